This design comes from an exercise in tuning for small area on the open sky130 flow, not from production work. RTL that was checked went through simulation tests only; none was proved equivalent to the original. Runs are listed by start time; runs that overlapped did not see each other's results, and the first one shown may already differ from the original design. Some runs may be left out. An edit can pass the tests and still lose a function that they never use. The RTL of runs 6, 7 and 9 was laid out without a check of its function. In runs 11 to 13 the design's own scripts or RTL, not TritonCTS, make the clock network. The flow treats the clock pin as an ideal source. Dropping or thinning the clock tree relies on that and would not hold on a real chip.

<file path="flow/design.v">
module keypad_scanner #(
    parameter CLK_FREQ = 27_000_000,
    parameter SCAN_FREQ = 1900 
)(
    input  logic clk_27mhz,
    input  logic reset_n,
    output logic [3:0] keypad_cols,
    input  logic [3:0] keypad_rows,
    output logic key_pressed,      
    output logic [7:0] key_code_raw 
);
    localparam SCAN_RATE_DIV = CLK_FREQ / (SCAN_FREQ * 4); 
    logic [$clog2(SCAN_RATE_DIV)-1:0] scan_counter;
    logic [1:0] col_reg;
    typedef enum logic { SCANNING, PRESSED } state_t;
    state_t state;
    logic [3:0] latched_cols;
    logic [3:0] latched_rows;
    wire any_row_low = ~(&keypad_rows);  
    always_comb begin
        case (col_reg)
            2'b00:   keypad_cols = 4'b1110;  
            2'b01:   keypad_cols = 4'b1101;  
            2'b10:   keypad_cols = 4'b1011;  
            default: keypad_cols = 4'b0111;  
        endcase
    end
    always_ff @(posedge clk_27mhz or negedge reset_n) begin
        if (!reset_n) begin
            scan_counter <= '0;
            col_reg <= '0;
            state <= SCANNING;
            latched_cols <= 4'b1111;
            latched_rows <= 4'b1111;
        end else begin
            case (state)
                SCANNING: begin
                    if (scan_counter == SCAN_RATE_DIV - 1) begin
                        scan_counter <= '0;
                        col_reg <= col_reg + 1;
                    end else begin
                        scan_counter <= scan_counter + 1;
                    end
                    if (any_row_low) begin
                        state <= PRESSED;
                        latched_cols <= keypad_cols;  
                        latched_rows <= keypad_rows; 
                    end
                end
                PRESSED: begin
                    if (!any_row_low) begin 
                        state <= SCANNING;  
                        latched_cols <= 4'b1111;  
                        latched_rows <= 4'b1111;
                    end
                end
            endcase
        end
    end
    assign key_pressed = (state == PRESSED);
    assign key_code_raw = {latched_cols, latched_rows};
endmodule
module debouncer #(
    parameter CLK_FREQ = 27_000_000,
    parameter DEBOUNCE_TIME_MS = 20
)(
    input  logic clk,
    input  logic reset_n,
    input  logic noisy_in,
    output logic clean_level,
    output logic tick_out
);
    localparam COUNTER_MAX = (CLK_FREQ / 1000) * DEBOUNCE_TIME_MS;
    localparam N = $clog2(COUNTER_MAX);
    typedef enum logic [1:0] { ZERO, WAIT1, ONE, WAIT0 } state_t;
    state_t state_reg, state_next;
    logic [N-1:0] q_reg, q_next;
    wire q_is_zero;
    always_ff @(posedge clk or negedge reset_n) begin
        if (!reset_n) begin
            state_reg <= ZERO; q_reg <= '0;
        end else begin
            state_reg <= state_next; q_reg <= q_next;
        end
    end
    assign q_next = (state_reg == ZERO || state_reg == ONE) ? COUNTER_MAX - 1 :
                    (q_is_zero) ? '0 : q_reg - 1;
    assign q_is_zero = (q_reg == 0);
    always_comb begin
        state_next = state_reg;
        tick_out = 1'b0;
        clean_level = (state_reg == ONE || state_reg == WAIT0);
        case (state_reg)
            ZERO:  if (noisy_in) state_next = WAIT1;
            WAIT1: if (!noisy_in) state_next = ZERO;
                   else if (q_is_zero) begin state_next = ONE; tick_out = 1'b1; end
            ONE:   if (!noisy_in) state_next = WAIT0;
            WAIT0: if (noisy_in) state_next = ONE;
                   else if (q_is_zero) begin state_next = ZERO; tick_out = 1'b1; end
            default: state_next = ZERO;
        endcase
    end
endmodule
module key_deco(
    input  logic clk_27mhz,
    input  logic reset_n,
    input  logic key_valid,
    input  logic [7:0] key_code_raw,
    output logic key_is_digit,
    output logic [3:0] digit_value
);
    logic [7:0] key_code_stable;
    always_ff @(posedge clk_27mhz or negedge reset_n) begin
        if (!reset_n)
            key_code_stable <= '0;
        else if (key_valid)
            key_code_stable <= key_code_raw;
    end
    always_comb begin
        key_is_digit = 0; 
        digit_value = 4'hF;
        if (key_valid) begin
            case (key_code_stable)
                8'b1110_1110: begin key_is_digit = 1; digit_value = 4'h1; end
                8'b1110_1101: begin key_is_digit = 1; digit_value = 4'h4; end
                8'b1110_1011: begin key_is_digit = 1; digit_value = 4'h7; end
                8'b1110_0111: begin key_is_digit = 1; digit_value = 4'hE; end
                8'b1101_1110: begin key_is_digit = 1; digit_value = 4'h2; end
                8'b1101_1101: begin key_is_digit = 1; digit_value = 4'h5; end
                8'b1101_1011: begin key_is_digit = 1; digit_value = 4'h8; end
                8'b1101_0111: begin key_is_digit = 1; digit_value = 4'h0; end
                8'b1011_1110: begin key_is_digit = 1; digit_value = 4'h3; end
                8'b1011_1101: begin key_is_digit = 1; digit_value = 4'h6; end
                8'b1011_1011: begin key_is_digit = 1; digit_value = 4'h9; end
                8'b1011_0111: begin key_is_digit = 1; digit_value = 4'hF; end
                8'b0111_1110: begin key_is_digit = 1; digit_value = 4'hA; end
                8'b0111_1101: begin key_is_digit = 1; digit_value = 4'hB; end
                8'b0111_1011: begin key_is_digit = 1; digit_value = 4'hC; end
                8'b0111_0111: begin key_is_digit = 1; digit_value = 4'hD; end
                default: begin
                    key_is_digit = 0;
                    digit_value = 4'hF;
                end
            endcase
        end
    end
endmodule
module button_controller(
    input  logic clk_27mhz,
    input  logic reset_n,
    input  logic btn_div,       
    input  logic btn_quot,      
    input  logic btn_rem,       
    input  logic btn_clear,     
    output logic op_div,        
    output logic op_quot,       
    output logic op_rem,        
    output logic op_clear       
);
    logic [2:0] btn_div_sync;
    logic [2:0] btn_quot_sync;
    logic [2:0] btn_rem_sync;
    logic [2:0] btn_clear_sync;
    logic btn_div_prev, btn_quot_prev, btn_rem_prev, btn_clear_prev;
    always_ff @(posedge clk_27mhz or negedge reset_n) begin
        if (!reset_n) begin
            btn_div_sync <= 3'b111;
            btn_quot_sync <= 3'b111;
            btn_rem_sync <= 3'b111;
            btn_clear_sync <= 3'b111;
            btn_div_prev <= 1'b1;
            btn_quot_prev <= 1'b1;
            btn_rem_prev <= 1'b1;
            btn_clear_prev <= 1'b1;
        end else begin
            btn_div_sync <= {btn_div_sync[1:0], btn_div};
            btn_quot_sync <= {btn_quot_sync[1:0], btn_quot};
            btn_rem_sync <= {btn_rem_sync[1:0], btn_rem};
            btn_clear_sync <= {btn_clear_sync[1:0], btn_clear};
            btn_div_prev <= btn_div_sync[2];
            btn_quot_prev <= btn_quot_sync[2];
            btn_rem_prev <= btn_rem_sync[2];
            btn_clear_prev <= btn_clear_sync[2];
        end
    end
    assign op_div = (btn_div_prev && !btn_div_sync[2]);
    assign op_quot = (btn_quot_prev && !btn_quot_sync[2]);
    assign op_rem = (btn_rem_prev && !btn_rem_sync[2]);
    assign op_clear = (btn_clear_prev && !btn_clear_sync[2]);
endmodule
module num_reg(
    input  logic clk,
    input  logic reset_n,
    input  logic clear,
    input  logic write_en,
    input  logic [3:0] digit_in,
    output logic [7:0] number_out
);
    logic [7:0] number_next;
    logic first_digit;  
    always_ff @(posedge clk or negedge reset_n) begin
        if (!reset_n) begin
            number_out <= '0;
            first_digit <= 1'b1;
        end else if (clear) begin
            number_out <= '0;
            first_digit <= 1'b1;
        end else if (write_en) begin
            number_out <= number_next;
            first_digit <= 1'b0;  
        end
    end
    always_comb begin
        if (first_digit) begin
            number_next = {4'b0, digit_in};
        end else begin
            number_next = (number_out << 4) | digit_in;
        end
    end
endmodule
module division_unit (
    input  logic        clk,
    input  logic        reset_n,
    input  logic        start,
    input  logic [7:0]  dividend,
    input  logic [7:0]  divisor,
    output logic [7:0]  quotient,
    output logic [7:0]  remainder,
    output logic        done,
    output logic        error  
);
    logic [15:0] shift_reg;  
    logic [3:0]  counter;  
    logic        busy;  
    logic [7:0]  divisor_reg;
    logic [8:0]  temp_diff;  
    logic        error_flag;
    always_ff @(posedge clk or negedge reset_n) begin
        if (!reset_n) begin
            shift_reg <= 0;
            counter <= 0;
            busy <= 0;
            error_flag <= 0;
            divisor_reg <= 0;
        end else begin
            if (start && !busy) begin
                error_flag <= 0;
                if (divisor == 0) begin
                    error_flag <= 1;
                    busy <= 0;  
                end else begin
                    shift_reg <= {8'b0, dividend};
                    divisor_reg <= divisor;
                    counter <= 8;
                    busy <= 1;
                end
            end else if (busy) begin
                if (counter > 0) begin
                    temp_diff = {shift_reg[14:8], shift_reg[7]} - {1'b0, divisor_reg};
                    if (!temp_diff[8]) begin  
                        shift_reg <= {temp_diff[7:0], shift_reg[6:0], 1'b1};
                    end else begin
                        shift_reg <= {shift_reg[14:0], 1'b0};
                    end
                    counter <= counter - 1;
                end else begin
                    busy <= 0;
                end
            end
        end
    end
    assign quotient = (error_flag) ? 8'hEE : shift_reg[7:0];  
    assign remainder = (error_flag) ? 8'hEE : shift_reg[15:8];  
    assign done = !busy; 
    assign error = error_flag;
endmodule
module fsm_controller(
    input  logic clk_27mhz,
    input  logic reset_n,
    input  logic key_is_digit,
    input  logic [3:0] digit_value,
    input  logic btn_div,
    input  logic btn_quot, 
    input  logic btn_rem,
    input  logic btn_clear,
    input  logic [7:0] quotient,
    input  logic [7:0] remainder,
    input  logic division_done,
    input  logic division_error,
    output logic num1_write_en,
    output logic num2_write_en,
    output logic num1_clear,
    output logic num2_clear,
    output logic start_division,
    output logic [15:0] display_data_out,
    output logic [2:0] current_state
);
    typedef enum logic [2:0] {
        IDLE,
        INPUT_NUM1,
        INPUT_NUM2,
        CALCULATING,
        SHOW_QUOTIENT,
        SHOW_REMAINDER,
        SHOW_ERROR   
    } state_t;
    state_t state_reg, state_next;
    logic [7:0] num1_reg, num2_reg;
    logic last_operation;  
    logic error_occurred;  
    always_ff @(posedge clk_27mhz or negedge reset_n) begin
        if (!reset_n) begin
            state_reg      <= IDLE;
            num1_reg       <= '0;
            num2_reg       <= '0;
            last_operation <= 0;
            error_occurred <= 0;
        end 
        else begin
            state_reg <= state_next;
            if (num1_clear)
                num1_reg <= '0;
            else if (num1_write_en)
                num1_reg <= (num1_reg << 4) | digit_value;
            if (num2_clear)
                num2_reg <= '0;
            else if (num2_write_en)
                num2_reg <= (num2_reg << 4) | digit_value;
            if (state_reg == INPUT_NUM2) begin
                if (btn_quot) last_operation <= 0;
                else if (btn_rem) last_operation <= 1;
            end
            if (division_done && division_error) begin
                error_occurred <= 1;
            end else if (btn_clear || btn_div) begin
                error_occurred <= 0;  
            end
        end
    end
    always_comb begin
        state_next     = state_reg;
        num1_write_en  = 1'b0;
        num2_write_en  = 1'b0;
        num1_clear     = 1'b0;
        num2_clear     = 1'b0;
        start_division = 1'b0;
        if (btn_clear) begin
            state_next = IDLE;
            num1_clear = 1'b1;
            num2_clear = 1'b1;
        end
        else begin
            case (state_reg)
                IDLE: begin
                    if (key_is_digit) begin
                        num1_clear    = 1'b1;
                        num1_write_en = 1'b1;
                        state_next    = INPUT_NUM1;
                    end
                end
                INPUT_NUM1: begin
                    if (key_is_digit)
                        num1_write_en = 1'b1;
                    else if (btn_div) begin
                        num2_clear = 1'b1;
                        state_next = INPUT_NUM2;
                    end
                end
                INPUT_NUM2: begin
                    if (key_is_digit) begin
                        num2_write_en = 1'b1;
                    end else if (btn_quot || btn_rem) begin
                        start_division = 1'b1;
                        state_next = CALCULATING;
                    end
                end
                CALCULATING: begin
                    if (division_done) begin
                        if (division_error) begin
                            state_next = SHOW_ERROR;
                        end else if (last_operation == 0) begin
                            state_next = SHOW_QUOTIENT;
                        end else begin
                            state_next = SHOW_REMAINDER;
                        end
                    end
                end
                SHOW_QUOTIENT: begin
                    if (btn_rem)
                        state_next = SHOW_REMAINDER;
                    else if (btn_div) begin
                        num1_clear = 1'b1;
                        num2_clear = 1'b1;
                        state_next = INPUT_NUM1;
                    end
                end
                SHOW_REMAINDER: begin
                    if (btn_quot)
                        state_next = SHOW_QUOTIENT;
                    else if (btn_div) begin
                        num1_clear = 1'b1;
                        num2_clear = 1'b1;
                        state_next = INPUT_NUM1;
                    end
                end
                SHOW_ERROR: begin
                    if (btn_clear) begin
                        state_next = IDLE;
                        num1_clear = 1'b1;
                        num2_clear = 1'b1;
                    end else if (btn_div) begin
                        num1_clear = 1'b1;
                        num2_clear = 1'b1;
                        state_next = INPUT_NUM1;
                    end
                end
                default: begin
                    state_next = IDLE;
                end
            endcase
        end
    end
    always_comb begin
        case (state_reg)
            IDLE:            display_data_out = 16'h0000;
            INPUT_NUM1:      display_data_out = {8'h00, num1_reg};
            INPUT_NUM2:      display_data_out = {8'h00, num2_reg};
            CALCULATING:     display_data_out = 16'hDDDD;
            SHOW_QUOTIENT:   display_data_out = {8'h00, quotient};
            SHOW_REMAINDER:  display_data_out = {8'h00, remainder};
            SHOW_ERROR:      display_data_out = 16'hEEEE;   
            default:         display_data_out = 16'h0000;
        endcase
    end
    assign current_state = state_reg;
endmodule
module display_refresh (
    input  logic clk,
    input  logic reset_n,
    input  logic [15:0] bcd_in,   
    output logic [7:0] segmentos_out,
    output logic [3:0] anodos_out
);
    localparam COUNTER_WIDTH = 14;
    logic [COUNTER_WIDTH-1:0] refresh_counter;
    always_ff @(posedge clk or negedge reset_n) begin
        if (!reset_n)
            refresh_counter <= '0;
        else
            refresh_counter <= refresh_counter + 1;
    end
    logic [3:0] bcd_digit;
    logic [1:0] digit_select;
    assign digit_select = refresh_counter[COUNTER_WIDTH-1:COUNTER_WIDTH-2];
    always_comb begin
        case (digit_select)
            2'b00:  bcd_digit = bcd_in[15:12];  
            2'b01:  bcd_digit = bcd_in[11:8];   
            2'b10:  bcd_digit = bcd_in[7:4];    
            default: bcd_digit = bcd_in[3:0];    
        endcase
    end
    always_comb begin
        case (bcd_digit)
            4'h0: segmentos_out[6:0] = 7'b0111111;  
            4'h1: segmentos_out[6:0] = 7'b0000110;  
            4'h2: segmentos_out[6:0] = 7'b1011011;  
            4'h3: segmentos_out[6:0] = 7'b1001111;  
            4'h4: segmentos_out[6:0] = 7'b1100110;  
            4'h5: segmentos_out[6:0] = 7'b1101101;  
            4'h6: segmentos_out[6:0] = 7'b1111101;  
            4'h7: segmentos_out[6:0] = 7'b0000111;  
            4'h8: segmentos_out[6:0] = 7'b1111111;  
            4'h9: segmentos_out[6:0] = 7'b1101111;  
            4'hA: segmentos_out[6:0] = 7'b1110111;  
            4'hB: segmentos_out[6:0] = 7'b1111100;  
            4'hC: segmentos_out[6:0] = 7'b0111001;  
            4'hD: segmentos_out[6:0] = 7'b1011110;  
            4'hE: segmentos_out[6:0] = 7'b1111001;  
            4'hF: segmentos_out[6:0] = 7'b1110001;  
            default: segmentos_out[6:0] = 7'b0000000;  
        endcase
        if (digit_select == 2'b01) 
            segmentos_out[7] = 1'b1; 
        else 
            segmentos_out[7] = 1'b0;
    end
    always_comb begin
        case (digit_select)
            2'b00:  anodos_out = 4'b0001;  
            2'b01:  anodos_out = 4'b0010;  
            2'b10:  anodos_out = 4'b0100;  
            default: anodos_out = 4'b1000;  
        endcase
    end
endmodule
module top (
    input  logic clk_27mhz,
    input  logic reset_n,
    output logic [3:0] keypad_cols,
    input  logic [3:0] keypad_rows,
    input  logic btn_div,       
    input  logic btn_quot,      
    input  logic btn_rem,       
    input  logic btn_clear,     
    output logic [7:0] segmentos_out,
    output logic [3:0] anodos_out
);
    logic key_pressed_noisy;
    logic [7:0] key_code_raw;
    logic key_valid_pulse;
    logic key_is_digit;
    logic [3:0] digit_value;
    logic op_div, op_quot, op_rem, op_clear;
    logic num1_write_en, num2_write_en;
    logic num1_clear, num2_clear;
    logic start_division;
    logic [2:0] current_state;
    logic [7:0] num1_reg, num2_reg;
    logic division_done, division_error;
    logic [7:0] quotient, remainder;
    logic [15:0] display_data;
    keypad_scanner u_scanner (
        .clk_27mhz(clk_27mhz),
        .reset_n(reset_n),
        .keypad_cols(keypad_cols),
        .keypad_rows(keypad_rows),
        .key_pressed(key_pressed_noisy),
        .key_code_raw(key_code_raw)
    );
    debouncer u_debouncer (
        .clk(clk_27mhz),
        .reset_n(reset_n),
        .noisy_in(key_pressed_noisy),
        .clean_level(),  
        .tick_out(key_valid_pulse)
    );
    key_deco u_decoder (
        .clk_27mhz(clk_27mhz),
        .reset_n(reset_n),
        .key_valid(key_valid_pulse),
        .key_code_raw(key_code_raw),
        .key_is_digit(key_is_digit),
        .digit_value(digit_value)
    );
    button_controller u_buttons (
        .clk_27mhz(clk_27mhz),
        .reset_n(reset_n),
        .btn_div(btn_div),
        .btn_quot(btn_quot),
        .btn_rem(btn_rem),
        .btn_clear(btn_clear),
        .op_div(op_div),
        .op_quot(op_quot),
        .op_rem(op_rem),
        .op_clear(op_clear)
    );
    num_reg u_reg1 (
        .clk(clk_27mhz),
        .reset_n(reset_n),
        .clear(num1_clear),
        .write_en(num1_write_en),
        .digit_in(digit_value),
        .number_out(num1_reg)
    );
    num_reg u_reg2 (
        .clk(clk_27mhz),
        .reset_n(reset_n),
        .clear(num2_clear),
        .write_en(num2_write_en),
        .digit_in(digit_value),
        .number_out(num2_reg)
    );
    division_unit u_div (
        .clk(clk_27mhz),
        .reset_n(reset_n),
        .start(start_division),
        .dividend(num1_reg),
        .divisor(num2_reg),
        .quotient(quotient),
        .remainder(remainder),
        .done(division_done),
        .error(division_error)
    );
    fsm_controller u_fsm (
        .clk_27mhz(clk_27mhz),
        .reset_n(reset_n),
        .key_is_digit(key_is_digit),
        .digit_value(digit_value),
        .btn_div(op_div),
        .btn_quot(op_quot),
        .btn_rem(op_rem),
        .btn_clear(op_clear),
        .quotient(quotient),
        .remainder(remainder),
        .division_done(division_done),
        .division_error(division_error),
        .num1_write_en(num1_write_en),
        .num2_write_en(num2_write_en),
        .num1_clear(num1_clear),
        .num2_clear(num2_clear),
        .start_division(start_division),
        .display_data_out(display_data),
        .current_state(current_state)
    );
    display_refresh u_display (
        .clk(clk_27mhz),
        .reset_n(reset_n),
        .bcd_in(display_data),
        .segmentos_out(segmentos_out),
        .anodos_out(anodos_out)
    );
endmodule
</file>
<file path="flow/run.sh">
#!/bin/bash
# synth_recipe.tcl (not shown) runs the flow's synth.tcl, then flattens the netlist and writes it again
# the make line also repeats each setting of config.mk as NAME=value (left out here)
make -C /OpenROAD-flow-scripts/flow DESIGN_CONFIG=/design/flow/config.mk WORK_HOME=/design/flow/orfs CLKGATE_MAP_FILE= SYNTH_SCRIPT=/design/flow/synth_recipe.tcl finish
</file>
<file path="flow/config.mk">
export PLATFORM = sky130hd
export DESIGN_NAME = top
export DESIGN_NICKNAME = top
export VERILOG_FILES = /design/flow/design.v
export SDC_FILE = /design/flow/constraint.sdc
export NUM_CORES = 4
export LEC_CHECK = 0
export CAP_MARGIN = 20
export CORE_MARGIN = 2
export CORE_UTILIZATION = 40
export SLEW_MARGIN = 20
</file>
<file path="flow/constraint.sdc">
create_clock -name core_clock -period 10.0 [get_ports {clk_27mhz}]
set_input_delay 2.0000 -clock core_clock [delete_from_list [all_inputs] [get_ports {clk_27mhz}]]
set_output_delay 2.0000 -clock core_clock [all_outputs]
set_load 0.01 [all_outputs]
</file>
==> results.py, run 1 <==
metrics = {
    "status": {
        "result_of_the_run": "finished clean",
    },
    "sta": {
        "final_hold_viol_count": 0,
        "tns_ns": 0,
        "layout_min_cycle_time_ns": 6.206,
        "max_freq_ghz": 0.1611,
        "setup_repair_after_global_routing_missed_its_margin": "false",
        "least_margin_pin_slew_ns": 0.9833,
        "final_max_slew_viol_count": 0,
        "worst_slew_margin_rel_pct": 34.29,
        "clock_skew_ns": 0.006682,
        "setup_viol_count_final": 0,
        "layout_worst_path_cycle_share_pct": 62.06,
    },
    "logic_synthesis": {
        "netlist_instances": 813,
        "synthArstFlopShare_pct": 100.0,
        "synth.net_count": 849,
        "synth-adder-area-share_pct": 4.276,
        "post_synthesis_mux_area_share_pct": 3.135,
        "synthesized_area_fraction_occupied_by_xor_and_xnor_cells_pct": 5.626,
        "syn_avg_cell_area_sq_um": 9.574,
        "yosys.area_share.simple_pct": 19.27,
        "count_of_cell_types_in_the_netlist": 75,
        "number_of_enable_flip_flop_cells_after_synthesis": 0,
        "post_synth_instance_area_sq_mm": 0.007784,
        "largest_family_of_logic_cells_by_synthesized_area": "simple AND/OR/NAND/NOR gates",
        "ys_seq_area_share_pct": 46.39,
        "synth-main-ff-cell": "dfrtp_1",
        "yosys_register_bits": 143,
        "yosysWarnings": 8,
        "synth-compound-area-share_pct": 16.70,
    },
    "die": {
        "fp.dieW_microns": 143.5,
        "placeable_core_region_sq_mm": 0.01927,
        "initial_utilization_pct": 40.39,
        "ioPinCount": 26,
        "die_area_sq_mm": 0.02059,
        "dieHeight_microns": 143.5,
        "fp-row-count": 51,
    },
    "global_route": {
        "maximum_number_of_pins_on_one_net_before_global_route_repair": 75,
        "grt_first_pass_wirelength_mm": 27.90,
        "gr-usage-all-layers_pct": 17.02,
        "grt_antenna_before_repair": 0,
        "grt.overflow.total": 0,
        "first_global_vias": 5545,
    },
    "detailed_routing": {
        "drt_wl_total_mm": 16.20,
        "first_iter_violations": 316,
        "drt_pre_antenna_iters": 5,
        "wl_per_cell_microns": 14.76,
        "final_antenna_net_count": 0,
        "dr_total_vias": 5820,
        "detail_route.drc_violations": 0,
        "detail_route.vias_per_cell": 5.301,
    },
    "clock_tree": {
        "cts.repair_timing.setup_buffer_count": 0,
        "total_clock_buffers_created_by_cts": 17,
        "cts_root_buf": "clkbuf_16",
        "tritoncts": "built",
        "cts_resized": 0,
        "worstSkewPairLatency_ns": 0.43,
        "cts_htree_levels": 4,
        "postCtsHoldBufs": 0,
        "clock_sinks": 143,
        "cts.clk_slew.worst_paths_ns": 0.06,
        "ctsLongestPathBuffers": 2,
    },
    "critical_path": {
        "worst_ep_required_time_ns": 8.00,
        "slowest_cell_on_crit_path": "dfrtp_1",
        "timing.setup.critical_path_class": "register to output pin",
        "critical_path.endpoint_type": "output pin",
        "crit_path_max_incr_delay_ns": 0.96,
        "worst_setup_path_start_kind": "register",
        "cp.arrival_ns": 4.21,
        "timing.critical_path.mode_cell": "inv_1",
        "path_max_fanout": 31,
        "series_of_cell_instances_along_the_critical_path": "mux2i_1 -> o311ai_0 -> a21oi_1 -> nor3_1 -> inv_1 -> ha_1 -> mux4_2 -> inv_1 -> clkdlybuf4s50_1",
    },
    "placement": {
        "buffer_ports.inserted": 25,
        "dp_hpwl_mm": 10.95,
        "place_congestion": 0.8213,
    },
    "final_layout": {
        "diodes": 0,
        "largest_reg_flops": 20,
        "area_growth_pct": 13.70,
        "share_of_post_route_cells_with_drive_strength_above_1_pct": 11.76,
        "design.final.nets": 856,
    },
    "run": {
        "maxCapViolCount": 0,
    },
    "hold_path": {
        "min-delay-path-class": "register to register",
    },
}
[final timing paths]
| kind | from | endpoint | slack (ns) | cells past startpoint |
|---|---|---|---|---|
| setup / recovery | u_fsm.state_reg[0] | segmentos_out[3] | 3.79 | 9 |
| max in group asynchronous | reset_n | u_fsm.state_reg[2] | 7.09 | 2 |
| hold / removal | u_buttons.btn_div_sync[0] | u_buttons.btn_div_sync[1] | 0.35 | 0 |
| min in group asynchronous | reset_n | u_debouncer.q_reg[5] | 1.58 | 1 |
| setup reg to reg | u_debouncer.q_reg[12] | u_div.shift_reg[1] | 6.66 | 8 |
| hold reg to reg | u_buttons.btn_div_sync[0] | u_buttons.btn_div_sync[1] | 0.35 | 0 |
[routing by layer]
layer  track usage, %  wire [microns]
met3            3.299             662
met2            25.74            7370
met4            7.121             422
met1            23.92            7745
met5                0               0
[per-stage QoR]
step	worst slack, ns	instance area (sq um)	cells	hold slack [ns]	util, %
final	3.794	8850	1098	0.3524	45.92
after global routing	3.444	8850	1098	0.3547	45.92
after CTS	3.778	8841	1098	0.3534	45.88
after detailed placement	4.227	8207	1066	0.3481	42.59
after global placement	4.348	8207	1066	0.3467	42.59
after floorplan	5.237	7784	813	0.3452	-
[cell type report]
cell class                 instances  area, sq um
fill                            1875        10420
multi-input combinational        586         3830
sequential                       143         3611
clock buffer                      17        425.4
tap                              265        331.6
timing repair buffer              29        281.5
clock inverter                    15        209.0
inverter                          43        161.4
[worst max-delay path, delay by kind of cell (launching register included)]
| family | cells | cell delay (ns) |
|---|---|---|
| DFF | 1 | 0.96 |
| adders and majority gates | 1 | 0.28 |
| and+or+nand+nor | 1 | 0.61 |
| muxes | 2 | 0.67 |
| AOI/OAI and AO/OA | 2 | 0.43 |
| buffers and inverters | 3 | 0.83 |
[cells in the final DEF (no fill, tap or decap), drive strengths merged, types with 10 or more instances in the layout]
| cell | netlist | routed |
|---|---|---|
| a211oi | 18 | 18 |
| a21oi | 30 | 30 |
| a22o | 12 | 12 |
| clkbuf | 30 | 17 |
| clkdlybuf4s50 | 0 | 24 |
| dfrtp | 117 | 117 |
| dfstp | 26 | 26 |
| ha | 25 | 25 |
| inv | 43 | 47 |
| mux2i | 12 | 12 |
| nand2 | 73 | 73 |
| nand2b | 20 | 20 |
| nand3 | 32 | 32 |
| nor2 | 79 | 79 |
| nor2b | 17 | 17 |
| nor3 | 21 | 21 |
| nor4 | 10 | 10 |
| o21a | 11 | 11 |
| o21ai | 59 | 59 |
| xnor2 | 28 | 28 |
| xor2 | 22 | 22 |
[cells by family (layout without fill, tap and decap cells)]
group | count (synthesis) | in the layout
AOI/OAI and AO/OA | 190 | 190
xor gates and xnor gates | 50 | 50
adders and majority gates | 26 | 26
buffers and inverters | 84 | 104
DFF | 143 | 143
muxes | 22 | 22
and+or+nand+nor | 298 | 298
[synth_stat cells (all sizes together) (7+ instances only)]
cell	n	area share, %
dfrtp	117	38
nor2	79	3.9
nand2	73	3.6
o21ai	59	3.8
inv	43	2.1
nand3	32	2.1
a21oi	30	2.0
clkbuf	30	1.4
xnor2	28	3.2
dfstp	26	8.8
ha	25	4.0
xor2	22	2.5
nor3	21	1.4
nand2b	20	1.6
a211oi	18	2.2
nor2b	17	1.4
a22o	12	1.4
mux2i	12	1.5
buf	11	1.1
o21a	11	1.1
nor4	10	0.80
a31oi	9	0.92
mux2	9	1.3
o22ai	8	0.64
or3	8	0.77
or4	7	0.77
Power of run 1 is not shown: the default activity estimate is doubtful for this run.
==> inputs of run 2 (changes only) <==
==> flow/design.v (replaced) <==
module top (
    input  logic clk_27mhz,
    input  logic reset_n,
    output logic [3:0] keypad_cols,
    input  logic [3:0] keypad_rows,
    input  logic btn_div,
    input  logic btn_quot,
    input  logic btn_rem,
    input  logic btn_clear,
    output logic [7:0] segmentos_out,
    output logic [3:0] anodos_out
);
    localparam int          SN      = 12;
    localparam logic [SN-1:0] SC_TAPS = 12'd2179;
    localparam logic [SN-1:0] SC_X    = 12'd1634;
    localparam logic [SN-1:0] SC_S0   = 12'd3268;
    logic          sc_pressed;
    logic [SN-1:0] sc_t;
    logic [1:0]    col;
    wire any_row_low = ~&keypad_rows;
    wire sc_end = (sc_t == SC_X);
    wire sc_fb  = (^(sc_t & SC_TAPS)) ^ sc_end;
    always_ff @(posedge clk_27mhz or negedge reset_n) begin
        if (!reset_n) begin
            sc_pressed <= 1'b0;
            sc_t       <= SC_S0;
            col        <= '0;
        end else if (!sc_pressed) begin
            sc_t <= {sc_t[SN-2:0], sc_fb};
            if (sc_end) col <= col + 2'd1;
            if (any_row_low) sc_pressed <= 1'b1;
        end else if (!any_row_low) begin
            sc_pressed <= 1'b0;
        end
    end
    always_comb begin
        case (col)
            2'd0:    keypad_cols = 4'b1110;
            2'd1:    keypad_cols = 4'b1101;
            2'd2:    keypad_cols = 4'b1011;
            default: keypad_cols = 4'b0111;
        endcase
    end
    localparam int          DN      = 20;
    localparam logic [DN-1:0] DB_TAPS = 20'd524292;
    localparam logic [DN-1:0] DB_L    = 20'd0;
    localparam logic [DN-1:0] DB_T    = 20'd380236;
    logic          db_wait, db_level;
    logic [DN-1:0] db_q;
    wire db_diff = sc_pressed ^ db_level;
    wire db_done = (db_q == DB_T);
    wire tick    = db_wait & db_diff & db_done;
    always_ff @(posedge clk_27mhz or negedge reset_n) begin
        if (!reset_n) begin
            db_wait  <= 1'b0;
            db_level <= 1'b0;
        end else begin
            db_wait  <= db_diff & ~(db_wait & db_done);
            db_level <= db_level ^ tick;
        end
    end
    always_ff @(posedge clk_27mhz) begin
        if (db_wait) db_q <= {~db_q[DN-2:0], ^(db_q & DB_TAPS)};
        else         db_q <= DB_L;
    end
    logic       cur_valid;
    logic [3:0] cur_val;
    always_comb begin
        cur_valid = 1'b1;
        case ({col, keypad_rows})
            6'b00_1110: cur_val = 4'h1;
            6'b00_1101: cur_val = 4'h4;
            6'b00_1011: cur_val = 4'h7;
            6'b00_0111: cur_val = 4'hE;
            6'b01_1110: cur_val = 4'h2;
            6'b01_1101: cur_val = 4'h5;
            6'b01_1011: cur_val = 4'h8;
            6'b01_0111: cur_val = 4'h0;
            6'b10_1110: cur_val = 4'h3;
            6'b10_1101: cur_val = 4'h6;
            6'b10_1011: cur_val = 4'h9;
            6'b10_0111: cur_val = 4'hF;
            6'b11_1110: cur_val = 4'hA;
            6'b11_1101: cur_val = 4'hB;
            6'b11_1011: cur_val = 4'hC;
            6'b11_0111: cur_val = 4'hD;
            default: begin cur_valid = 1'b0; cur_val = 4'hx; end
        endcase
    end
    logic       key_valid;
    logic [3:0] key_val;
    always_ff @(posedge clk_27mhz) begin
        if (!sc_pressed && (!db_level || tick)) begin
            key_valid <= cur_valid;
            key_val   <= cur_val;
        end
    end
    wire       kd = tick & db_level & key_valid;
    wire [3:0] dv = key_val;
    logic [2:0] s_div, s_quot, s_rem, s_clr;
    logic p_div, p_quot, p_rem, p_clr;
    always_ff @(posedge clk_27mhz or negedge reset_n) begin
        if (!reset_n) begin
            s_div <= 3'b111; s_quot <= 3'b111; s_rem <= 3'b111; s_clr <= 3'b111;
            p_div <= 1'b1;   p_quot <= 1'b1;   p_rem <= 1'b1;   p_clr <= 1'b1;
        end else begin
            s_div  <= {s_div[1:0],  btn_div};
            s_quot <= {s_quot[1:0], btn_quot};
            s_rem  <= {s_rem[1:0],  btn_rem};
            s_clr  <= {s_clr[1:0],  btn_clear};
            p_div  <= s_div[2];
            p_quot <= s_quot[2];
            p_rem  <= s_rem[2];
            p_clr  <= s_clr[2];
        end
    end
    wire opd = p_div  & ~s_div[2];
    wire opq = p_quot & ~s_quot[2];
    wire opr = p_rem  & ~s_rem[2];
    wire opc = p_clr  & ~s_clr[2];
    typedef enum logic [2:0] {
        IDLE, NUM1, NUM2, CALC_Q, CALC_R, SHOW_Q, SHOW_R, SHOW_E
    } state_t;
    state_t st;
    logic [15:0] sr;        
    logic [7:0]  num2;      
    logic        n1z, n2z;  
    logic [3:0]  dc;        
    localparam logic [3:0] DC_ERR = 4'hF;
    wire       busy  = (dc != 4'd0) && (dc != DC_ERR);
    wire       step  = busy && (dc != 4'd1);
    wire [7:0] num1v = n1z ? 8'h00 : sr[7:0];
    wire [7:0] num2v = n2z ? 8'h00 : num2;
    wire       start = (st == NUM2) && !opc && !kd && (opq || opr);
    wire       w1    = (st == NUM1) && !opc && kd;
    wire       w2    = (st == NUM2) && !opc && kd;
    wire [8:0] diff  = {1'b0, sr[14:7]} - {1'b0, num2};
    always_ff @(posedge clk_27mhz or negedge reset_n) begin
        if (!reset_n) begin
            st <= IDLE;
            dc <= 4'd0;
        end else begin
            if (start && !busy)  dc <= (num2v == 8'h00) ? DC_ERR : 4'd9;
            else if (busy)       dc <= dc - 4'd1;
            if (opc) st <= IDLE;
            else case (st)
                IDLE:   if (kd) st <= NUM1;
                NUM1:   if (!kd && opd) st <= NUM2;
                NUM2:   if (start) st <= opq ? CALC_Q : CALC_R;
                CALC_Q, CALC_R:
                        if (!busy) st <= (dc == DC_ERR) ? SHOW_E :
                                         (st == CALC_Q) ? SHOW_Q : SHOW_R;
                SHOW_Q: if (opr) st <= SHOW_R; else if (opd) st <= NUM1;
                SHOW_R: if (opq) st <= SHOW_Q; else if (opd) st <= NUM1;
                SHOW_E: if (opd) st <= NUM1;
                default: st <= IDLE;
            endcase
        end
    end
    wire to_num1 = !opc && (((st == IDLE) && kd) ||
                            ((st == SHOW_Q) && !opr && opd) ||
                            ((st == SHOW_R) && !opq && opd) ||
                            ((st == SHOW_E) && opd));
    wire to_num2 = !opc && (st == NUM1) && !kd && opd;
    always_ff @(posedge clk_27mhz) begin
        if (start && !busy)
            sr <= {8'h00, num1v};
        else if (step)
            sr <= diff[8] ? {sr[14:0], 1'b0} : {diff[7:0], sr[6:0], 1'b1};
        else if (w1)
            sr[7:0] <= {num1v[3:0], dv};
        if (to_num1)  n1z <= 1'b1;
        else if (w1)  n1z <= 1'b0;
        if (w2)       num2 <= {num2v[3:0], dv};
        if (to_num2)  n2z <= 1'b1;
        else if (w2)  n2z <= 1'b0;
    end
    localparam int          RL      = 12;
    localparam logic [RL-1:0] RF_TAPS = 12'd2179;
    logic [RL-1:0] rf_t;
    logic [1:0]    dsel;
    wire rf_end = (rf_t == '0);
    wire rf_fb  = (^(rf_t & RF_TAPS)) ^ (rf_t[RL-2:0] == '0);
    always_ff @(posedge clk_27mhz or negedge reset_n) begin
        if (!reset_n) begin
            rf_t <= RL'(1);
            dsel <= 2'd0;
        end else begin
            rf_t <= {rf_t[RL-2:0], rf_fb};
            if (rf_end) dsel <= dsel + 2'd1;
        end
    end
    logic [7:0] val;
    always_comb begin
        case (st)
            NUM1:    val = num1v;
            NUM2:    val = num2v;
            SHOW_Q:  val = sr[7:0];
            SHOW_R:  val = sr[15:8];
            default: val = 8'h00;
        endcase
    end
    logic [3:0] digit;
    always_comb begin
        if (st == CALC_Q || st == CALC_R) digit = 4'hD;
        else if (st == SHOW_E)            digit = 4'hE;
        else case (dsel)
            2'd2:    digit = val[7:4];
            2'd3:    digit = val[3:0];
            default: digit = 4'h0;
        endcase
    end
    always_comb begin
        case (digit)
            4'h0: segmentos_out[6:0] = 7'b0111111;
            4'h1: segmentos_out[6:0] = 7'b0000110;
            4'h2: segmentos_out[6:0] = 7'b1011011;
            4'h3: segmentos_out[6:0] = 7'b1001111;
            4'h4: segmentos_out[6:0] = 7'b1100110;
            4'h5: segmentos_out[6:0] = 7'b1101101;
            4'h6: segmentos_out[6:0] = 7'b1111101;
            4'h7: segmentos_out[6:0] = 7'b0000111;
            4'h8: segmentos_out[6:0] = 7'b1111111;
            4'h9: segmentos_out[6:0] = 7'b1101111;
            4'hA: segmentos_out[6:0] = 7'b1110111;
            4'hB: segmentos_out[6:0] = 7'b1111100;
            4'hC: segmentos_out[6:0] = 7'b0111001;
            4'hD: segmentos_out[6:0] = 7'b1011110;
            4'hE: segmentos_out[6:0] = 7'b1111001;
            default: segmentos_out[6:0] = 7'b1110001;
        endcase
        segmentos_out[7] = (dsel == 2'd1);
    end
    always_comb begin
        case (dsel)
            2'd0:    anodos_out = 4'b0001;
            2'd1:    anodos_out = 4'b0010;
            2'd2:    anodos_out = 4'b0100;
            default: anodos_out = 4'b1000;
        endcase
    end
endmodule
==> run 2 against run 1 <==
  * Still clean
  * Global-route usage is 1.5 points lower
  * Wire length fell by 34%
  * Critical path depth is 1 lower
  * Die area down 28%
  * Design area decreased by 30%
  * Synthesized cell count decreased by 35%
  * Worst setup slack improved by 0.68 ns
  * Register-to-register slack worse by 0.28 ns
  * First-iteration DRC count fell by 35%
==> results.py, run 2 <==
metrics = {
    "critical_path": {
        "cp.arrival_ns": 3.53,
        "worst_ep_required_time_ns": 8.00,
        "critical_path.endpoint_type": "output pin",
        "path_max_fanout": 29,
        "timing.setup.critical_path_class": "register to output pin",
        "crit_path_max_incr_delay_ns": 0.96,
        "series_of_cell_instances_along_the_critical_path": "mux2_2 -> a22oi_1 -> o22ai_1 -> a211o_1 -> ha_1 -> mux2_4 -> mux2i_1 -> clkdlybuf4s50_1",
        "slowest_cell_on_crit_path": "dfrtp_1",
        "worst_setup_path_start_kind": "register",
    },
    "final_layout": {
        "layout.cells.most_common": "nand2_1",
        "design.final.nets": 585,
        "share_of_post_route_cells_with_drive_strength_above_1_pct": 13.55,
        "final_cell_mix": "nand2_1, inv_1, ha_1, dfrtp_1, nor2b_1",
        "finalNonFillerCells": 722,
        "largest_reg_flops": 20,
        "diodes": 0,
        "area_growth_pct": 11.71,
        "fin_util_pct": 46.16,
    },
    "placement": {
        "placement.setup.worst_slack_ns": 4.840,
        "place_congestion": 0.8140,
        "buffer_ports.inserted": 25,
        "placed_cells_incl_taps": 706,
        "dp_hpwl_mm": 7.737,
    },
    "clock_tree": {
        "postCtsHoldBufs": 0,
        "clock_sinks": 105,
        "cts_root_buf": "clkbuf_16",
        "total_clock_buffers_created_by_cts": 9,
        "tritoncts": "built",
        "ctsLongestPathBuffers": 2,
        "cts_htree_levels": 3,
        "cts_resized": 0,
        "cts.clk_slew.worst_paths_ns": 0.07,
        "worstSkewPairLatency_ns": 0.35,
        "cts.repair_timing.setup_buffer_count": 0,
    },
    "sta": {
        "layout_min_cycle_time_ns": 5.530,
        "final.setup.worst_slack_ns": 4.470,
        "final_max_slew_viol_count": 0,
        "tns_ns": 0,
        "setup_repair_after_global_routing_missed_its_margin": "false",
        "final_hold_viol_count": 0,
        "least_margin_pin_slew_ns": 0.9480,
        "clock_skew_ns": 0.008458,
        "worst_slew_margin_rel_pct": 36.80,
        "max_freq_ghz": 0.1808,
        "layout_worst_path_cycle_share_pct": 55.30,
        "setup_viol_count_final": 0,
    },
    "die": {
        "placeable_core_region_sq_mm": 0.01335,
        "fp.dieW_microns": 121.4,
        "initial_utilization_pct": 41.32,
        "die_area_sq_mm": 0.01474,
        "dieHeight_microns": 121.4,
        "ioPinCount": 26,
        "fp-row-count": 42,
    },
    "logic_synthesis": {
        "ys_top_cells_by_area": "dfrtp_1, edfxtp_1, dfxtp_1",
        "synth-adder-area-share_pct": 7.849,
        "netlist_instances": 526,
        "post-synth-top-area-fraction_pct": 14.52,
        "most_used_standard_cells_in_the_synthesized_netlist": "nand2_1, inv_1, ha_1",
        "syn_avg_cell_area_sq_um": 10.49,
        "post_synth_instance_area_sq_mm": 0.005515,
        "largest_family_of_logic_cells_by_synthesized_area": "compound AO/OA/AOI/OAI gates",
        "cell_accounting_for_the_most_synthesized_area": "dfrtp_1",
        "yosys.area_share.simple_pct": 16.22,
        "yosys_register_bits": 105,
        "post_synthesis_mux_area_share_pct": 5.422,
        "synth.most_common_cell": "nand2_1",
        "count_of_cell_types_in_the_netlist": 81,
        "synthArstFlopShare_pct": 51.43,
        "number_of_enable_flip_flop_cells_after_synthesis": 21,
        "synth-compound-area-share_pct": 16.27,
        "synthesized_area_fraction_occupied_by_xor_and_xnor_cells_pct": 1.906,
        "synth-main-ff-cell": "dfrtp_1",
        "synth.net_count": 570,
        "ys_seq_area_share_pct": 47.32,
        "yosysWarnings": 1,
    },
    "global_route": {
        "grt.overflow.total": 0,
        "grt_antenna_before_repair": 0,
        "maximum_number_of_pins_on_one_net_before_global_route_repair": 55,
        "gr-usage-all-layers_pct": 15.55,
        "first_global_vias": 3747,
        "grt_first_pass_wirelength_mm": 18.22,
    },
    "detailed_routing": {
        "met2RoutedLength_mm": 4.967,
        "wl_per_cell_microns": 14.81,
        "route.met3.wl_microns": 472,
        "dr_total_vias": 3905,
        "first_iter_violations": 204,
        "route.top_layer_used": "met4",
        "drt_wl_total_mm": 10.69,
        "detail_route.vias_per_cell": 5.409,
        "drt_pre_antenna_iters": 5,
        "detail_route.drc_violations": 0,
        "wl_met1_mm": 5.065,
        "final_antenna_net_count": 0,
    },
    "hold_path": {
        "min-delay-path-class": "register to register",
    },
    "run": {
        "maxCapViolCount": 0,
    },
    "status": {
        "result_of_the_run": "finished clean",
    },
}
run 2: cell count changes in the layout (fill, tap and decap cells not counted), moves of 25 or more:
| cell | delta |
|---|---|
| nand2_1 | -30 |
| dfrtp_1 | -85 |
| nor2_1 | -50 |
| dfxtp_1 | +30 |
| nand3_1 | -25 |
| o21ai_0 | -41 |
run 2: worst max-delay path: cells and delay by family, from the launching register on:
kind	cells	cell delay, ns
AOI/OAI and AO/OA	3	0.57
adders and majority gates	1	0.25
buffers and inverters	1	0.55
DFF	1	0.96
muxes	3	0.84
run 2: cell families (layout without fill, tap and decap cells):
kind of cell,after synthesis,count (layout)
AOI/OAI and AO/OA,125,125
muxes,27,27
DFF,105,105
and+or+nand+nor,160,160
adders and majority gates,34,34
xor gates and xnor gates,12,12
buffers and inverters,63,83
run 2: worst paths after layout:
path / from / depth (start not counted) / endpoint / slack, ns
min in group asynchronous: reset_n / 2 / sc_t[8] / 1.77
setup / recovery: st[2] / 8 / segmentos_out[3] / 4.47
max in group asynchronous: reset_n / 2 / st[2] / 7.78
hold reg to reg: s_quot[0] / 0 / s_quot[1] / 0.35
setup reg to reg: sc_pressed / 9 / sr[5] / 6.38
hold / removal: s_quot[0] / 0 / s_quot[1] / 0.35
run 2: final cells by class:
class,instances,area (sq um)
Fill cell,1270,7187
Multi-Input combinational cell,358,2629
Sequential cell,105,2610
Timing Repair Buffer,27,260.3
Clock buffer,12,257.7
Tap cell,176,220.2
Inverter,40,150.1
Clock inverter,4,33.78
run 2: layer usage:
layer	vias to the layer above	track usage, %
met1	1885	21.10
li1	1904	-
met3	20	3.336
met4	0	5.819
met5	-	0
met2	96	24.44
run 2: through the flow:
stage / area (sq um) / hold WS (ns)
floorplan: 5515 / 0.3452
global placement: 5869 / 0.3466
detailed placement: 5869 / 0.3478
CTS: 6161 / 0.3515
global route: 6161 / 0.3512
finish: 6161 / 0.3502
Power of run 2 is not shown: the default activity estimate is doubtful for this run.
==> inputs of run 3 (changes only) <==
--- a/flow/config.mk
+++ b/flow/config.mk
@@ -7,5 +7,8 @@
 export LEC_CHECK = 0
 export CAP_MARGIN = 20
 export CORE_MARGIN = 2
-export CORE_UTILIZATION = 40
+export CORE_UTILIZATION = 65
+export CTS_BUF_LIST = sky130_fd_sc_hd__clkbuf_4 sky130_fd_sc_hd__clkbuf_8
+export CTS_CLUSTER_DIAMETER = 100
+export CTS_CLUSTER_SIZE = 30
 export SLEW_MARGIN = 20
==> run 3 against run 2 <==
  * Die area is 37% lower
  * Register-to-register slack better by 0.18 ns
  * Worst setup slack worse by 0.034 ns
  * Cell count is 9.8% lower
  * Hold slack better by 0.0068 ns
  * Non-clock buffer count stayed put
  * Sequential share of layout area is 1.4 points higher
  * Synthesized cell count stayed put
  * Design area is 3.1% lower
  * Critical path type unchanged
  * Critical endpoint unchanged
  * Highest routed layer unchanged
==> results.py, run 3 <==
metrics = {
    "sta": {
        "clock_skew_ns": 0.01403,
        "tns_ns": 0,
        "setup_viol_count_final": 0,
        "least_margin_pin_slew_ns": 0.9466,
        "layout_worst_path_cycle_share_pct": 55.63,
        "worst_slew_margin_rel_pct": 36.90,
        "setup_repair_after_global_routing_missed_its_margin": "false",
        "max_freq_ghz": 0.1797,
        "final_hold_viol_count": 0,
        "layout_min_cycle_time_ns": 5.563,
        "final_max_slew_viol_count": 0,
    },
    "critical_path": {
        "slowest_cell_on_crit_path": "dfrtp_1",
        "path_max_fanout": 29,
        "critical_path_buf_inv_count": 1,
        "worst_setup_path_start_kind": "register",
        "worst_ep_required_time_ns": 8.00,
        "critical_path.endpoint_type": "output pin",
        "crit_path_max_incr_delay_ns": 0.98,
        "cp.arrival_ns": 3.56,
        "timing.setup.critical_path_class": "register to output pin",
        "critical-path-top-delay-family": "flip-flops",
        "series_of_cell_instances_along_the_critical_path": "mux2_2 -> a22oi_1 -> o22ai_1 -> a211o_1 -> ha_1 -> mux2_4 -> mux2i_1 -> clkdlybuf4s50_1",
    },
    "logic_synthesis": {
        "netlist_instances": 526,
        "yosysWarnings": 1,
        "cell_accounting_for_the_most_synthesized_area": "dfrtp_1",
        "yosys_register_bits": 105,
        "ys_seq_area_share_pct": 47.32,
        "number_of_enable_flip_flop_cells_after_synthesis": 21,
        "synth.most_common_cell": "nand2_1",
        "synth-main-ff-cell": "dfrtp_1",
        "synth.net_count": 570,
        "most_used_standard_cells_in_the_synthesized_netlist": "nand2_1, inv_1, ha_1",
        "count_of_cell_types_in_the_netlist": 81,
        "ys_top_cells_by_area": "dfrtp_1, edfxtp_1, dfxtp_1",
        "post-synth-top-area-fraction_pct": 14.52,
        "post_synth_instance_area_sq_mm": 0.005515,
        "syn_avg_cell_area_sq_um": 10.49,
        "synthArstFlopShare_pct": 51.43,
    },
    "final_layout": {
        "design.final.nets": 585,
        "largest_reg_flops": 20,
        "share_of_post_route_cells_with_drive_strength_above_1_pct": 13.92,
        "diodes": 0,
        "area_growth_pct": 8.212,
        "layout.cells.most_common": "nand2_1",
        "final_cell_mix": "nand2_1, inv_1, ha_1, dfrtp_1, nor2b_1",
        "final.fill_count": 604,
    },
    "die": {
        "fp.dieW_microns": 96.12,
        "dieHeight_microns": 96.12,
        "placeable_core_region_sq_mm": 0.008217,
        "fp-row-count": 33,
        "initial_utilization_pct": 67.12,
        "ioPinCount": 26,
        "die_area_sq_mm": 0.009238,
    },
    "placement": {
        "dp_hpwl_mm": 7.586,
        "place_congestion": 0.8769,
        "buffer_ports.inserted": 25,
    },
    "global_route": {
        "first_global_vias": 3778,
        "grtUsageMet1_pct": 32.59,
        "maximum_number_of_pins_on_one_net_before_global_route_repair": 55,
        "gr-usage-all-layers_pct": 24.20,
        "grt.overflow.total": 0,
        "global_route.usage.met2_pct": 39.41,
        "grt_most_used_layer": "met2",
        "grt_antenna_before_repair": 0,
        "gr-usage-met3_pct": 4.150,
        "grt_first_pass_wirelength_mm": 17.37,
    },
    "detailed_routing": {
        "first_iter_violations": 200,
        "wl_per_cell_microns": 15.96,
        "final_antenna_net_count": 0,
        "detail_route.vias_per_cell": 5.978,
        "drt_wl_total_mm": 10.39,
        "drt_pre_antenna_iters": 5,
        "detail_route.drc_violations": 0,
        "dr_total_vias": 3892,
    },
    "run": {
        "maxCapViolCount": 0,
    },
    "clock_tree": {
        "cts.repair_timing.setup_buffer_count": 0,
        "clock_sinks": 105,
        "postCtsHoldBufs": 0,
        "worstSkewPairLatency_ns": 0.37,
        "cts_htree_levels": 3,
        "tritoncts": "built",
        "total_clock_buffers_created_by_cts": 9,
        "ctsLongestPathBuffers": 2,
        "cts_resized": 0,
        "cts.clk_slew.worst_paths_ns": 0.11,
        "cts_root_buf": "clkbuf_8",
    },
    "hold_path": {
        "min-delay-path-class": "register to register",
    },
    "status": {
        "result_of_the_run": "finished clean",
    },
}
==> run 3: cell families (layout without fill, tap and decap cells) <==
| group | after synthesis | in the layout | synth area share [%] |
|---|---|---|---|
| AOI/OAI and AO/OA | 125 | 125 | 16.27 |
| xor gates and xnor gates | 12 | 12 | 1.906 |
| adders and majority gates | 34 | 34 | 7.849 |
| buffers and inverters | 63 | 83 | 5.013 |
| DFF | 105 | 105 | 47.32 |
| muxes | 27 | 27 | 5.422 |
| and+or+nand+nor | 160 | 160 | 16.22 |
==> run 3: final timing paths <==
kind / from / end / slack, ns / cells past startpoint
setup / recovery: st[2] / segmentos_out[3] / 4.44 / 8
hold / removal: s_rem[0] / s_rem[1] / 0.36 / 0
setup reg to reg: sc_pressed / sr[0] / 6.56 / 9
hold reg to reg: s_rem[0] / s_rem[1] / 0.36 / 0
max in group asynchronous: reset_n / db_wait / 7.81 / 2
min in group asynchronous: reset_n / rf_t[1] / 1.74 / 2
==> run 3: cell type report <==
cell class	instances	area, sq um	area share (%)
Timing Repair Buffer	27	260.3	4.361
Tap cell	105	131.4	2.201
Inverter	40	150.1	2.516
Sequential cell	105	2610	43.73
Multi-Input combinational cell	358	2629	44.05
Clock buffer	9	123.9	2.075
Clock inverter	7	63.81	1.069
==> run 3: through the flow <==
| step | cells | util, % | hold WS [ns] | cell area [sq um] | setup WS, ns |
|---|---|---|---|---|---|
| floorplan | 526 | - | 0.3452 | 5515 | 5.624 |
| global placement | 635 | 70.35 | 0.3453 | 5781 | 4.935 |
| detailed placement | 635 | 70.35 | 0.3472 | 5781 | 4.841 |
| CTS | 651 | 72.64 | 0.3607 | 5968 | 4.425 |
| global route | 651 | 72.64 | 0.3616 | 5968 | 4.248 |
| finish | 651 | 72.64 | 0.3569 | 5968 | 4.437 |
==> run 3: layer usage <==
metal	share of wire (%)	vias up
li1	-	1917
met1	47	1872
met2	48	87
met3	3.7	16
met4	1.6	0
met5	0	-
Power of run 3 is not shown: the default activity estimate is doubtful for this run.
==> inputs of run 4 (changes only) <==
==> flow/flow/run.sh (new file) <==
#!/bin/bash
# Layout flow: the standard synthesis, its combinational logic re-mapped by
# ABC for area (flip-flops untouched, checked equivalent), then the standard
# ORFS floorplan-to-finish with smaller port buffers and a leaner clock tree.
set -euo pipefail
HERE=$(pwd)
R=$HERE/orfs/results/$FLOW_PLATFORM/top/base
LIB=$FLOW_HOME/platforms/sky130hd/lib/sky130_fd_sc_hd__tt_025C_1v80.lib

bash standard.sh synth > log_1_synth.txt 2>&1

cp "$R/1_2_yosys.v" "$HERE/synth_std.v"
for f in reabc check equiv; do
  sed -e "s|@LIB@|$LIB|g" -e "s|@IN@|$HERE/synth_std.v|g" -e "s|@OUT@|$HERE/synth_area.v|g" \
      -e "s|@ABC@|$HERE/flow/area.abc|g" -e "s|@STAT@|$HERE/synth_area_stat.txt|g" \
      "flow/$f.ys" > "$HERE/$f.ys"
done
if yosys -s "$HERE/reabc.ys" > log_2_reabc.txt 2>&1 &&
   yosys -s "$HERE/check.ys" > log_3_check.txt 2>&1 &&
   yosys -s "$HERE/equiv.ys" > log_4_equiv.txt 2>&1; then
  echo "using the re-mapped netlist" > netlist_choice.txt
  cp "$HERE/synth_area.v" "$R/1_2_yosys.v"
  rm -f "$R/1_synth.odb" "$R/1_synth.sdc"
else
  echo "re-mapping failed; using the standard netlist" > netlist_choice.txt
fi

bash standard.sh \
  "BUFFER_PORTS_ARGS=-buffer_cell sky130_fd_sc_hd__buf_1" \
  "CTS_ARGS=$(cat flow/cts_args.txt)" \
  finish > log_5_finish.txt 2>&1
==> flow/flow/area.abc (new file) <==
strash
&get -n
&deepsyn -T 20
&put
dch -f
amap
==> flow/flow/check.ys (new file) <==
read_liberty -lib @LIB@
read_verilog @OUT@
hierarchy -top top
check -assert -mapped
==> flow/flow/cts_args.txt (new file) <==
-sink_clustering_enable -repair_clock_nets -buf_list sky130_fd_sc_hd__clkbuf_16 -sink_clustering_size 30 -sink_clustering_max_diameter 100
==> flow/flow/equiv.ys (new file) <==
read_liberty -ignore_miss_func @LIB@
read_verilog @IN@
rename top gold
read_verilog @OUT@
rename top gate
flatten gold gate
opt_clean
async2sync
equiv_make gold gate eq
hierarchy -top eq
equiv_simple
equiv_induct
equiv_status -assert
==> flow/flow/reabc.ys (new file) <==
# Re-map the combinational logic of the standard synthesis for area.
# The flip-flops (instances, names and cell types) are kept as they are.
read_liberty -ignore_miss_func @LIB@
read_verilog -sv @IN@
hierarchy -top top
setattr -mod -set keep_hierarchy 1 sky130_fd_sc_hd__df* sky130_fd_sc_hd__edf*
flatten
rename -hide w:*.*
opt_clean -purge
abc -liberty @LIB@ -dont_use sky130_fd_sc_hd__lpflow_bleeder_1 -dont_use sky130_fd_sc_hd__lpflow_clkbufkapwr_1 -dont_use sky130_fd_sc_hd__lpflow_clkbufkapwr_16 -dont_use sky130_fd_sc_hd__lpflow_clkbufkapwr_2 -dont_use sky130_fd_sc_hd__lpflow_clkbufkapwr_4 -dont_use sky130_fd_sc_hd__lpflow_clkbufkapwr_8 -dont_use sky130_fd_sc_hd__lpflow_clkinvkapwr_1 -dont_use sky130_fd_sc_hd__lpflow_clkinvkapwr_16 -dont_use sky130_fd_sc_hd__lpflow_clkinvkapwr_2 -dont_use sky130_fd_sc_hd__lpflow_clkinvkapwr_4 -dont_use sky130_fd_sc_hd__lpflow_clkinvkapwr_8 -dont_use sky130_fd_sc_hd__lpflow_decapkapwr_12 -dont_use sky130_fd_sc_hd__lpflow_decapkapwr_3 -dont_use sky130_fd_sc_hd__lpflow_decapkapwr_4 -dont_use sky130_fd_sc_hd__lpflow_decapkapwr_6 -dont_use sky130_fd_sc_hd__lpflow_decapkapwr_8 -dont_use sky130_fd_sc_hd__lpflow_inputiso0n_1 -dont_use sky130_fd_sc_hd__lpflow_inputiso0p_1 -dont_use sky130_fd_sc_hd__lpflow_inputiso1n_1 -dont_use sky130_fd_sc_hd__lpflow_inputiso1p_1 -dont_use sky130_fd_sc_hd__lpflow_inputisolatch_1 -dont_use sky130_fd_sc_hd__lpflow_isobufsrc_1 -dont_use sky130_fd_sc_hd__lpflow_isobufsrc_16 -dont_use sky130_fd_sc_hd__lpflow_isobufsrc_2 -dont_use sky130_fd_sc_hd__lpflow_isobufsrc_4 -dont_use sky130_fd_sc_hd__lpflow_isobufsrc_8 -dont_use sky130_fd_sc_hd__lpflow_isobufsrckapwr_16 -dont_use sky130_fd_sc_hd__lpflow_lsbuf_lh_hl_isowell_tap_1 -dont_use sky130_fd_sc_hd__lpflow_lsbuf_lh_hl_isowell_tap_2 -dont_use sky130_fd_sc_hd__lpflow_lsbuf_lh_hl_isowell_tap_4 -dont_use sky130_fd_sc_hd__lpflow_lsbuf_lh_isowell_4 -dont_use sky130_fd_sc_hd__lpflow_lsbuf_lh_isowell_tap_1 -dont_use sky130_fd_sc_hd__lpflow_lsbuf_lh_isowell_tap_2 -dont_use sky130_fd_sc_hd__lpflow_lsbuf_lh_isowell_tap_4 -dont_use sky130_fd_sc_hd__probe_p_8 -dont_use sky130_fd_sc_hd__probec_p_8  -script @ABC@
opt_clean -purge
setundef -zero
hilomap -singleton -hicell sky130_fd_sc_hd__conb_1 HI -locell sky130_fd_sc_hd__conb_1 LO
splitnets
opt_clean -purge
insbuf -buf sky130_fd_sc_hd__buf_4 A X
select top
tee -o @STAT@ stat -liberty @LIB@
write_verilog -noattr -nohex -nodec -selected @OUT@
==> flow/standard.sh (new file) <==
#!/bin/bash
# synth_recipe.tcl (not shown) runs the flow's synth.tcl, then flattens the netlist and writes it again
# the make line also repeats each setting of config.mk as NAME=value (left out here)
make -C /OpenROAD-flow-scripts/flow DESIGN_CONFIG=/design/flow/config.mk WORK_HOME=/design/flow/orfs CLKGATE_MAP_FILE= SYNTH_SCRIPT=/design/flow/synth_recipe.tcl "${@:-finish}"
--- a/flow/config.mk
+++ b/flow/config.mk
@@ -8,7 +8,4 @@
 export CAP_MARGIN = 20
 export CORE_MARGIN = 2
 export CORE_UTILIZATION = 65
-export CTS_BUF_LIST = sky130_fd_sc_hd__clkbuf_4 sky130_fd_sc_hd__clkbuf_8
-export CTS_CLUSTER_DIAMETER = 100
-export CTS_CLUSTER_SIZE = 30
 export SLEW_MARGIN = 20
removed: flow/run.sh
==> run 4 against run 3 <==
  * Still clean
  * Sequential share of layout area grew 0.42 points
  * First-iteration DRC count increased by 14%
  * Cell count stayed put
  * Global-route usage is 0.64 points lower
  * Count of clock-buffer cells in the layout unchanged
  * Area after synthesis unchanged
  * Non-clock buffer count stayed put
  * Wire length shrank 1.1%
  * Register-to-register slack improved by 0.02 ns
  * Critical endpoint unchanged
  * Largest cell class unchanged
==> results.py, run 4 <==
metrics = {
    "status": {
        "result_of_the_run": "finished clean",
    },
    "final_layout": {
        "design.final.nets": 585,
        "diodes": 0,
        "postLayoutCellArea_sq_mm": 0.005912,
        "multi_input_area_sq_mm": 0.002629,
        "area_taken_by_flip_flops_and_latches_sq_mm": 0.002610,
        "largest_reg_flops": 20,
        "fin_util_pct": 71.95,
        "layout.cells.most_common": "nand2_1",
        "final.fill_count": 632,
        "final_cell_mix": "nand2_1, inv_1, ha_1, dfrtp_1, nor2b_1",
        "area_growth_pct": 7.191,
        "share_of_post_route_cells_with_drive_strength_above_1_pct": 13.55,
    },
    "critical_path": {
        "worst_setup_path_start_kind": "register",
        "cp.arrival_ns": 3.11,
        "timing.setup.critical_path_class": "register to output pin",
        "setup.worst_path.start": "st[2]",
        "critical_path.endpoint_type": "output pin",
        "crit_path_max_incr_delay_ns": 0.96,
        "slowest_cell_on_crit_path": "dfrtp_1",
        "worstReg2RegStart": "sc_pressed",
        "series_of_cell_instances_along_the_critical_path": "mux2_2 -> a22oi_1 -> o22ai_1 -> a211o_1 -> ha_1 -> mux2_4 -> mux2i_1 -> buf_1",
        "worst_ep_required_time_ns": 8.00,
        "path_max_fanout": 29,
    },
    "hold_path": {
        "min-delay-path-class": "register to register",
        "hp-start": "s_rem[1]",
    },
    "die": {
        "placeable_core_region_sq_mm": 0.008217,
        "fp.dieW_microns": 96.12,
        "dieHeight_microns": 96.12,
        "die_area_sq_mm": 0.009238,
        "fp-row-count": 33,
        "initial_utilization_pct": 67.12,
        "ioPinCount": 26,
    },
    "detailed_routing": {
        "drt_wl_total_mm": 10.27,
        "detail_route.vias_per_cell": 5.940,
        "detail_route.drc_violations": 0,
        "wl_per_cell_microns": 15.77,
        "final_antenna_net_count": 0,
        "dr_total_vias": 3867,
        "first_iter_violations": 228,
        "drt_pre_antenna_iters": 4,
    },
    "clock_tree": {
        "worstSkewPairLatency_ns": 0.33,
        "postCtsHoldBufs": 0,
        "ctsLongestPathBuffers": 2,
        "cts_root_buf": "clkbuf_16",
        "cts.clk_slew.worst_paths_ns": 0.07,
        "cts_resized": 0,
        "clock_sinks": 105,
        "cts.repair_timing.setup_buffer_count": 0,
        "tritoncts": "built",
        "cts_htree_levels": 3,
        "total_clock_buffers_created_by_cts": 9,
    },
    "placement": {
        "buffer_ports.inserted": 25,
        "dpl_cell_area_sq_mm": 0.005630,
        "dp_hpwl_mm": 7.425,
        "place_congestion": 0.8810,
    },
    "logic_synthesis": {
        "count_of_cell_types_in_the_netlist": 81,
        "post_synth_instance_area_sq_mm": 0.005515,
        "yosysWarnings": 1,
        "ys_seq_area_share_pct": 47.32,
        "yosys_register_bits": 105,
        "number_of_enable_flip_flop_cells_after_synthesis": 21,
        "most_used_standard_cells_in_the_synthesized_netlist": "nand2_1, inv_1, ha_1",
        "syn_avg_cell_area_sq_um": 10.49,
        "ys_top_cells_by_area": "dfrtp_1, edfxtp_1, dfxtp_1",
        "cell_accounting_for_the_most_synthesized_area": "dfrtp_1",
        "synthArstFlopShare_pct": 51.43,
        "post-synth-top-area-fraction_pct": 14.52,
        "synth-main-ff-cell": "dfrtp_1",
        "synth.net_count": 570,
        "netlist_instances": 526,
        "synth.most_common_cell": "nand2_1",
    },
    "sta": {
        "final_hold_viol_count": 0,
        "max_freq_ghz": 0.1955,
        "least_margin_pin_slew_ns": 0.9283,
        "worst_slew_margin_rel_pct": 38.11,
        "tns_ns": 0,
        "layout_min_cycle_time_ns": 5.114,
        "setup_viol_count_final": 0,
        "setup_repair_after_global_routing_missed_its_margin": "false",
        "clock_skew_ns": 0.01025,
        "layout_worst_path_cycle_share_pct": 51.14,
        "final_max_slew_viol_count": 0,
    },
    "global_route": {
        "gr-usage-all-layers_pct": 23.56,
        "grt.overflow.total": 0,
        "maximum_number_of_pins_on_one_net_before_global_route_repair": 55,
        "first_global_vias": 3605,
        "grt_antenna_before_repair": 0,
        "grt_first_pass_wirelength_mm": 16.82,
    },
    "run": {
        "maxCapViolCount": 0,
    },
}
## run 4: cell counts after synthesis
No cell type changed its count.
## run 4: path summary, 6_finish.rpt
check	cells after the start	to	slack, ns
setup / recovery	8	segmentos_out[3]	4.89
hold / removal	0	s_rem[2]	0.36
setup reg to reg	9	sr[1]	6.58
hold reg to reg	0	s_rem[2]	0.36
max in group asynchronous	2	sc_t[3]	7.79
min in group asynchronous	2	dsel[0]	1.77
## run 4: area by class of cell
class                           count  area share, %
Tap cell                          105          2.222
Clock inverter                      7         0.9524
Sequential cell                   105          44.15
Clock buffer                        9          3.810
Timing Repair Buffer               27          1.862
Inverter                           40          2.540
Multi-Input combinational cell    358          44.47
## run 4: kinds of logic (layout without fill, tap and decap cells)
family                     after synthesis  in the layout  share of synthesized area (%)
muxes                                   27             27                          5.422
adders and majority gates               34             34                          7.849
xor gates and xnor gates                12             12                          1.906
buffers and inverters                   63             83                          5.013
and+or+nand+nor                        160            160                          16.22
AOI/OAI and AO/OA                      125            125                          16.27
DFF                                    105            105                          47.32
## run 4: critical path, delay by kind of cell (launching register included)
kind,cells,cell delay [ns]
buffers and inverters,1,0.16
muxes,3,0.82
adders and majority gates,1,0.26
DFF,1,0.96
AOI/OAI and AO/OA,3,0.58
## run 4: metrics by stage
stage,std cells,hold WS [ns],worst slack [ns]
after CTS,651,0.3565,4.872
after floorplan,526,0.3452,5.624
after global routing,651,0.3604,4.641
final,651,0.3560,4.886
after global placement,635,0.3453,5.315
after detailed placement,635,0.3473,5.260
## run 4: routing by layer
metal  track usage [%]  vias up  wire length [microns]
met5                 0        -                      0
met1             32.60     1868                   4831
met3             4.150       15                    346
li1                  -     1919                      -
met4             6.786        0                    136
met2             38.19       65                   4953
Power of run 4 is not shown: the default activity estimate is doubtful for this run.
==> inputs of run 5 (changes only) <==
--- a/flow/design.v
+++ b/flow/design.v
@@ -16,7 +16,7 @@
     localparam logic [SN-1:0] SC_S0   = 12'd3268;
     logic          sc_pressed;
     logic [SN-1:0] sc_t;
-    logic [1:0]    col;
+    logic [1:0]    col;    
     wire any_row_low = ~&keypad_rows;
     wire sc_end = (sc_t == SC_X);
     wire sc_fb  = (^(sc_t & SC_TAPS)) ^ sc_end;
@@ -27,7 +27,7 @@
             col        <= '0;
         end else if (!sc_pressed) begin
             sc_t <= {sc_t[SN-2:0], sc_fb};
-            if (sc_end) col <= col + 2'd1;
+            if (sc_end) col <= {col[0], ~col[1]};
             if (any_row_low) sc_pressed <= 1'b1;
         end else if (!any_row_low) begin
             sc_pressed <= 1'b0;
@@ -35,9 +35,9 @@
     end
     always_comb begin
         case (col)
-            2'd0:    keypad_cols = 4'b1110;
-            2'd1:    keypad_cols = 4'b1101;
-            2'd2:    keypad_cols = 4'b1011;
+            2'b00:   keypad_cols = 4'b1110;
+            2'b01:   keypad_cols = 4'b1101;
+            2'b11:   keypad_cols = 4'b1011;
             default: keypad_cols = 4'b0111;
         endcase
     end
@@ -56,7 +56,7 @@
             db_level <= 1'b0;
         end else begin
             db_wait  <= db_diff & ~(db_wait & db_done);
-            db_level <= db_level ^ tick;
+            if (tick) db_level <= sc_pressed;
         end
     end
     always_ff @(posedge clk_27mhz) begin
@@ -76,14 +76,14 @@
             6'b01_1101: cur_val = 4'h5;
             6'b01_1011: cur_val = 4'h8;
             6'b01_0111: cur_val = 4'h0;
-            6'b10_1110: cur_val = 4'h3;
-            6'b10_1101: cur_val = 4'h6;
-            6'b10_1011: cur_val = 4'h9;
-            6'b10_0111: cur_val = 4'hF;
-            6'b11_1110: cur_val = 4'hA;
-            6'b11_1101: cur_val = 4'hB;
-            6'b11_1011: cur_val = 4'hC;
-            6'b11_0111: cur_val = 4'hD;
+            6'b11_1110: cur_val = 4'h3;
+            6'b11_1101: cur_val = 4'h6;
+            6'b11_1011: cur_val = 4'h9;
+            6'b11_0111: cur_val = 4'hF;
+            6'b10_1110: cur_val = 4'hA;
+            6'b10_1101: cur_val = 4'hB;
+            6'b10_1011: cur_val = 4'hC;
+            6'b10_0111: cur_val = 4'hD;
             default: begin cur_valid = 1'b0; cur_val = 4'hx; end
         endcase
     end
@@ -178,7 +178,7 @@
     localparam int          RL      = 12;
     localparam logic [RL-1:0] RF_TAPS = 12'd2179;
     logic [RL-1:0] rf_t;
-    logic [1:0]    dsel;
+    logic [1:0]    dsel;   
     wire rf_end = (rf_t == '0);
     wire rf_fb  = (^(rf_t & RF_TAPS)) ^ (rf_t[RL-2:0] == '0);
     always_ff @(posedge clk_27mhz or negedge reset_n) begin
@@ -187,28 +187,19 @@
             dsel <= 2'd0;
         end else begin
             rf_t <= {rf_t[RL-2:0], rf_fb};
-            if (rf_end) dsel <= dsel + 2'd1;
-        end
-    end
-    logic [7:0] val;
-    always_comb begin
-        case (st)
-            NUM1:    val = num1v;
-            NUM2:    val = num2v;
-            SHOW_Q:  val = sr[7:0];
-            SHOW_R:  val = sr[15:8];
-            default: val = 8'h00;
-        endcase
-    end
+            if (rf_end) dsel <= {dsel[0], ~dsel[1]};
+        end
+    end
+    wire [7:0] val = (st == SHOW_R) ? sr[15:8] : (st == NUM2) ? num2 : sr[7:0];
+    wire val_zero = (st == NUM1) ? n1z : (st == NUM2) ? n2z :
+                    !(st == SHOW_Q || st == SHOW_R);
     logic [3:0] digit;
     always_comb begin
         if (st == CALC_Q || st == CALC_R) digit = 4'hD;
         else if (st == SHOW_E)            digit = 4'hE;
-        else case (dsel)
-            2'd2:    digit = val[7:4];
-            2'd3:    digit = val[3:0];
-            default: digit = 4'h0;
-        endcase
+        else if (!dsel[1] || val_zero)    digit = 4'h0;
+        else if (dsel[0])                 digit = val[7:4];
+        else                              digit = val[3:0];
     end
     always_comb begin
         case (digit)
@@ -229,13 +220,13 @@
             4'hE: segmentos_out[6:0] = 7'b1111001;
             default: segmentos_out[6:0] = 7'b1110001;
         endcase
-        segmentos_out[7] = (dsel == 2'd1);
+        segmentos_out[7] = (dsel == 2'b01);
     end
     always_comb begin
         case (dsel)
-            2'd0:    anodos_out = 4'b0001;
-            2'd1:    anodos_out = 4'b0010;
-            2'd2:    anodos_out = 4'b0100;
+            2'b00:   anodos_out = 4'b0001;
+            2'b01:   anodos_out = 4'b0010;
+            2'b11:   anodos_out = 4'b0100;
             default: anodos_out = 4'b1000;
         endcase
     end
--- a/flow/flow/run.sh
+++ b/flow/flow/run.sh
@@ -12,12 +12,14 @@
 cp "$R/1_2_yosys.v" "$HERE/synth_std.v"
 for f in reabc check equiv; do
   sed -e "s|@LIB@|$LIB|g" -e "s|@IN@|$HERE/synth_std.v|g" -e "s|@OUT@|$HERE/synth_area.v|g" \
-      -e "s|@ABC@|$HERE/flow/area.abc|g" -e "s|@STAT@|$HERE/synth_area_stat.txt|g" \
+      -e "s|@ABC@|$HERE/flow/area.abc|g" -e "s|@STAT@|$HERE/synth_area_stat.txt|g" -e "s|@HERE@|$HERE|g" \
       "flow/$f.ys" > "$HERE/$f.ys"
 done
 if yosys -s "$HERE/reabc.ys" > log_2_reabc.txt 2>&1 &&
    yosys -s "$HERE/check.ys" > log_3_check.txt 2>&1 &&
-   yosys -s "$HERE/equiv.ys" > log_4_equiv.txt 2>&1; then
+   python3 flow/cutff.py "$HERE/synth_std.v" "$HERE/cut_std.v" 2> log_4_cut.txt &&
+   python3 flow/cutff.py "$HERE/synth_area.v" "$HERE/cut_area.v" 2>> log_4_cut.txt &&
+   yosys -s "$HERE/equiv.ys" > log_5_equiv.txt 2>&1; then
   echo "using the re-mapped netlist" > netlist_choice.txt
   cp "$HERE/synth_area.v" "$R/1_2_yosys.v"
   rm -f "$R/1_synth.odb" "$R/1_synth.sdc"
@@ -28,4 +30,4 @@
 bash standard.sh \
   "BUFFER_PORTS_ARGS=-buffer_cell sky130_fd_sc_hd__buf_1" \
   "CTS_ARGS=$(cat flow/cts_args.txt)" \
-  finish > log_5_finish.txt 2>&1
+  finish > log_6_finish.txt 2>&1
==> flow/flow/cts_args.txt (replaced) <==
-sink_clustering_enable -repair_clock_nets -dont_use_dummy_load -buf_list sky130_fd_sc_hd__clkbuf_8 -sink_clustering_size 30 -sink_clustering_max_diameter 100
==> flow/flow/cutff.py (new file) <==
#!/usr/bin/env python3
"""Cut the flip-flops out of a yosys-written netlist: each flip-flop's output
becomes an input port and each of its other pins' nets an output port, named
after the flip-flop instance. Used to compare two netlists combinationally.
usage: cutff.py in.v out.v"""
import re, sys
src = open(sys.argv[1]).read()
inst_re = re.compile(r'^\s*(sky130_fd_sc_hd__(?:df|edf|sdf|dl)\w*)\s+(\\\S+|\w+)\s*\((.*?)\);\s*$', re.S | re.M)
pin_re = re.compile(r'\.(\w+)\s*\(\s*(.*?)\s*\)\s*(?:,|$)', re.S)
ports, decls, assigns = [], [], []
n = 0
def repl(m):
    global n
    cell, name, body = m.group(1), m.group(2), m.group(3)
    key = re.sub(r'[^A-Za-z0-9_]', '_', name.lstrip('\\'))
    n += 1
    for pin, net in pin_re.findall(body):
        if pin == 'CLK': continue
        p = 'ff_%s__%s' % (key, pin)
        if pin in ('Q', 'Q_N'):
            decls.append('  input %s;' % p); assigns.append('  assign %s = %s ;' % (net, p))
        else:
            decls.append('  output %s;' % p); assigns.append('  assign %s = %s ;' % (p, net))
        ports.append(p)
    return ''
out = inst_re.sub(repl, src)
# add ports to the module header
m = re.search(r'module\s+top\s*\((.*?)\);', out, re.S)
hdr = m.group(1).strip()
out = out[:m.start(1)] + hdr + ', ' + ', '.join(ports) + out[m.end(1):]
out = out.replace('endmodule', '\n'.join(decls + assigns) + '\nendmodule', 1)
open(sys.argv[2], 'w').write(out)
print('cut %d flip-flops' % n, file=sys.stderr)
==> flow/flow/equiv.ys (replaced) <==
read_liberty -ignore_miss_func @LIB@
read_verilog @HERE@/cut_std.v
rename top gold
read_verilog @HERE@/cut_area.v
rename top gate
miter -equiv -flatten -make_assert gold gate m
hierarchy -top m
sat -verify -prove-asserts m
--- a/flow/config.mk
+++ b/flow/config.mk
@@ -7,5 +7,5 @@
 export LEC_CHECK = 0
 export CAP_MARGIN = 20
 export CORE_MARGIN = 2
-export CORE_UTILIZATION = 65
+export CORE_UTILIZATION = 75
 export SLEW_MARGIN = 20
==> run 5 against run 4 <==
  * Still clean on timing, DRC and antenna
  * Synthesized cell count is 12% lower
  * Global-route usage rose by 8.9 points
  * Design area fell by 21%
  * Via count is 7.5% lower
  * Count of clock-buffer cells in the layout unchanged
  * Worst setup slack got worse by 1.0 ns
  * Sequential share of layout area up 12 points
  * Cell count shrank 13%
  * Maximum frequency decreased by 17%
  * Clock skew increased by 0.021 ns
  * Non-clock buffer count unchanged
  * Highest routed layer unchanged
==> results.py, run 5 <==
metrics = {
    "status": {
        "result_of_the_run": "finished clean",
    },
    "sta": {
        "max_freq_ghz": 0.1628,
        "least_margin_pin_slew_ns": 0.9189,
        "final_hold_viol_count": 0,
        "layout_worst_path_cycle_share_pct": 61.44,
        "final.setup.worst_slack_ns": 3.856,
        "setup_repair_after_global_routing_missed_its_margin": "false",
        "setup_viol_count_final": 0,
        "clock_skew_ns": 0.03143,
        "layout_min_cycle_time_ns": 6.144,
        "worst_slew_margin_rel_pct": 38.52,
        "final_max_slew_viol_count": 0,
        "tns_ns": 0,
    },
    "detailed_routing": {
        "final_antenna_net_count": 0,
        "drt_pre_antenna_iters": 5,
        "first_iter_violations": 328,
        "detail_route.drc_violations": 0,
        "wl_per_cell_microns": 16.93,
        "drt_wl_total_mm": 9.619,
        "dr_total_vias": 3578,
        "detail_route.vias_per_cell": 6.299,
    },
    "global_route": {
        "grt.overflow.total": 0,
        "first_global_vias": 3446,
        "maximum_number_of_pins_on_one_net_before_global_route_repair": 55,
        "grt_antenna_before_repair": 0,
        "gr-usage-all-layers_pct": 32.51,
        "grt_first_pass_wirelength_mm": 15.88,
    },
    "clock_tree": {
        "ctsLongestPathBuffers": 2,
        "cts.clk_slew.worst_paths_ns": 0.08,
        "tritoncts": "built",
        "cts_htree_levels": 3,
        "cts_root_buf": "clkbuf_8",
        "postCtsHoldBufs": 0,
        "cts.repair_timing.setup_buffer_count": 0,
        "worstSkewPairLatency_ns": 0.36,
        "clock_sinks": 105,
        "cts_resized": 0,
        "total_clock_buffers_created_by_cts": 9,
    },
    "final_layout": {
        "share_of_post_route_cells_with_drive_strength_above_1_pct": 6.855,
        "largest_reg_flops": 20,
        "postLayoutCellArea_sq_mm": 0.004676,
        "layout.cells.most_common": "nor2_1",
        "area_growth_pct": 7.262,
        "design.final.nets": 508,
        "diodes": 0,
        "final_cell_mix": "nor2_1, clkinv_1, dfrtp_1, o21ai_0, dfxtp_1",
    },
    "placement": {
        "dpl_cell_area_sq_mm": 0.004552,
        "buffer_ports.inserted": 25,
        "placement.setup.worst_slack_ns": 4.358,
        "dp_hpwl_mm": 7.061,
        "place_congestion": 0.9485,
    },
    "critical_path": {
        "critical_path.endpoint_type": "output pin",
        "path_max_fanout": 10,
        "series_of_cell_instances_along_the_critical_path": "clkinv_1 -> nor2_1 -> clkinv_1 -> nor2_1 -> nor4_1 -> o21ai_0 -> clkinv_1 -> nor3_1 -> nor2_1 -> o21ai_0 -> o21ai_0 -> clkinv_1 -> o32ai_1 -> a31oi_1 -> clkinv_1 -> nor3_1 -> nor2_1 -> a31oi_1 -> buf_1",
        "cp.arrival_ns": 4.14,
        "crit_path_max_incr_delay_ns": 0.42,
        "timing.setup.critical_path_class": "register to output pin",
        "worst_setup_path_start_kind": "register",
        "timing.critical_path.mode_cell": "clkinv_1",
        "slowest_cell_on_crit_path": "dfrtp_1",
        "worst_ep_required_time_ns": 8.00,
    },
    "logic_synthesis": {
        "netlist_instances": 461,
        "synth.net_count": 471,
        "yosysWarnings": 1,
        "post_synth_instance_area_sq_mm": 0.004359,
        "syn_avg_cell_area_sq_um": 9.456,
    },
    "die": {
        "ioPinCount": 26,
        "placeable_core_region_sq_mm": 0.005574,
        "fp.dieW_microns": 80.24,
        "fp-row-count": 27,
        "die_area_sq_mm": 0.006438,
        "initial_utilization_pct": 78.20,
        "dieHeight_microns": 80.24,
    },
    "hold_path": {
        "min-delay-path-class": "register to register",
    },
    "run": {
        "maxCapViolCount": 0,
    },
}
==> run 5: metal layers <==
layer / vias to the layer above / wire length [microns] / GRT usage, %
met2: 176 / 4937 / 58.08
met5: - / 0 / 0
met4: 0 / 276 / 10.68
met3: 38 / 603 / 8.315
met1: 1686 / 3802 / 38.17
li1: 1678 / - / -
==> run 5: final timing paths <==
check,startpoint,end,slack [ns],cells past startpoint
max reg2reg,num2[0],sr[13],5.77,24
max,dsel[0],segmentos_out[0],3.86,19
min in group asynchronous,reset_n,dsel[0],1.76,2
max in group asynchronous,reset_n,dc[1],7.79,2
min reg2reg,s_clr[2],p_clr,0.35,0
min,s_clr[2],p_clr,0.35,0
==> run 5: critical path, delay by kind of cell (launching register included) <==
family          cells  cell delay (ns)
compound gates      6             1.27
buf+inv             6             0.96
simple gates        7             1.15
flops               1             0.42
==> run 5: metrics by stage <==
step / hold WS [ns] / utilization (%) / cells
2_1_floorplan: 0.3452 / - / 461
3_3_place_gp: 0.3454 / 81.66 / 559
3_5_place_dp: 0.3472 / 81.66 / 559
4_1_cts: 0.3491 / 83.88 / 568
5_1_grt: 0.3519 / 83.88 / 568
6_report: 0.3486 / 83.88 / 568
==> run 5: area by class of cell <==
class	count	area, sq um
sequential	105	2610
timing repair buffer	27	110.1
multi-input combinational	284	1475
fill	329	898.4
inverter	71	266.5
clock buffer	9	123.9
tap	72	90.09
Power of run 5 is not shown: the default activity estimate is doubtful for this run.
==> inputs of run 6 (changes only) <==
--- a/flow/design.v
+++ b/flow/design.v
@@ -97,27 +97,27 @@
     end
     wire       kd = tick & db_level & key_valid;
     wire [3:0] dv = key_val;
-    logic [2:0] s_div, s_quot, s_rem, s_clr;
-    logic p_div, p_quot, p_rem, p_clr;
-    always_ff @(posedge clk_27mhz or negedge reset_n) begin
-        if (!reset_n) begin
-            s_div <= 3'b111; s_quot <= 3'b111; s_rem <= 3'b111; s_clr <= 3'b111;
-            p_div <= 1'b1;   p_quot <= 1'b1;   p_rem <= 1'b1;   p_clr <= 1'b1;
-        end else begin
-            s_div  <= {s_div[1:0],  btn_div};
-            s_quot <= {s_quot[1:0], btn_quot};
-            s_rem  <= {s_rem[1:0],  btn_rem};
-            s_clr  <= {s_clr[1:0],  btn_clear};
-            p_div  <= s_div[2];
-            p_quot <= s_quot[2];
-            p_rem  <= s_rem[2];
-            p_clr  <= s_clr[2];
-        end
-    end
-    wire opd = p_div  & ~s_div[2];
-    wire opq = p_quot & ~s_quot[2];
-    wire opr = p_rem  & ~s_rem[2];
-    wire opc = p_clr  & ~s_clr[2];
+    logic       s_div, s_quot, s_rem, s_clr;
+    logic [2:0] e_div, e_quot, e_rem, e_clr;
+    always_ff @(posedge clk_27mhz or negedge reset_n) begin
+        if (!reset_n) begin
+            s_div <= 1'b1;  s_quot <= 1'b1;  s_rem <= 1'b1;  s_clr <= 1'b1;
+            e_div <= 3'b0;  e_quot <= 3'b0;  e_rem <= 3'b0;  e_clr <= 3'b0;
+        end else begin
+            s_div  <= btn_div;
+            s_quot <= btn_quot;
+            s_rem  <= btn_rem;
+            s_clr  <= btn_clear;
+            e_div  <= {e_div[1:0],  s_div  & ~btn_div};
+            e_quot <= {e_quot[1:0], s_quot & ~btn_quot};
+            e_rem  <= {e_rem[1:0],  s_rem  & ~btn_rem};
+            e_clr  <= {e_clr[1:0],  s_clr  & ~btn_clear};
+        end
+    end
+    wire opd = e_div[2];
+    wire opq = e_quot[2];
+    wire opr = e_rem[2];
+    wire opc = e_clr[2];
     typedef enum logic [2:0] {
         IDLE, NUM1, NUM2, CALC_Q, CALC_R, SHOW_Q, SHOW_R, SHOW_E
     } state_t;
--- a/flow/config.mk
+++ b/flow/config.mk
@@ -7,5 +7,5 @@
 export LEC_CHECK = 0
 export CAP_MARGIN = 20
 export CORE_MARGIN = 2
-export CORE_UTILIZATION = 75
+export CORE_UTILIZATION = 85
 export SLEW_MARGIN = 20
==> run 6 against run 5 <==
  * Still clean
  * Wire length grew 34%
  * Register-to-register slack worse by 0.73 ns
  * Cell count rose by 1.1%
  * Maximum frequency rose by 8.1%
  * Clock skew shrank 0.0051 ns
  * Via count grew 17%
  * Hold slack gained 0.011 ns
  * Highest routed layer unchanged
==> results.py, run 6 <==
metrics = {
    "critical_path": {
        "cp.arrival_ns": 3.68,
        "critical_path.endpoint_type": "output pin",
        "r2r_slack_ns": 5.04,
        "setup.worst_path.start": "st[2]",
        "worst_ep_required_time_ns": 8.00,
        "series_of_cell_instances_along_the_critical_path": "clkinv_1 -> nand2_1 -> nor2_1 -> nor4_1 -> o22ai_1 -> a31oi_1 -> clkinv_1 -> o221ai_1 -> o21a_1 -> nand3_1 -> o21ai_0 -> a21oi_1 -> nor2_1 -> buf_1",
        "timing.reg2reg.worst_path_depth": 23,
        "critical_path_buf_inv_count": 3,
        "worst_setup_path_start_kind": "register",
        "setup.worst_path.end": "segmentos_out[5]",
        "timing.critical_path.depth": 14,
        "worst_r2r_endpoint": "sr[0]",
        "slowest_cell_on_crit_path": "dfrtp_1",
        "path_max_fanout": 12,
        "crit_path_max_incr_delay_ns": 0.45,
        "timing.setup.critical_path_class": "register to output pin",
        "worstReg2RegStart": "num2[0]",
        "critical-path-top-delay-family": "compound AO/OA/AOI/OAI gates",
    },
    "placement": {
        "dp_hpwl_mm": 7.736,
        "placement.setup.worst_slack_ns": 4.882,
        "buffer_ports.inserted": 25,
        "place_congestion": 0.9704,
    },
    "sta": {
        "layout_min_cycle_time_ns": 5.682,
        "tns_ns": 0,
        "max_freq_ghz": 0.1760,
        "worst_slew_margin_rel_pct": 32.41,
        "final_max_slew_viol_count": 0,
        "setup_viol_count_final": 0,
        "layout_worst_path_cycle_share_pct": 56.82,
        "setup_repair_after_global_routing_missed_its_margin": "false",
        "final.setup.worst_slack_ns": 4.318,
        "final_hold_viol_count": 0,
        "clock_skew_ns": 0.02628,
        "least_margin_pin_slew_ns": 1.003,
    },
    "logic_synthesis": {
        "netlist_instances": 470,
        "yosysWarnings": 1,
        "synth.net_count": 480,
        "syn_avg_cell_area_sq_um": 9.365,
        "post_synth_instance_area_sq_mm": 0.004402,
    },
    "die": {
        "die_area_sq_mm": 0.005770,
        "fp.dieW_microns": 75.96,
        "placeable_core_region_sq_mm": 0.005042,
        "ioPinCount": 26,
        "initial_utilization_pct": 87.30,
        "dieHeight_microns": 75.96,
        "fp-row-count": 26,
    },
    "final_layout": {
        "share_of_post_route_cells_with_drive_strength_above_1_pct": 4.365,
        "final_cell_mix": "nor2_1, clkinv_1, dfrtp_1, nand2_1, o21ai_0",
        "design.final.nets": 516,
        "fin_util_pct": 93.47,
        "diodes": 0,
        "area_growth_pct": 7.078,
        "layout.cells.most_common": "nor2_1",
        "largest_reg_flops": 20,
        "final.fill_count": 163,
    },
    "hold_path": {
        "hp-start": "e_div[1]",
        "min-delay-path-class": "register to register",
    },
    "clock_tree": {
        "cts_root_buf": "clkbuf_8",
        "worstSkewPairLatency_ns": 0.38,
        "cts.repair_timing.setup_buffer_count": 0,
        "ctsLongestPathBuffers": 2,
        "clock_sinks": 105,
        "postCtsHoldBufs": 0,
        "tritoncts": "built",
        "cts_htree_levels": 3,
        "cts.clk_slew.worst_paths_ns": 0.10,
        "cts_resized": 0,
        "total_clock_buffers_created_by_cts": 9,
    },
    "global_route": {
        "grt.overflow.total": 0,
        "first_global_vias": 4117,
        "gr-usage-all-layers_pct": 47.13,
        "grt_first_pass_wirelength_mm": 20.86,
        "grt_antenna_before_repair": 0,
        "maximum_number_of_pins_on_one_net_before_global_route_repair": 55,
    },
    "detailed_routing": {
        "dr_total_vias": 4192,
        "first_iter_violations": 722,
        "drt_wl_total_mm": 12.91,
        "detail_route.vias_per_cell": 7.303,
        "wl_per_cell_microns": 22.49,
        "final_antenna_net_count": 0,
        "drt_pre_antenna_iters": 6,
        "detail_route.drc_violations": 0,
    },
    "run": {
        "maxCapViolCount": 0,
    },
    "status": {
        "result_of_the_run": "finished clean",
    },
}
## run 6: worst reg2reg max path: cells and delay by family, from the launching register on
family | cells | cell delay (ns)
compound gates | 9 | 2.15
buf+inv | 2 | 0.23
flops | 1 | 0.41
simple gates | 12 | 1.89
## run 6: worst min-delay path by stage
stage	end	cells past startpoint
2_1_floorplan	e_clr[1]	0
3_3_place_gp	e_div[2]	0
3_5_place_dp	e_div[1]	0
4_1_cts	e_div[2]	0
5_1_grt	e_quot[2]	0
6_report	e_div[2]	0
## run 6: metrics by stage
step	cells	instance area, sq um	hold WS [ns]
floorplan	470	4402	0.3312
global placement	565	4584	0.3323
detailed placement	565	4584	0.3363
CTS	574	4708	0.3624
global route	574	4713	0.3734
finish	574	4713	0.3595
## run 6: cell type report
cell class,count,area (sq um),area share [%]
Timing Repair Buffer,26,102.6,2.177
Clock buffer,9,123.9,2.628
Inverter,65,244.0,5.177
Multi-Input combinational cell,299,1560,33.10
Sequential cell,105,2595,55.06
Tap cell,70,87.58,1.858
## run 6: metal layers
layer  GRT usage (%)  vias to the layer above  routed length (microns)
li1                -                     1708                        -
met1           53.07                     1892                     4264
met2           77.41                      455                     6067
met3           16.31                      137                     1506
met4           29.27                        0                     1071
met5               0                        -                        0
Power of run 6 is not shown: the default activity estimate is doubtful for this run.
==> inputs of run 7 (changes only) <==
--- a/flow/design.v
+++ b/flow/design.v
@@ -125,23 +125,24 @@
     logic [15:0] sr;        
     logic [7:0]  num2;      
     logic        n1z, n2z;  
-    logic [3:0]  dc;        
+    logic [3:0]  dc;
     localparam logic [3:0] DC_ERR = 4'hF;
     wire       busy  = (dc != 4'd0) && (dc != DC_ERR);
-    wire       step  = busy && (dc != 4'd1);
+    wire       step  = busy && (dc != 4'b1000);
     wire [7:0] num1v = n1z ? 8'h00 : sr[7:0];
     wire [7:0] num2v = n2z ? 8'h00 : num2;
     wire       start = (st == NUM2) && !opc && !kd && (opq || opr);
     wire       w1    = (st == NUM1) && !opc && kd;
     wire       w2    = (st == NUM2) && !opc && kd;
     wire [8:0] diff  = {1'b0, sr[14:7]} - {1'b0, num2};
+    wire       ld    = start && !busy;
     always_ff @(posedge clk_27mhz or negedge reset_n) begin
         if (!reset_n) begin
             st <= IDLE;
             dc <= 4'd0;
         end else begin
-            if (start && !busy)  dc <= (num2v == 8'h00) ? DC_ERR : 4'd9;
-            else if (busy)       dc <= dc - 4'd1;
+            if (ld) dc <= {3'b111, num2v == 8'h00};
+            else    dc <= {dc[2:0], dc[3] & dc[2]};
             if (opc) st <= IDLE;
             else case (st)
                 IDLE:   if (kd) st <= NUM1;
@@ -163,12 +164,11 @@
                             ((st == SHOW_E) && opd));
     wire to_num2 = !opc && (st == NUM1) && !kd && opd;
     always_ff @(posedge clk_27mhz) begin
-        if (start && !busy)
-            sr <= {8'h00, num1v};
-        else if (step)
-            sr <= diff[8] ? {sr[14:0], 1'b0} : {diff[7:0], sr[6:0], 1'b1};
-        else if (w1)
-            sr[7:0] <= {num1v[3:0], dv};
+        if (ld || step)
+            sr[15:8] <= {8{step}} & (diff[8] ? sr[14:7] : diff[7:0]);
+        if (step || w1 || (ld && n1z))
+            sr[7:0] <= ({8{step}} & {sr[6:0], ~diff[8]}) |
+                       ({8{w1}} & {num1v[3:0], dv});
         if (to_num1)  n1z <= 1'b1;
         else if (w1)  n1z <= 1'b0;
         if (w2)       num2 <= {num2v[3:0], dv};
@@ -190,17 +190,17 @@
             if (rf_end) dsel <= {dsel[0], ~dsel[1]};
         end
     end
-    wire [7:0] val = (st == SHOW_R) ? sr[15:8] : (st == NUM2) ? num2 : sr[7:0];
-    wire val_zero = (st == NUM1) ? n1z : (st == NUM2) ? n2z :
-                    !(st == SHOW_Q || st == SHOW_R);
-    logic [3:0] digit;
-    always_comb begin
-        if (st == CALC_Q || st == CALC_R) digit = 4'hD;
-        else if (st == SHOW_E)            digit = 4'hE;
-        else if (!dsel[1] || val_zero)    digit = 4'h0;
-        else if (dsel[0])                 digit = val[7:4];
-        else                              digit = val[3:0];
-    end
+    wire dig_hi = dsel[1] &  dsel[0];    
+    wire dig_lo = dsel[1] & ~dsel[0];    
+    wire show1  = ((st == NUM1) & ~n1z) | (st == SHOW_Q);
+    wire show2  = (st == NUM2) & ~n2z;
+    wire showr  = (st == SHOW_R);
+    wire calc   = (st == CALC_Q) | (st == CALC_R);
+    wire err    = (st == SHOW_E);
+    wire [3:0] digit = ({4{show1 & dig_lo}} & sr[3:0])   | ({4{show1 & dig_hi}} & sr[7:4])   |
+                       ({4{showr & dig_lo}} & sr[11:8])  | ({4{showr & dig_hi}} & sr[15:12]) |
+                       ({4{show2 & dig_lo}} & num2[3:0]) | ({4{show2 & dig_hi}} & num2[7:4]) |
+                       {calc | err, calc | err, err, calc};
     always_comb begin
         case (digit)
             4'h0: segmentos_out[6:0] = 7'b0111111;
==> flow/flow/run.sh (replaced) <==
#!/bin/bash
# Layout flow: the standard synthesis, its combinational logic re-mapped by
# ABC for area (four runs in parallel, the smallest kept; flip-flops
# untouched; the result checked equivalent to the standard netlist), then
# the standard ORFS floorplan-to-finish with small port buffers and a leaner
# clock tree.
set -euo pipefail
HERE=$(pwd)
R=$HERE/orfs/results/$FLOW_PLATFORM/top/base
LIB=$FLOW_HOME/platforms/sky130hd/lib/sky130_fd_sc_hd__tt_025C_1v80.lib

bash standard.sh synth > log_1_synth.txt 2>&1
cp "$R/1_2_yosys.v" "$HERE/synth_std.v"

subst() {  # subst template output run-tag
  sed -e "s|@LIB@|$LIB|g" -e "s|@IN@|$HERE/synth_std.v|g" -e "s|@OUT@|$HERE/synth_area_$3.v|g" \
      -e "s|@ABC@|$HERE/flow/area$3.abc|g" -e "s|@STAT@|$HERE/synth_area_stat_$3.txt|g" \
      -e "s|@HERE@|$HERE|g" "$1" > "$2"
}
pids=()
for k in 0 1 2 3; do
  subst flow/reabc.ys "$HERE/reabc_$k.ys" $k
  yosys -s "$HERE/reabc_$k.ys" > "log_2_reabc_$k.txt" 2>&1 &
  pids+=($!)
done
for p in "${pids[@]}"; do wait "$p" || true; done
best=""; besta=""
for k in 0 1 2 3; do
  a=$(grep "Chip area for module" "$HERE/synth_area_stat_$k.txt" 2>/dev/null | awk '{print $NF}' || true)
  [ -n "$a" ] || continue
  echo "run $k: $a" >> reabc_areas.txt
  if [ -z "$besta" ] || awk "BEGIN{exit !($a < $besta)}"; then best=$k; besta=$a; fi
done
ok=0
if [ -n "$best" ]; then
  cp "$HERE/synth_area_$best.v" "$HERE/synth_area.v"
  sed -e "s|@LIB@|$LIB|g" -e "s|@OUT@|$HERE/synth_area.v|g" flow/check.ys > "$HERE/check.ys"
  sed -e "s|@LIB@|$LIB|g" -e "s|@HERE@|$HERE|g" flow/equiv.ys > "$HERE/equiv.ys"
  if yosys -s "$HERE/check.ys" > log_3_check.txt 2>&1 &&
     python3 flow/cutff.py "$HERE/synth_std.v" "$HERE/cut_std.v" 2> log_4_cut.txt &&
     python3 flow/cutff.py "$HERE/synth_area.v" "$HERE/cut_area.v" 2>> log_4_cut.txt &&
     yosys -s "$HERE/equiv.ys" > log_5_equiv.txt 2>&1; then
    ok=1
  fi
fi
if [ $ok = 1 ]; then
  echo "using the re-mapped netlist of run $best ($besta um2)" > netlist_choice.txt
  cp "$HERE/synth_area.v" "$R/1_2_yosys.v"
  rm -f "$R/1_synth.odb" "$R/1_synth.sdc"
else
  echo "re-mapping failed; using the standard netlist" > netlist_choice.txt
fi

bash standard.sh \
  "BUFFER_PORTS_ARGS=-buffer_cell sky130_fd_sc_hd__buf_1" \
  "CTS_ARGS=$(cat flow/cts_args.txt)" \
  finish > log_6_finish.txt 2>&1
==> flow/flow/area0.abc (new file) <==
strash
&get -n
&deepsyn -T 20 -S 0
&put
dch -f
amap
topo
strash
dch -f
amap
==> flow/flow/area1.abc (new file) <==
strash
&get -n
&deepsyn -T 20 -S 1
&put
dch -f
amap
topo
strash
dch -f
amap
==> flow/flow/area2.abc (new file) <==
strash
&get -n
&deepsyn -T 20 -S 2
&put
dch -f
amap
topo
strash
dch -f
amap
==> flow/flow/area3.abc (new file) <==
strash
&get -n
&deepsyn -T 20 -S 3
&put
dch -f
amap
topo
strash
dch -f
amap
--- a/flow/config.mk
+++ b/flow/config.mk
@@ -7,5 +7,5 @@
 export LEC_CHECK = 0
 export CAP_MARGIN = 20
 export CORE_MARGIN = 2
-export CORE_UTILIZATION = 85
+export CORE_UTILIZATION = 75
 export SLEW_MARGIN = 20
removed: flow/flow/area.abc
==> run 7 against run 6 <==
  * Still clean on timing, DRC and antenna
  * First-iteration DRC count fell by 69%
  * Sequential cell count stayed put
  * Die area up 11%
  * Design area down 1.3%
  * Wire length shrank 35%
  * Cell count fell by 4.2%
  * Core utilization shrank 9.5 points
  * Critical path depth stayed put
  * Highest routed layer unchanged
==> results.py, run 7 <==
metrics = {
    "clock_tree": {
        "cts_resized": 0,
        "clock_sinks": 105,
        "ctsLongestPathBuffers": 2,
        "cts_root_buf": "clkbuf_8",
        "tritoncts": "built",
        "worstSkewPairLatency_ns": 0.37,
        "total_clock_buffers_created_by_cts": 9,
        "cts.repair_timing.setup_buffer_count": 0,
        "cts_htree_levels": 3,
        "cts.clk_slew.worst_paths_ns": 0.08,
        "postCtsHoldBufs": 0,
    },
    "placement": {
        "dp_hpwl_mm": 6.040,
        "place_congestion": 0.9075,
        "buffer_ports.inserted": 25,
        "placement.setup.worst_slack_ns": 4.993,
    },
    "die": {
        "placeable_core_region_sq_mm": 0.005540,
        "initial_utilization_pct": 78.12,
        "fp.dieW_microns": 79.97,
        "dieHeight_microns": 79.97,
        "fp-row-count": 27,
        "ioPinCount": 26,
        "die_area_sq_mm": 0.006394,
    },
    "sta": {
        "layout_min_cycle_time_ns": 5.247,
        "clock_skew_ns": 0.03332,
        "layout_worst_path_cycle_share_pct": 52.47,
        "setup_viol_count_final": 0,
        "setup_repair_after_global_routing_missed_its_margin": "false",
        "max_freq_ghz": 0.1906,
        "worst_slew_margin_rel_pct": 35.81,
        "final_hold_viol_count": 0,
        "tns_ns": 0,
        "hold_ws_ns": 0.3534,
        "final_max_slew_viol_count": 0,
        "least_margin_pin_slew_ns": 0.9528,
        "final.setup.worst_slack_ns": 4.753,
    },
    "critical_path": {
        "timing.setup.critical_path_class": "register to output pin",
        "critical_path.endpoint_type": "output pin",
        "cp.arrival_ns": 3.25,
        "worstReg2RegStart": "num2[0]",
        "path_max_fanout": 8,
        "worst_ep_required_time_ns": 8.00,
        "setup.worst_path.start": "st[2]",
        "worst_setup_path_start_kind": "register",
    },
    "final_layout": {
        "area_growth_pct": 7.459,
        "fin_util_pct": 83.94,
        "design.final.nets": 490,
        "final_cell_mix": "nor2_1, clkinv_1, dfrtp_1, nand2_1, o21ai_0",
        "layout.cells.most_common": "nor2_1",
        "share_of_post_route_cells_with_drive_strength_above_1_pct": 4.812,
        "largest_reg_flops": 20,
        "diodes": 0,
    },
    "detailed_routing": {
        "detail_route.vias_per_cell": 6.100,
        "first_iter_violations": 225,
        "drt_wl_total_mm": 8.331,
        "final_antenna_net_count": 0,
        "wl_per_cell_microns": 15.15,
        "dr_total_vias": 3355,
        "drt_pre_antenna_iters": 4,
        "detail_route.drc_violations": 0,
    },
    "hold_path": {
        "min-delay-path-class": "register to register",
        "hp-start": "rf_t[4]",
    },
    "logic_synthesis": {
        "syn_avg_cell_area_sq_um": 9.770,
        "netlist_instances": 443,
        "synth.net_count": 453,
        "yosysWarnings": 1,
        "post_synth_instance_area_sq_mm": 0.004328,
    },
    "global_route": {
        "grt_first_pass_wirelength_mm": 13.77,
        "grt.overflow.total": 0,
        "gr-usage-all-layers_pct": 28.51,
        "maximum_number_of_pins_on_one_net_before_global_route_repair": 55,
        "first_global_vias": 3214,
        "grt_antenna_before_repair": 0,
    },
    "run": {
        "maxCapViolCount": 0,
    },
    "status": {
        "result_of_the_run": "finished clean",
    },
}
## run 7: stage by stage
step           cell area (sq um)  instances
2_1_floorplan               4328        443
3_3_place_gp                4526        541
3_5_place_dp                4526        541
4_1_cts                     4649        550
5_1_grt                     4651        550
6_report                    4651        550
## run 7: worst paths after layout
path / to / slack, ns / cells after the start
worst max-delay path: segmentos_out[1] / 4.75 / 14
worst min-delay path: rf_t[5] / 0.35 / 0
worst max register to register: sr[12] / 5.60 / 18
worst min register to register: rf_t[5] / 0.35 / 0
max in group asynchronous: dc[2] / 7.81 / 2
min in group asynchronous: db_wait / 1.74 / 2
## run 7: final cells by class
type	count	area [sq um]
sequential	105	2675
multi-input combinational	286	1460
fill	326	889.6
inverter	51	191.4
clock buffer	9	123.9
timing repair buffer	27	110.1
tap	72	90.09
## run 7: routing by layer
metal	vias to the layer above	track usage [%]	routed length, microns
met5	-	0	0
met4	0	11.86	159
met3	18	8.371	387
met2	113	48.50	4194
met1	1600	33.89	3590
li1	1624	-	-
## run 7: critical path: stages (launching register included)
cell       delay [ns]
dfrtp_1          0.47
clkinv_1         0.17
nand2_1          0.13
or3_1            0.13
or3_1            0.15
nor2_1           0.05
a2111oi_1        0.71
clkinv_1         0.24
nor2_1           0.22
clkinv_1         0.15
nor2_1           0.16
nor2_1           0.06
nor2_1           0.09
a21oi_1          0.05
buf_1            0.14
Power of run 7 is not shown: the default activity estimate is doubtful for this run.
==> inputs of run 8 (changes only) <==
--- a/flow/design.v
+++ b/flow/design.v
@@ -63,28 +63,28 @@
         if (db_wait) db_q <= {~db_q[DN-2:0], ^(db_q & DB_TAPS)};
         else         db_q <= DB_L;
     end
-    logic       cur_valid;
+    wire [3:0] rl = ~keypad_rows;
+    wire       cur_valid = (rl == 4'b0001) | (rl == 4'b0010) | (rl == 4'b0100) | (rl == 4'b1000);
+    wire [1:0] ri = {rl[2] | rl[3], rl[1] | rl[3]};
     logic [3:0] cur_val;
     always_comb begin
-        cur_valid = 1'b1;
-        case ({col, keypad_rows})
-            6'b00_1110: cur_val = 4'h1;
-            6'b00_1101: cur_val = 4'h4;
-            6'b00_1011: cur_val = 4'h7;
-            6'b00_0111: cur_val = 4'hE;
-            6'b01_1110: cur_val = 4'h2;
-            6'b01_1101: cur_val = 4'h5;
-            6'b01_1011: cur_val = 4'h8;
-            6'b01_0111: cur_val = 4'h0;
-            6'b11_1110: cur_val = 4'h3;
-            6'b11_1101: cur_val = 4'h6;
-            6'b11_1011: cur_val = 4'h9;
-            6'b11_0111: cur_val = 4'hF;
-            6'b10_1110: cur_val = 4'hA;
-            6'b10_1101: cur_val = 4'hB;
-            6'b10_1011: cur_val = 4'hC;
-            6'b10_0111: cur_val = 4'hD;
-            default: begin cur_valid = 1'b0; cur_val = 4'hx; end
+        case ({col, ri})
+            4'b00_00: cur_val = 4'h1;
+            4'b00_01: cur_val = 4'h4;
+            4'b00_10: cur_val = 4'h7;
+            4'b00_11: cur_val = 4'hE;
+            4'b01_00: cur_val = 4'h2;
+            4'b01_01: cur_val = 4'h5;
+            4'b01_10: cur_val = 4'h8;
+            4'b01_11: cur_val = 4'h0;
+            4'b11_00: cur_val = 4'h3;
+            4'b11_01: cur_val = 4'h6;
+            4'b11_10: cur_val = 4'h9;
+            4'b11_11: cur_val = 4'hF;
+            4'b10_00: cur_val = 4'hA;
+            4'b10_01: cur_val = 4'hB;
+            4'b10_10: cur_val = 4'hC;
+            default:  cur_val = 4'hD;
         endcase
     end
     logic       key_valid;
@@ -122,19 +122,19 @@
         IDLE, NUM1, NUM2, CALC_Q, CALC_R, SHOW_Q, SHOW_R, SHOW_E
     } state_t;
     state_t st;
-    logic [15:0] sr;        
-    logic [7:0]  num2;      
+    logic [15:0] sr;
+    logic [7:0]  dvs;       
     logic        n1z, n2z;  
     logic [3:0]  dc;
     localparam logic [3:0] DC_ERR = 4'hF;
     wire       busy  = (dc != 4'd0) && (dc != DC_ERR);
     wire       step  = busy && (dc != 4'b1000);
     wire [7:0] num1v = n1z ? 8'h00 : sr[7:0];
-    wire [7:0] num2v = n2z ? 8'h00 : num2;
+    wire [7:0] num2v = n2z ? 8'h00 : sr[15:8];
     wire       start = (st == NUM2) && !opc && !kd && (opq || opr);
-    wire       w1    = (st == NUM1) && !opc && kd;
-    wire       w2    = (st == NUM2) && !opc && kd;
-    wire [8:0] diff  = {1'b0, sr[14:7]} - {1'b0, num2};
+    wire       w1    = (st == NUM1) && kd;
+    wire       w2    = (st == NUM2) && kd;
+    wire [8:0] diff  = {1'b0, sr[14:7]} - {1'b0, dvs};
     wire       ld    = start && !busy;
     always_ff @(posedge clk_27mhz or negedge reset_n) begin
         if (!reset_n) begin
@@ -158,22 +158,18 @@
             endcase
         end
     end
-    wire to_num1 = !opc && (((st == IDLE) && kd) ||
-                            ((st == SHOW_Q) && !opr && opd) ||
-                            ((st == SHOW_R) && !opq && opd) ||
-                            ((st == SHOW_E) && opd));
-    wire to_num2 = !opc && (st == NUM1) && !kd && opd;
     always_ff @(posedge clk_27mhz) begin
-        if (ld || step)
-            sr[15:8] <= {8{step}} & (diff[8] ? sr[14:7] : diff[7:0]);
+        if (ld || step || w2)
+            sr[15:8] <= ({8{step}} & (diff[8] ? sr[14:7] : diff[7:0])) |
+                        ({8{w2}} & {num2v[3:0], dv});
+        if (ld) dvs <= sr[15:8];
         if (step || w1 || (ld && n1z))
             sr[7:0] <= ({8{step}} & {sr[6:0], ~diff[8]}) |
                        ({8{w1}} & {num1v[3:0], dv});
-        if (to_num1)  n1z <= 1'b1;
-        else if (w1)  n1z <= 1'b0;
-        if (w2)       num2 <= {num2v[3:0], dv};
-        if (to_num2)  n2z <= 1'b1;
-        else if (w2)  n2z <= 1'b0;
+        if (st != NUM1 && st != NUM2) n1z <= 1'b1;
+        else if (w1)                  n1z <= 1'b0;
+        if (st != NUM2) n2z <= 1'b1;
+        else if (w2)    n2z <= 1'b0;
     end
     localparam int          RL      = 12;
     localparam logic [RL-1:0] RF_TAPS = 12'd2179;
@@ -193,13 +189,11 @@
     wire dig_hi = dsel[1] &  dsel[0];    
     wire dig_lo = dsel[1] & ~dsel[0];    
     wire show1  = ((st == NUM1) & ~n1z) | (st == SHOW_Q);
-    wire show2  = (st == NUM2) & ~n2z;
-    wire showr  = (st == SHOW_R);
+    wire showr  = ((st == NUM2) & ~n2z) | (st == SHOW_R);
     wire calc   = (st == CALC_Q) | (st == CALC_R);
     wire err    = (st == SHOW_E);
     wire [3:0] digit = ({4{show1 & dig_lo}} & sr[3:0])   | ({4{show1 & dig_hi}} & sr[7:4])   |
                        ({4{showr & dig_lo}} & sr[11:8])  | ({4{showr & dig_hi}} & sr[15:12]) |
-                       ({4{show2 & dig_lo}} & num2[3:0]) | ({4{show2 & dig_hi}} & num2[7:4]) |
                        {calc | err, calc | err, err, calc};
     always_comb begin
         case (digit)
==> run 8 against run 7 <==
  * Worst setup slack lost 0.24 ns
  * First-iteration DRC count grew 11%
  * Still clean
  * Non-clock buffer count is the same
  * Design area is 1.2% lower
  * Wire length up 5.3%
  * Largest cell class unchanged
  * Critical path depth decreased by 1
  * Global-route usage rose by 1.5 points
  * Via count is 1.6% lower
==> results.py, run 8 <==
metrics = {
    "status": {
        "result_of_the_run": "finished clean",
    },
    "clock_tree": {
        "cts_root_buf": "clkbuf_8",
        "tritoncts": "built",
        "cts.repair_timing.setup_buffer_count": 0,
        "cts_resized": 0,
        "clock_sinks": 105,
        "total_clock_buffers_created_by_cts": 9,
        "ctsLongestPathBuffers": 2,
        "postCtsHoldBufs": 0,
        "cts.clk_slew.worst_paths_ns": 0.08,
        "worstSkewPairLatency_ns": 0.36,
        "cts_htree_levels": 3,
    },
    "run": {
        "maxCapViolCount": 0,
    },
    "final_layout": {
        "layout.cells.most_common": "nor2_1",
        "largest_reg_flops": 20,
        "design.final.nets": 475,
        "finalNonFillerCells": 535,
        "final_cell_mix": "nor2_1, clkinv_1, dfrtp_1, nand2_1, edfxtp_1",
        "diodes": 0,
        "share_of_post_route_cells_with_drive_strength_above_1_pct": 4.752,
        "area_growth_pct": 7.398,
    },
    "detailed_routing": {
        "route.met3.wl_microns": 494,
        "drt_pre_antenna_iters": 5,
        "met2RoutedLength_mm": 4.261,
        "drt_wl_total_mm": 8.771,
        "detail_route.drc_violations": 0,
        "wl_met1_mm": 3.748,
        "wl_per_cell_microns": 16.39,
        "dr_total_vias": 3301,
        "route.top_layer_used": "met4",
        "detail_route.vias_per_cell": 6.170,
        "first_iter_violations": 250,
        "final_antenna_net_count": 0,
    },
    "global_route": {
        "grt.overflow.total": 0,
        "maximum_number_of_pins_on_one_net_before_global_route_repair": 55,
        "grt_antenna_before_repair": 0,
        "first_global_vias": 3110,
        "gr-usage-all-layers_pct": 30.00,
        "grt_first_pass_wirelength_mm": 14.38,
    },
    "critical_path": {
        "worstReg2RegStart": "sr[8]",
        "path_max_fanout": 8,
        "series_of_cell_instances_along_the_critical_path": "clkinv_1 -> nor2_1 -> nor2_1 -> clkinv_1 -> nor2_1 -> nor4_1 -> nor2_1 -> clkinv_1 -> nor2_1 -> a221oi_1 -> a21oi_1 -> o32a_1 -> buf_1",
        "timing.setup.critical_path_class": "register to output pin",
        "setup.worst_path.end": "segmentos_out[0]",
        "critical_path_buf_inv_count": 4,
        "worst_setup_path_start_kind": "register",
        "timing.critical_path.mode_cell": "nor2_1",
        "worst_ep_required_time_ns": 8.00,
        "timing.reg2reg.worst_path_depth": 19,
        "crit_path_max_incr_delay_ns": 0.76,
        "r2r_slack_ns": 6.30,
        "critical_path.endpoint_type": "output pin",
        "worst_r2r_endpoint": "sr[13]",
        "critical-path-top-delay-family": "simple AND/OR/NAND/NOR gates",
        "cp.arrival_ns": 3.48,
        "timing.critical_path.depth": 13,
        "slowest_cell_on_crit_path": "nor4_1",
        "setup.worst_path.start": "st[1]",
    },
    "sta": {
        "setup_repair_after_global_routing_missed_its_margin": "false",
        "least_margin_pin_slew_ns": 0.8693,
        "final_hold_viol_count": 0,
        "max_freq_ghz": 0.1824,
        "tns_ns": 0,
        "clock_skew_ns": 0.03600,
        "hold_ws_ns": 0.3410,
        "layout_min_cycle_time_ns": 5.483,
        "setup_viol_count_final": 0,
        "final_max_slew_viol_count": 0,
        "worst_slew_margin_rel_pct": 41.79,
        "layout_worst_path_cycle_share_pct": 54.83,
    },
    "die": {
        "dieHeight_microns": 79.54,
        "fp.dieW_microns": 79.54,
        "die_area_sq_mm": 0.006326,
        "placeable_core_region_sq_mm": 0.005507,
        "fp-row-count": 27,
        "ioPinCount": 26,
        "initial_utilization_pct": 77.71,
    },
    "logic_synthesis": {
        "syn_avg_cell_area_sq_um": 9.998,
        "yosysWarnings": 1,
        "post_synth_instance_area_sq_mm": 0.004279,
        "netlist_instances": 428,
        "synth.net_count": 438,
    },
    "placement": {
        "place_congestion": 0.9391,
        "buffer_ports.inserted": 25,
        "placed_cells_incl_taps": 526,
        "dp_hpwl_mm": 5.978,
    },
    "hold_path": {
        "min-delay-path-class": "register to register",
    },
}
run 8: worst min path at each step:
stage               startpoint       end  slack (ns)  depth (start not counted)
finish                e_clr[1]  e_clr[2]        0.34                          0
global placement      e_clr[0]  e_clr[1]        0.34                          0
floorplan             e_clr[0]  e_clr[1]        0.33                          0
CTS                   e_clr[1]  e_clr[2]        0.34                          0
detailed placement    e_clr[1]  e_clr[2]        0.33                          0
global route          e_clr[1]  e_clr[2]        0.36                          0
run 8: layout make-up:
| class | count | area [sq um] |
|---|---|---|
| Multi-Input combinational cell | 256 | 1349 |
| Sequential cell | 105 | 2675 |
| Timing Repair Buffer | 27 | 110.1 |
| Tap cell | 72 | 90.09 |
| Clock buffer | 9 | 123.9 |
| Fill cell | 300 | 910.9 |
| Inverter | 66 | 247.7 |
run 8: metrics by stage:
stage	setup WS, ns	util [%]	area (sq um)
3_3_place_gp	5.262	81.21	4472
3_5_place_dp	5.054	81.21	4472
4_1_cts	4.616	83.46	4596
2_1_floorplan	5.547	-	4279
5_1_grt	4.212	83.46	4596
6_report	4.517	83.46	4596
run 8: worst reg2reg max path: cells and delay by family, from the launching register on:
family / cells / cell delay [ns]
AO/OA/AOI/OAI: 10 / 1.87
buffers and inverters: 1 / 0.18
flip-flops: 1 / 0.41
AND/OR/NAND/NOR: 8 / 0.97
run 8: routing by layer:
| layer | global-route usage (%) | vias to the layer above |
|---|---|---|
| met2 | 49.58 | 152 |
| met1 | 39.12 | 1545 |
| met5 | 0 | - |
| li1 | - | 1574 |
| met3 | 5.090 | 30 |
| met4 | 13.79 | 0 |
Power of run 8 is not shown: the default activity estimate is doubtful for this run.
==> inputs of run 9 (changes only) <==
--- a/flow/design.v
+++ b/flow/design.v
@@ -119,7 +119,8 @@
     wire opr = e_rem[2];
     wire opc = e_clr[2];
     typedef enum logic [2:0] {
-        IDLE, NUM1, NUM2, CALC_Q, CALC_R, SHOW_Q, SHOW_R, SHOW_E
+        IDLE = 3'd0, SHOW_E = 3'd1, NUM1 = 3'd2, NUM2 = 3'd3,
+        SHOW_Q = 3'd4, SHOW_R = 3'd5, CALC_Q = 3'd6, CALC_R = 3'd7
     } state_t;
     state_t st;
     logic [15:0] sr;
--- a/flow/config.mk
+++ b/flow/config.mk
@@ -7,5 +7,5 @@
 export LEC_CHECK = 0
 export CAP_MARGIN = 20
 export CORE_MARGIN = 2
-export CORE_UTILIZATION = 75
+export CORE_UTILIZATION = 90
 export SLEW_MARGIN = 20
==> run 9 against run 8 <==
  * The flow now stops in 3_3_place_gp
  * Area after synthesis down 0.23%
  * Synthesized cell count up 1.2%
==> results.py, run 9 <==
metrics = {
    "die": {
        "dieHeight_microns": 72.87,
        "ioPinCount": 26,
        "fp.dieW_microns": 72.87,
        "fp-row-count": 25,
        "initial_utilization_pct": 91.60,
    },
    "placement": {
        "buffer_ports.inserted": 25,
    },
    "status": {
        "failing_step": "3_3_place_gp",
        "result_of_the_run": "stopped before the end",
        "error": "[ERROR GPL-0301] Utilization 101.899 % exceeds 100%.",
    },
    "logic_synthesis": {
        "synth.net_count": 443,
        "syn_avg_cell_area_sq_um": 9.859,
        "yosysWarnings": 1,
        "netlist_instances": 433,
        "post_synth_instance_area_sq_mm": 0.004269,
    },
}
==> inputs of run 10 (changes only) <==
--- a/flow/design.v
+++ b/flow/design.v
@@ -97,27 +97,27 @@
     end
     wire       kd = tick & db_level & key_valid;
     wire [3:0] dv = key_val;
-    logic       s_div, s_quot, s_rem, s_clr;
-    logic [2:0] e_div, e_quot, e_rem, e_clr;
-    always_ff @(posedge clk_27mhz or negedge reset_n) begin
-        if (!reset_n) begin
-            s_div <= 1'b1;  s_quot <= 1'b1;  s_rem <= 1'b1;  s_clr <= 1'b1;
-            e_div <= 3'b0;  e_quot <= 3'b0;  e_rem <= 3'b0;  e_clr <= 3'b0;
-        end else begin
-            s_div  <= btn_div;
-            s_quot <= btn_quot;
-            s_rem  <= btn_rem;
-            s_clr  <= btn_clear;
-            e_div  <= {e_div[1:0],  s_div  & ~btn_div};
-            e_quot <= {e_quot[1:0], s_quot & ~btn_quot};
-            e_rem  <= {e_rem[1:0],  s_rem  & ~btn_rem};
-            e_clr  <= {e_clr[1:0],  s_clr  & ~btn_clear};
-        end
-    end
-    wire opd = e_div[2];
-    wire opq = e_quot[2];
-    wire opr = e_rem[2];
-    wire opc = e_clr[2];
+    logic [2:0] s_div, s_quot, s_rem, s_clr;
+    logic       e_div, e_quot, e_rem, e_clr;
+    always_ff @(posedge clk_27mhz or negedge reset_n) begin
+        if (!reset_n) begin
+            s_div <= 3'b111;  s_quot <= 3'b111;  s_rem <= 3'b111;  s_clr <= 3'b111;
+            e_div <= 1'b0;    e_quot <= 1'b0;    e_rem <= 1'b0;    e_clr <= 1'b0;
+        end else begin
+            s_div  <= {s_div[1:0],  btn_div};
+            s_quot <= {s_quot[1:0], btn_quot};
+            s_rem  <= {s_rem[1:0],  btn_rem};
+            s_clr  <= {s_clr[1:0],  btn_clear};
+            e_div  <= s_div[2]  & ~s_div[1];
+            e_quot <= s_quot[2] & ~s_quot[1];
+            e_rem  <= s_rem[2]  & ~s_rem[1];
+            e_clr  <= s_clr[2]  & ~s_clr[1];
+        end
+    end
+    wire opd = e_div;
+    wire opq = e_quot;
+    wire opr = e_rem;
+    wire opc = e_clr;
     typedef enum logic [2:0] {
         IDLE = 3'd0, SHOW_E = 3'd1, NUM1 = 3'd2, NUM2 = 3'd3,
         SHOW_Q = 3'd4, SHOW_R = 3'd5, CALC_Q = 3'd6, CALC_R = 3'd7
--- a/flow/config.mk
+++ b/flow/config.mk
@@ -7,5 +7,5 @@
 export LEC_CHECK = 0
 export CAP_MARGIN = 20
 export CORE_MARGIN = 2
-export CORE_UTILIZATION = 90
+export CORE_UTILIZATION = 75
 export SLEW_MARGIN = 20
==> run 10 against run 9 <==
  * Now clean on timing, DRC and antenna
  * Synthesized cell count is 1.8% lower
  * Area after synthesis is 0.26% lower
==> results.py, run 10 <==
metrics = {
    "critical_path": {
        "worst_ep_required_time_ns": 8.00,
        "series_of_cell_instances_along_the_critical_path": "clkinv_1 -> nor2_1 -> clkinv_1 -> nor2_1 -> o21bai_1 -> or3_1 -> o22a_1 -> o221ai_1 -> or2_0 -> nor2_1 -> nor2_1 -> nor2_1 -> a211oi_1 -> buf_1",
        "timing.critical_path.mode_cell": "nor2_1",
        "worstReg2RegStart": "sr[8]",
        "critical_path.endpoint_type": "output pin",
        "worst_setup_path_start_kind": "register",
        "slowest_cell_on_crit_path": "dfrtp_1",
        "timing.setup.critical_path_class": "register to output pin",
        "critical-path-top-delay-family": "simple AND/OR/NAND/NOR gates",
        "critical_path_buf_inv_count": 3,
        "setup.worst_path.start": "st[1]",
        "cp.arrival_ns": 3.19,
        "crit_path_max_incr_delay_ns": 0.40,
        "path_max_fanout": 5,
    },
    "run": {
        "maxCapViolCount": 0,
    },
    "detailed_routing": {
        "detail_route.vias_per_cell": 6.041,
        "wl_per_cell_microns": 15.78,
        "drt_pre_antenna_iters": 5,
        "drt_wl_total_mm": 8.409,
        "dr_total_vias": 3220,
        "final_antenna_net_count": 0,
        "first_iter_violations": 255,
        "detail_route.drc_violations": 0,
    },
    "hold_path": {
        "hp-start": "s_clr[0]",
        "min-delay-path-class": "register to register",
    },
    "die": {
        "ioPinCount": 26,
        "placeable_core_region_sq_mm": 0.005507,
        "initial_utilization_pct": 77.32,
        "fp.dieW_microns": 79.35,
        "die_area_sq_mm": 0.006296,
        "dieHeight_microns": 79.35,
        "fp-row-count": 27,
    },
    "final_layout": {
        "area_growth_pct": 7.611,
        "layout.cells.most_common": "nor2_1",
        "largest_reg_flops": 20,
        "design.final.nets": 473,
        "diodes": 0,
        "final_cell_mix": "nor2_1, clkinv_1, dfrtp_1, nand2_1, edfxtp_1",
        "share_of_post_route_cells_with_drive_strength_above_1_pct": 6.725,
    },
    "global_route": {
        "grt_antenna_before_repair": 0,
        "gr-usage-all-layers_pct": 28.37,
        "grt.overflow.total": 0,
        "first_global_vias": 3043,
        "grt_first_pass_wirelength_mm": 13.57,
        "maximum_number_of_pins_on_one_net_before_global_route_repair": 55,
    },
    "sta": {
        "layout_min_cycle_time_ns": 5.189,
        "final_max_slew_viol_count": 0,
        "worst_slew_margin_rel_pct": 49.85,
        "setup_viol_count_final": 0,
        "hold_ws_ns": 0.3617,
        "final_hold_viol_count": 0,
        "setup_repair_after_global_routing_missed_its_margin": "false",
        "layout_worst_path_cycle_share_pct": 51.89,
        "clock_skew_ns": 0.03189,
        "least_margin_pin_slew_ns": 0.7489,
        "max_freq_ghz": 0.1927,
        "tns_ns": 0,
    },
    "clock_tree": {
        "worstSkewPairLatency_ns": 0.37,
        "postCtsHoldBufs": 0,
        "cts.clk_slew.worst_paths_ns": 0.09,
        "cts_root_buf": "clkbuf_8",
        "cts.repair_timing.setup_buffer_count": 0,
        "cts_htree_levels": 3,
        "tritoncts": "built",
        "ctsLongestPathBuffers": 2,
        "total_clock_buffers_created_by_cts": 9,
        "cts_resized": 0,
        "clock_sinks": 105,
    },
    "logic_synthesis": {
        "synth.net_count": 435,
        "post_synth_instance_area_sq_mm": 0.004258,
        "netlist_instances": 425,
        "syn_avg_cell_area_sq_um": 10.02,
        "yosysWarnings": 1,
    },
    "placement": {
        "buffer_ports.inserted": 25,
        "place_congestion": 0.8788,
        "dp_hpwl_mm": 6.076,
    },
    "status": {
        "result_of_the_run": "finished clean",
    },
}
## run 10: final cells by class
type / instances / area (sq um)
Clock buffer: 9 / 123.9
Fill cell: 327 / 924.6
Inverter: 57 / 214.0
Multi-Input combinational cell: 262 / 1351
Sequential cell: 105 / 2685
Tap cell: 72 / 90.09
Timing Repair Buffer: 28 / 117.6
## run 10: worst reg2reg max path, delay by kind of cell, from the launching register on
family / cells / cell delay [ns]
buf+inv: 3 / 0.63
flops: 1 / 0.42
simple gates: 9 / 1.47
compound gates: 7 / 1.16
## run 10: final timing paths
path                                    end  slack [ns]  cells after the start
max                        segmentos_out[1]        4.81                     14
max reg2reg                          sr[13]        6.16                     19
min                                s_clr[1]        0.36                      0
max in group asynchronous             e_rem        7.82                      2
min reg2reg                        s_clr[1]        0.36                      0
min in group asynchronous             e_clr        1.75                      2
## run 10: routing by layer
layer	GRT usage, %	wire length, microns	part of all wire (%)
met1	35.77	3593	43
met4	10.17	140	1.7
met5	0	0	0
met3	6.705	458	5.4
met2	48.31	4217	50
## run 10: metrics by stage
stage	util (%)	instance area (sq um)	setup slack, ns	cells
2_1_floorplan	-	4258	5.584	425
3_3_place_gp	80.96	4458	5.445	524
3_5_place_dp	80.96	4458	5.234	524
4_1_cts	83.21	4582	4.852	533
5_1_grt	83.21	4582	4.529	533
6_report	83.21	4582	4.811	533
Power of run 10 is not shown: the default activity estimate is doubtful for this run.
==> inputs of run 11 (changes only) <==
--- a/flow/flow/run.sh
+++ b/flow/flow/run.sh
@@ -2,8 +2,8 @@
 # Layout flow: the standard synthesis, its combinational logic re-mapped by
 # ABC for area (four runs in parallel, the smallest kept; flip-flops
 # untouched; the result checked equivalent to the standard netlist), then
-# the standard ORFS floorplan-to-finish with small port buffers and a leaner
-# clock tree.
+# the standard ORFS floorplan-to-finish with small port buffers and a
+# hand-built clock tree.
 set -euo pipefail
 HERE=$(pwd)
 R=$HERE/orfs/results/$FLOW_PLATFORM/top/base
@@ -51,7 +51,9 @@
   echo "re-mapping failed; using the standard netlist" > netlist_choice.txt
 fi
 
-bash standard.sh \
-  "BUFFER_PORTS_ARGS=-buffer_cell sky130_fd_sc_hd__buf_1" \
-  "CTS_ARGS=$(cat flow/cts_args.txt)" \
-  finish > log_6_finish.txt 2>&1
+# Placement with small port buffers, then a clock tree of four buffers
+# driven by the clock port (one per cluster of flip-flops), then the rest.
+bash standard.sh "BUFFER_PORTS_ARGS=-buffer_cell sky130_fd_sc_hd__buf_1" place > log_6_place.txt 2>&1
+IN_ODB=$R/3_place.odb IN_SDC=$R/3_place.sdc OUT_ODB=$R/4_1_cts.odb OUT_SDC=$R/4_cts.sdc \
+  NB=4 BUF=sky130_fd_sc_hd__clkbuf_16 openroad -no_init -exit flow/mcts.tcl > log_7_cts.txt 2>&1
+bash standard.sh "BUFFER_PORTS_ARGS=-buffer_cell sky130_fd_sc_hd__buf_1" finish > log_8_finish.txt 2>&1
==> flow/flow/mcts.tcl (new file) <==
# Manual clock tree: the clock port drives NB clock buffers directly, each
# feeding the clock pins of one cluster of flip-flops (k-means on position).
# usage: env IN_ODB IN_SDC OUT_ODB OUT_SDC NB BUF
set P $::env(FLOW_HOME)/platforms/sky130hd
read_lef $P/lef/sky130_fd_sc_hd.tlef
read_lef $P/lef/sky130_fd_sc_hd_merged.lef
read_liberty $P/lib/sky130_fd_sc_hd__tt_025C_1v80.lib
read_db $::env(IN_ODB)
read_sdc $::env(IN_SDC)
source $P/setRC.tcl
set block [ord::get_db_block]
set nb $::env(NB)
set bufm [[ord::get_db] findMaster $::env(BUF)]
set clkport [$block findBTerm clk_27mhz]
set clknet [$clkport getNet]
# sinks: the flip-flop clock pins on the clock net
set sinks {}
foreach it [$clknet getITerms] {
  set inst [$it getInst]
  set bb [$inst getBBox]
  lappend sinks [list $it [expr {([$bb xMin]+[$bb xMax])/2.0}] [expr {([$bb yMin]+[$bb yMax])/2.0}]]
}
puts "sinks: [llength $sinks]"
# k-means, initialised from sinks sorted by angle around the centre
set cx 0; set cy 0
foreach s $sinks { set cx [expr {$cx + [lindex $s 1]}]; set cy [expr {$cy + [lindex $s 2]}] }
set cx [expr {$cx / [llength $sinks]}]; set cy [expr {$cy / [llength $sinks]}]
set sorted [lsort -real -index 3 [lmap s $sinks {concat $s [expr {atan2([lindex $s 2]-$cy, [lindex $s 1]-$cx)}]}]]
set n [llength $sorted]
set cent {}
for {set k 0} {$k < $nb} {incr k} {
  set s [lindex $sorted [expr {int(($k + 0.5) * $n / $nb)}]]
  lappend cent [list [lindex $s 1] [lindex $s 2]]
}
# balanced assignment: each cluster takes at most ceil(n/nb) sinks
set cap [expr {int(ceil(double($n) / $nb))}]
for {set iter 0} {$iter < 30} {incr iter} {
  set pairs {}
  foreach s $sinks {
    for {set k 0} {$k < $nb} {incr k} {
      set c [lindex $cent $k]
      lappend pairs [list [expr {abs([lindex $s 1]-[lindex $c 0]) + abs([lindex $s 2]-[lindex $c 1])}] $k [lindex $s 0] [lindex $s 1] [lindex $s 2]]
    }
  }
  set pairs [lsort -real -index 0 $pairs]
  array unset asg; array unset cnt
  for {set k 0} {$k < $nb} {incr k} { set cnt($k) 0 }
  foreach p $pairs {
    set it [lindex $p 2]
    if {[info exists asg($it)]} continue
    set k [lindex $p 1]
    if {$cnt($k) >= $cap} continue
    set asg($it) [list $k [lindex $p 3] [lindex $p 4]]
    incr cnt($k)
  }
  set newc {}
  for {set k 0} {$k < $nb} {incr k} { set sx($k) 0; set sy($k) 0 }
  foreach it [array names asg] {
    lassign $asg($it) k x y
    set sx($k) [expr {$sx($k)+$x}]; set sy($k) [expr {$sy($k)+$y}]
  }
  for {set k 0} {$k < $nb} {incr k} {
    lappend newc [list [expr {$sx($k)/max(1,$cnt($k))}] [expr {$sy($k)/max(1,$cnt($k))}]]
  }
  set cent $newc
}
# build the tree
for {set k 0} {$k < $nb} {incr k} {
  set inst [odb::dbInst_create $block $bufm "clkbuf_m_$k"]
  set c [lindex $cent $k]
  $inst setLocation [expr {int([lindex $c 0])}] [expr {int([lindex $c 1])}]
  $inst setPlacementStatus PLACED
  set net [odb::dbNet_create $block "clknet_m_$k"]
  $net setSigType CLOCK
  [$inst findITerm A] connect $clknet
  [$inst findITerm X] connect $net
  set bnet($k) $net
  puts "cluster $k: $cnt($k) sinks at $c"
}
foreach it [array names asg] {
  set k [lindex $asg($it) 0]
  $it disconnect
  $it connect $bnet($k)
}
detailed_placement
check_placement -verbose
set_propagated_clock [all_clocks]
estimate_parasitics -placement
report_clock_skew
report_check_types -max_slew -max_capacitance -violators
write_db $::env(OUT_ODB)
write_sdc -no_timestamp $::env(OUT_SDC)
removed: flow/flow/cts_args.txt
==> run 11 against run 10 <==
  * Area after synthesis did not move
  * Still clean on timing, DRC and antenna
  * Synthesized cell count did not move
  * Design area shrank 0.52%
  * Critical path type unchanged
  * Worst setup slack better by 0.093 ns
  * Global-route usage up 0.91 points
  * Sequential cell count stayed put
==> results.py, run 11 <==
metrics = {
    "critical_path": {
        "worstReg2RegStart": "sr[8]",
        "path_max_fanout": 5,
        "slowest_cell_on_crit_path": "dfrtp_1",
        "series_of_cell_instances_along_the_critical_path": "clkinv_1 -> nor2_1 -> clkinv_1 -> nor2_1 -> o21bai_1 -> or3_1 -> o22a_1 -> o221ai_1 -> or2_0 -> nor2_1 -> nor2_1 -> nor2_1 -> a211oi_1 -> buf_1",
        "worst_setup_path_start_kind": "register",
        "timing.critical_path.mode_cell": "nor2_1",
        "critical-path-top-delay-family": "simple AND/OR/NAND/NOR gates",
        "critical_path.endpoint_type": "output pin",
        "timing.setup.critical_path_class": "register to output pin",
        "worst_ep_required_time_ns": 8.00,
        "setup.worst_path.start": "st[1]",
        "crit_path_max_incr_delay_ns": 0.43,
        "critical_path_buf_inv_count": 3,
        "cp.arrival_ns": 3.10,
    },
    "sta": {
        "clock_skew_ns": 0.01071,
        "final.setup.worst_slack_ns": 4.904,
        "worst_slew_margin_rel_pct": 47.40,
        "least_margin_pin_slew_ns": 0.7855,
        "layout_min_cycle_time_ns": 5.096,
        "setup_repair_after_global_routing_missed_its_margin": "false",
        "final_max_slew_viol_count": 0,
        "tns_ns": 0,
        "final_hold_viol_count": 0,
        "setup_viol_count_final": 0,
        "max_freq_ghz": 0.1962,
        "layout_worst_path_cycle_share_pct": 50.96,
    },
    "status": {
        "result_of_the_run": "finished clean",
    },
    "detailed_routing": {
        "final_antenna_net_count": 0,
        "dr_total_vias": 3235,
        "first_iter_violations": 276,
        "drt_pre_antenna_iters": 6,
        "detail_route.drc_violations": 0,
        "wl_per_cell_microns": 16.80,
        "drt_wl_total_mm": 8.870,
        "detail_route.vias_per_cell": 6.127,
    },
    "logic_synthesis": {
        "netlist_instances": 425,
        "syn_avg_cell_area_sq_um": 10.02,
        "synth.net_count": 435,
        "post_synth_instance_area_sq_mm": 0.004258,
        "yosysWarnings": 1,
    },
    "die": {
        "die_area_sq_mm": 0.006296,
        "fp-row-count": 27,
        "fp.dieW_microns": 79.35,
        "placeable_core_region_sq_mm": 0.005507,
        "initial_utilization_pct": 77.32,
        "ioPinCount": 26,
        "dieHeight_microns": 79.35,
    },
    "final_layout": {
        "largest_reg_flops": 20,
        "layout.cells.most_common": "nor2_1",
        "diodes": 0,
        "final_cell_mix": "nor2_1, clkinv_1, dfrtp_1, nand2_1, edfxtp_1",
        "area_growth_pct": 7.053,
        "share_of_post_route_cells_with_drive_strength_above_1_pct": 5.702,
        "design.final.nets": 468,
    },
    "global_route": {
        "gr-usage-all-layers_pct": 29.28,
        "maximum_number_of_pins_on_one_net_before_global_route_repair": 55,
        "grt.overflow.total": 0,
        "grt_first_pass_wirelength_mm": 14.62,
        "grt_antenna_before_repair": 0,
        "first_global_vias": 3101,
    },
    "placement": {
        "buffer_ports.inserted": 25,
        "placement.setup.worst_slack_ns": 5.234,
        "dp_hpwl_mm": 6.076,
        "place_congestion": 0.8788,
    },
    "clock_tree": {
        "worstSkewPairLatency_ns": 0.16,
        "cts.clk_slew.worst_paths_ns": 0.10,
    },
    "run": {
        "maxCapViolCount": 0,
    },
    "hold_path": {
        "min-delay-path-class": "register to register",
        "hp-start": "s_rem[0]",
    },
}
## run 11: metal layers
metal / wire length (microns) / part of all wire (%) / global-route usage [%]
met1: 3504 / 40 / 39.17
met2: 4591 / 52 / 53.31
met3: 635 / 7.2 / 2.500
met4: 139 / 1.6 / 5.345
met5: 0 / 0 / 0
## run 11: cell type report
type	instances	area (sq um)
plain buffers	4	100.1
fillers	319	948.4
inverters	57	214.0
multi-input cells	262	1351
flip-flops and latches	105	2685
well taps	72	90.09
repair buffers	28	117.6
## run 11: stage by stage
stage	instance area (sq um)	std cells	hold slack, ns	utilization (%)
after floorplan	4258	425	0.3452	-
after global placement	4458	524	0.3453	80.96
after detailed placement	4458	524	0.3501	80.96
after global routing	4558	528	0.3661	82.78
final	4558	528	0.3625	82.78
## run 11: worst paths after layout
| check | end | slack [ns] | cells past startpoint |
|---|---|---|---|
| min in group asynchronous | rf_t[1] | 1.95 | 2 |
| worst max-delay path | segmentos_out[1] | 4.90 | 14 |
| worst min-delay path | s_rem[1] | 0.36 | 0 |
| worst min register to register | s_rem[1] | 0.36 | 0 |
| max in group asynchronous | dc[3] | 7.61 | 2 |
| worst max register to register | sr[13] | 6.11 | 19 |
## run 11: worst register-to-register path: stages (launching register included)
cell	delay (ns)
edfxtp_1	0.42
clkinv_1	0.19
nor2_1	0.16
nor2_1	0.07
nand2_1	0.08
o21ai_0	0.12
nand2_1	0.10
o21ai_0	0.11
and2_0	0.17
a21oi_1	0.15
and2_0	0.17
or2_0	0.19
a21oi_1	0.13
and2_0	0.21
o22ai_1	0.26
clkinv_1	0.19
nor2_1	0.32
clkinv_1	0.26
o32a_1	0.33
o21ai_0	0.10
Power of run 11 is not shown: the default activity estimate is doubtful for this run.
==> inputs of run 12 (changes only) <==
--- a/flow/design.v
+++ b/flow/design.v
@@ -135,7 +135,16 @@
     wire       start = (st == NUM2) && !opc && !kd && (opq || opr);
     wire       w1    = (st == NUM1) && kd;
     wire       w2    = (st == NUM2) && kd;
-    wire [8:0] diff  = {1'b0, sr[14:7]} - {1'b0, dvs};
+    logic [8:0] diff;
+    always_comb begin
+        logic b;
+        b = 1'b0;
+        for (int i = 0; i < 8; i++) begin
+            diff[i] = sr[7+i] ^ dvs[i] ^ b;
+            b = (~sr[7+i] & dvs[i]) | (~(sr[7+i] ^ dvs[i]) & b);
+        end
+        diff[8] = b;
+    end
     wire       ld    = start && !busy;
     always_ff @(posedge clk_27mhz or negedge reset_n) begin
         if (!reset_n) begin
--- a/flow/flow/run.sh
+++ b/flow/flow/run.sh
@@ -1,6 +1,6 @@
 #!/bin/bash
 # Layout flow: the standard synthesis, its combinational logic re-mapped by
-# ABC for area (four runs in parallel, the smallest kept; flip-flops
+# ABC for area (eight runs, four at a time, the smallest kept; flip-flops
 # untouched; the result checked equivalent to the standard netlist), then
 # the standard ORFS floorplan-to-finish with small port buffers and a
 # hand-built clock tree.
@@ -17,15 +17,18 @@
       -e "s|@ABC@|$HERE/flow/area$3.abc|g" -e "s|@STAT@|$HERE/synth_area_stat_$3.txt|g" \
       -e "s|@HERE@|$HERE|g" "$1" > "$2"
 }
-pids=()
-for k in 0 1 2 3; do
-  subst flow/reabc.ys "$HERE/reabc_$k.ys" $k
-  yosys -s "$HERE/reabc_$k.ys" > "log_2_reabc_$k.txt" 2>&1 &
-  pids+=($!)
+RUNS="0 1 2 3 4 5 6 7"
+for batch in "0 1 2 3" "4 5 6 7"; do
+  pids=()
+  for k in $batch; do
+    subst flow/reabc.ys "$HERE/reabc_$k.ys" $k
+    yosys -s "$HERE/reabc_$k.ys" > "log_2_reabc_$k.txt" 2>&1 &
+    pids+=($!)
+  done
+  for p in "${pids[@]}"; do wait "$p" || true; done
 done
-for p in "${pids[@]}"; do wait "$p" || true; done
 best=""; besta=""
-for k in 0 1 2 3; do
+for k in $RUNS; do
   a=$(grep "Chip area for module" "$HERE/synth_area_stat_$k.txt" 2>/dev/null | awk '{print $NF}' || true)
   [ -n "$a" ] || continue
   echo "run $k: $a" >> reabc_areas.txt
==> flow/flow/area4.abc (new file) <==
strash
&get -n
&deepsyn -T 20 -S 4
&put
dch -f
amap
topo
strash
dch -f
amap
==> flow/flow/area5.abc (new file) <==
strash
&get -n
&deepsyn -T 20 -S 5
&put
dch -f
amap
topo
strash
dch -f
amap
==> flow/flow/area6.abc (new file) <==
strash
&get -n
&deepsyn -T 20 -S 6
&put
dch -f
amap
topo
strash
dch -f
amap
==> flow/flow/area7.abc (new file) <==
strash
&get -n
&deepsyn -T 20 -S 7
&put
dch -f
amap
topo
strash
dch -f
amap
==> run 12 against run 11 <==
  * Maximum frequency down 0.79%
  * Register-to-register slack worse by 1.2 ns
  * Clock skew up 0.0021 ns
  * Die area down 0.11%
  * Critical path depth unchanged
  * Still clean on timing, DRC and antenna
  * Core utilization down 0.091 points
  * Hold slack worse by 0.014 ns
  * Sequential share of layout area up 0.065 points
==> results.py, run 12 <==
metrics = {
    "final_layout": {
        "share_of_post_route_cells_with_drive_strength_above_1_pct": 5.830,
        "final_cell_mix": "nor2_1, clkinv_1, dfrtp_1, edfxtp_1, nand2_1",
        "diodes": 0,
        "area_growth_pct": 7.061,
        "largest_reg_flops": 20,
        "fin_util_pct": 82.69,
        "design.final.nets": 458,
        "final.fill_count": 310,
        "layout.cells.most_common": "nor2_1",
    },
    "sta": {
        "layout_worst_path_cycle_share_pct": 51.37,
        "clock_skew_ns": 0.01280,
        "final_max_slew_viol_count": 0,
        "setup_viol_count_final": 0,
        "worst_slew_margin_rel_pct": 37.99,
        "setup_repair_after_global_routing_missed_its_margin": "false",
        "tns_ns": 0,
        "hold_ws_ns": 0.3480,
        "max_freq_ghz": 0.1947,
        "least_margin_pin_slew_ns": 0.9205,
        "layout_min_cycle_time_ns": 5.137,
        "final_hold_viol_count": 0,
    },
    "critical_path": {
        "r2r_slack_ns": 4.89,
        "series_of_cell_instances_along_the_critical_path": "clkinv_1 -> nor2_1 -> clkinv_1 -> nor2_1 -> o21ai_0 -> or3_1 -> o22ai_1 -> nor4_1 -> clkinv_1 -> o21ai_0 -> nand2_1 -> a21oi_1 -> nor3_1 -> buf_1",
        "worst_r2r_endpoint": "sr[14]",
        "crit_path_max_incr_delay_ns": 0.67,
        "worst_setup_path_start_kind": "register",
        "worstReg2RegStart": "sr[7]",
        "slowest_cell_on_crit_path": "nor4_1",
        "cp.arrival_ns": 3.14,
        "timing.reg2reg.worst_path_depth": 26,
        "worst_ep_required_time_ns": 8.00,
        "path_max_fanout": 5,
        "timing.critical_path.mode_cell": "clkinv_1",
        "critical_path.endpoint_type": "output pin",
        "setup.worst_path.end": "segmentos_out[3]",
        "timing.setup.critical_path_class": "register to output pin",
        "setup.worst_path.start": "st[1]",
    },
    "hold_path": {
        "hp-start": "s_quot[0]",
        "min-delay-path-class": "register to register",
    },
    "detailed_routing": {
        "detail_route.drc_violations": 0,
        "first_iter_violations": 384,
        "dr_total_vias": 3184,
        "wl_per_cell_microns": 15.57,
        "detail_route.vias_per_cell": 6.147,
        "final_antenna_net_count": 0,
        "drt_wl_total_mm": 8.065,
        "drt_pre_antenna_iters": 5,
    },
    "die": {
        "fp.dieW_microns": 79.30,
        "fp-row-count": 27,
        "ioPinCount": 26,
        "die_area_sq_mm": 0.006288,
        "dieHeight_microns": 79.30,
        "initial_utilization_pct": 77.23,
        "placeable_core_region_sq_mm": 0.005507,
    },
    "global_route": {
        "maximum_number_of_pins_on_one_net_before_global_route_repair": 55,
        "grt_antenna_before_repair": 0,
        "grt_most_used_layer": "met2",
        "grtUsageMet1_pct": 38.42,
        "grt_first_pass_wirelength_mm": 13.36,
        "grt.overflow.total": 0,
        "gr-usage-met3_pct": 1.818,
        "global_route.usage.met2_pct": 45.68,
        "gr-usage-all-layers_pct": 26.44,
        "first_global_vias": 2875,
    },
    "logic_synthesis": {
        "yosysWarnings": 1,
        "netlist_instances": 415,
        "syn_avg_cell_area_sq_um": 10.25,
        "synth.net_count": 425,
        "post_synth_instance_area_sq_mm": 0.004253,
    },
    "status": {
        "result_of_the_run": "finished clean",
    },
    "placement": {
        "place_congestion": 0.9786,
        "dp_hpwl_mm": 5.740,
        "buffer_ports.inserted": 25,
    },
    "run": {
        "maxCapViolCount": 0,
    },
    "clock_tree": {
        "cts.clk_slew.worst_paths_ns": 0.10,
        "worstSkewPairLatency_ns": 0.16,
    },
}
## run 12: critical path, delay by kind of cell, from the launching register on
family	cells	cell delay (ns)
buffers and inverters	4	0.66
AOI/OAI and AO/OA	4	0.69
DFF	1	0.43
and+or+nand+nor	6	1.20
## run 12: final cells by class
cell class	count	area (sq um)	area share [%]
Sequential cell	105	2685	58.97
Buffer	4	100.1	2.198
Multi-Input combinational cell	248	1331	29.24
Inverter	61	229.0	5.029
Tap cell	72	90.09	1.979
Timing Repair Buffer	28	117.6	2.583
## run 12: stage by stage
stage                     setup slack [ns]  instances  area (sq um)
after global placement               5.334        514          4453
after detailed placement             5.024        514          4453
after global routing                 4.426        518          4553
final                                4.863        518          4553
after floorplan                      5.741        415          4253
## run 12: layer usage
layer  vias to the layer above  routed length (microns)
met1                      1506                     3656
met5                         -                        0
met4                         0                      102
met3                        12                      420
li1                       1535                        -
met2                       131                     3885
## run 12: how the worst min path moves through the flow
stage / slack [ns] / endpoint / cells after the start
floorplan: 0.35 / s_clr[1] / 0
finish: 0.35 / s_quot[1] / 0
global placement: 0.35 / s_div[1] / 0
global route: 0.36 / s_quot[1] / 0
detailed placement: 0.35 / s_quot[1] / 0
Power of run 12 is not shown: the default activity estimate is doubtful for this run.
==> inputs of run 13 (changes only) <==
==> flow/flow/area0.abc (replaced) <==
strash
&get -n
&deepsyn -T 20 -S 0
&put
dch -f
amap
topo
strash
dch -f
amap
topo
strash
dch -f
amap
==> flow/flow/area1.abc (replaced) <==
strash
&get -n
&deepsyn -T 20 -S 1
&put
dch -f
amap
topo
strash
dch -f
amap
topo
strash
dch -f
amap
==> flow/flow/area2.abc (replaced) <==
strash
&get -n
&deepsyn -T 20 -S 2
&put
dch -f
amap
topo
strash
dch -f
amap
topo
strash
dch -f
amap
==> flow/flow/area3.abc (replaced) <==
strash
&get -n
&deepsyn -T 20 -S 3
&put
dch -f
amap
topo
strash
dch -f
amap
topo
strash
dch -f
amap
==> flow/flow/area4.abc (replaced) <==
strash
&get -n
&deepsyn -T 20 -S 4
&put
dch -f
amap
topo
strash
dch -f
amap
topo
strash
dch -f
amap
==> flow/flow/area5.abc (replaced) <==
strash
&get -n
&deepsyn -T 20 -S 5
&put
dch -f
amap
topo
strash
dch -f
amap
topo
strash
dch -f
amap
==> flow/flow/area6.abc (replaced) <==
strash
&get -n
&deepsyn -T 20 -S 6
&put
dch -f
amap
topo
strash
dch -f
amap
topo
strash
dch -f
amap
==> flow/flow/area7.abc (replaced) <==
strash
&get -n
&deepsyn -T 20 -S 7
&put
dch -f
amap
topo
strash
dch -f
amap
topo
strash
dch -f
amap
--- a/flow/config.mk
+++ b/flow/config.mk
@@ -7,5 +7,5 @@
 export LEC_CHECK = 0
 export CAP_MARGIN = 20
 export CORE_MARGIN = 2
-export CORE_UTILIZATION = 75
+export CORE_UTILIZATION = 80
 export SLEW_MARGIN = 20
==> run 13 against run 12 <==
  * Cell count is 1.9% higher
  * Via count is 6.8% higher
  * Core utilization is 6.3 points higher
  * Register-to-register slack better by 0.77 ns
  * Hold slack better by 0.012 ns
  * Still clean
  * First-iteration DRC count is 11% lower
  * Die area is 6.0% lower
==> results.py, run 13 <==
metrics = {
    "status": {
        "result_of_the_run": "finished clean",
    },
    "sta": {
        "layout_min_cycle_time_ns": 5.294,
        "worst_slew_margin_rel_pct": 28.29,
        "layout_worst_path_cycle_share_pct": 52.94,
        "tns_ns": 0,
        "max_freq_ghz": 0.1889,
        "setup_repair_after_global_routing_missed_its_margin": "false",
        "least_margin_pin_slew_ns": 1.072,
        "final_max_slew_viol_count": 0,
        "final_hold_viol_count": 0,
        "setup_viol_count_final": 0,
        "clock_skew_ns": 0.009724,
    },
    "critical_path": {
        "slowest_cell_on_crit_path": "dfrtp_1",
        "timing.setup.critical_path_class": "register to output pin",
        "critical_path.endpoint_type": "output pin",
        "path_max_fanout": 7,
        "cp.arrival_ns": 3.29,
        "series_of_cell_instances_along_the_critical_path": "clkinv_1 -> nor3_1 -> o21ai_0 -> or3_1 -> o22ai_1 -> a21oi_1 -> o221ai_1 -> clkinv_1 -> nor2_1 -> clkinv_1 -> nor2_1 -> nor2_1 -> o22a_1 -> buf_1",
        "crit_path_max_incr_delay_ns": 0.41,
        "worst_ep_required_time_ns": 8.00,
        "critical-path-top-delay-family": "simple AND/OR/NAND/NOR gates",
        "critical_path_buf_inv_count": 4,
        "worst_setup_path_start_kind": "register",
    },
    "final_layout": {
        "design.final.nets": 470,
        "final_cell_mix": "nor2_1, clkinv_1, dfrtp_1, nand2_1, o21ai_0",
        "layout.cells.most_common": "nor2_1",
        "postLayoutCellArea_sq_mm": 0.004547,
        "final.fill_count": 226,
        "multi_input_area_sq_mm": 0.001343,
        "area_taken_by_flip_flops_and_latches_sq_mm": 0.002685,
        "area_growth_pct": 7.008,
        "largest_reg_flops": 20,
        "share_of_post_route_cells_with_drive_strength_above_1_pct": 5.677,
        "diodes": 0,
    },
    "detailed_routing": {
        "drt_pre_antenna_iters": 7,
        "first_iter_violations": 343,
        "final_antenna_net_count": 0,
        "detail_route.vias_per_cell": 6.443,
        "wl_per_cell_microns": 17.87,
        "detail_route.drc_violations": 0,
        "dr_total_vias": 3402,
        "drt_wl_total_mm": 9.436,
    },
    "global_route": {
        "grt_most_used_layer": "met2",
        "global_route.usage.met2_pct": 59.04,
        "grtUsageMet1_pct": 43.60,
        "gr-usage-met3_pct": 3.176,
        "first_global_vias": 3341,
        "grt.overflow.total": 0,
        "grt_first_pass_wirelength_mm": 15.89,
        "maximum_number_of_pins_on_one_net_before_global_route_repair": 55,
        "grt_antenna_before_repair": 0,
        "gr-usage-all-layers_pct": 33.48,
    },
    "clock_tree": {
        "cts.clk_slew.worst_paths_ns": 0.10,
        "worstSkewPairLatency_ns": 0.16,
    },
    "placement": {
        "dp_hpwl_mm": 6.131,
        "dpl_cell_area_sq_mm": 0.004447,
        "buffer_ports.inserted": 25,
        "place_congestion": 0.8579,
    },
    "logic_synthesis": {
        "post_synth_instance_area_sq_mm": 0.004249,
        "synth.net_count": 437,
        "yosysWarnings": 1,
        "netlist_instances": 427,
        "syn_avg_cell_area_sq_um": 9.951,
    },
    "die": {
        "fp.dieW_microns": 76.88,
        "ioPinCount": 26,
        "fp-row-count": 26,
        "placeable_core_region_sq_mm": 0.005107,
        "die_area_sq_mm": 0.005911,
        "initial_utilization_pct": 83.19,
        "dieHeight_microns": 76.88,
    },
    "hold_path": {
        "min-delay-path-class": "register to register",
    },
    "run": {
        "maxCapViolCount": 0,
    },
}
run 13: final timing paths:
kind	from	endpoint	slack [ns]	cells past startpoint
worst max-delay path	st[1]	segmentos_out[1]	4.71	14
worst min-delay path	s_quot[0]	s_quot[1]	0.36	0
worst max register to register	sc_pressed	sr[2]	5.66	7
worst min register to register	s_quot[0]	s_quot[1]	0.36	0
max in group asynchronous	reset_n	sc_t[8]	7.63	2
min in group asynchronous	reset_n	dsel[0]	1.94	2
run 13: cell type report:
class	instances	area share (%)
tap	70	1.926
sequential	105	59.05
inverter	57	4.706
timing repair buffer	28	2.587
buffer	4	2.201
multi-input combinational	264	29.53
run 13: per-layer routing:
layer,vias to the layer above,routed length [microns]
li1,1540,-
met3,41,581
met5,-,0
met4,0,381
met2,199,4879
met1,1622,3594
run 13: through the flow:
| stage | hold slack [ns] | utilization, % | instances | setup WS, ns |
|---|---|---|---|---|
| floorplan | 0.3452 | - | 427 | 5.232 |
| global placement | 0.3455 | 87.07 | 524 | 5.376 |
| detailed placement | 0.3475 | 87.07 | 524 | 5.127 |
| global route | 0.3632 | 89.03 | 528 | 4.422 |
| finish | 0.3597 | 89.03 | 528 | 4.706 |
Power of run 13 is not shown: the default activity estimate is doubtful for this run.

==> re-timing with driven ports <==
No port has a modelled driver above. Below, the same layouts with a new extraction and two added sets of constraints.
Step 1: set_driving_cell puts a clkbuf_16 on clk_27mhz and a buf_2 on each other input, an assumption about the parent block.
Step 2 also shifts input and output timing later by t, the mid clock arrival at the registers, as if the neighbouring blocks saw the same clock.
a / b / c = no drivers / after step 1 / after step 2; a / b = the first two.
run	t, ns	setup WS [ns]	worst hold slack (ns)	worst register clock-pin slew, ns	worst data-port slew with drivers (ns)
run 1	0.463	3.794 / 3.754 / 4.217	0.352 / 0.352 / 0.352	0.07 / 0.07	0.04
run 2	0.385	4.470 / 4.428 / 4.813	0.350 / 0.350 / 0.350	0.07 / 0.07	0.03
run 3	0.393	4.437 / 4.404 / 4.797	0.357 / 0.357 / 0.357	0.11 / 0.11	0.03
run 4	0.368	4.886 / 4.847 / 5.215	0.356 / 0.356 / 0.356	0.07 / 0.07	0.03
run 5	0.374	3.856 / 3.827 / 4.201	0.349 / 0.349 / 0.349	0.09 / 0.09	0.03
run 6	0.393	4.318 / 4.289 / 4.683	0.360 / 0.360 / 0.360	0.10 / 0.10	0.04
run 7	0.386	4.753 / 4.720 / 5.105	0.353 / 0.353 / 0.353	0.10 / 0.10	0.03
run 8	0.370	4.517 / 4.487 / 4.857	0.341 / 0.341 / 0.341	0.10 / 0.10	0.03
run 10	0.379	4.811 / 4.782 / 5.161	0.362 / 0.362 / 0.362	0.10 / 0.10	0.03
run 11	0.234	4.904 / 4.828 / 5.062	0.362 / 0.362 / 0.362	0.10 / 0.10	0.03
run 12	0.230	4.863 / 4.789 / 4.886	0.348 / 0.348 / 0.348	0.10 / 0.10	0.03
run 13	0.233	4.706 / 4.630 / 4.863	0.360 / 0.360 / 0.360	0.10 / 0.10	0.03
After both steps setup and hold are still met in every run listed.
